From an optimization exercise on the open Yosys and OpenROAD flow, aimed at small area and few clock cycles; shortcuts taken in it are not production practice. Only simulation tests tie the RTL to the original design; equivalence was not proved. Runs are listed by start time; runs that overlapped did not see each other's results, and the first one shown may already differ from the original design. The series may have gaps, and a smaller design here may also do less where the tests do not look.

### design/flow/design.v
`timescale 10 ns / 10 ns
module BufferedPipeline #(parameter
		DATA_END = 0
	)(
		input wire validIn,  
		input wire [DATA_END:0] dataIn,  
		input wire busyIn,	  
		input wire validOut,  
		output wire busyOut,  
		output wire [DATA_END:0] currentData,  
		output wire validData,  
		output wire memoryTransfer,  
		input clk,
		input reset
	);
reg [DATA_END:0] inputData,storedData;
reg validInput,validStored;
assign busyOut = validStored;  
assign validData = validInput;
assign currentData = inputData;  
assign memoryTransfer = (validOut & !busyIn);  
always @(posedge clk)
begin
	if(!validInput)  
	begin
		if(validIn)
		begin
			inputData <= dataIn;
			validInput <= 1'b1;
		end
	end
	else if(memoryTransfer)  
	begin
		if(validStored)  
		begin
			inputData <= storedData;
			storedData <= 0;  
			validStored <= 1'b0;
		end
		else if(validIn)  
		begin
			inputData <= dataIn;
			validInput <= 1'b1;  
		end
		else 
		begin
			validInput <= 1'b0;  
			inputData <= 0;
		end
	end
	else if(validIn & !validStored)  
	begin
		storedData <= dataIn;
		validStored <= 1'b1; 
	end
	if(reset)
	begin
		validInput <= 1'b0;
		validStored <= 1'b0;
		inputData <= 0;
		storedData <= 0;
	end
end
endmodule
module MultiCycleBufferedPipeline #(parameter
		DATA_END = 0,
		MAXIMUM_CYCLES_BITS = 8
	)(
		input wire validIn,
		input wire [DATA_END:0] dataIn,
		input wire busyIn,
		output wire busyOut,
		output wire [DATA_END:0] currentData,
		output wire validData,
		output wire [MAXIMUM_CYCLES_BITS-1:0] currentCycles,
		input  wire [MAXIMUM_CYCLES_BITS-1:0] maximumCycles,
		input wire increment,		 
		output wire memoryTransfer,  
		output wire earlyEnd,
		output wire validOut, 		 
		input clk,
		input reset
	);
reg [MAXIMUM_CYCLES_BITS-1:0] cycleCounter;
assign currentCycles = cycleCounter;
assign validOut = (validData & (earlyEnd | (cycleCounter == maximumCycles)));
assign earlyEnd = ((cycleCounter + 1 == maximumCycles) & increment & !busyIn);
BufferedPipeline #(.DATA_END(DATA_END)) pipeline(
		.validIn(validIn),
		.dataIn(dataIn),
		.busyIn(busyIn),
		.validOut(earlyEnd | validOut),  
		.busyOut(busyOut),
		.currentData(currentData),
		.validData(validData),
		.memoryTransfer(memoryTransfer),
		.clk(clk),
		.reset(reset)
	);
always @(posedge clk)
begin
	if(increment)
	begin
		cycleCounter <= cycleCounter + 1;
	end
	if(reset | memoryTransfer | earlyEnd)  
	begin
		cycleCounter <= 0;
	end
end
endmodule
module FSMBufferedPipeline #(parameter
		DATA_END = 0,
		MAXIMUM_STATE_BITS = 8
	)(
		input wire validIn,
		input wire [DATA_END:0] dataIn,
		input wire busyIn,
		output wire busyOut,
		output wire [DATA_END:0] currentData,
		output wire validData,
		output reg [MAXIMUM_STATE_BITS-1:0] currentState,
		input  wire [MAXIMUM_STATE_BITS-1:0] nextState,
		output wire memoryTransfer,  
		input wire validOut,
		input clk,
		input reset
	);
BufferedPipeline #(.DATA_END(DATA_END)) pipeline(
		.validIn(validIn),
		.dataIn(dataIn),
		.busyIn(busyIn),
		.validOut(validOut), 
		.busyOut(busyOut),
		.currentData(currentData),
		.validData(validData),
		.memoryTransfer(memoryTransfer),
		.clk(clk),
		.reset(reset)
	);
wire cannotProgress = (validOut & busyIn);
always @(posedge clk)
begin
	if(validData & !cannotProgress)  
	begin
		currentState <= nextState;
	end
	if(reset)
	begin
		currentState <= 0;
	end
end
endmodule
`timescale 10 ns / 10 ns
module AndTerminalCase(
		input wire [29:0] f,
		input wire [29:0] g,
		output wire hit,
		output reg [29:0] result
	);
wire equal_f_zero,equal_g_zero,equal_negate,equal_f_g,equal_g_one,equal_f_one;
assign equal_f_zero = (f == 30'h3fffffff);
assign equal_g_zero = (g == 30'h3fffffff);
assign equal_negate = ((f[29:1] == g[29:1] && f[0] != g[0]));
assign equal_f_g = (f == g);
assign equal_g_one = (g == 30'h3ffffffe);
assign equal_f_one = (f == 30'h3ffffffe);
wire return_zero,return_f,return_g;
assign return_zero = (equal_f_zero | equal_g_zero | equal_negate);
assign return_f = (equal_f_g | equal_g_one);
assign return_g = equal_f_one;
assign hit = (return_zero | return_f | return_g);
always @*
begin
	casez({return_zero,return_f,return_g})  
	3'b000: begin
		result = 30'h00000000;  
	end
	3'b001: begin
		result = g;
	end
	3'b01?: begin
		result = f;
	end
	3'b1??: begin
		result = 30'h3fffffff;
	end
	endcase
end
endmodule
`timescale 10 ns / 10 ns
module ExistTerminalCase(
		input wire [29:0] f,
		input wire [10-1:0] top,
		input wire [10-1:0] cubeLastVar,
		output wire hit,
		output wire [29:0] result
	);
wire topBigger,equal_f_zero,equal_f_one;
assign topBigger = (top > cubeLastVar);
assign equal_f_zero = (f == 30'h3fffffff);
assign equal_f_one = (f == 30'h3ffffffe);
assign hit = (topBigger | equal_f_zero | equal_f_one);
assign result = f;
endmodule
module ExistTerminalCaseNoVar(
		input wire [29:0] f,
		output wire hit,
		output wire [29:0] result
	);
wire equal_f_zero,equal_f_one;
assign equal_f_zero = (f == 30'h3fffffff);
assign equal_f_one = (f == 30'h3ffffffe);
assign hit = (equal_f_zero | equal_f_one);
assign result = f;
endmodule
`timescale 10 ns / 10 ns
module AbstractTerminalCase(
		input wire [29:0] f,
		input wire [29:0] g,
		output wire hit,
		output wire [29:0] result
	);
wire equal_f_zero,equal_g_zero,equal_negate,equal_f_one,equal_g_one;
assign equal_f_zero = (f == 30'h3fffffff);
assign equal_g_zero = (g == 30'h3fffffff);
assign equal_negate = ((f[29:1] == g[29:1] && f[0] != g[0]));
assign equal_f_one = (f == 30'h3ffffffe);
assign equal_g_one = (g == 30'h3ffffffe);
wire return_zero,return_one;
assign return_zero = (equal_f_zero | equal_g_zero | equal_negate);
assign return_one = (equal_f_one && equal_g_one);
assign hit = (return_zero | return_one);
assign result = return_one ? 30'h3ffffffe : 30'h3fffffff;
endmodule
`timescale 10 ns / 10 ns
module ApplySimpleCasesNoVar(
		input wire [(2-1):0] typeIn,
		input wire [29:0] f,
		input wire [29:0] g,
		output reg [(2-1):0] outType,
		output reg [29:0] outF,
		output reg [29:0] outG,
		output reg hit,
		output reg [29:0] result
	);
wire equal_f_one,equal_f_g,equal_g_one;
assign equal_f_one = (f == 30'h3ffffffe);
assign equal_f_g = (f == g);
assign equal_g_one = (g == 30'h3ffffffe);
wire typeEqualAbstract,transformExistG,transformExistF;
assign typeEqualAbstract = (typeIn == 2);
assign transformExistG = (equal_f_one | equal_f_g);
assign transformExistF = equal_g_one;
reg checkExistGSimpleCase;
always @*
begin
	checkExistGSimpleCase = 0;
	casez({typeEqualAbstract,transformExistG,transformExistF})
	4'b11?: begin
		checkExistGSimpleCase = 1;
		outF = g;
		outG = 30'h3fffffff;  
		outType = 1;
	end
	4'b101:begin
		outF = f; 
		outG = 30'h3fffffff;  
		outType = 1;
	end
	default:begin
		outF = f;
		outG = g;
		outType = typeIn;
	end
	endcase
end
wire andHit;
wire [29:0] andResult;
AndTerminalCase terminalAnd(
		.f(f),
		.g(g),
		.hit(andHit),
		.result(andResult));
wire existHit;
wire [29:0] existResult;
ExistTerminalCaseNoVar terminalExist(
		.f(f),
		.hit(existHit),
		.result(existResult));
wire transformedExistHit;
wire [29:0] transformedExistResult;
ExistTerminalCaseNoVar transformedTerminalExist(  
		.f(g),
		.hit(transformedExistHit),
		.result(transformedExistResult));
wire abstractHit;
wire [29:0] abstractResult;
AbstractTerminalCase terminalAbstract(
		.f(f),
		.g(g),
		.hit(abstractHit),
		.result(abstractResult));
wire existFinalHit;
wire [29:0] existFinalResult;
assign existFinalHit = (checkExistGSimpleCase ? transformedExistHit : existHit);
assign existFinalResult = (checkExistGSimpleCase ? transformedExistResult : existResult);
always @*
begin
	case(typeIn)
		0:begin
			hit = andHit;
			result = andResult;
		end
		1:begin
			hit = existFinalHit;
			result = existFinalResult;
		end
		2:begin
			hit = abstractHit;
			result = abstractResult;
		end
		3:begin
			hit = (f == 30'h3fffffff | f == 30'h3ffffffe);
			result = f;
		end
		default:begin
			hit = 1'b0;
			result = 30'h00000000;  
		end
	endcase
end
endmodule
`timescale 10 ns / 10 ns
module ApplySimpleCases(
		input wire [(2-1):0] typeIn,
		input wire [29:0] f,
		input wire [29:0] g,
		input wire [10-1:0] top,
		input wire [10-1:0] cubeLastVar,
		output reg [(2-1):0]  outType,
		output reg [29:0] outF,
		output reg [29:0] outG,
		output reg hit,
		output reg [29:0] result
	);
wire topBigger,equal_f_one,equal_f_g,equal_g_one;
assign topBigger = (top > cubeLastVar);
assign equal_f_one = (f == 30'h3ffffffe);
assign equal_f_g = (f == g);
assign equal_g_one = (g == 30'h3ffffffe);
wire typeEqualAbstract,transformAnd,transformExistG,transformExistF;
assign typeEqualAbstract = (typeIn == 2);
assign transformAnd = topBigger;
assign transformExistG = (equal_f_one | equal_f_g);
assign transformExistF = equal_g_one;
reg checkExistGSimpleCase;
always @*
begin
	checkExistGSimpleCase = 0;
	casez({typeEqualAbstract,transformAnd,transformExistG,transformExistF})
	4'b11??: begin
		outF = f;
		outG = g;
		outType = 0;
	end
	4'b101?: begin
		checkExistGSimpleCase = 1;
		outF = g;
		outG = 30'h3fffffff;  
		outType = 1;
	end
	4'b1001:begin
		outF = f; 
		outG = 30'h3fffffff;  
		outType = 1;
	end
	default:begin
		outF = f;
		outG = g;
		outType = typeIn;
	end
	endcase
end
wire andHit;
wire [29:0] andResult;
AndTerminalCase terminalAnd(
		.f(f),
		.g(g),
		.hit(andHit),
		.result(andResult));
wire existHit;
wire [29:0] existResult;
ExistTerminalCase terminalExist(
		.f(f),
		.top(top),
		.cubeLastVar(cubeLastVar),
		.hit(existHit),
		.result(existResult));
wire transformedExistHit;
wire [29:0] transformedExistResult;
ExistTerminalCase transformedTerminalExist(  
		.f(g),
		.top(top),
		.cubeLastVar(cubeLastVar),
		.hit(transformedExistHit),
		.result(transformedExistResult));
wire abstractHit;
wire [29:0] abstractResult;
AbstractTerminalCase terminalAbstract(
		.f(f),
		.g(g),
		.hit(abstractHit),
		.result(abstractResult));
wire existFinalHit;
wire [29:0] existFinalResult;
assign existFinalHit = (checkExistGSimpleCase ? transformedExistHit : existHit);
assign existFinalResult = (checkExistGSimpleCase ? transformedExistResult : existResult);
always @*
begin
	case(typeIn)
		0:begin
			hit = andHit;
			result = andResult;
		end
		1:begin
			hit = existFinalHit;
			result = existFinalResult;
		end
		2:begin
			hit = abstractHit;
			result = abstractResult;
		end
		3:begin
			hit = (f == 30'h3fffffff | f == 30'h3ffffffe);
			result = f;
		end
		default:begin
			hit = 1'b0;
			result = 30'h00000000;  
		end
	endcase
end
endmodule
`timescale 10 ns / 10 ns
module Apply (
		input wire [29:0] f,
		input wire [29:0] g,
		input wire [(2-1):0]  typeIn,
		input wire valid,
		output wire simpleCaseHit,
		output wire [29:0] simpleCaseResult,
		output wire validOut,
		output wire [29:0] fn,
		output wire [29:0] fnv,
		output wire [29:0] gn,
		output wire [29:0] gnv,
		output wire quantifyOut,
		output wire [29:0] outF,
		output wire [29:0] outG,
		output wire [(2-1):0] outType,
		output wire [10-1:0] topOut,
		input wire insertValueIntoSimpleCache,
		input wire [18-1:0] simpleCacheIndex,
		input wire [2-1:0] simpleCacheValue, 
		input wire [15:0] avs_config_address, 
		input wire avs_config_write,
		input wire [31:0] avs_config_writedata,
		input wire avs_config_read,
		output wire [31:0] avs_config_readdata,
		output wire avs_config_readdatavalid,
		output wire avs_config_waitrequest,
		output reg [127:0] aso_var_request_data,
		input wire aso_var_request_ready,
		output reg aso_var_request_valid,
		output reg [127:0] aso_node_request_data,
		input wire aso_node_request_ready,
		output reg aso_node_request_valid,
		output reg [127:0] aso_cache_request_data,
		input wire aso_cache_request_ready,
		output reg aso_cache_request_valid,
		input wire [95:0] asi_result_data,
		input wire [1:0] asi_result_channel,
		input wire asi_result_valid,
		input wire [15:0] asi_var_data,
		input wire asi_var_valid,
		input wire clk,
		input wire reset
	);
assign avs_config_waitrequest = 1'b0;
reg [10-1:0] cubeLastVar;
reg [31:0] quantify [1:0];  
reg [1:0] simpleCache [63:0];  
reg [10-1:0] nextVar [63:0];  
reg doInsertValueIntoSimpleCache;
reg [18-1:0] storedSimpleCacheIndex;
reg [2-1:0] storedSimpleCacheValue; 
always @(posedge clk)
begin
	doInsertValueIntoSimpleCache <= insertValueIntoSimpleCache;
	storedSimpleCacheIndex <= simpleCacheIndex;
	storedSimpleCacheValue <= simpleCacheValue; 
	if(doInsertValueIntoSimpleCache)
	begin
		simpleCache[storedSimpleCacheIndex[5:0]] <= storedSimpleCacheValue;
	end
	if(reset)
	begin
		doInsertValueIntoSimpleCache <= 0;
		storedSimpleCacheIndex <= 0;
		storedSimpleCacheValue <= 0;
	end
end
reg hpsPerformWrite;
reg hpsCubeLastVarOperation;
reg [15:0] hpsQuantifyIndex;
reg [31:0] valueToWriteOrRead,quantifyValueRead;
reg hpsPerformRead;
reg hpsReturnData;
reg quantifyDoRead,hpsPerformNextVarRead;
reg hpsPerformNextVarWrite;
reg [10-1:0] hpsNextVarIndex,valueForNextVar,hpsNextVarIndexToRead;
localparam 	SET_CUBE_LAST_VAR = 15'h0005,
			SET_QUANTIFY = 128,
			SET_NEXT_VAR = 256;
always @(posedge clk)
begin
	hpsPerformWrite <= 1'b0;
	hpsCubeLastVarOperation <= 1'b0;
	hpsQuantifyIndex <= 0;
	valueToWriteOrRead <= 0;
	hpsPerformRead <= 1'b0;
	hpsReturnData <= 1'b0;
	quantifyDoRead <= 0;
	hpsPerformNextVarWrite <= 1'b0;
	hpsPerformNextVarRead <= 1'b0;
	if(avs_config_write)
	begin
		if(avs_config_address >= SET_NEXT_VAR)
		begin
			hpsPerformNextVarWrite <= 1'b1;
			hpsNextVarIndex <= avs_config_address - SET_NEXT_VAR;
			valueForNextVar <= avs_config_writedata; 
		end
		else if(avs_config_address >= SET_QUANTIFY)
		begin
			hpsPerformWrite <= 1'b1;
			hpsQuantifyIndex <= avs_config_address - SET_QUANTIFY;
			valueToWriteOrRead <= avs_config_writedata;
		end
		else 
		if(avs_config_address == SET_CUBE_LAST_VAR)
		begin
			hpsPerformWrite <= 1'b1;
			hpsCubeLastVarOperation <= 1'b1;
			valueToWriteOrRead <= avs_config_writedata;
		end
	end
	if(hpsPerformNextVarWrite)
	begin
		nextVar[hpsNextVarIndex[5:0]] <= valueForNextVar;
	end
	if(avs_config_read)
	begin
		if(avs_config_address >= SET_NEXT_VAR)
		begin
			hpsPerformNextVarRead <= 1'b1;
			hpsNextVarIndexToRead <= avs_config_address - SET_NEXT_VAR;
		end
		else if(avs_config_address >= SET_QUANTIFY)
		begin
			hpsPerformRead <= 1'b1;
			hpsQuantifyIndex <= avs_config_address - SET_QUANTIFY;
		end
		else if(avs_config_address == SET_CUBE_LAST_VAR)
		begin
			hpsPerformRead <= 1'b1;
			hpsCubeLastVarOperation <= 1'b1;
		end
	end
	if(hpsPerformNextVarRead)
	begin
		hpsReturnData <= 1'b1;
		valueToWriteOrRead <= nextVar[hpsNextVarIndexToRead[5:0]];
	end
	if(hpsPerformWrite)
	begin
		if(hpsCubeLastVarOperation)
		begin
			cubeLastVar <= valueToWriteOrRead[11:0];
		end
		else 
		begin
			quantify[hpsQuantifyIndex[0]] <= valueToWriteOrRead;	
		end
	end
	else
	if(hpsPerformRead)
	begin
		if(hpsCubeLastVarOperation)
		begin
			hpsReturnData <= 1'b1;
			valueToWriteOrRead <= cubeLastVar;
		end
		else 
		begin
			quantifyValueRead <= quantify[hpsQuantifyIndex[0]];	
			quantifyDoRead <= 1;
		end
	end
	if(quantifyDoRead)
	begin
		hpsReturnData <= 1'b1;
		valueToWriteOrRead <= quantifyValueRead;
	end
	if(reset)
	begin
		quantifyValueRead <= 0;
		hpsNextVarIndex <= 0;
		valueForNextVar <= 0;
		hpsNextVarIndexToRead <= 0;
	end
end
assign avs_config_readdata = hpsReturnData ? valueToWriteOrRead : 0;
assign avs_config_readdatavalid = hpsReturnData;
reg [66:0] apply_input;
always @*
begin
	apply_input = 0;
	apply_input[2:0] = 0; 
	apply_input[3:3] = 0;  
	apply_input[33:4] = f;
	apply_input[63:34] = g;
	apply_input[66:64] = typeIn;
end
wire stage_1_validData;
wire stage_21_busy;
wire [66:0] stage_1_data;
BufferedPipeline #(.DATA_END(66)) stage_1(
		.validIn(valid),
		.busyOut(),
		.busyIn(stage_21_busy),
		.dataIn(apply_input),
		.validData(stage_1_validData),
		.currentData(stage_1_data),
		.memoryTransfer(),
		.validOut(stage_1_validData),
		.clk(clk),
		.reset(reset)
	);
wire [29:0] stage_1_f = stage_1_data[33:4];
wire [29:0] stage_1_g = stage_1_data[63:34];
wire [(2-1):0] stage_1_type = stage_1_data[66:64];
wire [29:0] stage_1_simpleResult;
wire stage_1_hit;
wire [(2-1):0] stage_1_typeOut;
wire [29:0] stage_1_fOut,stage_1_gOut;
ApplySimpleCasesNoVar stage_1_simple_case_no_var(
		.typeIn(stage_1_type),
		.f(stage_1_f),
		.g(stage_1_g),
		.outType(stage_1_typeOut),
		.outF(stage_1_fOut),
		.outG(stage_1_gOut),
		.hit(stage_1_hit),
		.result(stage_1_simpleResult)
	);
wire stage_1_f_bigger = (stage_1_f > stage_1_g);
wire stage_1_reorder = (stage_1_typeOut != 1 && stage_1_typeOut != 3);
wire [29:0] stage_1_finalF = (stage_1_reorder & stage_1_f_bigger) ? stage_1_gOut : stage_1_fOut;
wire [29:0] stage_1_finalG = (stage_1_reorder & stage_1_f_bigger) ? stage_1_fOut : stage_1_gOut;
reg [97:0] stage_12_data;
always @*
begin
	stage_12_data = 0;
	stage_12_data[2:0] = 0;  
	stage_12_data[3:3] = 0;  
	stage_12_data[33:4] = stage_1_finalF;
	stage_12_data[63:34] = stage_1_finalG;
	stage_12_data[66:64] = stage_1_typeOut;
	stage_12_data[96:67] = 0; 
	stage_12_data[97:97] = 0;  
end
wire stage_1_simpleCaseHit = stage_1_hit & stage_1_validData;
wire [29:0] stage_1_simpleCaseResult = (stage_1_hit & stage_1_validData) ? stage_1_simpleResult : 0;
wire stage_2_validData;
wire stage_32_busy;
wire [97:0] stage_2_data;
reg stage_2_validOut;
wire [3:0] stage_2_state;
reg [3:0] stage_2_next_state;
FSMBufferedPipeline #(.DATA_END(97),.MAXIMUM_STATE_BITS(4)) stage_2(
		.validIn(stage_1_validData & !stage_1_hit),
		.busyOut(stage_21_busy),
		.busyIn(stage_32_busy),
		.dataIn(stage_12_data),
		.validData(stage_2_validData),
		.currentData(stage_2_data),
		.currentState(stage_2_state),
		.nextState(stage_2_next_state),
		.memoryTransfer(),
		.validOut(stage_2_validOut),
		.clk(clk),
		.reset(reset)
	);
wire stage_2_responseValid = asi_var_valid;
reg [10-1:0] stage_2_stored_f_var,stage_2_stored_g_var;
reg stage_2_storeFirstRegister,stage_2_storeSecondRegister,stage_2_clearStoredRegisters;
always @(posedge clk)
begin
	if(stage_2_storeFirstRegister)
	begin
		stage_2_stored_f_var <= asi_var_data;
	end
	if(stage_2_storeSecondRegister)
	begin
		stage_2_stored_g_var <= asi_var_data;
	end
	if(stage_2_clearStoredRegisters)
	begin
		stage_2_stored_f_var <= 12'hfff;  
		stage_2_stored_g_var <= 12'hfff;
	end
	if(reset)
	begin
		stage_2_stored_f_var <= 0;
		stage_2_stored_g_var <= 0;
	end
end
wire stage_2_simpleCase = stage_2_data[97:97];
wire [29:0] stage_2_f = stage_2_data[33:4];
wire [29:0] stage_2_g = stage_2_data[63:34];
wire [(2-1):0] stage_2_type = stage_2_data[66:64];
always @*
begin
	stage_2_validOut = 1'b0;
	stage_2_next_state = 0;
	aso_var_request_data = 0;
	aso_var_request_valid = 0;
	stage_2_storeFirstRegister = 1'b0;
	stage_2_storeSecondRegister = 1'b0;
	stage_2_clearStoredRegisters = 1'b0;
	if(stage_2_validData)
	begin
		stage_2_next_state = stage_2_state;  
		casez(stage_2_state)
		4'b0000:begin  
			stage_2_clearStoredRegisters = 1'b1;
			if(stage_2_simpleCase)
			begin
				stage_2_validOut = 1'b1;
				stage_2_next_state = 0;
			end
			else
			begin
				aso_var_request_valid = 1'b1;
				aso_var_request_data[31:3] = stage_2_f[29:1];
				aso_var_request_data[2:0] = 3'b010;
				if(aso_var_request_ready)
				begin
					stage_2_next_state[0] = 1;  
					if(stage_2_type == 1 | stage_2_type == 3)
					begin
						stage_2_next_state[1] = 1;  
					end
				end
			end
		end
		4'b0001: begin  
			aso_var_request_valid = 1'b1;
			aso_var_request_data[31:3] = stage_2_g[29:1];
			aso_var_request_data[2:0] = 3'b010;
			if(stage_2_responseValid)
			begin
				stage_2_storeFirstRegister = 1'b1;
				stage_2_next_state[2] = 1;  
			end
			if(aso_var_request_ready)
			begin
				stage_2_next_state[1] = 1;  
			end
		end
		4'b001?: begin  
			if(stage_2_responseValid)
			begin
				stage_2_storeFirstRegister = 1'b1;
				stage_2_next_state[2] = 1;  
				if(stage_2_type == 1 | stage_2_type == 3)
				begin
					stage_2_next_state[3] = 1;  
				end
			end
		end
		4'b010?: begin  
			aso_var_request_valid = 1'b1;
			aso_var_request_data[31:3] = stage_2_g[29:1];
			aso_var_request_data[2:0] = 3'b010;
			if(aso_var_request_ready)
			begin
				stage_2_next_state[1] = 1;  
			end
		end
		4'b011?: begin  
			if(stage_2_responseValid)
			begin
				stage_2_storeSecondRegister = 1'b1;
				stage_2_next_state[3] = 1;  
			end
		end
		4'b1???: begin  
			stage_2_next_state = 0;
			stage_2_validOut = 1'b1;
		end
		endcase
	end
end
reg [109:0] stage_23_data;
wire [10-1:0] stage_2_top = (stage_2_stored_f_var < stage_2_stored_g_var ? stage_2_stored_f_var : stage_2_stored_g_var);
always @*
begin
	stage_23_data = 0;	
	stage_23_data[97:0] = stage_2_data;
	stage_23_data[109:100] = stage_2_top;
	stage_23_data[98:98] = (stage_2_stored_f_var == stage_2_top);
	stage_23_data[99:99] = (stage_2_stored_g_var == stage_2_top);
end
wire [109:0] stage_3_data;
wire stage_3_validData;
wire stage_43_busy;
BufferedPipeline #(.DATA_END(109)) stage_3(
		.validIn(stage_2_validOut),
		.dataIn(stage_23_data),
		.busyIn(stage_43_busy),
		.validOut(stage_3_validData),  
		.busyOut(stage_32_busy),
		.currentData(stage_3_data),
		.validData(stage_3_validData),
		.memoryTransfer(),
		.clk(clk),
		.reset(reset)
	);
wire [10-1:0] stage_3_top = stage_3_data[109:100];
wire [(2-1):0] stage_3_type = stage_3_data[66:64];
wire [29:0] stage_3_f = stage_3_data[33:4];
wire [29:0] stage_3_g = stage_3_data[63:34];
wire [29:0] stage_3_outF,stage_3_outG,stage_3_simpleResult;
wire [(2-1):0] stage_3_typeOut;
wire stage_3_hit;
ApplySimpleCases stage_3_simple_case(
		.typeIn(stage_3_type),
		.f(stage_3_f),
		.g(stage_3_g),
		.top(stage_3_top),
		.cubeLastVar(cubeLastVar),
		.outType(stage_3_typeOut),
		.outF(stage_3_outF),
		.outG(stage_3_outG),
		.hit(stage_3_hit),
		.result(stage_3_simpleResult)
	);
reg [120:0] stage_34_data;
wire [31:0] stage_3_quantifyData = quantify[stage_3_top[5]];
always @*
begin
	stage_34_data = 0;
	stage_34_data[109:0] = stage_3_data;
	stage_34_data[33:4] = stage_3_outF;
	stage_34_data[63:34] = stage_3_outG;
	stage_34_data[66:64] = stage_3_typeOut;
	stage_34_data[97:97] = 0; 
	stage_34_data[96:67] = 0;  
	stage_34_data[110:110] = stage_3_quantifyData[stage_3_top[4:0]];
	stage_34_data[120:111] = nextVar[stage_3_top[5:0]];
end
wire stage_3_simpleCaseHit = stage_3_hit & stage_3_validData;
wire [29:0] stage_3_simpleCaseResult = (stage_3_hit & stage_3_validData) ? stage_3_simpleResult : 0;
wire [120:0] stage_4_data;
wire stage_4_validData;
wire stage_54_busy;
BufferedPipeline #(.DATA_END(120)) stage_4(
		.validIn(stage_3_validData & !stage_3_hit),
		.dataIn(stage_34_data),
		.busyIn(stage_54_busy),
		.validOut(stage_4_validData),  
		.busyOut(stage_43_busy),
		.currentData(stage_4_data),
		.validData(stage_4_validData),
		.memoryTransfer(),
		.clk(clk),
		.reset(reset)
	);
wire [29:0] stage_4_f = stage_4_data[33:4];
wire [29:0] stage_4_g = stage_4_data[63:34];
wire [(2-1):0] stage_4_type = stage_4_data[66:64];
wire stage_4_stored_quantify = stage_4_data[110:110];
wire [10-1:0] stage_4_top = stage_4_data[109:100];
wire [10-1:0] stage_4_nextTop = stage_4_data[120:111];
wire stage_4_quantify = (stage_4_type == 0 | stage_4_type == 3 ? 1'b0 : stage_4_stored_quantify);
reg [130:0] stage_45_data;
always @*
begin
	stage_45_data = 0;	
	stage_45_data[109:0] = stage_4_data[109:0];
	stage_45_data[110:110] = stage_4_quantify;
	stage_45_data[130:113] = ((stage_4_f + stage_4_g + stage_4_type) ^ stage_4_quantify);
	stage_45_data[112:111] = ((^stage_4_f) * 2 + (^stage_4_g) + stage_4_type + stage_4_quantify);
	stage_45_data[109:100] = (stage_4_type == 3 ? stage_4_nextTop : stage_4_top);
end
wire [130:0] stage_5_data;
wire stage_5_validData;
wire stage_65_busy;
BufferedPipeline #(.DATA_END(130)) stage_5(
		.validIn(stage_4_validData),
		.dataIn(stage_45_data),
		.busyIn(stage_65_busy),
		.validOut(stage_5_validData),  
		.busyOut(stage_54_busy),
		.currentData(stage_5_data),
		.validData(stage_5_validData),
		.memoryTransfer(),
		.clk(clk),
		.reset(reset)
	);
wire [18-1:0] stage_5_hashIndex = stage_5_data[130:113];
reg [132:0] stage_56_data;
always @*
begin
	stage_56_data = 0;	
	stage_56_data[130:0] = stage_5_data;
	stage_56_data[132:131] = simpleCache[stage_5_hashIndex[5:0]];
end
wire stage_6_validData;
wire stage_76_busy;
wire [132:0] stage_6_data;
reg stage_6_validOut;
wire [1:0] stage_6_state;
reg [1:0] stage_6_next_state;
FSMBufferedPipeline #(.DATA_END(132),.MAXIMUM_STATE_BITS(2)) stage_6(
		.validIn(stage_5_validData),
		.busyOut(stage_65_busy),
		.busyIn(stage_76_busy),
		.dataIn(stage_56_data),
		.validData(stage_6_validData),
		.currentData(stage_6_data),
		.currentState(stage_6_state),
		.nextState(stage_6_next_state),
		.memoryTransfer(),
		.validOut(stage_6_validOut),
		.clk(clk),
		.reset(reset)
	);
localparam [1:0] STAGE_6_ID = 2'b10;
wire stage_6_responseValid = (asi_result_valid & asi_result_channel == STAGE_6_ID);
reg [95:0] stage_6_storedCacheEntry;
reg stage_6_storeRegister;
always @(posedge clk)
begin
	if(stage_6_storeRegister)
	begin
		stage_6_storedCacheEntry <= asi_result_data;
	end
	if(reset)
	begin
		stage_6_storedCacheEntry <= 0;
	end
end
wire stage_6_simpleCase = stage_6_data[97:97];
wire [18-1:0] stage_6_cache_hash = stage_6_data[130:113];
wire [2-1:0] stage_6_simpleHash = stage_6_data[112:111];
wire [2-1:0] stage_6_storedSimpleHash = stage_6_data[132:131];
always @*
begin
	stage_6_validOut = 1'b0;
	stage_6_next_state = 0;
	aso_cache_request_data = 0;
	aso_cache_request_valid = 0;
	stage_6_storeRegister = 1'b0;
	if(stage_6_validData)
	begin
		stage_6_next_state = stage_6_state;  
		casez(stage_6_state)
		4'b00:begin  
			if(stage_6_simpleCase | stage_6_simpleHash != stage_6_storedSimpleHash)  
			begin
				stage_6_validOut = 1'b1;
				stage_6_next_state = 0;
			end
			else
			begin
				aso_cache_request_valid = 1'b1;
				aso_cache_request_data[31:3] = stage_6_cache_hash;
				aso_cache_request_data[2:0] = 3'b011;
				if(aso_cache_request_ready)
				begin
					stage_6_next_state[0] = 1;
				end
			end
		end
		4'b01: begin  
			if(stage_6_responseValid)
			begin
				stage_6_storeRegister = 1'b1;
				stage_6_next_state[1] = 1;  
			end
		end
		4'b1?: begin  
			stage_6_next_state = 0;
			stage_6_validOut = 1'b1;
		end
		endcase
	end
end
wire [29:0] stage_6_f = stage_6_data[33:4];
wire [29:0] stage_6_g = stage_6_data[63:34];
wire [(2-1):0] stage_6_type = stage_6_data[66:64];
wire stage_6_quantify = stage_6_data[110:110];
wire [29:0] stage_6_cache_result = stage_6_storedCacheEntry[93:64];
wire stage_6_equal_f = (stage_6_f == stage_6_storedCacheEntry[29:0]);
wire stage_6_equal_g = (stage_6_g == stage_6_storedCacheEntry[61:32]);
wire stage_6_equal_type = (stage_6_type == stage_6_storedCacheEntry[95:94]);
wire stage_6_equal_quantify = (stage_6_quantify == stage_6_storedCacheEntry[30:30]);
wire stage_6_equal_to_cache_entry = (stage_6_equal_f & stage_6_equal_g & stage_6_equal_type & stage_6_equal_quantify);
reg [132:0] stage_67_data;
always @*
begin
	stage_67_data = stage_6_data;	
	if(stage_6_equal_to_cache_entry & !stage_6_simpleCase & stage_6_simpleHash == stage_6_storedSimpleHash)
	begin
		stage_67_data[97:97] = 0; 
		stage_67_data[96:67] = 0; 
	end
end
wire stage_6_hit = (stage_6_equal_to_cache_entry & !stage_6_simpleCase & stage_6_simpleHash == stage_6_storedSimpleHash);
wire stage_6_simpleCaseHit = stage_6_validOut & stage_6_hit;
wire [29:0] stage_6_simpleCaseResult = (stage_6_validOut & stage_6_hit) ? stage_6_cache_result : 0;
assign simpleCaseHit = stage_1_simpleCaseHit | stage_3_simpleCaseHit | stage_6_simpleCaseHit;
assign simpleCaseResult = stage_1_simpleCaseResult | stage_3_simpleCaseResult | stage_6_simpleCaseResult;
wire stage_7_validData;
wire [132:0] stage_7_data;
reg stage_7_validOut;
wire [3:0] stage_7_state;
reg [3:0] stage_7_next_state;
FSMBufferedPipeline #(.DATA_END(132),.MAXIMUM_STATE_BITS(4)) stage_7(
		.validIn(stage_6_validOut & !stage_6_hit),
		.busyOut(stage_76_busy),
		.busyIn(1'b0),
		.dataIn(stage_67_data),
		.validData(stage_7_validData),
		.currentData(stage_7_data),
		.currentState(stage_7_state),
		.nextState(stage_7_next_state),
		.memoryTransfer(),
		.validOut(stage_7_validOut),
		.clk(clk),
		.reset(reset)
	);
localparam [1:0] STAGE_7_ID = 2'b01;
wire stage_7_responseValid = (asi_result_valid & asi_result_channel == STAGE_7_ID);
wire [29:0] stage_7_f,stage_7_g;
assign stage_7_f = stage_7_data[33:4];
assign stage_7_g = stage_7_data[63:34];
wire stage_7_fetchF = stage_7_data[98:98];
wire stage_7_fetchG = stage_7_data[99:99];
reg [64-1:0] stage_7_stored_f_node,stage_7_stored_g_node;
reg stage_7_storeFirstRegister,stage_7_storeSecondRegister,stage_7_clearStoredRegisters;
wire stage_7_simpleCase = stage_7_data[97:97];
always @(posedge clk)
begin
	if(stage_7_storeFirstRegister)
	begin
		stage_7_stored_f_node <= asi_result_data;
	end
	if(stage_7_storeSecondRegister)
	begin
		stage_7_stored_g_node <= asi_result_data;
	end
	if(stage_7_clearStoredRegisters)
	begin
		stage_7_stored_f_node <= {2'b0,stage_7_f,2'b0,stage_7_f};
		stage_7_stored_g_node <= {2'b0,stage_7_g,2'b0,stage_7_g};
	end
	if(reset)
	begin
		stage_7_stored_f_node <= 0;
		stage_7_stored_g_node <= 0;
	end
end
always @*
begin
	stage_7_validOut = 1'b0;
	stage_7_next_state = 0;
	aso_node_request_data = 0;
	aso_node_request_valid = 0;
	stage_7_storeFirstRegister = 1'b0;
	stage_7_storeSecondRegister = 1'b0;
	stage_7_clearStoredRegisters = 1'b0;
	if(stage_7_validData)
	begin
		stage_7_next_state = stage_7_state;  
		casez(stage_7_state)
		4'b0000:begin  
			stage_7_clearStoredRegisters = 1'b1;
			if(stage_7_simpleCase)
			begin
				stage_7_validOut = 1'b1;
				stage_7_next_state = 0;
			end
			else
			begin
				aso_node_request_valid = 1'b1;
				aso_node_request_data[2:0] = 3'b001;  
				if(stage_7_fetchF)
				begin
					aso_node_request_data[31:3] = stage_7_f[29:1];
					if(aso_node_request_ready)
					begin
						stage_7_next_state[0] = 1;
					end
				end
				else 
				begin 
					aso_node_request_data[31:3] = stage_7_g[29:1];
					if(aso_node_request_ready)
					begin
						stage_7_next_state[0] = 1;
						stage_7_next_state[2] = 1;
						stage_7_next_state[1] = 1;
					end
				end
			end
		end
		4'b0001: begin  
			if(stage_7_fetchG)
			begin
				aso_node_request_valid = 1'b1;
				aso_node_request_data[31:3] = stage_7_g[29:1];
				aso_node_request_data[2:0] = 3'b001;
				if(aso_node_request_ready)
				begin
					stage_7_next_state[1] = 1;  
				end
			end
			if(stage_7_responseValid)
			begin
				stage_7_storeFirstRegister = 1'b1;
				stage_7_next_state[2] = 1;  
			end
		end
		4'b001?: begin  
			if(stage_7_responseValid)
			begin
				stage_7_storeFirstRegister = 1'b1;
				stage_7_next_state[2] = 1;  
			end
		end
		4'b010?: begin  
			if(stage_7_fetchG)
			begin
				aso_node_request_valid = 1'b1;
				aso_node_request_data[31:3] = stage_7_g[29:1];
				aso_node_request_data[2:0] = 3'b001;
				if(aso_node_request_ready)
				begin
					stage_7_next_state[1] = 1;  
				end
			end
			else 
			begin
				stage_7_next_state[1] = 1;
				stage_7_next_state[3] = 1;
			end
		end
		4'b011?: begin  
			if(stage_7_responseValid)
			begin
				stage_7_storeSecondRegister = 1'b1;
				stage_7_next_state[3] = 1;  
			end
		end
		4'b1???: begin  
			stage_7_next_state = 0;
			stage_7_validOut = 1'b1;
		end
		endcase
	end
end
wire [1:0] stage_7_type = stage_7_data[66:64];
wire stage_7_negateF = stage_7_f[0];
wire [29:0] stage_7_finalFn = {stage_7_stored_f_node[61:33],stage_7_stored_f_node[32] ^ (stage_7_fetchF & stage_7_negateF)};
wire [29:0] stage_7_finalFnv = {stage_7_stored_f_node[29:1],stage_7_stored_f_node[0] ^ (stage_7_fetchF & stage_7_negateF)};
wire [29:0] stage_7_finalGn = {stage_7_stored_g_node[61:33],stage_7_stored_g_node[32] ^ (stage_7_fetchG & stage_7_g[0])};
wire [29:0] stage_7_finalGnv = {stage_7_stored_g_node[29:1],stage_7_stored_g_node[0] ^ (stage_7_fetchG & stage_7_g[0])};
assign quantifyOut = stage_7_data[110:110];
assign outType = stage_7_type;
assign fn = stage_7_finalFn;
assign fnv = stage_7_finalFnv;
assign gn = stage_7_finalGn;
assign gnv = stage_7_finalGnv;
assign outF = stage_7_data[33:4];
assign outG = stage_7_data[63:34];
assign topOut = stage_7_data[109:100];
assign validOut = stage_7_validOut | simpleCaseHit;  
endmodule
### design/flow/run.sh
#!/bin/bash
# synth_recipe.tcl (not shown) runs the flow's synth.tcl, then flattens the netlist and writes it again
# the make line also repeats each setting of config.mk as NAME=value (left out here)
make -C /OpenROAD-flow-scripts/flow DESIGN_CONFIG=/design/flow/config.mk WORK_HOME=/design/flow/orfs CLKGATE_MAP_FILE= SYNTH_SCRIPT=/design/flow/synth_recipe.tcl finish
### design/flow/config.mk
export PLATFORM = sky130hd
export DESIGN_NAME = Apply
export DESIGN_NICKNAME = Apply
export VERILOG_FILES = /design/flow/design.v
export SDC_FILE = /design/flow/constraint.sdc
export NUM_CORES = 4
export LEC_CHECK = 0
export CAP_MARGIN = 20
export CORE_MARGIN = 2
export CORE_UTILIZATION = 40
export PLACE_DENSITY = 0.6
export SLEW_MARGIN = 20
### design/flow/constraint.sdc
create_clock -name core_clock -period 10.0 [get_ports {clk}]
set_input_delay 2.0000 -clock core_clock [delete_from_list [all_inputs] [get_ports {clk}]]
set_output_delay 2.0000 -clock core_clock [all_outputs]
set_load 0.01 [all_outputs]
==> impl_metrics.tcl, run 1 <==
set metrics [dict create \
    dr.pass1.iters 6 \
    num_vias 79500 \
    grt_overflow 0 \
    drive_above_1_share_pct 12.0 \
    reg2reg_to "stage_4.inputData[99]" \
    nets 10300 \
    chipWidth_um 518 \
    r2r_cells 15 \
    final.min_clock_period_ns 7.74 \
    syn_to_final_growth_pct 13.6 \
    synth_area_leaders "dfxtp_1 28%, edfxtp_1 24%, mux4_2 10%" \
    hp-class "register to register" \
    fill_cells 24200 \
    synth-edff-count 842 \
    finalClockSkew_ns 0.104 \
    start_kind "register" \
    slowest_stage "nor4_1" \
    reg2reg_from "stage_3.inputData[100]" \
    place.gp.congestion 0.920 \
    numPortBuffers 574 \
    setup_viol_count_final 0 \
    whs_path_depth 2 \
    hold_violations 0 \
    yosys_register_bits 2320 \
    path_max_fanout 33 \
    ctsHoldBuffers 0 \
    syn_area_per_cell_um2 10.6 \
    regToRegSetupSlack_ns 5.29 \
    cts_tree "done" \
    grt_pass1_vias 75000 \
    synth_top_area_cell "dfxtp_1" \
    drc 0 \
    antenna_found_initial 11 \
    grt_pass1_wl_um 488000 \
    maxSlewViolCount 0 \
    initial_core_util_pct 40.2 \
    setup_tns_ns 0 \
    run_status "timing/DRC/antenna clean" \
    critPathKind "register to output pin" \
    end_kind "output pin" \
    postRouteAntennaNets 0 \
    crit_required_ns 8.00 \
    core.rowCount 188 \
    slew_headroom_pct 19.7 \
    ctsResizeCount 0 \
    hp-start "stage_2.pipeline.storedData[22]" \
    cp_top_family "simple AND/OR/NAND/NOR gates" \
    netlist_instances 9999 \
    cp_slowest_stage_delay_ns 0.79 \
    ys_warn_count 13 \
    final_common_cell "dfxtp_1" \
    path_clk_slew_ns 0.06 \
    worstMarginPinSlew_ns 1.20 \
    cts_buffers 238 \
    dieArea_um2 268000 \
    min_to "stage_2.pipeline.inputData[22]" \
    grtUsageTotal_pct 23.4 \
    routed_wl_um 328000 \
    cts_root_buffer "clkbuf_16" \
    period_share_pct 77.4 \
    hpwlAfterDp_um 223000 \
    async_reset_ff_share_pct 0 \
    pin_count 901 \
    yosysSeqAreaShare_pct 52.0 \
    path_buf_inv 2 \
    ys.flop_type "dfxtp_1" \
    core_region_area_um2 263000 \
    worstSkewPairLatency_ns 0.92 \
    synth_top_area_share_pct 28.0 \
    wire_per_inst_um 24.0 \
    clockBufferDepth 3 \
    cp.arrival_ns 5.74 \
    cts_htree_levels 4 \
    synth_area_um2 106000 \
    fmax_ghz 0.129 \
    post-cts-setup-buffers 0 \
    grt_max_degree 174 \
    synth.distinct_cells 80 \
    layout_common_cells "1461 x dfxtp_1, 1148 x nor2_1, 1062 x nand2_1" \
    cts_sinks 2320 \
    initialDrtViolationCount 8614 \
    die_y_um 518 \
    cp_cell_sequence "nand4_1, nor4_1, nand2_1, buf_4, o221ai_1, a21oi_1, o22ai_1, nand2_1, o211ai_1, clkdlybuf4s50_1" \
    routed_via_density 5.81 \
    rsz0062_at_grt "false" \
    cpMostUsedCell "nand2_1" \
    cap_violations 0 \
]
[synth_stat cells, types with 145 or more instances]
cell	instances
nand2_1	1069
a211oi_1	213
a221oi_1	285
a31oi_1	145
nor2_1	1160
a22oi_1	341
dfxtp_1	1478
buf_4	434
o21ai_0	317
clkbuf_1	734
nor3_1	360
mux4_2	483
edfxtp_1	842
a21oi_1	597
nand3_1	230
[flip-flops by register name (all words and copies together) (netlist names), 74 cells and up, named ones only]
name and cells:
nextVar 640, stage_7.pipeline.inputData 75, stage_7.pipeline.storedData 75, simpleCache 128, stage_6_storedCacheEntry 93, stage_5.inputData 95, stage_5.storedData 95, stage_6.pipeline.inputData 97
stage_3.inputData 74, stage_4.storedData 85, stage_4.inputData 85, stage_3.storedData 74, stage_6.pipeline.storedData 97
[through the flow]
stage / util, % / hold WS, ns / instances / worst slack [ns] / cell area, um2
after floorplan: - / 0.418 / 10300 / 4.89 / 107000
after global placement: 42.5 / 0.433 / 13200 / 3.41 / 112000
after detailed placement: 42.5 / 0.442 / 13200 / 3.31 / 112000
after CTS: 45.6 / 0.448 / 13700 / 2.35 / 120000
after global routing: 45.7 / 0.462 / 13700 / 2.00 / 120000
final: 45.7 / 0.446 / 13700 / 2.26 / 120000
[routing by layer]
layer	vias up	share of wire [%]	GRT usage [%]
met5	-	0.0076	0
li1	36100	-	-
met1	39700	42	31.7
met3	509	7.5	4.34
met2	3156	47	37.4
met4	4	3.7	8.45
[how the worst max path moves through the flow]
stage,cells after the start,start,to
2_1_floorplan,14,stage_3.inputData[100],validOut
3_3_place_gp,11,stage_1.inputData[55],simpleCaseResult[28]
3_5_place_dp,11,stage_1.inputData[53],simpleCaseResult[28]
4_1_cts,11,stage_1.inputData[53],simpleCaseResult[28]
5_1_grt,11,stage_1.inputData[51],simpleCaseResult[28]
6_report,10,stage_1.inputData[5],simpleCaseResult[28]
[worst register-to-register path, stage by stage (launching register included)]
cell       delay (ns)
dfxtp_2          0.76
inv_1            0.20
ha_1             0.23
nor2b_1          0.11
o21ai_0          0.08
a31oi_1          0.15
o31ai_1          0.10
buf_4            0.17
a2bb2oi_1        0.13
a21boi_2         0.19
o211ai_2         0.15
buf_4            0.39
nand2_1          0.64
buf_4            0.50
a221oi_1         0.60
nor3_1           0.11
[layout make-up]
cell class / count / area (um2) / area share [%]
Clock buffer: 321 / 6630 / 5.53
Multi-Input combinational cell: 6586 / 45100 / 37.6
Antenna cell: 3 / 7.51 / 0.00626
Inverter: 81 / 305 / 0.255
Timing Repair Buffer: 737 / 7110 / 5.93
Tap cell: 3515 / 4400 / 3.67
Sequential cell: 2320 / 54900 / 45.8
Clock inverter: 122 / 1440 / 1.20
[cells by family after synthesis]
family	share of synthesized area, %
XOR/XNOR	1.54
other	0.00355
flip-flops	52.0
buffers and inverters	6.66
AND/OR/NAND/NOR	12.5
multiplexers	11.4
adder cells (fa/ha/maj)	1.08
AO/OA/AOI/OAI	14.8
Testbench counts, summed over its fixed seeds: cycles 61,036.
Power of run 1 is not shown: the default activity estimate is doubtful for this run.
==> inputs of run 2 (changes only) <==
==> design/flow/design.v (replaced) <==
`timescale 10 ns / 10 ns
module Apply (
		input wire [29:0] f,
		input wire [29:0] g,
		input wire [1:0]  typeIn,
		input wire valid,
		output wire simpleCaseHit,
		output wire [29:0] simpleCaseResult,
		output wire validOut,
		output wire [29:0] fn,
		output wire [29:0] fnv,
		output wire [29:0] gn,
		output wire [29:0] gnv,
		output wire quantifyOut,
		output wire [29:0] outF,
		output wire [29:0] outG,
		output wire [1:0] outType,
		output wire [9:0] topOut,
		input wire insertValueIntoSimpleCache,
		input wire [17:0] simpleCacheIndex,
		input wire [1:0] simpleCacheValue,
		input wire [15:0] avs_config_address,
		input wire avs_config_write,
		input wire [31:0] avs_config_writedata,
		input wire avs_config_read,
		output wire [31:0] avs_config_readdata,
		output wire avs_config_readdatavalid,
		output wire avs_config_waitrequest,
		output reg [127:0] aso_var_request_data,
		input wire aso_var_request_ready,
		output reg aso_var_request_valid,
		output reg [127:0] aso_node_request_data,
		input wire aso_node_request_ready,
		output reg aso_node_request_valid,
		output reg [127:0] aso_cache_request_data,
		input wire aso_cache_request_ready,
		output reg aso_cache_request_valid,
		input wire [95:0] asi_result_data,
		input wire [1:0] asi_result_channel,
		input wire asi_result_valid,
		input wire [15:0] asi_var_data,
		input wire asi_var_valid,
		input wire clk,
		input wire reset
	);
assign avs_config_waitrequest = 1'b0;
reg [9:0]  cubeLastVar;
reg [31:0] quantify [0:1];
reg [9:0]  nextVar [0:63];
reg [1:0]  simpleCache [0:63];
wire cfgNext  = |avs_config_address[15:8];
wire cfgQuant = !cfgNext & avs_config_address[7];
wire cfgCube  = (avs_config_address == 16'd5);
always @(posedge clk)
begin
	if(avs_config_write & cfgNext)
		nextVar[avs_config_address[5:0]] <= avs_config_writedata[9:0];
	if(avs_config_write & cfgQuant)
		quantify[avs_config_address[0]] <= avs_config_writedata;
	if(avs_config_write & cfgCube)
		cubeLastVar <= avs_config_writedata[9:0];
	if(insertValueIntoSimpleCache)
		simpleCache[simpleCacheIndex[5:0]] <= simpleCacheValue;
end
reg readValid;
reg readNext, readQuant;
reg [5:0] readIndex;
always @(posedge clk)
begin
	readValid <= avs_config_read & (cfgNext | cfgQuant | cfgCube);
	if(avs_config_read)
	begin
		readNext <= cfgNext;
		readQuant <= cfgQuant;
		readIndex <= avs_config_address[5:0];
	end
	if(reset)
		readValid <= 1'b0;
end
reg busy;               
reg hitNoVar;           
reg [29:0] F, G;        
reg [1:0]  T;           
reg [9:0]  fVar, gVar;
reg varFIssued, varGIssued, varFDone, varGDone;
reg nodeFIssued, nodeGIssued, nodeFDone, nodeGDone;
reg cacheIssued, cacheDone, cacheHit;
reg [29:0] cacheResult;
reg [59:0] nodeF, nodeG;   
reg [1:0] skipNode;      
wire fConst = &f[29:1];
wire gConst = &g[29:1];
wire fZero = fConst & f[0];
wire fOne  = fConst & ~f[0];
wire gZero = gConst & g[0];
wire gOne  = gConst & ~g[0];
wire sameNode = (f[29:1] == g[29:1]);
wire fEqG = sameNode & (f[0] == g[0]);
wire fNegG = sameNode & (f[0] != g[0]);
wire fBigger = (f > g);
reg inHit;
reg [29:0] inResult;
reg [29:0] inF, inG;
reg [1:0] inT;
always @*
begin
	inHit = 1'b0;
	inResult = f;
	case(typeIn)
		2'd0: begin
			inHit = fZero | gZero | fNegG | fEqG | gOne | fOne;
			if(fZero | gZero | fNegG)
				inResult = 30'h3fffffff;
			else if(fEqG | gOne)
				inResult = f;
			else
				inResult = g;
		end
		2'd1, 2'd3: begin
			inHit = fConst;
			inResult = f;
		end
		default: begin  
			inHit = fZero | gZero | fNegG | (fOne & gOne);
			inResult = (fOne & gOne) ? 30'h3ffffffe : 30'h3fffffff;
		end
	endcase
	inT = typeIn;
	inF = f;
	inG = g;
	if(typeIn == 2'd2 & (fOne | fEqG))
	begin
		inT = 2'd1;
		inF = g;
		inG = 30'h3fffffff;
	end
	else if(typeIn == 2'd2 & gOne)
	begin
		inT = 2'd1;
		inG = 30'h3fffffff;
	end
	else if(!typeIn[0] & fBigger)  
	begin
		inF = g;
		inG = f;
	end
end
wire start = valid & !inHit;
wire needG = !T[0];     
wire varsDone = varFDone & (varGDone | !needG);
wire [9:0] gVarEff = needG ? gVar : 10'h3ff;
wire fVarLeq = (fVar <= gVarEff);
wire [9:0] top = fVarLeq ? fVar : gVarEff;
wire fetchF = fVarLeq;
wire fetchG = (gVarEff <= fVar);
wire topBigger = (top > cubeLastVar);
wire varHit = (T == 2'd1) & topBigger;
wire [1:0] T3 = (T == 2'd2 & topBigger) ? 2'd0 : T;
wire [31:0] quantWord = quantify[busy ? top[5] : readIndex[0]];
wire [5:0] nextIndex = busy ? top[5:0] : readIndex;
wire [9:0] nextTop = nextVar[nextIndex];
wire q = (T3[0] ^ T3[1]) & quantWord[top[4:0]];
wire [17:0] hash = (F[17:0] + G[17:0] + {16'b0, T3}) ^ {17'b0, q};
wire [1:0] simpleHash = {^F, 1'b0} + {1'b0, ^G} + T3 + {1'b0, q};
wire simpleMatch = (simpleCache[hash[5:0]] == simpleHash);
wire hashKnown = T[0] == T[1] ? 1'b1 : varsDone;  
wire cacheResolved = hashKnown & (!simpleMatch | cacheDone);
wire doneVarHit = busy & varsDone & varHit;
wire doneCacheHit = busy & varsDone & !varHit & cacheDone & cacheHit;
wire doneNodes = busy & varsDone & !varHit & cacheResolved & !(cacheDone & cacheHit) &
	(!fetchF | nodeFDone) & (!fetchG | nodeGDone);
wire finish = doneVarHit | doneCacheHit | doneNodes;
always @*
begin
	aso_var_request_data = 128'b0;
	aso_var_request_data[2:0] = 3'b010;
	aso_var_request_data[31:3] = valid ? inF[29:1] : (varFIssued ? G[29:1] : F[29:1]);
	aso_var_request_valid = start | (busy & (!varFIssued | (needG & !varGIssued)));
	aso_node_request_data = 128'b0;
	aso_node_request_data[2:0] = 3'b001;
	aso_node_request_data[31:3] = valid ? inF[29:1] : (nodeFIssued ? G[29:1] : F[29:1]);
	aso_node_request_valid = start | (busy & (!nodeFIssued | (!nodeGIssued & (needG | (varsDone & fetchG)))));
	aso_cache_request_data = 128'b0;
	aso_cache_request_data[2:0] = 3'b011;
	aso_cache_request_data[20:3] = hash;
	aso_cache_request_valid = busy & hashKnown & !(varsDone & varHit) & simpleMatch & !cacheIssued;
end
wire varAccept = aso_var_request_valid & aso_var_request_ready;
wire nodeAccept = aso_node_request_valid & aso_node_request_ready;
wire cacheAccept = aso_cache_request_valid & aso_cache_request_ready;
wire varAnswer = asi_var_valid;
wire nodeAnswer = asi_result_valid & (asi_result_channel == 2'b01);
wire cacheAnswer = asi_result_valid & (asi_result_channel == 2'b10);
wire varTake = varAnswer;
wire cacheTake = cacheAnswer;
wire nodeTake = nodeAnswer & (skipNode == 2'd0);
wire nodeDrop = nodeAnswer & (skipNode != 2'd0);
wire [1:0] nodeOwed = {1'b0, nodeFIssued} + {1'b0, nodeGIssued} + {1'b0, nodeAccept}
	- {1'b0, nodeFDone} - {1'b0, nodeGDone} - {1'b0, nodeTake};
wire cacheEntryHit = (asi_result_data[29:0] == F) & (asi_result_data[61:32] == G) &
	(asi_result_data[95:94] == T3) & (asi_result_data[30] == q);
always @(posedge clk)
begin
	hitNoVar <= valid & inHit;
	skipNode <= skipNode - {1'b0, nodeDrop} + (finish ? nodeOwed : 2'd0);
	if(valid)
	begin
		busy <= !inHit;
		F <= inHit ? inResult : inF;
		G <= inG;
		T <= inT;
		varFIssued <= varAccept;
		nodeFIssued <= nodeAccept;
		varGIssued <= 1'b0;
		nodeGIssued <= 1'b0;
		varFDone <= 1'b0;
		varGDone <= 1'b0;
		nodeFDone <= 1'b0;
		nodeGDone <= 1'b0;
		cacheIssued <= 1'b0;
		cacheDone <= 1'b0;
	end
	else
	begin
		if(finish)
			busy <= 1'b0;
		if(varAccept)
		begin
			varFIssued <= 1'b1;
			if(varFIssued)
				varGIssued <= 1'b1;
		end
		if(nodeAccept)
		begin
			nodeFIssued <= 1'b1;
			if(nodeFIssued)
				nodeGIssued <= 1'b1;
		end
		if(cacheAccept)
			cacheIssued <= 1'b1;
		if(varTake)
		begin
			if(!varFDone)
			begin
				varFDone <= 1'b1;
				fVar <= asi_var_data[9:0];
			end
			else
			begin
				varGDone <= 1'b1;
				gVar <= asi_var_data[9:0];
			end
		end
		if(nodeTake)
		begin
			if(!nodeFDone)
			begin
				nodeFDone <= 1'b1;
				nodeF <= {asi_result_data[61:32], asi_result_data[29:0]};
			end
			else
			begin
				nodeGDone <= 1'b1;
				nodeG <= {asi_result_data[61:32], asi_result_data[29:0]};
			end
		end
		if(cacheTake)
		begin
			cacheDone <= 1'b1;
			cacheHit <= cacheEntryHit;
			cacheResult <= asi_result_data[93:64];
		end
	end
	if(reset)
	begin
		busy <= 1'b0;
		hitNoVar <= 1'b0;
		skipNode <= 2'd0;
	end
end
assign validOut = hitNoVar | finish;
assign simpleCaseHit = hitNoVar | doneVarHit | doneCacheHit;
assign simpleCaseResult = doneCacheHit ? cacheResult : F;
assign fn  = fetchF ? {nodeF[59:31], nodeF[30] ^ F[0]} : F;
assign fnv = fetchF ? {nodeF[29:1], nodeF[0] ^ F[0]} : F;
assign gn  = fetchG ? {nodeG[59:31], nodeG[30] ^ G[0]} : G;
assign gnv = fetchG ? {nodeG[29:1], nodeG[0] ^ G[0]} : G;
assign quantifyOut = q;
assign outF = F;
assign outG = G;
assign outType = T3;
assign topOut = (T == 2'd3) ? nextTop : top;
assign avs_config_readdata = readNext ? {22'b0, nextTop} : (readQuant ? quantWord : {22'b0, cubeLastVar});
assign avs_config_readdatavalid = readValid;
endmodule
==> run 2 against run 1 <==
  * Now fails the layout checks on setup timing
  * Hold slack better by 0.019 ns
  * Core utilization up 3.9 points
  * Sequential cell count down 1222
  * Final cell count down 51%
  * Largest cell class unchanged
  * Highest routed layer unchanged
  * Clock skew down 0.055 ns
==> impl_metrics.tcl, run 2 <==
set metrics [dict create \
    run_status "complete, but fails checks" \
    check.faults "setup timing" \
    path_max_fanout 6 \
    synth.most_common_cell "edfxtp_1" \
    slew_headroom_pct 24.7 \
    ys_warn_count 1 \
    cpMostUsedCell "o21a_1" \
    yosys_register_bits 1098 \
    maxSlewViolCount 0 \
    synth_top_area_cell "edfxtp_1" \
    cp_slowest_stage_delay_ns 0.65 \
    ys.flop_type "edfxtp_1" \
    reg2reg_to "skipNode[1]" \
    initial_core_util_pct 40.4 \
    hpwlAfterDp_um 153000 \
    critPathKind "register to output pin" \
    end_kind "output pin" \
    synth-xor-area-share_pct 2.43 \
    clockBufferDepth 3 \
    finalClockSkew_ns 0.0490 \
    dpl-instance-area_um2 61800 \
    chipWidth_um 372 \
    fin_area_um2 66400 \
    fin_ws_ns -0.326 \
    period_share_pct 103 \
    layout_common_cells "1085 x edfxtp_1, 572 x nand2_1, 548 x clkdlybuf4s50_1" \
    postRouteAntennaNets 0 \
    whs_ns 0.464 \
    dieArea_um2 138000 \
    path_clk_slew_ns 0.06 \
    dr.pass1.iters 8 \
    synth-edff-count 1085 \
    worstMarginPinSlew_ns 1.12 \
    fmax_ghz 0.0968 \
    hp-class "register to register" \
    cp_top_family "compound AO/OA/AOI/OAI gates" \
    antenna_found_initial 40 \
    core.rowCount 134 \
    die_y_um 372 \
    grt_max_degree 81 \
    muxShareOfSynthArea_pct 10.9 \
    reg2reg_from "T[0]" \
    grt_pass1_vias 35700 \
    whs_path_depth 2 \
    grtUsageTotal_pct 29.4 \
    hold_violations 0 \
    synth_area_um2 54100 \
    grt_overflow 0 \
    final_common_cell "edfxtp_1" \
    worst-path-stages 39 \
    setup_viol_count_final 2 \
    pin_count 901 \
    synth_compound_area_share_pct 7.18 \
    worstSkewPairLatency_ns 0.77 \
    largest_reg_flops 640 \
    syn_to_final_growth_pct 22.8 \
    async_reset_ff_share_pct 0 \
    yosysSeqAreaShare_pct 60.7 \
    synth_common_cells "1085 x edfxtp_1, 577 x nand2_1, 312 x buf_4, 312 x nor2_1, 177 x clkbuf_1" \
    synth_area_leaders "edfxtp_1 60%, mux4_2 7.1%, buf_4 4.3%" \
    synth_top_area_share_pct 60.2 \
    cap_violations 0 \
    numPortBuffers 570 \
    place.gp.congestion 0.998 \
    start_kind "register" \
    r2r_cells 46 \
    cts_buffers 115 \
    core_region_area_um2 134000 \
    drc 0 \
    num_vias 37600 \
    synth-simple-area-share_pct 9.87 \
    nets 5152 \
    cts_htree_levels 3 \
    synth.distinct_cells 89 \
    synth_top_family_by_area "multiplexers" \
    drive_above_1_share_pct 17.0 \
    cts_root_buffer "clkbuf_16" \
    cp.arrival_ns 8.33 \
    crit_required_ns 8.00 \
    netlist_instances 4100 \
    syn_area_per_cell_um2 13.2 \
    grt_pass1_wl_um 282000 \
    cts_sinks 1098 \
    path_buf_inv 9 \
    hp-start "cacheIssued" \
    fill_cells 11600 \
    routed_via_density 5.62 \
    slowest_stage "fa_2" \
    synthAdderAreaFrac_pct 2.24 \
    final.min_clock_period_ns 10.33 \
    routed_wl_um 208000 \
    cts_tree "done" \
    wire_per_inst_um 31.2 \
    min_to "cacheIssued" \
    initialDrtViolationCount 4376 \
    regToRegSetupSlack_ns 1.13 \
    rsz0062_at_grt "true" \
]
==> run 2: cell count changes after synthesis, sizes merged, moves of 243 or more <==
| cell | change |
|---|---|
| a22oi | -329 |
| a21oi | -569 |
| dfxtp | -1465 |
| clkbuf | -557 |
| nand2 | -490 |
| nor2 | -847 |
| mux4 | -312 |
| edfxtp | +243 |
| o21ai | -256 |
| nor3 | -322 |
| a221oi | -289 |
==> run 2: final cells by class <==
| type | instances | area [um2] | area share (%) |
|---|---|---|---|
| antenna | 14 | 35.0 | 0.0528 |
| clock inverter | 71 | 787 | 1.19 |
| tap | 1768 | 2210 | 3.33 |
| sequential | 1098 | 32800 | 49.5 |
| clock buffer | 144 | 3050 | 4.59 |
| timing repair buffer | 810 | 7560 | 11.4 |
| multi-input combinational | 2680 | 19500 | 29.4 |
| inverter | 98 | 370 | 0.558 |
==> run 2: cells by family (layout without fill, tap and decap cells) <==
kind of cell	Yosys count	count (layout)
compound gates	549	549
xor+xnor	150	150
fa+ha+maj	94	94
buf+inv	629	1123
flops	1098	1098
mux	364	364
other cells	2	323
simple gates	1214	1214
==> run 2: worst reg2reg max path, delay by kind of cell, from the launching register on <==
kind	cells	cell delay, ns
AND/OR/NAND/NOR	7	0.86
multiplexers	2	0.52
adder cells (fa/ha/maj)	7	2.15
buffers and inverters	11	1.22
flip-flops	1	0.51
XOR/XNOR	2	0.29
AO/OA/AOI/OAI	17	3.21
==> run 2: per-stage QoR <==
stage                     cells  util, %  worst slack [ns]  TNS [ns]
after floorplan            4407        -            0.0700         0
after global placement     6438     46.2            -0.454     -1.38
after detailed placement   6438     46.2            -0.533     -1.62
after CTS                  6665     49.4            -0.277    -0.539
after global routing       6680     49.6            -0.633     -2.12
final                      6683     49.6            -0.326    -0.613
==> run 2: how the worst max path moves through the flow <==
stage | from | to
finish | T[0] | validOut
global route | T[0] | validOut
CTS | T[0] | validOut
detailed placement | T[0] | aso_cache_request_valid
global placement | T[0] | aso_cache_request_valid
floorplan | T[0] | aso_cache_request_valid
==> run 2: repair_timing <==
item / 4_1_cts / 5_1_grt
setup endpoints to repair: 11 / 9
gates cloned: 0 / 1
endpoints found under the hold margin: 0 / 0
pin swaps: 31 / 22
setup buffers: 12 / 6
gates resized for setup: 103 / 47
hold buffers: 0 / 0
==> run 2: layer usage <==
metal	up-vias	GRT usage, %	part of all wire, %
met3	317	10.2	11
met1	19100	38.3	39
met5	-	1.08	0.19
met2	1895	43.8	44
met4	28	13.8	5.3
li1	16200	-	-
Testbench counts for the RTL of run 2, summed over its fixed seeds: cycles 33,378.
Power of run 2 is not shown: the default activity estimate is doubtful for this run.
==> inputs of run 3 (changes only) <==
--- a/design/flow/design.v
+++ b/design/flow/design.v
@@ -82,11 +82,11 @@
 reg [29:0] F, G;        
 reg [1:0]  T;           
+reg pF, pG;             
 reg [9:0]  fVar, gVar;
 reg varFIssued, varGIssued, varFDone, varGDone;
-reg nodeFIssued, nodeGIssued, nodeFDone, nodeGDone;
-reg cacheIssued, cacheDone, cacheHit;
-reg [29:0] cacheResult;
-reg [59:0] nodeF, nodeG;   
-reg [1:0] skipNode;      
+reg nodeFIssued, nodeGIssued, nodeFDone;
+reg cacheIssued, cacheMiss;
+reg [59:0] nodeF;       
+reg [1:0] skipVar, skipNode;   
 wire fConst = &f[29:1];
 wire gConst = &g[29:1];
@@ -99,8 +99,11 @@
 wire fNegG = sameNode & (f[0] != g[0]);
 wire fBigger = (f > g);
+wire fParity = ^f;
+wire gParity = ^g;
 reg inHit;
 reg [29:0] inResult;
 reg [29:0] inF, inG;
 reg [1:0] inT;
+reg inFFromG, inGFromF, inGZero;
 always @*
 begin
@@ -127,24 +130,33 @@
 	endcase
 	inT = typeIn;
-	inF = f;
-	inG = g;
+	inFFromG = 1'b0;
+	inGFromF = 1'b0;
+	inGZero = 1'b0;
 	if(typeIn == 2'd2 & (fOne | fEqG))
 	begin
 		inT = 2'd1;
-		inF = g;
-		inG = 30'h3fffffff;
+		inFFromG = 1'b1;
+		inGZero = 1'b1;
 	end
 	else if(typeIn == 2'd2 & gOne)
 	begin
 		inT = 2'd1;
-		inG = 30'h3fffffff;
+		inGZero = 1'b1;
 	end
 	else if(!typeIn[0] & fBigger)  
 	begin
-		inF = g;
-		inG = f;
+		inFFromG = 1'b1;
+		inGFromF = 1'b1;
 	end
+	inF = inFFromG ? g : f;
+	inG = inGZero ? 30'h3fffffff : (inGFromF ? f : g);
 end
 wire start = valid & !inHit;
+wire inHashDirect = (typeIn[0] == typeIn[1]);
+wire [17:0] inHash = f[17:0] + g[17:0] + {16'b0, typeIn};
+wire inSwap = !typeIn[0] & fBigger;
+wire inFParity = inFFromG ? gParity : fParity;
+wire inGParity = inGZero ? 1'b0 : (inGFromF ? fParity : gParity);  
+wire [1:0] inSimpleHash = {inSwap ? gParity : fParity, 1'b0} + {1'b0, inSwap ? fParity : gParity} + typeIn;
 wire needG = !T[0];     
 wire varsDone = varFDone & (varGDone | !needG);
@@ -155,20 +167,50 @@
 wire fetchG = (gVarEff <= fVar);
 wire topBigger = (top > cubeLastVar);
-wire varHit = (T == 2'd1) & topBigger;
+wire varFNow = varTake & !varFDone;
+wire varGNow = varTake & varFDone;
+wire [9:0] fVarCur = varFNow ? asi_var_data[9:0] : fVar;
+wire [9:0] gVarCur = needG ? (varGNow ? asi_var_data[9:0] : gVar) : 10'h3ff;
+wire varsDoneCur = (varFDone | varFNow) & (varGDone | varGNow | !needG);
+wire fetchFCur = (fVarCur <= gVarCur);
+wire fetchGCur = (gVarCur <= fVarCur);
+wire [9:0] topCur = fetchFCur ? fVarCur : gVarCur;
 wire [1:0] T3 = (T == 2'd2 & topBigger) ? 2'd0 : T;
 wire [31:0] quantWord = quantify[busy ? top[5] : readIndex[0]];
-wire [5:0] nextIndex = busy ? top[5:0] : readIndex;
+wire [5:0] nextIndex = busy ? topCur[5:0] : readIndex;
 wire [9:0] nextTop = nextVar[nextIndex];
 wire q = (T3[0] ^ T3[1]) & quantWord[top[4:0]];
 wire [17:0] hash = (F[17:0] + G[17:0] + {16'b0, T3}) ^ {17'b0, q};
-wire [1:0] simpleHash = {^F, 1'b0} + {1'b0, ^G} + T3 + {1'b0, q};
-wire simpleMatch = (simpleCache[hash[5:0]] == simpleHash);
-wire hashKnown = T[0] == T[1] ? 1'b1 : varsDone;  
-wire cacheResolved = hashKnown & (!simpleMatch | cacheDone);
-wire doneVarHit = busy & varsDone & varHit;
-wire doneCacheHit = busy & varsDone & !varHit & cacheDone & cacheHit;
-wire doneNodes = busy & varsDone & !varHit & cacheResolved & !(cacheDone & cacheHit) &
-	(!fetchF | nodeFDone) & (!fetchG | nodeGDone);
+wire [1:0] simpleHash = {pF, 1'b0} + {1'b0, pG} + T3 + {1'b0, q};
+wire [1:0] simpleCacheEntry = simpleCache[valid ? inHash[5:0] : hash[5:0]];
+wire inSimpleMatch = (simpleCacheEntry == inSimpleHash);
+wire simpleMatch = (simpleCacheEntry == simpleHash);
+wire hashKnown = (T[0] == T[1]) | varsDone;  
+reg simpleChecked, simpleMatched;
+always @(posedge clk)
+begin
+	simpleChecked <= busy & hashKnown & !valid;
+	simpleMatched <= simpleMatch;
+end
+wire varAnswer = asi_var_valid;
+wire nodeAnswer = asi_result_valid & (asi_result_channel == 2'b01);
+wire cacheAnswer = asi_result_valid & (asi_result_channel == 2'b10);
+wire varTake = varAnswer & (skipVar == 2'd0);
+wire varDrop = varAnswer & (skipVar != 2'd0);
+wire nodeTake = nodeAnswer & (skipNode == 2'd0);
+wire nodeDrop = nodeAnswer & (skipNode != 2'd0);
+wire cacheTake = cacheAnswer;
+wire nodeFNow = nodeTake & !nodeFDone;
+wire nodeGNow = nodeTake & nodeFDone;
+wire [59:0] nodeAnswerFields = {asi_result_data[61:32], asi_result_data[29:0]};
+wire cacheEntryHit = (asi_result_data[29:0] == F) & (asi_result_data[61:32] == G) &
+	(asi_result_data[95:94] == T3) & (asi_result_data[30] == q);
+wire doneVarHit = busy & (T == 2'd1) & varTake & !varFDone & (asi_var_data[9:0] > cubeLastVar);
+wire doneCacheHit = busy & cacheTake & cacheEntryHit;
+wire cacheResolved = simpleChecked & (!simpleMatched | cacheMiss | (cacheTake & !cacheEntryHit));
+wire doneNodes = busy & varsDoneCur & cacheResolved &
+	(!fetchFCur | nodeFDone) & (!fetchGCur | nodeGNow);
 wire finish = doneVarHit | doneCacheHit | doneNodes;
+wire nodeGWanted = needG ? (varGIssued & (T[1] | cacheIssued | (simpleChecked & !simpleMatched)) & !(varsDone & !fetchG)) :
+	(varsDone & fetchG);
 always @*
 begin
@@ -180,27 +222,21 @@
 	aso_node_request_data[2:0] = 3'b001;
 	aso_node_request_data[31:3] = valid ? inF[29:1] : (nodeFIssued ? G[29:1] : F[29:1]);
-	aso_node_request_valid = start | (busy & (!nodeFIssued | (!nodeGIssued & (needG | (varsDone & fetchG)))));
+	aso_node_request_valid = start | (busy & (!nodeFIssued | (!nodeGIssued & nodeGWanted)));
 	aso_cache_request_data = 128'b0;
 	aso_cache_request_data[2:0] = 3'b011;
-	aso_cache_request_data[20:3] = hash;
-	aso_cache_request_valid = busy & hashKnown & !(varsDone & varHit) & simpleMatch & !cacheIssued;
+	aso_cache_request_data[20:3] = valid ? inHash : hash;
+	aso_cache_request_valid = (start & inHashDirect & inSimpleMatch) |
+		(busy & simpleChecked & simpleMatched & !cacheIssued & !(T == 2'd1 & topBigger));
 end
 wire varAccept = aso_var_request_valid & aso_var_request_ready;
 wire nodeAccept = aso_node_request_valid & aso_node_request_ready;
 wire cacheAccept = aso_cache_request_valid & aso_cache_request_ready;
-wire varAnswer = asi_var_valid;
-wire nodeAnswer = asi_result_valid & (asi_result_channel == 2'b01);
-wire cacheAnswer = asi_result_valid & (asi_result_channel == 2'b10);
-wire varTake = varAnswer;
-wire cacheTake = cacheAnswer;
-wire nodeTake = nodeAnswer & (skipNode == 2'd0);
-wire nodeDrop = nodeAnswer & (skipNode != 2'd0);
-wire [1:0] nodeOwed = {1'b0, nodeFIssued} + {1'b0, nodeGIssued} + {1'b0, nodeAccept}
-	- {1'b0, nodeFDone} - {1'b0, nodeGDone} - {1'b0, nodeTake};
-wire cacheEntryHit = (asi_result_data[29:0] == F) & (asi_result_data[61:32] == G) &
-	(asi_result_data[95:94] == T3) & (asi_result_data[30] == q);
+wire [1:0] varOwed = {1'b0, varFIssued} + {1'b0, varGIssued} + {1'b0, varAccept}
+	- {1'b0, varFDone} - {1'b0, varGDone} - {1'b0, varTake};
+wire [1:0] nodeOwed = {1'b0, nodeFIssued & !nodeFDone & !nodeFNow} + {1'b0, nodeGIssued & !nodeGNow} + {1'b0, nodeAccept};
 always @(posedge clk)
 begin
 	hitNoVar <= valid & inHit;
+	skipVar <= skipVar - {1'b0, varDrop} + (finish ? varOwed : 2'd0);
 	skipNode <= skipNode - {1'b0, nodeDrop} + (finish ? nodeOwed : 2'd0);
 	if(valid)
@@ -210,6 +246,9 @@
 		G <= inG;
 		T <= inT;
+		pF <= inFParity;
+		pG <= inGParity;
 		varFIssued <= varAccept;
 		nodeFIssued <= nodeAccept;
+		cacheIssued <= cacheAccept;
 		varGIssued <= 1'b0;
 		nodeGIssued <= 1'b0;
@@ -217,7 +256,5 @@
 		varGDone <= 1'b0;
 		nodeFDone <= 1'b0;
-		nodeGDone <= 1'b0;
-		cacheIssued <= 1'b0;
-		cacheDone <= 1'b0;
+		cacheMiss <= 1'b0;
 	end
 	else
@@ -252,23 +289,13 @@
 			end
 		end
-		if(nodeTake)
-		begin
-			if(!nodeFDone)
-			begin
-				nodeFDone <= 1'b1;
-				nodeF <= {asi_result_data[61:32], asi_result_data[29:0]};
-			end
-			else
-			begin
-				nodeGDone <= 1'b1;
-				nodeG <= {asi_result_data[61:32], asi_result_data[29:0]};
-			end
-		end
-		if(cacheTake)
+		if(nodeFNow)
 		begin
-			cacheDone <= 1'b1;
-			cacheHit <= cacheEntryHit;
-			cacheResult <= asi_result_data[93:64];
+			nodeFDone <= 1'b1;
+			nodeF <= nodeAnswerFields;
 		end
+		if(nodeGNow & !finish)
+			nodeGIssued <= 1'b0;
+		if(cacheTake & !cacheEntryHit)
+			cacheMiss <= 1'b1;
 	end
 	if(reset)
@@ -276,4 +303,5 @@
 		busy <= 1'b0;
 		hitNoVar <= 1'b0;
+		skipVar <= 2'd0;
 		skipNode <= 2'd0;
 	end
@@ -281,14 +309,14 @@
 assign validOut = hitNoVar | finish;
 assign simpleCaseHit = hitNoVar | doneVarHit | doneCacheHit;
-assign simpleCaseResult = doneCacheHit ? cacheResult : F;
-assign fn  = fetchF ? {nodeF[59:31], nodeF[30] ^ F[0]} : F;
-assign fnv = fetchF ? {nodeF[29:1], nodeF[0] ^ F[0]} : F;
-assign gn  = fetchG ? {nodeG[59:31], nodeG[30] ^ G[0]} : G;
-assign gnv = fetchG ? {nodeG[29:1], nodeG[0] ^ G[0]} : G;
+assign simpleCaseResult = doneCacheHit ? asi_result_data[93:64] : F;
+assign fn  = fetchFCur ? {nodeF[59:31], nodeF[30] ^ F[0]} : F;
+assign fnv = fetchFCur ? {nodeF[29:1], nodeF[0] ^ F[0]} : F;
+assign gn  = fetchGCur ? {asi_result_data[61:33], asi_result_data[32] ^ G[0]} : G;
+assign gnv = fetchGCur ? {asi_result_data[29:1], asi_result_data[0] ^ G[0]} : G;
 assign quantifyOut = q;
 assign outF = F;
 assign outG = G;
 assign outType = T3;
-assign topOut = (T == 2'd3) ? nextTop : top;
+assign topOut = (T == 2'd3) ? nextTop : topCur;
 assign avs_config_readdata = readNext ? {22'b0, nextTop} : (readQuant ? quantWord : {22'b0, cubeLastVar});
 assign avs_config_readdatavalid = readValid;
==> run 3 against run 2 <==
  * Still fails the layout checks on setup timing
  * Via count increased by 6.5%
  * Sequential cell count decreased by 86
  * Setup slack improved by 0.15 ns
  * Routed wire length increased by 5.4%
  * Clock-buffer cell count decreased by 21
  * Non-clock buffer count increased by 148
  * Die area decreased by 2.0%
  * Sequential share of layout area decreased by 4.6 points
  * Hold slack improved by 0.041 ns
  * Design area increased by 1.6%
  * First-iteration DRC count increased by 15%
  * Synthesized cell count increased by 6.6%
  * Critical endpoint is now aso_cache_request_valid
  * Highest routed layer unchanged
==> impl_metrics.tcl, run 3 <==
set metrics [dict create \
    setup_tns_ns -0.178 \
    async_reset_ff_share_pct 0 \
    synth_common_cells "997 x edfxtp_1, 642 x nand2_1, 310 x buf_4" \
    syn_to_final_growth_pct 27.3 \
    place.gp.congestion 1.07 \
    yosys_register_bits 1012 \
    ys_warn_count 1 \
    cts_buffers 107 \
    nets 5639 \
    path_buf_inv 13 \
    core_region_area_um2 131000 \
    grt_pass1_wl_um 297000 \
    core.rowCount 133 \
    hp-start "cacheMiss" \
    clockBufferDepth 3 \
    antenna_found_initial 45 \
    grt_pass1_vias 37600 \
    synth-edff-count 997 \
    path_max_fanout 8 \
    syn_area_per_cell_um2 12.1 \
    cap_violations 0 \
    wire_per_inst_um 31.0 \
    synth_area_leaders "edfxtp_1 56%, nand2_1 4.5%, buf_4 4.4%" \
    setup_viol_count_final 1 \
    cts_tree "done" \
    cpMostUsedCell "buf_4" \
    fmax_ghz 0.0983 \
    dieArea_um2 135000 \
    netlist_instances 4369 \
    cp_slowest_stage_delay_ns 0.52 \
    routed_via_density 5.64 \
    numPortBuffers 570 \
    critPathKind "register to output pin" \
    finalClockSkew_ns 0.0715 \
    rsz0062_at_grt "true" \
    pin_count 901 \
    synth_top_area_share_pct 56.5 \
    period_share_pct 102 \
    postRouteAntennaNets 0 \
    worstSkewPairLatency_ns 0.74 \
    grt_overflow 0 \
    cts_root_buffer "clkbuf_16" \
    drive_above_1_share_pct 17.8 \
    cp.arrival_ns 8.18 \
    synth_top_area_cell "edfxtp_1" \
    cts_sinks 1012 \
    hpwlAfterDp_um 163000 \
    routed_wl_um 220000 \
    crit_required_ns 8.00 \
    initialDrtViolationCount 5033 \
    startpoint "T[0]" \
    check.faults "setup timing" \
    cp_top_family "buffers and inverters" \
    initial_core_util_pct 40.3 \
    path_clk_slew_ns 0.07 \
    start_kind "register" \
    drc 0 \
    largest_reg_flops 640 \
    dr.pass1.iters 6 \
    layout_common_cells "997 x edfxtp_1, 627 x nand2_1, 497 x clkdlybuf4s50_1" \
    run_status "complete, but fails checks" \
    ys.flop_type "edfxtp_1" \
    maxSlewViolCount 0 \
    synth.most_common_cell "edfxtp_1" \
    slew_headroom_pct 26.9 \
    final_common_cell "edfxtp_1" \
    synth.distinct_cells 89 \
    grt_max_degree 156 \
    fill_cells 11400 \
    grtUsageTotal_pct 31.4 \
    slowest_stage "or4_1" \
    fin_ws_ns -0.178 \
    cts_htree_levels 3 \
    worstMarginPinSlew_ns 1.10 \
    hp-class "register to register" \
    final.min_clock_period_ns 10.18 \
    synth_area_um2 53000 \
    hold_violations 0 \
    end_kind "output pin" \
    reg2reg_from "T[0]" \
    chipWidth_um 368 \
    die_y_um 368 \
    yosysSeqAreaShare_pct 57.1 \
    num_vias 40000 \
]
[run 3: kinds of logic (layout without fill, tap and decap cells)]
| group | after synthesis | count (layout) | synth area share, % |
|---|---|---|---|
| other cells | 2 | 331 | 0.0142 |
| simple gates | 1267 | 1267 | 10.5 |
| buf+inv | 656 | 1298 | 6.99 |
| mux | 378 | 378 | 9.58 |
| xor+xnor | 163 | 163 | 2.69 |
| fa+ha+maj | 157 | 157 | 3.85 |
| flops | 1012 | 1012 | 57.1 |
| compound gates | 734 | 734 | 9.27 |
[run 3: final timing paths]
| check | slack, ns | cells after the start | end |
|---|---|---|---|
| worst max-delay path | -0.18 | 36 | aso_cache_request_valid |
| worst min register to register | 0.51 | 2 | cacheMiss |
| worst min-delay path | 0.51 | 2 | cacheMiss |
| worst max register to register | 1.97 | 38 | skipVar[1] |
[run 3: worst register-to-register path: cells and delay by family (launching register included)]
kind            cells  cell delay (ns)
compound gates     10             2.05
xor+xnor            3             0.45
fa+ha+maj           4             0.95
buf+inv             9             1.19
flops               1             0.48
simple gates       12             2.84
[run 3: what timing repair did]
item / in CTS / in global routing
setup buffers: 50 / 8
setup endpoints to repair: 50 / 54
pin swaps: 49 / 33
cloned: 7 / 0
resized for setup: 190 / 132
hold buffers: 0 / 0
[run 3: per-stage QoR]
step                      hold slack (ns)  instance area [um2]  std cells  utilization [%]  setup slack (ns)
after CTS                           0.506                66800       7065             50.8            -0.146
after floorplan                     0.424                54200       4676                -             0.664
after global routing                0.527                67400       7091             51.3            -0.367
final                               0.506                67500       7095             51.3            -0.178
after detailed placement            0.491                61800       6808             47.0            -0.788
after global placement              0.444                61800       6807             47.0            -0.647
[run 3: layout make-up]
type / count / area, um2 / share of cell area [%]
Clock inverter: 77 / 1060 / 1.57
Timing Repair Buffer: 958 / 9320 / 13.8
Multi-Input combinational cell: 3008 / 21300 / 31.6
Tap cell: 1755 / 2200 / 3.26
Sequential cell: 1012 / 30200 / 44.8
Inverter: 140 / 533 / 0.790
Antenna cell: 22 / 55.1 / 0.0816
Clock buffer: 123 / 2740 / 4.06
[run 3: layer usage]
| layer | vias to the layer above | wire length, um | GRT usage, % |
|---|---|---|---|
| met5 | - | 115 | 0 |
| met4 | 18 | 14100 | 17.6 |
| met3 | 441 | 22600 | 8.40 |
| met2 | 2185 | 95300 | 46.1 |
| met1 | 20100 | 87700 | 42.2 |
| li1 | 17200 | - | - |
Testbench counts for the RTL of run 3, summed over its fixed seeds: cycles 31,167.
Power of run 3 is not shown: the default activity estimate is doubtful for this run.
==> inputs of run 4 (changes only) <==
--- a/design/flow/design.v
+++ b/design/flow/design.v
@@ -83,5 +83,7 @@
 reg [1:0]  T;           
 reg pF, pG;             
-reg [9:0]  fVar, gVar;
+reg [9:0]  fVar;
+reg [9:0]  top;          
+reg fetchF, fetchG, q;
 reg varFIssued, varGIssued, varFDone, varGDone;
 reg nodeFIssued, nodeGIssued, nodeFDone;
@@ -161,35 +163,30 @@
 wire needG = !T[0];     
 wire varsDone = varFDone & (varGDone | !needG);
-wire [9:0] gVarEff = needG ? gVar : 10'h3ff;
-wire fVarLeq = (fVar <= gVarEff);
-wire [9:0] top = fVarLeq ? fVar : gVarEff;
-wire fetchF = fVarLeq;
-wire fetchG = (gVarEff <= fVar);
-wire topBigger = (top > cubeLastVar);
 wire varFNow = varTake & !varFDone;
 wire varGNow = varTake & varFDone;
-wire [9:0] fVarCur = varFNow ? asi_var_data[9:0] : fVar;
-wire [9:0] gVarCur = needG ? (varGNow ? asi_var_data[9:0] : gVar) : 10'h3ff;
-wire varsDoneCur = (varFDone | varFNow) & (varGDone | varGNow | !needG);
-wire fetchFCur = (fVarCur <= gVarCur);
-wire fetchGCur = (gVarCur <= fVarCur);
-wire [9:0] topCur = fetchFCur ? fVarCur : gVarCur;
-wire [1:0] T3 = (T == 2'd2 & topBigger) ? 2'd0 : T;
-wire [31:0] quantWord = quantify[busy ? top[5] : readIndex[0]];
-wire [5:0] nextIndex = busy ? topCur[5:0] : readIndex;
+wire varsArrive = needG ? varGNow : varFNow;
+wire [9:0] newFVar = varFDone ? fVar : asi_var_data[9:0];
+wire [9:0] newGVar = needG ? asi_var_data[9:0] : 10'h3ff;
+wire newFetchF = (newFVar <= newGVar);
+wire newFetchG = (newGVar <= newFVar);
+wire [9:0] newTop = newFetchF ? newFVar : newGVar;
+wire newTopBigger = (newTop > cubeLastVar);
+wire [1:0] newT = (T == 2'd2 & newTopBigger) ? 2'd0 : T;
+wire [63:0] quantBits = {quantify[1], quantify[0]};
+wire newQ = (newT[0] ^ newT[1]) & quantBits[newTop[5:0]];
+wire andVarsNow = varGNow & (T == 2'd0);
+wire varsDoneCur = varsDone | andVarsNow;
+wire fetchFCur = andVarsNow ? newFetchF : fetchF;
+wire fetchGCur = andVarsNow ? newFetchG : fetchG;
+wire [9:0] topCur = andVarsNow ? newTop : top;
+wire [31:0] quantWord = quantify[readIndex[0]];
+wire [5:0] nextIndex = busy ? top[5:0] : readIndex;
 wire [9:0] nextTop = nextVar[nextIndex];
-wire q = (T3[0] ^ T3[1]) & quantWord[top[4:0]];
-wire [17:0] hash = (F[17:0] + G[17:0] + {16'b0, T3}) ^ {17'b0, q};
-wire [1:0] simpleHash = {pF, 1'b0} + {1'b0, pG} + T3 + {1'b0, q};
+wire [17:0] hash = (F[17:0] + G[17:0] + {16'b0, T}) ^ {17'b0, q};
+wire [1:0] simpleHash = {pF, 1'b0} + {1'b0, pG} + T + {1'b0, q};
 wire [1:0] simpleCacheEntry = simpleCache[valid ? inHash[5:0] : hash[5:0]];
 wire inSimpleMatch = (simpleCacheEntry == inSimpleHash);
 wire simpleMatch = (simpleCacheEntry == simpleHash);
 wire hashKnown = (T[0] == T[1]) | varsDone;  
-reg simpleChecked, simpleMatched;
-always @(posedge clk)
-begin
-	simpleChecked <= busy & hashKnown & !valid;
-	simpleMatched <= simpleMatch;
-end
 wire varAnswer = asi_var_valid;
 wire nodeAnswer = asi_result_valid & (asi_result_channel == 2'b01);
@@ -204,12 +201,12 @@
 wire [59:0] nodeAnswerFields = {asi_result_data[61:32], asi_result_data[29:0]};
 wire cacheEntryHit = (asi_result_data[29:0] == F) & (asi_result_data[61:32] == G) &
-	(asi_result_data[95:94] == T3) & (asi_result_data[30] == q);
-wire doneVarHit = busy & (T == 2'd1) & varTake & !varFDone & (asi_var_data[9:0] > cubeLastVar);
+	(asi_result_data[95:94] == T) & (asi_result_data[30] == q);
+wire doneVarHit = busy & (T == 2'd1) & varFNow & newTopBigger;
 wire doneCacheHit = busy & cacheTake & cacheEntryHit;
-wire cacheResolved = simpleChecked & (!simpleMatched | cacheMiss | (cacheTake & !cacheEntryHit));
+wire cacheResolved = hashKnown & (!simpleMatch | cacheMiss | (cacheTake & !cacheEntryHit));
 wire doneNodes = busy & varsDoneCur & cacheResolved &
 	(!fetchFCur | nodeFDone) & (!fetchGCur | nodeGNow);
 wire finish = doneVarHit | doneCacheHit | doneNodes;
-wire nodeGWanted = needG ? (varGIssued & (T[1] | cacheIssued | (simpleChecked & !simpleMatched)) & !(varsDone & !fetchG)) :
+wire nodeGWanted = needG ? (varGIssued & (T[1] | cacheIssued | !simpleMatch) & !(varsDone & !fetchG)) :
 	(varsDone & fetchG);
 always @*
@@ -227,5 +224,5 @@
 	aso_cache_request_data[20:3] = valid ? inHash : hash;
 	aso_cache_request_valid = (start & inHashDirect & inSimpleMatch) |
-		(busy & simpleChecked & simpleMatched & !cacheIssued & !(T == 2'd1 & topBigger));
+		(busy & hashKnown & simpleMatch & !cacheIssued);
 end
 wire varAccept = aso_var_request_valid & aso_var_request_ready;
@@ -248,4 +245,5 @@
 		pF <= inFParity;
 		pG <= inGParity;
+		q <= 1'b0;
 		varFIssued <= varAccept;
 		nodeFIssued <= nodeAccept;
@@ -276,16 +274,18 @@
 		if(cacheAccept)
 			cacheIssued <= 1'b1;
-		if(varTake)
+		if(varFNow)
 		begin
-			if(!varFDone)
-			begin
-				varFDone <= 1'b1;
-				fVar <= asi_var_data[9:0];
-			end
-			else
-			begin
-				varGDone <= 1'b1;
-				gVar <= asi_var_data[9:0];
-			end
+			varFDone <= 1'b1;
+			fVar <= asi_var_data[9:0];
+		end
+		if(varGNow)
+			varGDone <= 1'b1;
+		if(varsArrive)
+		begin
+			top <= newTop;
+			fetchF <= newFetchF;
+			fetchG <= newFetchG;
+			T <= newT;
+			q <= newQ;
 		end
 		if(nodeFNow)
@@ -317,5 +317,5 @@
 assign outF = F;
 assign outG = G;
-assign outType = T3;
+assign outType = T;
 assign topOut = (T == 2'd3) ? nextTop : topCur;
 assign avs_config_readdata = readNext ? {22'b0, nextTop} : (readQuant ? quantWord : {22'b0, cubeLastVar});
==> run 4 against run 3 <==
  * The run now finishes clean
  * Via count down 7.2%
  * Synthesized cell count down 7.7%
  * Routed wire length up 1.2%
  * Global-route usage up 1.1 points
  * Synthesized area down 1.4%
  * Clock-buffer cell count up 10
  * Die area down 1.3%
  * Hold slack better by 0.011 ns
  * Sequential share of layout area up 3.4 points
  * Critical path type is now input pin to output pin
==> impl_metrics.tcl, run 4 <==
set metrics [dict create \
    cts_tree "done" \
    final.min_clock_period_ns 9.60 \
    grt_pass1_vias 34500 \
    critPathKind "input pin to output pin" \
    cp.arrival_ns 7.60 \
    synth-edff-count 999 \
    crit_required_ns 8.00 \
    cap_violations 0 \
    reg2reg_from "varFDone" \
    fin_ws_ns 0.405 \
    synth_top_family_by_area "multiplexers" \
    hold_violations 0 \
    period_share_pct 96.0 \
    cts_sinks 1014 \
    async_reset_ff_share_pct 0 \
    grt_overflow 0 \
    initialDrtViolationCount 5370 \
    r2r_cells 25 \
    maxSlewViolCount 0 \
    drive_above_1_share_pct 12.0 \
    numPortBuffers 570 \
    synth.distinct_cells 81 \
    yosys_register_bits 1014 \
    dr.pass1.iters 6 \
    synth_area_um2 52300 \
    cts_htree_levels 3 \
    ys_warn_count 1 \
    netlist_instances 4034 \
    nets 5031 \
    slew_headroom_pct 19.2 \
    muxShareOfSynthArea_pct 11.6 \
    path_max_fanout 27 \
    largest_reg_flops 640 \
    hp-start "cacheMiss" \
    place.gp.congestion 1.01 \
    pin_count 901 \
    worstSkewPairLatency_ns 0.74 \
    synth.most_common_cell "edfxtp_1" \
    grtUsageTotal_pct 32.5 \
    core.rowCount 132 \
    final_cells 6479 \
    grt_max_degree 85 \
    hp-class "register to register" \
    setup_tns_ns 0 \
    slowest_stage "fa_1" \
    synth_compound_area_share_pct 8.05 \
    worstMarginPinSlew_ns 1.19 \
    fmax_ghz 0.104 \
    ys.flop_type "edfxtp_1" \
    clockBufferDepth 3 \
    dpl.cell_count 6269 \
    wire_per_inst_um 34.3 \
    post-cts-setup-buffers 0 \
    routed_wl_um 222000 \
    cts_root_buffer "clkbuf_16" \
    run_status "timing/DRC/antenna clean" \
    cp_cell_sequence "clkdlybuf4s50_1, inv_1, fa_1, inv_1, ha_1, fa_1, nand2b_1, nand2_2, inv_6, mux2i_1, mux4_1, mux2i_1, o22ai_1, o21ai_0, nor4b_1, nor4b_1, or3_1, clkdlybuf4s50_1" \
    cp_slowest_stage_delay_ns 0.60 \
    postRouteAntennaNets 0 \
    setup_viol_count_final 0 \
    grt_pass1_wl_um 291000 \
    synthAdderAreaFrac_pct 3.46 \
    synth_top_area_share_pct 57.4 \
    routed_via_density 5.73 \
    synth_area_leaders "edfxtp_1 57%, mux4_2 7.5%, buf_4 4.5%" \
    finalClockSkew_ns 0.0295 \
    initial_core_util_pct 40.3 \
    ctsResizeCount 0 \
    yosysSeqAreaShare_pct 58.0 \
    end_kind "output pin" \
    layout_common_cells "999 x edfxtp_1, 559 x clkdlybuf4s50_1, 513 x nand2_1" \
    drc 0 \
    core_region_area_um2 130000 \
    synth-xor-area-share_pct 2.73 \
    antenna_found_initial 49 \
    whs_path_depth 2 \
    start_kind "input pin" \
    cts_buffers 107 \
    path_clk_slew_ns 0.06 \
    hpwlAfterDp_um 169000 \
    rsz0062_at_grt "false" \
    synth_common_cells "999 x edfxtp_1, 513 x nand2_1, 313 x buf_4" \
    num_vias 37100 \
    synth-simple-area-share_pct 9.34 \
    final_common_cell "edfxtp_1" \
    startpoint "f[1]" \
    ctsHoldBuffers 0 \
    syn_area_per_cell_um2 13.0 \
    synth_top_area_cell "edfxtp_1" \
    fin_util_pct 48.5 \
    dpl_worst_slack_ns 0.451 \
    syn_to_final_growth_pct 20.3 \
    chipWidth_um 366 \
    dieArea_um2 134000 \
    die_y_um 366 \
]
[run 4: final timing paths]
check                                          endpoint  slack (ns)
worst max-delay path            aso_cache_request_valid        0.40
worst min register to register                cacheMiss        0.52
worst max register to register              skipNode[1]        2.81
worst min-delay path                          cacheMiss        0.52
[run 4: worst max-delay path, delay by kind of cell]
family	cells	cell delay [ns]
AOI/OAI and AO/OA	2	0.37
muxes	3	0.81
and+or+nand+nor	5	1.42
adders and majority gates	3	1.36
buffers and inverters	5	1.62
[run 4: metrics by stage]
step / hold slack, ns / area [um2]
3_3_place_gp: 0.502 / 59300
4_1_cts: 0.515 / 62800
5_1_grt: 0.551 / 62900
3_5_place_dp: 0.501 / 59300
6_report: 0.516 / 62900
2_1_floorplan: 0.437 / 53400
[run 4: routing by layer]
metal	wire, um	track usage (%)	vias up
met5	179	0	-
met4	13100	17.2	32
met3	34800	16.3	380
met2	93900	46.4	2340
met1	80400	40.2	18600
li1	-	-	15700
[run 4: logic make-up (layout without fill, tap and decap cells)]
family / count (synthesis) / after routing
AOI/OAI and AO/OA: 639 / 639
xor gates and xnor gates: 162 / 162
adders and majority gates: 139 / 139
buffers and inverters: 625 / 1010
DFF: 1014 / 1014
muxes: 363 / 363
other: 2 / 320
and+or+nand+nor: 1090 / 1090
[run 4: layout make-up]
type                    count  area, um2
clock inverters            65        786
multi-input cells        2702      19700
fillers                 11500      66800
inverters                 109        424
repair buffers            703       6700
well taps                1742       2180
flip-flops and latches   1014      30300
clock buffers             133       2780
diodes                     11       27.5
Testbench counts for the RTL of run 4, summed over its fixed seeds: cycles 30,243.
Power of run 4 is not shown: the default activity estimate is doubtful for this run.
==> inputs of run 5 (changes only) <==
==> design/flow/flow/run.sh (new file) <==
#!/bin/bash
# Standard layout, with the smallest buffer on the ports instead of the default delay buffer.
set -euo pipefail
bash standard.sh 'BUFFER_PORTS_ARGS=-buffer_cell sky130_fd_sc_hd__buf_1' finish > standard_flow.log 2>&1
==> design/flow/standard.sh (new file) <==
#!/bin/bash
# synth_recipe.tcl (not shown) runs the flow's synth.tcl, then flattens the netlist and writes it again
# the make line also repeats each setting of config.mk as NAME=value (left out here)
make -C /OpenROAD-flow-scripts/flow DESIGN_CONFIG=/design/flow/config.mk WORK_HOME=/design/flow/orfs CLKGATE_MAP_FILE= SYNTH_SCRIPT=/design/flow/synth_recipe.tcl "${@:-finish}"
--- a/design/flow/config.mk
+++ b/design/flow/config.mk
@@ -9,4 +9,6 @@
 export CORE_MARGIN = 2
 export CORE_UTILIZATION = 40
+export CTS_BUF_LIST = sky130_fd_sc_hd__clkbuf_8
+export CTS_CLUSTER_SIZE = 30
 export PLACE_DENSITY = 0.6
 export SLEW_MARGIN = 20
removed: design/flow/run.sh
==> run 5 against run 4 <==
  * Still clean on timing, DRC and antenna
  * Clock skew increased by 0.0061 ns
  * Design area decreased by 6.2%
  * Register-to-register slack got worse by 0.52 ns
  * Clock-buffer cell count increased by 45
  * Via count increased by 1.1%
  * Non-clock buffer count decreased by 22
  * Routed wire length decreased by 1.5%
  * Highest routed layer unchanged
==> impl_metrics.tcl, run 5 <==
set metrics [dict create \
    die_y_um 366 \
    critPathKind "input pin to output pin" \
    synth_area_leaders "edfxtp_1 57%, mux4_2 7.5%, buf_4 4.5%" \
    postRouteAntennaNets 0 \
    core.rowCount 132 \
    nets 5072 \
    num_vias 37500 \
    synth-simple-area-share_pct 9.34 \
    synth.most_common_cell "edfxtp_1" \
    initialDrtViolationCount 5125 \
    dpl-instance-area_um2 55600 \
    post-cts-setup-buffers 0 \
    hpwlAfterDp_um 166000 \
    hold_violations 0 \
    synth_top_area_share_pct 57.4 \
    min_to "cacheMiss" \
    place.gp.congestion 1.00 \
    pin_count 901 \
    worstSkewPairLatency_ns 0.91 \
    finalClockSkew_ns 0.0355 \
    synth_compound_area_share_pct 8.05 \
    numPortBuffers 570 \
    fin_util_pct 45.5 \
    synthAdderAreaFrac_pct 3.46 \
    antenna_found_initial 53 \
    run_status "timing/DRC/antenna clean" \
    wire_per_inst_um 33.3 \
    syn_area_per_cell_um2 13.0 \
    largest_reg_flops 640 \
    fmax_ghz 0.108 \
    setup_viol_count_final 0 \
    r2r_cells 25 \
    yosysSeqAreaShare_pct 58.0 \
    synth_area_um2 52300 \
    dieArea_um2 134000 \
    dr.pass1.iters 10 \
    drc 0 \
    setup_tns_ns 0 \
    synth.distinct_cells 81 \
    wl_met3_um 34800 \
    wl_met2_um 92800 \
    synth-xor-area-share_pct 2.73 \
    start_kind "input pin" \
    ctsResizeCount 0 \
    core_region_area_um2 130000 \
    grt_pass1_vias 34400 \
    crit_required_ns 8.00 \
    async_reset_ff_share_pct 0 \
    cp_slowest_stage_delay_ns 0.75 \
    layout_common_cells "999 x edfxtp_1, 557 x buf_1, 513 x nand2_1" \
    grt_pass1_wl_um 287000 \
    routed_via_density 5.71 \
    ys_warn_count 1 \
    hp-start "cacheMiss" \
    reg2reg_from "varFDone" \
    cts_sinks 1014 \
    rsz0062_at_grt "false" \
    drive_above_1_share_pct 12.8 \
    yosys_register_bits 1014 \
    cp_cell_sequence "buf_1, or2_2, ha_1, nor2b_1, o21bai_1, a211o_1, and3_1, nand2_1, o21ai_0, inv_1, ha_1, nand3_1, o41ai_1, nor3_1, a21oi_1, a41o_1, or2_2, nand2b_1, buf_1" \
    grt_max_degree 91 \
    cts_tree "done" \
    worstMarginPinSlew_ns 1.18 \
    grt_overflow 0 \
    syn_to_final_growth_pct 12.8 \
    maxSlewViolCount 0 \
    clockBufferDepth 3 \
    path_clk_slew_ns 0.06 \
    reg2reg_to "skipNode[1]" \
    initial_core_util_pct 40.3 \
    ys.flop_type "edfxtp_1" \
    whs_path_depth 2 \
    netlist_instances 4034 \
    end_kind "output pin" \
    period_share_pct 92.4 \
    path_max_fanout 20 \
    cts_htree_levels 4 \
    grtUsageTotal_pct 32.1 \
    fin_area_um2 59000 \
    ctsHoldBuffers 0 \
    synth_top_family_by_area "multiplexers" \
    cp.arrival_ns 7.24 \
    synth_common_cells "999 x edfxtp_1, 513 x nand2_1, 313 x buf_4" \
    chipWidth_um 366 \
    routed_wl_um 219000 \
    regToRegSetupSlack_ns 2.29 \
    slew_headroom_pct 20.3 \
    synth_top_area_cell "edfxtp_1" \
    slowest_stage "o21ai_0" \
    final.min_clock_period_ns 9.24 \
    cts_root_buffer "clkbuf_8" \
    hp-class "register to register" \
    top_layer_used "met5" \
    final_common_cell "edfxtp_1" \
    cap_violations 0 \
    fill_cells 12000 \
    muxShareOfSynthArea_pct 11.6 \
    cts_buffers 170 \
    m1WireLength_um 78500 \
    synth-edff-count 999 \
]
run 5: stage by stage:
step | std cells | hold slack (ns) | setup WS (ns)
finish | 6572 | 0.493 | 0.758
floorplan | 4341 | 0.437 | 2.19
CTS | 6555 | 0.497 | 0.884
global route | 6562 | 0.554 | 0.528
detailed placement | 6247 | 0.481 | 0.948
global placement | 6246 | 0.474 | 0.942
run 5: cell families (layout without fill, tap and decap cells):
family	count (synthesis)	count (layout)
simple gates	1090	1090
fa+ha+maj	139	139
flops	1014	1014
xor+xnor	162	162
compound gates	639	639
buf+inv	625	1098
other cells	2	325
mux	363	363
run 5: metal layers:
metal  GRT usage [%]  up-vias
li1                -    15800
met1            39.5    18900
met2            45.8     2387
met3            16.8      385
met4            16.1       38
met5               0        -
run 5: final cells by class:
type	count	area, um2	area share [%]
Tap cell	1742	2180	3.69
Sequential cell	1014	30300	51.4
Timing Repair Buffer	681	3050	5.17
Multi-Input combinational cell	2702	19700	33.4
Clock buffer	178	2450	4.15
Clock inverter	130	856	1.45
Inverter	109	424	0.719
Antenna cell	16	40.0	0.0679
run 5: how the worst max path moves through the flow:
stage                     to            start  slack (ns)  depth (start not counted)
floorplan           validOut  asi_var_data[5]        2.19                         21
global placement    validOut  asi_var_data[5]        0.94                         19
detailed placement  validOut  asi_var_data[5]        0.95                         21
CTS                 validOut         varFDone        0.88                         20
global route        validOut         varFDone        0.53                         18
finish              validOut  asi_var_data[1]        0.76                         19
run 5: critical path, delay by kind of cell:
kind,cells,cell delay [ns]
fa+ha+maj,2,0.65
buf+inv,3,0.52
simple gates,8,1.70
compound gates,6,2.36
Power of run 5 is not shown: the default activity estimate is doubtful for this run.
==> inputs of run 6 (changes only) <==
==> design/flow/run.sh (new file) <==
#!/bin/bash
# synth_recipe.tcl (not shown) runs the flow's synth.tcl, then flattens the netlist and writes it again
# the make line also repeats each setting of config.mk as NAME=value (left out here)
make -C /OpenROAD-flow-scripts/flow DESIGN_CONFIG=/design/flow/config.mk WORK_HOME=/design/flow/orfs CLKGATE_MAP_FILE= SYNTH_SCRIPT=/design/flow/synth_recipe.tcl finish
removed: design/flow/flow/run.sh
removed: design/flow/standard.sh
==> run 6 against run 5 <==
  * Still clean on timing, DRC and antenna
  * Sequential share of layout area down 2.9 points
  * Routed wire length up 2.1%
  * Synthesized cell count unchanged
  * Critical path depth down 1
  * Final cell count up 0.46%
  * Clock-buffer cell count down 3
==> impl_metrics.tcl, run 6 <==
set metrics [dict create \
    run_status "timing/DRC/antenna clean" \
    ys_warn_count 1 \
    r2r_cells 25 \
    hpwlAfterDp_um 169000 \
    reg2reg_to "skipNode[1]" \
    drive_above_1_share_pct 12.9 \
    slew_headroom_pct 19.1 \
    hp-class "register to register" \
    synth_top_area_share_pct 57.4 \
    cts_tree "done" \
    synth.most_common_cell "edfxtp_1" \
    ctsResizeCount 0 \
    cts_sinks 1014 \
    fin_util_pct 48.2 \
    core_region_area_um2 130000 \
    syn_area_per_cell_um2 13.0 \
    synth.distinct_cells 81 \
    cp.arrival_ns 7.60 \
    postRouteAntennaNets 0 \
    grt_pass1_wl_um 292000 \
    dpl_worst_slack_ns 0.451 \
    die_y_um 366 \
    path_max_fanout 27 \
    period_share_pct 96.0 \
    yosysSeqAreaShare_pct 58.0 \
    core.rowCount 132 \
    chipWidth_um 366 \
    dr.pass1.iters 6 \
    end_kind "output pin" \
    largest_reg_flops 640 \
    place.gp.congestion 1.01 \
    synth_area_um2 52300 \
    post-cts-setup-buffers 0 \
    netlist_instances 4034 \
    fin_ws_ns 0.396 \
    num_vias 37700 \
    pin_count 901 \
    hold_violations 0 \
    cts_root_buffer "clkbuf_8" \
    regToRegSetupSlack_ns 2.76 \
    start_kind "input pin" \
    whs_ns 0.516 \
    fill_cells 11600 \
    dieArea_um2 134000 \
    whs_path_depth 2 \
    synth_common_cells "999 x edfxtp_1, 513 x nand2_1, 313 x buf_4" \
    min_to "cacheMiss" \
    cts_buffers 169 \
    grt_overflow 0 \
    clockBufferDepth 3 \
    synth-edff-count 999 \
    ys.flop_type "edfxtp_1" \
    setup_viol_count_final 0 \
    ctsHoldBuffers 0 \
    syn_to_final_growth_pct 19.5 \
    routed_wl_um 224000 \
    routed_via_density 5.71 \
    grt_max_degree 85 \
    initialDrtViolationCount 5328 \
    cap_violations 0 \
    worstSkewPairLatency_ns 0.91 \
    wire_per_inst_um 33.9 \
    maxSlewViolCount 0 \
    hp-start "cacheMiss" \
    layout_common_cells "999 x edfxtp_1, 559 x clkdlybuf4s50_1, 513 x nand2_1" \
    yosys_register_bits 1014 \
    antenna_found_initial 47 \
    fmax_ghz 0.104 \
    worstMarginPinSlew_ns 1.19 \
    finalClockSkew_ns 0.0409 \
    grt_pass1_vias 35100 \
    synth_area_leaders "edfxtp_1 57%, mux4_2 7.5%, buf_4 4.5%" \
    numPortBuffers 570 \
    reg2reg_from "varFDone" \
    rsz0062_at_grt "false" \
    cts_htree_levels 4 \
    async_reset_ff_share_pct 0 \
    setup_tns_ns 0 \
    synth_top_area_cell "edfxtp_1" \
    drc 0 \
    final.min_clock_period_ns 9.60 \
    nets 5094 \
    path_clk_slew_ns 0.06 \
    grtUsageTotal_pct 32.7 \
    final_common_cell "edfxtp_1" \
    critPathKind "input pin to output pin" \
    crit_required_ns 8.00 \
    initial_core_util_pct 40.3 \
]
-- run 6: cell types whose count changed in the layout (fill, tap and decap cells not counted), moves of 9 or more --
cell,before,now
buf_2,1,10
clkdlybuf4s50_1,0,559
buf_1,557,0
buf_4,107,131
clkbuf_2,10,0
diode_2,16,25
-- run 6: routing by layer --
metal,wire (um),vias up,track usage (%)
li1,-,15900,-
met1,80700,18900,40.0
met2,95500,2459,46.9
met3,35100,399,17.1
met4,12300,28,16.7
met5,172,-,0
-- run 6: worst max-delay path by stage --
stage                     from                 endpoint  cells past startpoint  slack (ns)
6_report                  f[1]  aso_cache_request_valid                     18        0.40
5_1_grt                   f[1]  aso_cache_request_valid                     18         0.1
4_1_cts                   f[1]   aso_node_request_valid                     18        0.43
3_5_place_dp              f[1]   aso_node_request_valid                     18        0.45
3_3_place_gp              f[1]   aso_node_request_valid                     18        0.47
2_1_floorplan  asi_var_data[5]                 validOut                     21        2.19
-- run 6: critical path: stages --
cell	delay, ns
clkdlybuf4s50_1	0.57
inv_1	0.14
fa_1	0.55
inv_1	0.05
ha_1	0.21
fa_1	0.60
nand2b_1	0.22
nand2_2	0.12
inv_6	0.25
mux2i_1	0.14
mux4_1	0.52
mux2i_1	0.15
o22ai_1	0.16
o21ai_0	0.22
nor4b_1	0.35
nor4b_1	0.36
or3_1	0.36
clkdlybuf4s50_1	0.60
-- run 6: metrics by stage --
step | instance area, um2 | instances
after floorplan | 53400 | 4341
final | 62500 | 6602
after global routing | 62500 | 6591
after CTS | 62400 | 6575
after detailed placement | 59300 | 6269
after global placement | 59300 | 6269
-- run 6: logic make-up after synthesis --
| family | Yosys count | synth area share [%] |
|---|---|---|
| and+or+nand+nor | 1090 | 9.34 |
| DFF | 1014 | 58.0 |
| AOI/OAI and AO/OA | 639 | 8.05 |
| buffers and inverters | 625 | 6.89 |
| muxes | 363 | 11.6 |
| xor gates and xnor gates | 162 | 2.73 |
| adders and majority gates | 139 | 3.46 |
| other | 2 | 0.0144 |
-- run 6: cell type report --
type                    instances  area (um2)  area share, %
repair buffers                704        6710           10.7
clock buffers                 175        2410           3.85
inverters                     109         424          0.679
flip-flops and latches       1014       30300           48.5
multi-input cells            2702       19700           31.5
diodes                         25        62.6          0.100
clock inverters               131         721           1.15
well taps                    1742        2180           3.49
Power of run 6 is not shown: the default activity estimate is doubtful for this run.
==> inputs of run 7 (changes only) <==
--- a/design/flow/design.v
+++ b/design/flow/design.v
@@ -182,5 +182,12 @@
 wire [31:0] quantWord = quantify[readIndex[0]];
 wire [5:0] nextIndex = busy ? top[5:0] : readIndex;
-wire [9:0] nextTop = nextVar[nextIndex];
+reg [9:0] nextTop;
+integer ni;  
+always @*
+begin
+	nextTop = 10'b0;
+	for(ni = 0; ni < 64; ni = ni + 1)
+		nextTop = nextTop | (nextVar[ni] & {10{nextIndex == ni}});
+end
 wire [17:0] hash = (F[17:0] + G[17:0] + {16'b0, T}) ^ {17'b0, q};
 wire [1:0] simpleHash = {pF, 1'b0} + {1'b0, pG} + T + {1'b0, q};
==> design/flow/flow/run.sh (new file) <==
#!/bin/bash
# Standard layout, with the smallest buffer on the ports instead of the default delay buffer.
set -euo pipefail
bash standard.sh 'BUFFER_PORTS_ARGS=-buffer_cell sky130_fd_sc_hd__buf_1' finish > standard_flow.log 2>&1
==> design/flow/standard.sh (new file) <==
#!/bin/bash
# synth_recipe.tcl (not shown) runs the flow's synth.tcl, then flattens the netlist and writes it again
# the make line also repeats each setting of config.mk as NAME=value (left out here)
make -C /OpenROAD-flow-scripts/flow DESIGN_CONFIG=/design/flow/config.mk WORK_HOME=/design/flow/orfs CLKGATE_MAP_FILE= SYNTH_SCRIPT=/design/flow/synth_recipe.tcl "${@:-finish}"
--- a/design/flow/config.mk
+++ b/design/flow/config.mk
@@ -9,6 +9,4 @@
 export CORE_MARGIN = 2
 export CORE_UTILIZATION = 40
-export CTS_BUF_LIST = sky130_fd_sc_hd__clkbuf_8
-export CTS_CLUSTER_SIZE = 30
 export PLACE_DENSITY = 0.6
 export SLEW_MARGIN = 20
removed: design/flow/run.sh
==> run 7 against run 6 <==
  * Hold slack better by 0.012 ns
  * Sequential share of layout area is 3.5 points higher
  * First-iteration DRC count is 1.6% higher
  * Critical path depth is 2 lower
  * Sequential cell count stayed put
  * Final cell count is 1.7% lower
==> impl_metrics.tcl, run 7 <==
set metrics [dict create \
    run_status "timing/DRC/antenna clean" \
    regToRegSetupSlack_ns 2.97 \
    chipWidth_um 361 \
    cts_root_buffer "clkbuf_16" \
    ctsResizeCount 0 \
    routed_via_density 6.04 \
    start_kind "input pin" \
    synth-edff-count 999 \
    num_vias 39200 \
    setup_viol_count_final 0 \
    maxSlewViolCount 0 \
    grt_max_degree 117 \
    hp-class "register to register" \
    die_y_um 361 \
    synth_common_cells "999 x edfxtp_1, 456 x nand2_1, 317 x nor2_1" \
    min_to "varGDone" \
    synth.distinct_cells 90 \
    final.min_clock_period_ns 8.78 \
    ctsHoldBuffers 0 \
    drive_above_1_share_pct 10.5 \
    fill_cells 11700 \
    cts_htree_levels 3 \
    yosysSeqAreaShare_pct 59.5 \
    hpwlAfterDp_um 180000 \
    slew_headroom_pct 6.40 \
    nets 5123 \
    antenna_found_initial 41 \
    period_share_pct 87.8 \
    reg2reg_from "F[1]" \
    rsz0062_at_grt "false" \
    ys_warn_count 1 \
    cts_sinks 1014 \
    postRouteAntennaNets 0 \
    netlist_instances 4112 \
    crit_required_ns 8.00 \
    routed_wl_um 240000 \
    cts_tree "done" \
    core_region_area_um2 126000 \
    reg2reg_to "skipNode[1]" \
    wire_per_inst_um 36.9 \
    cap_violations 0 \
    hp-start "varGDone" \
    grt_overflow 0 \
    yosys_register_bits 1014 \
    fin_area_um2 58300 \
    post-cts-setup-buffers 0 \
    path_max_fanout 15 \
    synth.most_common_cell "edfxtp_1" \
    cts_buffers 106 \
    initialDrtViolationCount 5415 \
    dpl-instance-area_um2 54600 \
    worstSkewPairLatency_ns 0.73 \
    r2r_cells 24 \
    cp.arrival_ns 6.78 \
    dieArea_um2 130000 \
    fmax_ghz 0.114 \
    largest_reg_flops 640 \
    whs_ns 0.528 \
    numPortBuffers 570 \
    synth_area_um2 50900 \
    initial_core_util_pct 40.4 \
    syn_to_final_growth_pct 14.5 \
    hold_violations 0 \
    final_cells 6487 \
    finalClockSkew_ns 0.0491 \
    async_reset_ff_share_pct 0 \
    place.gp.congestion 1.03 \
    core.rowCount 130 \
    worstMarginPinSlew_ns 1.40 \
    whs_path_depth 2 \
    dr.pass1.iters 6 \
    syn_area_per_cell_um2 12.4 \
    layout_common_cells "999 x edfxtp_1, 557 x buf_1, 456 x nand2_1" \
    final_common_cell "edfxtp_1" \
    clockBufferDepth 3 \
    synth_top_area_cell "edfxtp_1" \
    ys.flop_type "edfxtp_1" \
    synth_area_leaders "edfxtp_1 59%, buf_4 4.6%, nand2_1 3.4%" \
    grtUsageTotal_pct 35.6 \
    grt_pass1_wl_um 313000 \
    end_kind "output pin" \
    dpl.cell_count 6269 \
    critPathKind "input pin to output pin" \
    synth_top_area_share_pct 58.9 \
    drc 0 \
    pin_count 901 \
    grt_pass1_vias 34900 \
    setup_tns_ns 0 \
    path_clk_slew_ns 0.06 \
]
-- run 7: cell count changes after synthesis, sizes merged, moves of 24 or more --
cell | before | now
nor2 | 253 | 317
and2 | 51 | 7
a211oi | 118 | 70
a22o | 1 | 154
xnor2 | 79 | 103
mux4 | 184 | 26
nand4 | 34 | 89
a311oi | 28 | 4
nand2 | 515 | 456
a221oi | 8 | 153
-- run 7: area by class of cell --
class / instances / area, um2 / area share, %
Multi-Input combinational cell: 2811 / 18700 / 32.1
Sequential cell: 1014 / 30300 / 52.0
Clock buffer: 129 / 2800 / 4.81
Timing Repair Buffer: 693 / 3130 / 5.36
Clock inverter: 68 / 822 / 1.41
Inverter: 103 / 394 / 0.676
Tap cell: 1650 / 2060 / 3.54
Antenna cell: 19 / 47.5 / 0.0816
-- run 7: kinds of logic after synthesis --
group | after synthesis | share of synthesized area (%)
AOI/OAI and AO/OA | 855 | 12.3
xor gates and xnor gates | 167 | 2.89
adders and majority gates | 139 | 3.56
buffers and inverters | 594 | 6.78
DFF | 1014 | 59.5
muxes | 200 | 4.73
other | 2 | 0.0148
and+or+nand+nor | 1141 | 10.2
-- run 7: per-stage QoR --
stage / util, % / worst slack (ns)
6_report: 46.3 / 1.22
5_1_grt: 46.3 / 0.947
4_1_cts: 46.2 / 1.29
3_3_place_gp: 43.3 / 1.35
2_1_floorplan: - / 2.10
3_5_place_dp: 43.3 / 1.32
-- run 7: metal layers --
layer	routed length (um)	GRT usage [%]
met1	89700	45.9
met5	88	0
met3	30200	11.8
met2	108000	55.0
met4	11900	15.2
-- run 7: worst max path at each step --
stage	cells past startpoint	slack, ns	endpoint	startpoint
6_report	16	1.22	aso_node_request_valid	typeIn[1]
5_1_grt	20	0.95	validOut	asi_var_data[9]
4_1_cts	18	1.29	validOut	typeIn[1]
3_5_place_dp	18	1.32	validOut	typeIn[1]
3_3_place_gp	18	1.35	validOut	typeIn[1]
2_1_floorplan	20	2.10	validOut	asi_var_data[8]
-- run 7: worst max-delay path, stage by stage --
cell	delay, ns
buf_1	0.42
fa_1	0.53
ha_1	0.20
inv_1	0.08
fa_1	0.46
nand2_1	0.19
nand2_1	0.10
inv_2	0.36
mux4_2	0.40
mux2i_1	0.29
mux2i_1	0.25
xor2_1	0.20
a32o_1	0.33
nor4_2	0.40
a31oi_1	0.23
buf_1	0.32
Testbench counts for the RTL of run 7, summed over its fixed seeds: cycles 30,243.
Power of run 7 is not shown: the default activity estimate is doubtful for this run.
==> inputs of run 8 (changes only) <==
--- a/design/flow/config.mk
+++ b/design/flow/config.mk
@@ -9,4 +9,6 @@
 export CORE_MARGIN = 2
 export CORE_UTILIZATION = 40
+export CTS_CLUSTER_DIAMETER = 150
+export CTS_CLUSTER_SIZE = 20
 export PLACE_DENSITY = 0.6
 export SLEW_MARGIN = 20
==> run 8 against run 7 <==
  * Still clean on timing, DRC and antenna
  * Sequential cell count did not move
  * Via count fell by 0.86%
  * Clock skew fell by 0.017 ns
  * Design area fell by 3.5%
  * Register-to-register slack got worse by 0.02 ns
  * Die area did not move
  * Synthesized area did not move
  * Routed wire length fell by 0.39%
  * Non-clock buffer count fell by 2
  * Core utilization fell by 1.6 points
  * Global-route usage fell by 0.23 points
  * Largest cell class unchanged
==> impl_metrics.tcl, run 8 <==
set metrics [dict create \
    setup_viol_count_final 0 \
    worstMarginPinSlew_ns 1.41 \
    ctsResizeCount 0 \
    ctsHoldBuffers 0 \
    hp-class "register to register" \
    cp.arrival_ns 6.82 \
    dpl.cell_count 6269 \
    chipWidth_um 361 \
    cp_cell_sequence "buf_1, fa_1, ha_1, inv_1, fa_1, nand2_1, nand2_1, inv_2, mux4_2, mux2i_1, mux2i_1, xor2_1, a32o_1, nor4_2, a31oi_1, buf_1" \
    async_reset_ff_share_pct 0 \
    ys_warn_count 1 \
    cts_sinks 1014 \
    synth_top_area_cell "edfxtp_1" \
    yosysSeqAreaShare_pct 59.5 \
    synth_area_leaders "edfxtp_1 59%, buf_4 4.6%, nand2_1 3.4%" \
    final_cells 6364 \
    post-cts-setup-buffers 0 \
    place.gp.congestion 1.03 \
    hpwlAfterDp_um 180000 \
    cp_top_family "buffers and inverters" \
    largest_reg_flops 640 \
    netlist_instances 4112 \
    maxSlewViolCount 0 \
    initialDrtViolationCount 5266 \
    grt_max_degree 117 \
    period_share_pct 88.2 \
    wire_per_inst_um 37.5 \
    dr.pass1.iters 6 \
    synth_common_cells "999 x edfxtp_1, 456 x nand2_1, 317 x nor2_1" \
    grtUsageTotal_pct 35.4 \
    initial_core_util_pct 40.4 \
    final_common_cell "edfxtp_1" \
    fmax_ghz 0.113 \
    postRouteAntennaNets 0 \
    cts_root_buffer "clkbuf_16" \
    path_clk_slew_ns 0.10 \
    rsz0062_at_grt "false" \
    end_kind "output pin" \
    grt_pass1_wl_um 311000 \
    crit_required_ns 8.00 \
    drive_above_1_share_pct 8.70 \
    synth-edff-count 999 \
    slew_headroom_pct 5.96 \
    yosys_register_bits 1014 \
    layout_common_cells "999 x edfxtp_1, 557 x buf_1, 456 x nand2_1" \
    start_kind "input pin" \
    final.min_clock_period_ns 8.82 \
    routed_via_density 6.10 \
    cts_htree_levels 2 \
    core.rowCount 130 \
    numPortBuffers 570 \
    dieArea_um2 130000 \
    fill_cells 11900 \
    core_region_area_um2 126000 \
    slowest_stage "fa_1" \
    drc 0 \
    nets 5072 \
    syn_area_per_cell_um2 12.4 \
    critPathKind "input pin to output pin" \
    setup_tns_ns 0 \
    syn_to_final_growth_pct 10.5 \
    cts_tree "done" \
    cp_slowest_stage_delay_ns 0.53 \
    synth_top_area_share_pct 58.9 \
    die_y_um 361 \
    fin_util_pct 44.7 \
    worstSkewPairLatency_ns 0.72 \
    clockBufferDepth 3 \
    grt_overflow 0 \
    dpl_worst_slack_ns 1.32 \
    pin_count 901 \
    antenna_found_initial 43 \
    synth_area_um2 50900 \
    path_max_fanout 15 \
    run_status "timing/DRC/antenna clean" \
    cts_buffers 57 \
    hold_violations 0 \
    path_buf_inv 4 \
    synth.distinct_cells 90 \
    cap_violations 0 \
    grt_pass1_vias 34300 \
    finalClockSkew_ns 0.0324 \
    routed_wl_um 239000 \
    synth.most_common_cell "edfxtp_1" \
    fin_ws_ns 1.18 \
    num_vias 38800 \
    ys.flop_type "edfxtp_1" \
]
-- run 8: per-stage QoR --
step           area [um2]  hold slack [ns]
6_report            56200            0.534
4_1_cts             56200            0.530
3_3_place_gp        54500            0.501
5_1_grt             56200            0.558
3_5_place_dp        54600            0.506
2_1_floorplan       52100            0.465
-- run 8: layout make-up --
| class | instances | area, um2 | area share [%] |
|---|---|---|---|
| Sequential cell | 1014 | 30300 | 53.9 |
| Antenna cell | 13 | 32.5 | 0.0579 |
| Multi-Input combinational cell | 2811 | 18700 | 33.3 |
| Clock inverter | 6 | 124 | 0.220 |
| Clock buffer | 76 | 1500 | 2.66 |
| Timing Repair Buffer | 691 | 3100 | 5.52 |
| Inverter | 103 | 394 | 0.701 |
| Tap cell | 1650 | 2060 | 3.67 |
-- run 8: worst register-to-register path, cell delays in order, from the launching register on --
cell      delay (ns)
edfxtp_1        0.90
fa_1            0.54
ha_1            0.23
fa_1            0.57
or2_1           0.22
nand2_1         0.11
inv_2           0.36
mux4_2          0.41
mux2i_1         0.30
mux2i_1         0.25
xor2_1          0.20
a32o_1          0.33
nor4_2          0.40
a31oi_1         0.24
nand2_1         0.16
inv_1           0.08
fa_1            0.54
nand2_1         0.05
ha_1            0.28
inv_1           0.04
ha_1            0.18
xnor2_1         0.14
xnor2_1         0.21
xnor2_1         0.14
nor2_1          0.05
-- run 8: cells by family (layout without fill, tap and decap cells) --
family	Yosys count	in the layout	share of synthesized area [%]
compound gates	855	855	12.3
xor+xnor	167	167	2.89
fa+ha+maj	139	139	3.56
buf+inv	594	876	6.78
flops	1014	1014	59.5
mux	200	200	4.73
other cells	2	322	0.0148
simple gates	1141	1141	10.2
-- run 8: worst paths after layout --
check | from | slack (ns) | cells past startpoint | endpoint
worst max register to register | F[1] | 2.95 | 24 | skipNode[1]
worst min-delay path | varGDone | 0.53 | 2 | varGDone
worst max-delay path | typeIn[1] | 1.18 | 16 | aso_node_request_valid
worst min register to register | varGDone | 0.53 | 2 | varGDone
-- run 8: per-layer routing --
| layer | share of wire [%] | global-route usage [%] | up-vias |
|---|---|---|---|
| li1 | - | - | 16000 |
| met1 | 38 | 46.6 | 19700 |
| met2 | 45 | 54.8 | 2656 |
| met3 | 12 | 10.3 | 380 |
| met4 | 4.8 | 14.2 | 16 |
| met5 | 0.16 | 1.52 | - |
Power of run 8 is not shown: the default activity estimate is doubtful for this run.
==> inputs of run 9 (changes only) <==
--- a/design/flow/config.mk
+++ b/design/flow/config.mk
@@ -9,6 +9,6 @@
 export CORE_MARGIN = 2
 export CORE_UTILIZATION = 40
-export CTS_CLUSTER_DIAMETER = 150
-export CTS_CLUSTER_SIZE = 20
+export CTS_CLUSTER_DIAMETER = 100
+export CTS_CLUSTER_SIZE = 24
 export PLACE_DENSITY = 0.6
 export SLEW_MARGIN = 20
==> run 9 against run 8 <==
  * Register-to-register slack improved by 0.07 ns
  * Core utilization about the same
  * Clock-buffer cell count decreased by 15
  * Sequential share of layout area about the same
  * Largest cell class unchanged
  * Hold slack improved by 0.0024 ns
  * Die area unchanged
  * First-iteration DRC count increased by 4.4%
==> impl_metrics.tcl, run 9 <==
set metrics [dict create \
    cap_violations 0 \
    run_status "timing/DRC/antenna clean" \
    fin_ws_ns 1.21 \
    dpl-instance-area_um2 54600 \
    fill_cells 11900 \
    routed_via_density 6.10 \
    synth_area_um2 50900 \
    finalClockSkew_ns 0.0126 \
    maxSlewViolCount 0 \
    core_region_area_um2 126000 \
    cp_slowest_stage_delay_ns 0.53 \
    path_buf_inv 4 \
    numPortBuffers 570 \
    period_share_pct 87.9 \
    final.min_clock_period_ns 8.79 \
    syn_area_per_cell_um2 12.4 \
    async_reset_ff_share_pct 0 \
    synth.most_common_cell "edfxtp_1" \
    worstSkewPairLatency_ns 0.69 \
    slowest_stage "fa_1" \
    initialDrtViolationCount 5498 \
    initial_core_util_pct 40.4 \
    dr.pass1.iters 6 \
    synth_top_area_share_pct 58.9 \
    cts_root_buffer "clkbuf_16" \
    layout_common_cells "999 x edfxtp_1, 557 x buf_1, 456 x nand2_1" \
    hp-class "register to register" \
    hpwlAfterDp_um 180000 \
    cp_top_family "adder cells" \
    cts_tree "done" \
    final_common_cell "edfxtp_1" \
    drc 0 \
    critPathKind "input pin to output pin" \
    hold_violations 0 \
    chipWidth_um 361 \
    core.rowCount 130 \
    yosys_register_bits 1014 \
    largest_reg_flops 640 \
    final_cells 6370 \
    slew_headroom_pct 14.1 \
    dieArea_um2 130000 \
    ys.flop_type "edfxtp_1" \
    die_y_um 361 \
    ys_warn_count 1 \
    ctsResizeCount 0 \
    antenna_found_initial 45 \
    cp_cell_sequence "buf_1, fa_1, ha_1, inv_1, fa_1, nand2_1, nand2_1, inv_2, mux4_2, mux2i_1, mux2i_1, xor2_1, a32o_1, a31oi_4, nand2_1, o21ai_0, nand2b_1, buf_1" \
    path_clk_slew_ns 0.10 \
    wire_per_inst_um 37.4 \
    crit_required_ns 8.00 \
    dpl_worst_slack_ns 1.32 \
    nets 5068 \
    place.gp.congestion 1.03 \
    synth-edff-count 999 \
    grt_max_degree 117 \
    pin_count 901 \
    fmax_ghz 0.114 \
    synth.distinct_cells 90 \
    worstMarginPinSlew_ns 1.29 \
    fin_area_um2 56200 \
    path_max_fanout 15 \
    synth_common_cells "999 x edfxtp_1, 456 x nand2_1, 317 x nor2_1" \
    cts_htree_levels 2 \
    routed_wl_um 238000 \
    cts_sinks 1014 \
    drive_above_1_share_pct 8.85 \
    postRouteAntennaNets 0 \
    grt_overflow 0 \
    rsz0062_at_grt "false" \
    setup_tns_ns 0 \
    clockBufferDepth 3 \
    setup_viol_count_final 0 \
    syn_to_final_growth_pct 10.5 \
    post-cts-setup-buffers 0 \
    yosysSeqAreaShare_pct 59.5 \
    synth_area_leaders "edfxtp_1 59%, buf_4 4.6%, nand2_1 3.4%" \
    ctsHoldBuffers 0 \
    grt_pass1_wl_um 311000 \
    cp.arrival_ns 6.79 \
    end_kind "output pin" \
    cts_buffers 52 \
    synth_top_area_cell "edfxtp_1" \
    dpl.cell_count 6269 \
    grt_pass1_vias 34200 \
    netlist_instances 4112 \
    cpMostUsedCell "nand2_1" \
    grtUsageTotal_pct 35.3 \
    num_vias 38900 \
    start_kind "input pin" \
]
## run 9: cell counts after synthesis
Identical to the previous run, type by type.
## run 9: worst reg2reg max path, cell delays in order (launching register included)
cell and delay [ns]:
edfxtp_1 0.87, fa_1 0.54, ha_1 0.23, fa_1 0.56, or2_1 0.22, nand2_1 0.11, inv_2 0.36, mux4_2 0.40
mux2i_1 0.29, mux2i_1 0.24, xor2_1 0.20, a32o_1 0.33, nor4_2 0.40, a31oi_1 0.24, nand2_1 0.15, inv_1 0.07
fa_1 0.54, nand2_1 0.05, ha_1 0.28, inv_1 0.04, ha_1 0.18, xnor2_1 0.17, xnor2_1 0.17, xnor2_1 0.14
nor2_1 0.05
## run 9: worst paths after layout
kind,startpoint,endpoint,slack (ns),depth (start not counted)
worst max-delay path,typeIn[1],validOut,1.21,18
worst min-delay path,varGDone,varGDone,0.54,2
worst max register to register,F[1],skipNode[1],3.02,24
worst min register to register,varGDone,varGDone,0.54,2
## run 9: kinds of logic (layout without fill, tap and decap cells)
family                     count (synthesis)  in the layout  share of synthesized area [%]
other                                      2            331                         0.0148
buffers and inverters                    594            873                           6.78
xor gates and xnor gates                 167            167                           2.89
DFF                                     1014           1014                           59.5
and+or+nand+nor                         1141           1141                           10.2
muxes                                    200            200                           4.73
AOI/OAI and AO/OA                        855            855                           12.3
adders and majority gates                139            139                           3.56
## run 9: through the flow
stage,hold WS (ns),utilization (%)
2_1_floorplan,0.465,-
3_3_place_gp,0.501,43.3
3_5_place_dp,0.506,43.3
4_1_cts,0.530,44.6
5_1_grt,0.559,44.7
6_report,0.537,44.7
## run 9: per-layer routing
| metal | track usage (%) | up-vias | routed length (um) |
|---|---|---|---|
| met4 | 14.2 | 14 | 11200 |
| met2 | 55.1 | 2687 | 108000 |
| met3 | 11.0 | 387 | 28300 |
| met1 | 45.8 | 19700 | 90400 |
| met5 | 0 | - | 109 |
| li1 | - | 16100 | - |
## run 9: final cells by class
type | count | area (um2) | area share, %
well taps | 1650 | 2060 | 3.67
repair buffers | 692 | 3120 | 5.54
clock inverters | 17 | 256 | 0.456
inverters | 103 | 394 | 0.701
flip-flops and latches | 1014 | 30300 | 53.9
diodes | 22 | 55.1 | 0.0979
multi-input cells | 2811 | 18700 | 33.3
clock buffers | 61 | 1350 | 2.39
Power of run 9 is not shown: the default activity estimate is doubtful for this run.
==> inputs of run 10 (changes only) <==
==> design/flow/flow/run.sh (replaced) <==
#!/bin/bash
# Standard layout with two changes:
#  - synthesis maps the logic with an area-oriented ABC script (registers are
#    mapped by the standard synthesis before ABC runs, so they are unchanged);
#  - the ports get the smallest buffer instead of the default delay buffer.
set -euo pipefail
cp -r "$FLOW_HOME/scripts" ./scripts_area
cat > ./scripts_area/abc_area.script <<'ABC'
strash
ifraig
dc2
strash
&get -n
&dch -f
&nf
&put
ABC
bash standard.sh "SCRIPTS_DIR=$PWD/scripts_area" ABC_AREA=1 synth > synth_flow.log 2>&1
bash standard.sh 'BUFFER_PORTS_ARGS=-buffer_cell sky130_fd_sc_hd__buf_1' finish > standard_flow.log 2>&1
==> run 10 against run 9 <==
  * Sequential share of layout area up 0.98 points
  * Highest routed layer unchanged
  * Routed wire length down 6.5%
  * Design area down 1.8%
==> impl_metrics.tcl, run 10 <==
set metrics [dict create \
    run_status "timing/DRC/antenna clean" \
    final.min_clock_period_ns 9.19 \
    postRouteAntennaNets 0 \
    synth_common_cells "999 x edfxtp_1, 459 x nand2_1, 314 x nor2_1" \
    netlist_instances 3765 \
    rsz0062_at_grt "false" \
    nets 4961 \
    regToRegSetupSlack_ns 2.35 \
    num_vias 37500 \
    period_share_pct 91.9 \
    yosysSeqAreaShare_pct 61.9 \
    worstMarginPinSlew_ns 1.25 \
    synth_area_leaders "edfxtp_1 61%, buf_4 4.7%, nand2_1 3.5%" \
    path_buf_inv 5 \
    final_common_cell "edfxtp_1" \
    finalClockSkew_ns 0.0290 \
    worstSkewPairLatency_ns 0.70 \
    cts_sinks 1014 \
    synth_top_area_share_pct 61.3 \
    syn_area_per_cell_um2 13.0 \
    ys_warn_count 1 \
    hp-class "register to register" \
    dr.pass1.iters 12 \
    cp_slowest_stage_delay_ns 0.55 \
    ys.flop_type "edfxtp_1" \
    largest_reg_flops 640 \
    cp_cell_sequence "buf_1, fa_1, ha_1, clkinv_1, fa_1, a21oi_4, buf_4, mux4_2, nor2_1, o22ai_1, mux2i_1, mux2i_1, xnor2_1, nand2_1, nor4_1, o31ai_1, a21boi_0, clkinv_1, buf_1" \
    hp-start "varGIssued" \
    routed_via_density 6.01 \
    path_clk_slew_ns 0.11 \
    synth.distinct_cells 59 \
    synth_area_um2 49000 \
    core.rowCount 128 \
    end_kind "output pin" \
    reg2reg_to "skipNode[1]" \
    fmax_ghz 0.109 \
    cap_violations 0 \
    async_reset_ff_share_pct 0 \
    final_cells 6237 \
    slowest_stage "mux2i_1" \
    grt_max_degree 93 \
    hold_violations 0 \
    antenna_found_initial 40 \
    clockBufferDepth 3 \
    cts_root_buffer "clkbuf_16" \
    reg2reg_from "T[1]" \
    initialDrtViolationCount 6676 \
    grt_overflow 0 \
    cts_htree_levels 2 \
    die_y_um 354 \
    core_region_area_um2 122000 \
    multi_input_area_um2 17200 \
    cp.arrival_ns 7.19 \
    pin_count 901 \
    drc 0 \
    initial_core_util_pct 40.3 \
    start_kind "input pin" \
    ctsResizeCount 0 \
    chipWidth_um 354 \
    cp_top_family "compound AO/OA/AOI/OAI gates" \
    r2r_cells 26 \
    setup_viol_count_final 0 \
    layout_common_cells "999 x edfxtp_1, 557 x buf_1, 459 x nand2_1" \
    yosys_register_bits 1014 \
    syn_to_final_growth_pct 12.8 \
    min_to "varGIssued" \
    numPortBuffers 570 \
    drive_above_1_share_pct 7.28 \
    cts_buffers 51 \
    grt_pass1_wl_um 292000 \
    setup_tns_ns 0 \
    slew_headroom_pct 16.5 \
    hpwlAfterDp_um 170000 \
    path_max_fanout 18 \
    place.gp.congestion 1.08 \
    wire_per_inst_um 35.8 \
    synth-edff-count 999 \
    synth.most_common_cell "edfxtp_1" \
    grt_pass1_vias 33700 \
    critPathKind "input pin to output pin" \
    whs_path_depth 2 \
    dieArea_um2 125000 \
    ctsHoldBuffers 0 \
    crit_required_ns 8.00 \
    fill_cells 11300 \
    grtUsageTotal_pct 34.3 \
    routed_wl_um 223000 \
    dpl.cell_count 6136 \
    post-cts-setup-buffers 0 \
    cts_tree "done" \
    maxSlewViolCount 0 \
    synth_top_area_cell "edfxtp_1" \
    regArea_um2 30300 \
]
==> run 10: cell count changes in the layout (fill, tap and decap cells not counted), moves of 41 or more <==
cell / before / now
nor2b_1: 78 / 17
o21ai_0: 64 / 187
nor2_2: 82 / 25
nor2_1: 230 / 289
mux2i_1: 129 / 170
inv_1: 98 / 0
clkinv_1: 1 / 125
a22o_1: 154 / 19
a222oi_1: 1 / 146
buf_4: 117 / 177
a221oi_1: 153 / 51
a21oi_1: 184 / 128
a211oi_1: 69 / 5
==> run 10: cell type report <==
| cell class | instances | area share, % |
|---|---|---|
| clock buffer | 61 | 2.42 |
| clock inverter | 13 | 0.505 |
| antenna | 24 | 0.109 |
| tap | 1625 | 3.68 |
| timing repair buffer | 751 | 6.43 |
| inverter | 125 | 0.849 |
| sequential | 1014 | 54.9 |
| multi-input combinational | 2624 | 31.1 |
==> run 10: worst max-delay path by stage <==
stage                    from                endpoint  slack, ns  depth (start not counted)
finish              typeIn[1]  aso_node_request_valid       0.81                         19
global route        typeIn[1]  aso_node_request_valid       0.53                         19
CTS                 typeIn[1]  aso_node_request_valid       0.82                         19
detailed placement  typeIn[1]  aso_node_request_valid       0.85                         19
global placement    typeIn[1]  aso_node_request_valid       0.96                         19
floorplan                f[1]  aso_node_request_valid       0.80                         16
==> run 10: kinds of logic (layout without fill, tap and decap cells) <==
family	count (synthesis)	in the layout	share of synthesized area, %
simple gates	1047	1047	9.38
flops	1014	1014	61.9
compound gates	729	729	10.6
buf+inv	434	950	5.70
mux	244	244	5.98
xor+xnor	156	156	2.79
fa+ha+maj	139	139	3.71
other cells	2	333	0.0153
==> run 10: through the flow <==
| step | worst slack, ns | instance area, um2 | utilization (%) | hold WS [ns] |
|---|---|---|---|---|
| 2_1_floorplan | 0.802 | 50100 | - | 0.463 |
| 3_3_place_gp | 0.956 | 53500 | 44.0 | 0.486 |
| 3_5_place_dp | 0.851 | 53500 | 44.0 | 0.504 |
| 4_1_cts | 0.824 | 55100 | 45.3 | 0.521 |
| 5_1_grt | 0.533 | 55200 | 45.4 | 0.529 |
| 6_report | 0.808 | 55200 | 45.4 | 0.515 |
==> run 10: worst register-to-register path: cells and delay by family (launching register included) <==
kind            cells  cell delay [ns]
mux                 3             0.95
simple gates        8             1.06
compound gates      4             1.14
xor+xnor            3             0.52
buf+inv             2             0.44
flops               1             1.04
fa+ha+maj           6             2.37
==> run 10: routing by layer <==
metal,global-route usage (%),vias up,routed length (um)
li1,-,15500,-
met1,46.3,19000,86600
met2,49.2,2646,94400
met3,14.3,313,33200
met4,12.2,10,8610
met5,2.11,-,126
Power of run 10 is not shown: the default activity estimate is doubtful for this run.
==> inputs of run 11 (changes only) <==
--- a/design/flow/design.v
+++ b/design/flow/design.v
@@ -46,5 +46,5 @@
 assign avs_config_waitrequest = 1'b0;
 reg [9:0]  cubeLastVar;
-reg [31:0] quantify [0:1];
+reg [63:0] quantBits;    
 reg [9:0]  nextVar [0:63];
 reg [1:0]  simpleCache [0:63];
@@ -57,5 +57,10 @@
 		nextVar[avs_config_address[5:0]] <= avs_config_writedata[9:0];
 	if(avs_config_write & cfgQuant)
-		quantify[avs_config_address[0]] <= avs_config_writedata;
+	begin
+		if(avs_config_address[0])
+			quantBits[63:32] <= avs_config_writedata;
+		else
+			quantBits[31:0] <= avs_config_writedata;
+	end
 	if(avs_config_write & cfgCube)
 		cubeLastVar <= avs_config_writedata[9:0];
@@ -65,5 +70,4 @@
 reg readValid;
 reg readNext, readQuant;
-reg [5:0] readIndex;
 always @(posedge clk)
 begin
@@ -73,5 +77,4 @@
 		readNext <= cfgNext;
 		readQuant <= cfgQuant;
-		readIndex <= avs_config_address[5:0];
 	end
 	if(reset)
@@ -83,5 +86,4 @@
 reg [1:0]  T;           
 reg pF, pG;             
-reg [9:0]  fVar;
 reg [9:0]  top;          
 reg fetchF, fetchG, q;
@@ -100,5 +102,18 @@
 wire fEqG = sameNode & (f[0] == g[0]);
 wire fNegG = sameNode & (f[0] != g[0]);
-wire fBigger = (f > g);
+reg [31:0] cmpGt, cmpEq;
+integer cl, ci;
+always @*
+begin
+	cmpGt = {2'b0, f & ~g};
+	cmpEq = {2'b11, ~(f ^ g)};
+	for(cl = 1; cl < 32; cl = cl * 2)
+		for(ci = 0; ci < 32; ci = ci + 2 * cl)
+		begin
+			cmpGt[ci] = cmpGt[ci + cl] | (cmpEq[ci + cl] & cmpGt[ci]);
+			cmpEq[ci] = cmpEq[ci + cl] & cmpEq[ci];
+		end
+end
+wire fBigger = cmpGt[0];
 wire fParity = ^f;
 wire gParity = ^g;
@@ -166,5 +181,5 @@
 wire varGNow = varTake & varFDone;
 wire varsArrive = needG ? varGNow : varFNow;
-wire [9:0] newFVar = varFDone ? fVar : asi_var_data[9:0];
+wire [9:0] newFVar = varFDone ? top : asi_var_data[9:0];
 wire [9:0] newGVar = needG ? asi_var_data[9:0] : 10'h3ff;
 wire newFetchF = (newFVar <= newGVar);
@@ -173,5 +188,4 @@
 wire newTopBigger = (newTop > cubeLastVar);
 wire [1:0] newT = (T == 2'd2 & newTopBigger) ? 2'd0 : T;
-wire [63:0] quantBits = {quantify[1], quantify[0]};
 wire newQ = (newT[0] ^ newT[1]) & quantBits[newTop[5:0]];
 wire andVarsNow = varGNow & (T == 2'd0);
@@ -180,6 +194,6 @@
 wire fetchGCur = andVarsNow ? newFetchG : fetchG;
 wire [9:0] topCur = andVarsNow ? newTop : top;
-wire [31:0] quantWord = quantify[readIndex[0]];
-wire [5:0] nextIndex = busy ? top[5:0] : readIndex;
+wire [31:0] quantWord = top[0] ? quantBits[63:32] : quantBits[31:0];
+wire [5:0] nextIndex = top[5:0];
 reg [9:0] nextTop;
 integer ni;  
@@ -282,13 +296,11 @@
 			cacheIssued <= 1'b1;
 		if(varFNow)
-		begin
 			varFDone <= 1'b1;
-			fVar <= asi_var_data[9:0];
-		end
 		if(varGNow)
 			varGDone <= 1'b1;
+		if(varTake)
+			top <= newTop;
 		if(varsArrive)
 		begin
-			top <= newTop;
 			fetchF <= newFetchF;
 			fetchG <= newFetchG;
@@ -306,4 +318,6 @@
 			cacheMiss <= 1'b1;
 	end
+	if(avs_config_read)
+		top[5:0] <= avs_config_address[5:0];
 	if(reset)
 	begin
--- a/design/flow/flow/run.sh
+++ b/design/flow/flow/run.sh
@@ -17,3 +17,3 @@
 ABC
 bash standard.sh "SCRIPTS_DIR=$PWD/scripts_area" ABC_AREA=1 synth > synth_flow.log 2>&1
-bash standard.sh 'BUFFER_PORTS_ARGS=-buffer_cell sky130_fd_sc_hd__buf_1' finish > standard_flow.log 2>&1
+bash standard.sh 'BUFFER_PORTS_ARGS=-buffer_cell sky130_fd_sc_hd__buf_1' SKIP_REPAIR_TIE_FANOUT=1 finish > standard_flow.log 2>&1
==> run 11 against run 10 <==
  * Clock-buffer cell count shrank 2
  * Fmax shrank 2.4%
  * Design area down 3.9%
  * Die area decreased by 0.96%
  * Clock skew is 0.020 ns lower
  * Core utilization down 1.3 points
  * Setup slack worse by 0.23 ns
  * Final cell count is 5.8% lower
  * Sequential share of layout area is 1.3 points higher
  * Hold slack worse by 0.021 ns
  * Sequential cell count shrank 17
  * Synthesized area shrank 0.97%
==> impl_metrics.tcl, run 11 <==
set metrics [dict create \
    place.gp.congestion 1.05 \
    pin_count 901 \
    wire_per_inst_um 35.5 \
    clockBufferDepth 3 \
    grt_pass1_wl_um 279000 \
    rsz0062_at_grt "false" \
    path_max_fanout 24 \
    reg2reg_to "skipNode[1]" \
    initial_core_util_pct 40.4 \
    grt_overflow 0 \
    postRouteAntennaNets 0 \
    yosys_register_bits 997 \
    run_status "timing/DRC/antenna clean" \
    ys.flop_type "edfxtp_1" \
    syn_area_per_cell_um2 12.9 \
    nets 4603 \
    regToRegSetupSlack_ns 2.52 \
    end_kind "output pin" \
    final_common_cell "edfxtp_1" \
    post-cts-setup-buffers 0 \
    cts_htree_levels 2 \
    cap_violations 0 \
    core.rowCount 127 \
    cts_buffers 49 \
    crit_required_ns 8.00 \
    cp_slowest_stage_delay_ns 0.51 \
    dpl.cell_count 5769 \
    fill_cells 11300 \
    finalClockSkew_ns 0.00882 \
    whs_path_depth 2 \
    cp.arrival_ns 7.42 \
    hold_violations 0 \
    core_region_area_um2 120000 \
    ys_warn_count 1 \
    async_reset_ff_share_pct 0 \
    synth_top_area_cell "edfxtp_1" \
    final.min_clock_period_ns 9.42 \
    netlist_instances 3753 \
    yosysSeqAreaShare_pct 61.4 \
    maxSlewViolCount 0 \
    numPortBuffers 570 \
    routed_wl_um 209000 \
    final_cells 5874 \
    synth_top_area_share_pct 60.9 \
    largest_reg_flops 640 \
    ctsHoldBuffers 0 \
    start_kind "input pin" \
    syn_to_final_growth_pct 9.47 \
    drc 0 \
    cp_cell_sequence "buf_1, fa_1, ha_1, fa_1, mux2i_1, clkinv_1, buf_12, mux4_2, nor2_1, o32ai_1, a21oi_1, a22oi_1, xnor2_1, nand2_1, o41ai_1, nand2_1, a21boi_0, clkinv_1, buf_1" \
    grt_max_degree 306 \
    cts_sinks 997 \
    fmax_ghz 0.106 \
    ctsResizeCount 0 \
    grtUsageTotal_pct 32.5 \
    fin_util_pct 44.2 \
    hpwlAfterDp_um 159000 \
    setup_viol_count_final 0 \
    die_y_um 352 \
    dieArea_um2 124000 \
    antenna_found_initial 45 \
    regArea_um2 29800 \
    slowest_stage "fa_1" \
    cts_root_buffer "clkbuf_16" \
    critPathKind "input pin to output pin" \
    synth_area_leaders "edfxtp_1 61%, buf_4 4.8%, mux2i_1 4.3%" \
    slew_headroom_pct 20.2 \
    layout_common_cells "983 x edfxtp_1, 557 x buf_1, 486 x nand2_1" \
    num_vias 35900 \
    period_share_pct 94.2 \
    synth_common_cells "983 x edfxtp_1, 487 x nand2_1, 339 x nor2_1" \
    crit_path_end "aso_node_request_valid" \
    r2r_cells 27 \
    setup_tns_ns 0 \
    hp-class "register to register" \
    cts_tree "done" \
    multi_input_area_um2 16000 \
    chipWidth_um 352 \
    startpoint "f[1]" \
    worstSkewPairLatency_ns 0.70 \
    synth-edff-count 983 \
    worstMarginPinSlew_ns 1.20 \
    routed_via_density 6.11 \
    synth_area_um2 48500 \
    reg2reg_from "T[1]" \
    grt_pass1_vias 33100 \
    synth.distinct_cells 59 \
    path_clk_slew_ns 0.10 \
    initialDrtViolationCount 6186 \
    dr.pass1.iters 12 \
    synth.most_common_cell "edfxtp_1" \
    drive_above_1_share_pct 6.38 \
]
run 11: changes by cell type in the layout (fill, tap and decap cells not counted), sizes merged, moves of 24 or more:
cell / before / now
o21ai: 193 / 74
mux2i: 170 / 206
buf: 738 / 703
nand2b: 37 / 13
a221oi: 51 / 22
conb: 309 / 2
nor2: 314 / 339
a22oi: 57 / 117
nand2: 459 / 487
run 11: metal layers:
| layer | vias to the layer above | global-route usage [%] | part of all wire [%] | wire length [um] |
|---|---|---|---|---|
| li1 | 15000 | - | - | - |
| met1 | 18000 | 42.3 | 37 | 77400 |
| met2 | 2493 | 49.2 | 44 | 91700 |
| met3 | 373 | 10.8 | 13 | 28100 |
| met4 | 12 | 14.6 | 5.3 | 11000 |
| met5 | - | 1.38 | 0.15 | 320 |
run 11: worst min path at each step:
stage,to,startpoint,slack (ns)
3_5_place_dp,cacheMiss,cacheMiss,0.47
2_1_floorplan,cacheMiss,cacheMiss,0.43
5_1_grt,varGDone,varGDone,0.53
3_3_place_gp,cacheMiss,cacheMiss,0.45
4_1_cts,cacheMiss,cacheMiss,0.49
6_report,cacheMiss,cacheMiss,0.49
run 11: critical path: cells and delay by family:
kind	cells	cell delay, ns
fa+ha+maj	3	1.25
buf+inv	5	1.60
mux	2	0.50
xor+xnor	1	0.19
compound gates	5	1.61
simple gates	3	0.25
run 11: logic make-up after synthesis:
logic type | synth area share [%]
and+or+nand+nor | 9.55
DFF | 61.4
AOI/OAI and AO/OA | 10.4
buffers and inverters | 5.74
muxes | 6.23
xor gates and xnor gates | 2.94
adders and majority gates | 3.69
other | 0.0155
run 11: cell type report:
type	instances	area share, %
multi-input combinational	2323	30.2
antenna	31	0.146
inverter	124	0.877
clock buffer	59	2.38
tap	1612	3.80
sequential	997	56.1
timing repair buffer	716	6.19
clock inverter	12	0.262
run 11: stage by stage:
stage / instance area [um2] / hold WS [ns] / setup WS [ns]
2_1_floorplan: 48500 / 0.427 / 0.149
6_report: 53100 / 0.494 / 0.583
3_3_place_gp: 51500 / 0.445 / 0.776
5_1_grt: 53100 / 0.527 / 0.302
3_5_place_dp: 51600 / 0.471 / 0.734
4_1_cts: 53000 / 0.494 / 0.692
Testbench counts for the RTL of run 11, summed over its fixed seeds: cycles 30,243.
Power of run 11 is not shown: the default activity estimate is doubtful for this run.
==> inputs of run 12 (changes only) <==
--- a/design/flow/design.v
+++ b/design/flow/design.v
@@ -83,5 +83,5 @@
 reg busy;               
 reg hitNoVar;           
-reg [29:0] F, G;        
+reg [29:0] opF, opG;        
 reg [1:0]  T;           
 reg pF, pG;             
@@ -172,8 +172,15 @@
 wire inHashDirect = (typeIn[0] == typeIn[1]);
 wire [17:0] inHash = f[17:0] + g[17:0] + {16'b0, typeIn};
-wire inSwap = !typeIn[0] & fBigger;
 wire inFParity = inFFromG ? gParity : fParity;
 wire inGParity = inGZero ? 1'b0 : (inGFromF ? fParity : gParity);  
-wire [1:0] inSimpleHash = {inSwap ? gParity : fParity, 1'b0} + {1'b0, inSwap ? fParity : gParity} + typeIn;
+wire [1:0] inSimpleHash = {inFParity, 1'b0} + {1'b0, inGParity} + typeIn;
+wire varAnswer = asi_var_valid;
+wire nodeAnswer = asi_result_valid & (asi_result_channel == 2'b01);
+wire cacheAnswer = asi_result_valid & (asi_result_channel == 2'b10);
+wire varTake = varAnswer & (skipVar == 2'd0);
+wire varDrop = varAnswer & (skipVar != 2'd0);
+wire nodeTake = nodeAnswer & (skipNode == 2'd0);
+wire nodeDrop = nodeAnswer & (skipNode != 2'd0);
+wire cacheTake = cacheAnswer;
 wire needG = !T[0];     
 wire varsDone = varFDone & (varGDone | !needG);
@@ -202,7 +209,7 @@
 	nextTop = 10'b0;
 	for(ni = 0; ni < 64; ni = ni + 1)
-		nextTop = nextTop | (nextVar[ni] & {10{nextIndex == ni}});
+		nextTop = nextTop | (nextVar[ni] & {10{nextIndex == ni[5:0]}});
 end
-wire [17:0] hash = (F[17:0] + G[17:0] + {16'b0, T}) ^ {17'b0, q};
+wire [17:0] hash = (opF[17:0] + opG[17:0] + {16'b0, T}) ^ {17'b0, q};
 wire [1:0] simpleHash = {pF, 1'b0} + {1'b0, pG} + T + {1'b0, q};
 wire [1:0] simpleCacheEntry = simpleCache[valid ? inHash[5:0] : hash[5:0]];
@@ -210,16 +217,8 @@
 wire simpleMatch = (simpleCacheEntry == simpleHash);
 wire hashKnown = (T[0] == T[1]) | varsDone;  
-wire varAnswer = asi_var_valid;
-wire nodeAnswer = asi_result_valid & (asi_result_channel == 2'b01);
-wire cacheAnswer = asi_result_valid & (asi_result_channel == 2'b10);
-wire varTake = varAnswer & (skipVar == 2'd0);
-wire varDrop = varAnswer & (skipVar != 2'd0);
-wire nodeTake = nodeAnswer & (skipNode == 2'd0);
-wire nodeDrop = nodeAnswer & (skipNode != 2'd0);
-wire cacheTake = cacheAnswer;
 wire nodeFNow = nodeTake & !nodeFDone;
 wire nodeGNow = nodeTake & nodeFDone;
 wire [59:0] nodeAnswerFields = {asi_result_data[61:32], asi_result_data[29:0]};
-wire cacheEntryHit = (asi_result_data[29:0] == F) & (asi_result_data[61:32] == G) &
+wire cacheEntryHit = (asi_result_data[29:0] == opF) & (asi_result_data[61:32] == opG) &
 	(asi_result_data[95:94] == T) & (asi_result_data[30] == q);
 wire doneVarHit = busy & (T == 2'd1) & varFNow & newTopBigger;
@@ -235,9 +234,9 @@
 	aso_var_request_data = 128'b0;
 	aso_var_request_data[2:0] = 3'b010;
-	aso_var_request_data[31:3] = valid ? inF[29:1] : (varFIssued ? G[29:1] : F[29:1]);
+	aso_var_request_data[31:3] = valid ? inF[29:1] : (varFIssued ? opG[29:1] : opF[29:1]);
 	aso_var_request_valid = start | (busy & (!varFIssued | (needG & !varGIssued)));
 	aso_node_request_data = 128'b0;
 	aso_node_request_data[2:0] = 3'b001;
-	aso_node_request_data[31:3] = valid ? inF[29:1] : (nodeFIssued ? G[29:1] : F[29:1]);
+	aso_node_request_data[31:3] = valid ? inF[29:1] : (nodeFIssued ? opG[29:1] : opF[29:1]);
 	aso_node_request_valid = start | (busy & (!nodeFIssued | (!nodeGIssued & nodeGWanted)));
 	aso_cache_request_data = 128'b0;
@@ -261,6 +260,6 @@
 	begin
 		busy <= !inHit;
-		F <= inHit ? inResult : inF;
-		G <= inG;
+		opF <= inHit ? inResult : inF;
+		opG <= inG;
 		T <= inT;
 		pF <= inFParity;
@@ -330,12 +329,12 @@
 assign validOut = hitNoVar | finish;
 assign simpleCaseHit = hitNoVar | doneVarHit | doneCacheHit;
-assign simpleCaseResult = doneCacheHit ? asi_result_data[93:64] : F;
-assign fn  = fetchFCur ? {nodeF[59:31], nodeF[30] ^ F[0]} : F;
-assign fnv = fetchFCur ? {nodeF[29:1], nodeF[0] ^ F[0]} : F;
-assign gn  = fetchGCur ? {asi_result_data[61:33], asi_result_data[32] ^ G[0]} : G;
-assign gnv = fetchGCur ? {asi_result_data[29:1], asi_result_data[0] ^ G[0]} : G;
+assign simpleCaseResult = doneCacheHit ? asi_result_data[93:64] : opF;
+assign fn  = fetchFCur ? {nodeF[59:31], nodeF[30] ^ opF[0]} : opF;
+assign fnv = fetchFCur ? {nodeF[29:1], nodeF[0] ^ opF[0]} : opF;
+assign gn  = fetchGCur ? {asi_result_data[61:33], asi_result_data[32] ^ opG[0]} : opG;
+assign gnv = fetchGCur ? {asi_result_data[29:1], asi_result_data[0] ^ opG[0]} : opG;
 assign quantifyOut = q;
-assign outF = F;
-assign outG = G;
+assign outF = opF;
+assign outG = opG;
 assign outType = T;
 assign topOut = (T == 2'd3) ? nextTop : topCur;
==> design/flow/flow/run.sh (replaced) <==
#!/bin/bash
# Standard layout (standard.sh) with three changes:
#  - synthesis maps the logic with an area-oriented ABC script; the registers
#    are mapped by the standard synthesis before ABC runs, so they are the same;
#  - the ports get the smallest buffer (buf_1) instead of the default delay buffer;
#  - constant outputs share one tie cell per value instead of one tie cell each.
# Each step's full output goes to its own log file in this folder.
set -euo pipefail
cp -r "$FLOW_HOME/scripts" ./scripts_area
cat > ./scripts_area/abc_area.script <<'ABC'
strash
ifraig
dc2
strash
&get -n
&dch -f
&nf
&put
ABC
bash standard.sh "SCRIPTS_DIR=$PWD/scripts_area" ABC_AREA=1 synth > synth_flow.log 2>&1
bash standard.sh 'BUFFER_PORTS_ARGS=-buffer_cell sky130_fd_sc_hd__buf_1' SKIP_REPAIR_TIE_FANOUT=1 finish > standard_flow.log 2>&1
==> run 12 against run 11 <==
  * Design area up 0.33%
  * Sequential cell count unchanged
  * Core utilization grew 0.15 points
  * Register-to-register slack got worse by 0.03 ns
  * Synthesized area hardly changed
  * Clock skew is 0.036 ns higher
  * Fmax up 1.4%
  * Critical path type unchanged
  * Sequential share of layout area down 0.18 points
  * Via count is 2.2% higher
  * Die area is essentially flat
==> impl_metrics.tcl, run 12 <==
set metrics [dict create \
    hpwlAfterDp_um 157000 \
    initialDrtViolationCount 6445 \
    r2r_cells 29 \
    grtUsageTotal_pct 32.4 \
    clockBufferDepth 3 \
    syn_area_per_cell_um2 12.5 \
    routed_via_density 6.14 \
    cp_cell_sequence "buf_1, fa_1, ha_1, fa_1, mux2i_1, buf_4, clkinv_1, buf_4, mux4_2, o21ai_0, o22ai_1, a21oi_1, a22oi_1, xnor2_1, nand2_1, clkinv_1, a221oi_1, or2_0, buf_1" \
    yosys_register_bits 997 \
    grt_max_degree 306 \
    syn_to_final_growth_pct 9.86 \
    worstSkewPairLatency_ns 0.68 \
    grt_overflow 0 \
    synth-edff-count 983 \
    routed_wl_um 209000 \
    start_kind "input pin" \
    place.gp.congestion 1.09 \
    wire_per_inst_um 34.9 \
    synth_area_um2 48500 \
    final.min_clock_period_ns 9.29 \
    async_reset_ff_share_pct 0 \
    dpl.cell_count 5888 \
    final_common_cell "edfxtp_1" \
    cts_tree "done" \
    path_max_fanout 17 \
    cap_violations 0 \
    finalClockSkew_ns 0.0446 \
    hp-class "register to register" \
    netlist_instances 3863 \
    chipWidth_um 352 \
    drive_above_1_share_pct 7.01 \
    grt_pass1_vias 33100 \
    ys_warn_count 1 \
    post-cts-setup-buffers 0 \
    fin_ws_ns 0.712 \
    synth_top_area_share_pct 60.9 \
    postRouteAntennaNets 0 \
    maxSlewViolCount 0 \
    cts_sinks 997 \
    drc 0 \
    num_vias 36700 \
    synth_common_cells "983 x edfxtp_1, 600 x nand2_1, 323 x nor2_1" \
    cts_root_buffer "clkbuf_16" \
    rsz0062_at_grt "false" \
    ys.flop_type "edfxtp_1" \
    hold_violations 0 \
    setup_viol_count_final 0 \
    synth_area_leaders "edfxtp_1 61%, buf_4 4.8%, nand2_1 4.6%" \
    cp_slowest_stage_delay_ns 0.64 \
    setup_tns_ns 0 \
    slowest_stage "a221oi_1" \
    path_clk_slew_ns 0.10 \
    yosysSeqAreaShare_pct 61.5 \
    cts_buffers 51 \
    critPathKind "input pin to output pin" \
    ctsHoldBuffers 0 \
    core.rowCount 127 \
    worstMarginPinSlew_ns 1.15 \
    largest_reg_flops 640 \
    synth.most_common_cell "edfxtp_1" \
    whs_path_depth 2 \
    final_cells 5980 \
    pin_count 901 \
    synth.distinct_cells 59 \
    period_share_pct 92.9 \
    dr.pass1.iters 8 \
    fmax_ghz 0.108 \
    ctsResizeCount 0 \
    dieArea_um2 124000 \
    grt_pass1_wl_um 278000 \
    layout_common_cells "983 x edfxtp_1, 599 x nand2_1, 557 x buf_1" \
    run_status "timing/DRC/antenna clean" \
    die_y_um 352 \
    crit_required_ns 8.00 \
    synth_top_area_cell "edfxtp_1" \
    dpl_worst_slack_ns 0.736 \
    slew_headroom_pct 22.8 \
    core_region_area_um2 120000 \
    nets 4724 \
    end_kind "output pin" \
    cp.arrival_ns 7.29 \
    initial_core_util_pct 40.4 \
    numPortBuffers 570 \
    cts_htree_levels 2 \
    fill_cells 11300 \
    antenna_found_initial 31 \
]
-- run 12: routing by layer --
| metal | routed length, um | vias up | part of all wire [%] | track usage, % |
|---|---|---|---|---|
| met4 | 10100 | 12 | 4.8 | 12.8 |
| li1 | - | 15400 | - | - |
| met2 | 89600 | 2601 | 43 | 47.7 |
| met5 | 77 | - | 0.037 | 0 |
| met3 | 32600 | 361 | 16 | 13.8 |
| met1 | 76100 | 18300 | 37 | 42.0 |
-- run 12: worst paths after layout --
path                  start     endpoint  slack [ns]
setup / recovery  typeIn[1]     validOut        0.71
hold / removal    cacheMiss    cacheMiss        0.50
setup reg to reg       T[0]  skipNode[1]        2.49
hold reg to reg   cacheMiss    cacheMiss        0.50
-- run 12: through the flow --
step | hold slack (ns) | area (um2) | utilization [%]
floorplan | 0.427 | 48500 | -
global placement | 0.443 | 51600 | 43.0
detailed placement | 0.474 | 51600 | 43.0
CTS | 0.499 | 53200 | 44.3
global route | 0.509 | 53200 | 44.3
finish | 0.497 | 53300 | 44.3
-- run 12: worst max-delay path, delay by kind of cell --
family | cells | cell delay (ns)
muxes | 2 | 0.36
AOI/OAI and AO/OA | 5 | 1.42
adders and majority gates | 3 | 1.25
xor gates and xnor gates | 1 | 0.12
buffers and inverters | 6 | 1.78
and+or+nand+nor | 2 | 0.32
-- run 12: layout make-up --
| type | count | area, um2 | area share [%] |
|---|---|---|---|
| flip-flops and latches | 997 | 29800 | 56.0 |
| multi-input cells | 2433 | 16100 | 30.2 |
| repair buffers | 725 | 3360 | 6.30 |
| well taps | 1612 | 2020 | 3.79 |
| clock buffers | 61 | 1310 | 2.47 |
| inverters | 124 | 465 | 0.874 |
| clock inverters | 14 | 211 | 0.397 |
| diodes | 14 | 35.0 | 0.0658 |
-- run 12: cells by family (layout without fill, tap and decap cells) --
| group | after synthesis | count (layout) | share of synthesized area, % |
|---|---|---|---|
| simple gates | 1237 | 1237 | 11.0 |
| mux | 173 | 173 | 4.63 |
| fa+ha+maj | 137 | 137 | 3.69 |
| xor+xnor | 166 | 166 | 3.00 |
| flops | 997 | 997 | 61.5 |
| compound gates | 718 | 718 | 10.4 |
| buf+inv | 433 | 924 | 5.75 |
| other cells | 2 | 16 | 0.0155 |
Testbench counts for the RTL of run 12, summed over its fixed seeds: cycles 30,243.
Power of run 12 is not shown: the default activity estimate is doubtful for this run.
==> inputs of run 13 (changes only) <==
--- a/design/flow/design.v
+++ b/design/flow/design.v
@@ -102,18 +102,5 @@
 wire fEqG = sameNode & (f[0] == g[0]);
 wire fNegG = sameNode & (f[0] != g[0]);
-reg [31:0] cmpGt, cmpEq;
-integer cl, ci;
-always @*
-begin
-	cmpGt = {2'b0, f & ~g};
-	cmpEq = {2'b11, ~(f ^ g)};
-	for(cl = 1; cl < 32; cl = cl * 2)
-		for(ci = 0; ci < 32; ci = ci + 2 * cl)
-		begin
-			cmpGt[ci] = cmpGt[ci + cl] | (cmpEq[ci + cl] & cmpGt[ci]);
-			cmpEq[ci] = cmpEq[ci + cl] & cmpEq[ci];
-		end
-end
-wire fBigger = cmpGt[0];
+wire fBigger = (f > g);
 wire fParity = ^f;
 wire gParity = ^g;
@@ -195,5 +182,13 @@
 wire newTopBigger = (newTop > cubeLastVar);
 wire [1:0] newT = (T == 2'd2 & newTopBigger) ? 2'd0 : T;
-wire newQ = (newT[0] ^ newT[1]) & quantBits[newTop[5:0]];
+reg newQuantBit;
+integer qi;  
+always @*
+begin
+	newQuantBit = 1'b0;
+	for(qi = 0; qi < 64; qi = qi + 1)
+		newQuantBit = newQuantBit | (quantBits[qi] & (newTop[5:0] == qi[5:0]));
+end
+wire newQ = (newT[0] ^ newT[1]) & newQuantBit;
 wire andVarsNow = varGNow & (T == 2'd0);
 wire varsDoneCur = varsDone | andVarsNow;
==> run 13 against run 12 <==
  * Still clean
  * Setup slack better by 0.32 ns
  * Synthesized area is 0.64% lower
  * Hold slack worse by 0.024 ns
  * Register-to-register slack better by 0.44 ns
  * Critical path type unchanged
==> impl_metrics.tcl, run 13 <==
set metrics [dict create \
    slew_headroom_pct 15.9 \
    regToRegSetupSlack_ns 2.93 \
    maxSlewViolCount 0 \
    largest_reg_flops 640 \
    cap_violations 0 \
    synth_area_leaders "edfxtp_1 61%, buf_4 4.8%, nand2_1 3.4%" \
    initial_core_util_pct 40.3 \
    hp-class "register to register" \
    layout_common_cells "983 x edfxtp_1, 557 x buf_1, 433 x nand2_1" \
    whs_path_depth 2 \
    crit_required_ns 8.00 \
    hpwlAfterDp_um 157000 \
    whs_ns 0.473 \
    path_clk_slew_ns 0.11 \
    end_kind "output pin" \
    chipWidth_um 351 \
    syn_to_final_growth_pct 9.95 \
    synth.most_common_cell "edfxtp_1" \
    ctsHoldBuffers 0 \
    nets 4582 \
    ys.flop_type "edfxtp_1" \
    period_share_pct 89.7 \
    numPortBuffers 570 \
    reg2reg_from "T[1]" \
    yosysSeqAreaShare_pct 61.9 \
    num_vias 35700 \
    finalClockSkew_ns 0.0436 \
    fill_cells 11200 \
    hold_violations 0 \
    min_to "cacheMiss" \
    grtUsageTotal_pct 33.2 \
    netlist_instances 3726 \
    setup_viol_count_final 0 \
    grt_overflow 0 \
    grt_max_degree 306 \
    critPathKind "input pin to output pin" \
    regArea_um2 29800 \
    dieArea_um2 123000 \
    multi_input_area_um2 15700 \
    cts_root_buffer "clkbuf_16" \
    routed_wl_um 210000 \
    synth.distinct_cells 56 \
    wire_per_inst_um 35.9 \
    setup_tns_ns 0 \
    die_y_um 351 \
    final.min_clock_period_ns 8.97 \
    hp-start "cacheMiss" \
    path_max_fanout 7 \
    cp_cell_sequence "buf_1, fa_1, ha_1, clkinv_1, fa_1, nor2b_1, o21ai_0, a21oi_1, o21ai_0, a21oi_1, o21ai_0, a21boi_0, o21ai_0, a21oi_1, o21ai_0, a21boi_0, o21ai_0, a21oi_1, o21ai_0, a31o_1, o22ai_1, buf_1" \
    final_common_cell "edfxtp_1" \
    clockBufferDepth 3 \
    cpMostUsedCell "o21ai_0" \
    postRouteAntennaNets 0 \
    synth_top_area_cell "edfxtp_1" \
    synth_common_cells "983 x edfxtp_1, 433 x nand2_1, 341 x nor2_1" \
    drc 0 \
    rsz0062_at_grt "false" \
    cts_tree "done" \
    yosys_register_bits 997 \
    synth-edff-count 983 \
    antenna_found_initial 33 \
    cts_buffers 52 \
    initialDrtViolationCount 5763 \
    worstMarginPinSlew_ns 1.25 \
    ctsResizeCount 0 \
    synth_area_um2 48200 \
    routed_via_density 6.11 \
    cts_htree_levels 2 \
    cts_sinks 997 \
    async_reset_ff_share_pct 0 \
    pin_count 901 \
    synth_top_area_share_pct 61.3 \
    run_status "timing/DRC/antenna clean" \
    reg2reg_to "skipNode[1]" \
    ys_warn_count 1 \
    fmax_ghz 0.112 \
    core.rowCount 127 \
    r2r_cells 27 \
    syn_area_per_cell_um2 12.9 \
    cp_slowest_stage_delay_ns 0.62 \
    cp.arrival_ns 6.97 \
    drive_above_1_share_pct 7.19 \
    post-cts-setup-buffers 0 \
    grt_pass1_vias 32800 \
    start_kind "input pin" \
    slowest_stage "fa_1" \
    place.gp.congestion 1.06 \
    core_region_area_um2 120000 \
    worstSkewPairLatency_ns 0.68 \
    grt_pass1_wl_um 279000 \
    dr.pass1.iters 8 \
]
run 13: metrics by stage:
stage               std cells  instance area (um2)  worst slack, ns  utilization [%]
CTS                      5825                52900             1.18             44.2
detailed placement       5748                51300             1.21             42.9
global route             5837                52900            0.646             44.2
global placement         5747                51300             1.21             42.9
floorplan                3726                48200            0.301                -
finish                   5849                53000             1.03             44.3
run 13: cell type report:
| type | count | area share [%] |
|---|---|---|
| timing repair buffer | 720 | 6.20 |
| inverter | 134 | 0.950 |
| antenna | 23 | 0.109 |
| tap | 1612 | 3.81 |
| clock buffer | 63 | 2.58 |
| multi-input combinational | 2286 | 29.7 |
| clock inverter | 14 | 0.392 |
| sequential | 997 | 56.3 |
run 13: metal layers:
metal / global-route usage (%) / vias to the layer above / part of all wire [%]
li1: - / 15000 / -
met2: 51.3 / 2416 / 45
met3: 10.7 / 352 / 13
met1: 42.4 / 17900 / 36
met4: 15.3 / 10 / 5.4
met5: 0 / - / 0.082
run 13: logic make-up (layout without fill, tap and decap cells):
family,Yosys count,after routing,synth area share [%]
and+or+nand+nor,1078,1078,9.84
DFF,997,997,61.9
AOI/OAI and AO/OA,715,715,10.9
buffers and inverters,443,931,5.86
muxes,196,196,4.94
xor gates and xnor gates,159,159,2.89
adders and majority gates,136,136,3.69
other,2,25,0.0156
run 13: how the worst max path moves through the flow:
stage          startpoint                          to  slack [ns]  cells past startpoint
2_1_floorplan        g[1]     aso_cache_request_valid        0.30                     16
3_3_place_gp         f[1]      aso_node_request_valid        1.21                     19
3_5_place_dp         f[1]                    validOut        1.21                     18
4_1_cts              f[1]                    validOut        1.18                     18
5_1_grt              f[1]  aso_cache_request_data[20]        0.65                     22
6_report             f[1]  aso_cache_request_data[20]        1.03                     22
run 13: worst max-delay path: cells and delay by family:
kind	cells	cell delay, ns
AOI/OAI and AO/OA	15	3.07
adders and majority gates	3	1.22
buffers and inverters	3	0.53
and+or+nand+nor	1	0.15
Testbench counts for the RTL of run 13, summed over its fixed seeds: cycles 30,243.
Power of run 13 is not shown: the default activity estimate is doubtful for this run.
==> inputs of run 14 (changes only) <==
--- a/design/flow/config.mk
+++ b/design/flow/config.mk
@@ -10,5 +10,5 @@
 export CORE_UTILIZATION = 40
 export CTS_CLUSTER_DIAMETER = 100
-export CTS_CLUSTER_SIZE = 24
+export CTS_CLUSTER_SIZE = 28
 export PLACE_DENSITY = 0.6
 export SLEW_MARGIN = 20
==> run 14 against run 13 <==
  * Sequential cell count did not move
  * Largest cell class unchanged
  * Critical path type unchanged
  * Register-to-register slack about the same
  * Still clean on timing, DRC and antenna
  * Critical path depth did not move
  * Setup slack gained 0.0036 ns
  * First-iteration DRC count up 5.9%
==> impl_metrics.tcl, run 14 <==
set metrics [dict create \
    run_status "timing/DRC/antenna clean" \
    post-cts-setup-buffers 0 \
    cts_tree "done" \
    ys_warn_count 1 \
    wire_per_inst_um 35.9 \
    period_share_pct 89.6 \
    start_kind "input pin" \
    setup_tns_ns 0 \
    chipWidth_um 351 \
    cp_top_family "compound AO/OA/AOI/OAI gates" \
    core.rowCount 127 \
    slew_headroom_pct 15.5 \
    largest_reg_flops 640 \
    antenna_found_initial 30 \
    yosysSeqAreaShare_pct 61.9 \
    cts_htree_levels 2 \
    maxSlewViolCount 0 \
    netlist_instances 3726 \
    synth.most_common_cell "edfxtp_1" \
    regArea_um2 29800 \
    grtUsageTotal_pct 33.1 \
    dieArea_um2 123000 \
    dr.pass1.iters 9 \
    ctsResizeCount 0 \
    finalClockSkew_ns 0.0731 \
    hold_violations 0 \
    ctsHoldBuffers 0 \
    cts_root_buffer "clkbuf_16" \
    end_kind "output pin" \
    postRouteAntennaNets 0 \
    worstSkewPairLatency_ns 0.70 \
    num_vias 35900 \
    yosys_register_bits 997 \
    syn_area_per_cell_um2 12.9 \
    drc 0 \
    cts_buffers 46 \
    final_common_cell "edfxtp_1" \
    hpwlAfterDp_um 157000 \
    synth_common_cells "983 x edfxtp_1, 433 x nand2_1, 341 x nor2_1" \
    initial_core_util_pct 40.3 \
    cp.arrival_ns 6.96 \
    syn_to_final_growth_pct 9.66 \
    crit_required_ns 8.00 \
    grt_overflow 0 \
    grt_pass1_wl_um 278000 \
    core_region_area_um2 120000 \
    synth_top_area_share_pct 61.3 \
    ys.flop_type "edfxtp_1" \
    synth_area_leaders "edfxtp_1 61%, buf_4 4.8%, nand2_1 3.4%" \
    path_buf_inv 3 \
    fmax_ghz 0.112 \
    initialDrtViolationCount 6105 \
    synth.distinct_cells 56 \
    cts_sinks 997 \
    async_reset_ff_share_pct 0 \
    cp_cell_sequence "buf_1, fa_1, ha_1, clkinv_1, fa_1, nor2b_1, o21ai_0, a21oi_1, o21ai_0, a21oi_1, o21ai_0, a21boi_0, o21ai_0, a21oi_1, o21ai_0, a21boi_0, o21ai_0, a21oi_1, o21ai_0, a31o_1, o22ai_1, buf_1" \
    critPathKind "input pin to output pin" \
    drive_above_1_share_pct 7.09 \
    slowest_stage "fa_1" \
    place.gp.congestion 1.06 \
    die_y_um 351 \
    rsz0062_at_grt "false" \
    numPortBuffers 570 \
    path_clk_slew_ns 0.11 \
    fin_util_pct 44.1 \
    multi_input_area_um2 15700 \
    routed_wl_um 210000 \
    grt_pass1_vias 32800 \
    cap_violations 0 \
    synth-edff-count 983 \
    cpMostUsedCell "o21ai_0" \
    synth_top_area_cell "edfxtp_1" \
    path_max_fanout 7 \
    final.min_clock_period_ns 8.96 \
    synth_area_um2 48200 \
    setup_viol_count_final 0 \
    routed_via_density 6.14 \
    pin_count 901 \
    layout_common_cells "983 x edfxtp_1, 557 x buf_1, 433 x nand2_1" \
    fill_cells 11200 \
    grt_max_degree 306 \
    worstMarginPinSlew_ns 1.25 \
    hp-class "register to register" \
    cp_slowest_stage_delay_ns 0.62 \
    clockBufferDepth 3 \
    nets 4576 \
]
-- run 14: cell counts after synthesis --
Identical to the previous run, type by type.
-- run 14: stage by stage --
step | worst slack (ns) | hold slack, ns | std cells | instance area, um2
4_1_cts | 1.18 | 0.477 | 5817 | 52700
5_1_grt | 0.646 | 0.532 | 5829 | 52800
3_3_place_gp | 1.21 | 0.440 | 5747 | 51300
2_1_floorplan | 0.301 | 0.430 | 3726 | 48200
6_report | 1.04 | 0.473 | 5840 | 52800
3_5_place_dp | 1.21 | 0.450 | 5748 | 51300
-- run 14: worst paths after layout --
| path | endpoint | slack, ns | cells after the start | startpoint |
|---|---|---|---|---|
| setup / recovery | aso_cache_request_data[20] | 1.04 | 22 | f[1] |
| hold / removal | cacheMiss | 0.47 | 2 | cacheMiss |
| setup reg to reg | skipNode[1] | 2.94 | 27 | T[1] |
| hold reg to reg | cacheMiss | 0.47 | 2 | cacheMiss |
-- run 14: kinds of logic after synthesis --
family / share of synthesized area, %
DFF: 61.9
buffers and inverters: 5.86
xor gates and xnor gates: 2.89
adders and majority gates: 3.69
muxes: 4.94
AOI/OAI and AO/OA: 10.9
and+or+nand+nor: 9.84
other: 0.0156
-- run 14: final cells by class --
type                       count  area share, %
sequential                   997           56.4
multi-input combinational   2286           29.8
timing repair buffer         720           6.21
tap                         1612           3.82
clock buffer                  55           2.28
inverter                     134          0.952
clock inverter                14          0.433
antenna                       22          0.104
-- run 14: metal layers --
metal	global-route usage [%]	wire length [um]	up-vias
met5	0	171	-
met4	16.2	11900	8
met3	10.2	27600	399
met2	51.0	93900	2499
met1	42.5	76300	18000
li1	-	-	15000
-- run 14: worst min-delay path, stage by stage, from the launching register on --
cell and delay, ns:
dfxtp_1 0.32, nor2_1 0.05, nor2_1 0.07
Power of run 14 is not shown: the default activity estimate is doubtful for this run.
==> inputs of run 15 (changes only) <==
--- a/design/flow/config.mk
+++ b/design/flow/config.mk
@@ -9,6 +9,6 @@
 export CORE_MARGIN = 2
 export CORE_UTILIZATION = 40
-export CTS_CLUSTER_DIAMETER = 100
-export CTS_CLUSTER_SIZE = 28
+export CTS_CLUSTER_DIAMETER = 80
+export CTS_CLUSTER_SIZE = 30
 export PLACE_DENSITY = 0.6
 export SLEW_MARGIN = 20
==> run 15 against run 14 <==
  * Clock skew is 0.0025 ns higher
  * Hold slack got worse by 0.0079 ns
  * Fmax rose by 0.27%
  * Clock-buffer cell count rose by 2
  * Setup slack improved by 0.024 ns
  * Non-clock buffer count is the same
  * Global-route usage rose by 0.13 points
  * Synthesized area is the same
  * Synthesized cell count did not move
  * Via count increased by 0.19%
  * Routed wire length increased by 0.28%
  * Final cell count grew 0.45%
  * Critical endpoint unchanged
==> impl_metrics.tcl, run 15 <==
set metrics [dict create \
    run_status "timing/DRC/antenna clean" \
    final.min_clock_period_ns 8.94 \
    netlist_instances 3726 \
    ys_warn_count 1 \
    dr.pass1.iters 12 \
    reg2reg_from "T[1]" \
    synth-edff-count 983 \
    cap_violations 0 \
    maxSlewViolCount 0 \
    largest_reg_flops 640 \
    dpl-instance-area_um2 51300 \
    ctsResizeCount 0 \
    regToRegSetupSlack_ns 2.94 \
    place.gp.congestion 1.06 \
    worstMarginPinSlew_ns 1.24 \
    rsz0062_at_grt "false" \
    num_vias 35900 \
    layout_common_cells "983 x edfxtp_1, 557 x buf_1, 433 x nand2_1" \
    routed_via_density 6.13 \
    syn_to_final_growth_pct 10.7 \
    synth_compound_area_share_pct 10.9 \
    synth_common_cells "983 x edfxtp_1, 433 x nand2_1, 341 x nor2_1" \
    finalClockSkew_ns 0.0756 \
    yosys_register_bits 997 \
    grt_pass1_wl_um 279000 \
    synthAdderAreaFrac_pct 3.69 \
    cts_sinks 997 \
    startpoint "f[1]" \
    synth_area_leaders "edfxtp_1 61%, buf_4 4.8%, nand2_1 3.4%" \
    final_common_cell "edfxtp_1" \
    ys.flop_type "edfxtp_1" \
    start_kind "input pin" \
    nets 4585 \
    synth_top_area_share_pct 61.3 \
    hp-start "cacheMiss" \
    hpwlAfterDp_um 157000 \
    wl_met3_um 27100 \
    hp-class "register to register" \
    numPortBuffers 570 \
    fill_cells 11100 \
    async_reset_ff_share_pct 0 \
    routed_wl_um 210000 \
    synth_area_um2 48200 \
    hold_violations 0 \
    postRouteAntennaNets 0 \
    chipWidth_um 351 \
    dpl.cell_count 5748 \
    initialDrtViolationCount 6067 \
    synth.distinct_cells 56 \
    drc 0 \
    cts_root_buffer "clkbuf_16" \
    antenna_found_initial 36 \
    clockBufferDepth 3 \
    wire_per_inst_um 35.9 \
    drive_above_1_share_pct 7.71 \
    grt_max_degree 306 \
    synth_top_area_cell "edfxtp_1" \
    period_share_pct 89.4 \
    dieArea_um2 123000 \
    path_max_fanout 7 \
    cp.arrival_ns 6.94 \
    pin_count 901 \
    syn_area_per_cell_um2 12.9 \
    worstSkewPairLatency_ns 0.74 \
    wl_met2_um 94700 \
    grt_pass1_vias 32800 \
    fin_area_um2 53300 \
    core.rowCount 127 \
    grt_overflow 0 \
    final_cells 5866 \
    synth-xor-area-share_pct 2.89 \
    top_layer_used "met5" \
    end_kind "output pin" \
    yosysSeqAreaShare_pct 61.9 \
    ctsHoldBuffers 0 \
    fin_util_pct 44.6 \
    setup_tns_ns 0 \
    setup_viol_count_final 0 \
    grtUsageTotal_pct 33.3 \
    post-cts-setup-buffers 0 \
    synth.most_common_cell "edfxtp_1" \
    cts_htree_levels 2 \
    synth-simple-area-share_pct 9.84 \
    fmax_ghz 0.112 \
    die_y_um 351 \
    path_clk_slew_ns 0.08 \
    crit_required_ns 8.00 \
    muxShareOfSynthArea_pct 4.94 \
    m1WireLength_um 77400 \
    critPathKind "input pin to output pin" \
    cts_tree "done" \
    slew_headroom_pct 16.3 \
    cts_buffers 55 \
    core_region_area_um2 120000 \
    synth_top_family_by_area "compound AO/OA/AOI/OAI gates" \
    initial_core_util_pct 40.3 \
]
==> run 15: cell types whose count changed in the layout (fill, tap and decap cells not counted), sizes merged <==
cell      previous run  this run
clkinv             139       149
clkinvlp             0         3
bufinv               0         2
inv                  9        15
clkbuf              68        70
diode               22        25
==> run 15: cell type report <==
class | count | area (um2) | share of cell area, %
sequential | 997 | 29800 | 55.9
multi-input combinational | 2286 | 15700 | 29.5
timing repair buffer | 720 | 3280 | 6.15
tap | 1612 | 2020 | 3.78
clock buffer | 57 | 1410 | 2.63
clock inverter | 35 | 543 | 1.02
inverter | 134 | 503 | 0.943
antenna | 25 | 62.6 | 0.117
==> run 15: final timing paths <==
path,endpoint,depth (start not counted)
worst max-delay path,aso_cache_request_data[20],22
worst min-delay path,cacheMiss,2
worst max register to register,skipNode[1],27
worst min register to register,cacheMiss,2
==> run 15: metrics by stage <==
step	setup WS (ns)	hold slack [ns]
finish	1.06	0.465
global route	0.646	0.525
CTS	1.17	0.471
detailed placement	1.21	0.450
global placement	1.21	0.440
floorplan	0.301	0.430
==> run 15: cell families after synthesis <==
group,after synthesis
AOI/OAI and AO/OA,715
xor gates and xnor gates,159
adders and majority gates,136
buffers and inverters,443
DFF,997
muxes,196
other,2
and+or+nand+nor,1078
==> run 15: critical path: stages <==
cell and delay [ns]:
buf_1 0.25, fa_1 0.62, ha_1 0.17, clkinv_1 0.09, fa_1 0.44, nor2b_1 0.14
o21ai_0 0.12, a21oi_1 0.33, o21ai_0 0.18, a21oi_1 0.28, o21ai_0 0.16, a21boi_0 0.28
o21ai_0 0.18, a21oi_1 0.22, o21ai_0 0.14, a21boi_0 0.26, o21ai_0 0.15, a21oi_1 0.20
o21ai_0 0.13, a31o_1 0.23, o22ai_1 0.16, buf_1 0.19
==> run 15: metal layers <==
metal  vias up  global-route usage [%]
li1      15000                       -
met1     18100                    42.9
met2      2422                    51.3
met3       361                    9.99
met4        10                    15.7
met5         -                       0
Power of run 15 is not shown: the default activity estimate is doubtful for this run.

## static timing again, ports no longer ideal
How much do the figures lean on ideal ports? The routed layouts below were timed once more, with nothing changed but the port constraints. Step 1 assumes that a clkbuf_16 drives the clock port and a buf_2 every other input. Step 2 moves the port delays by t, midway between the first and last clock arrival at a register: inputs arrive t later, outputs are due t later. That takes back most of the time a late clock gives input paths. Slacks: ideal / step 1 / step 2; pairs: ideal / step 1.
run	shift t [ns]	setup WS [ns]	hold WS [ns]	slew at the worst register clock pin (ns)
run 1	0.968	2.261 / 2.164 / 3.132	0.446 / 0.446 / 0.446	0.07 / 0.07
run 2	0.801	-0.326 / -0.398 / 0.404	0.464 / 0.464 / 0.464	0.07 / 0.07
run 3	0.776	-0.178 / -0.251 / 0.063	0.506 / 0.506 / 0.506	0.08 / 0.08
run 4	0.804	0.405 / 0.375 / 0.375	0.516 / 0.516 / 0.516	0.07 / 0.07
run 5	0.978	0.758 / 0.690 / 0.714	0.493 / 0.493 / 0.493	0.07 / 0.07
run 6	0.970	0.396 / 0.366 / 0.366	0.516 / 0.516 / 0.516	0.07 / 0.07
run 7	0.787	1.217 / 1.067 / 1.067	0.528 / 0.528 / 0.528	0.07 / 0.07
run 8	0.792	1.182 / 1.009 / 1.009	0.534 / 0.534 / 0.534	0.11 / 0.11
run 9	0.782	1.208 / 1.048 / 1.048	0.537 / 0.537 / 0.537	0.10 / 0.10
run 10	0.778	0.808 / 0.624 / 0.624	0.515 / 0.515 / 0.515	0.11 / 0.11
run 11	0.770	0.583 / 0.538 / 0.538	0.494 / 0.494 / 0.494	0.11 / 0.11
run 12	0.748	0.712 / 0.688 / 0.688	0.497 / 0.497 / 0.497	0.11 / 0.11
run 13	0.728	1.034 / 0.975 / 0.975	0.473 / 0.473 / 0.473	0.11 / 0.11
run 14	0.731	1.038 / 0.979 / 0.979	0.473 / 0.473 / 0.473	0.12 / 0.12
run 15	0.771	1.062 / 1.002 / 1.002	0.465 / 0.465 / 0.465	0.12 / 0.12
For run 10, which loses most, drivers alone change the setup slack by -0.184 ns; drivers and shift together by -0.184 ns.
